This design comes from an exercise in tuning for small area and a short achievable clock period on the open sky130 flow, not from production work. At most, simulation tests tie the RTL to the original design; equivalence was not proved. Runs are listed by start time; runs that overlapped did not see each other's results, and the first one shown may already differ from the original design. Some runs may be left out. An edit can pass the tests and still lose a function that they never use. Only the layout flow was run in runs 2 to 4 and 6; the RTL was not checked for function there.

===== flow/config.mk =====
export PLATFORM = sky130hd
export DESIGN_NAME = iir
export DESIGN_NICKNAME = iir
export VERILOG_FILES = /design/flow/design.v
export SDC_FILE = /design/flow/constraint.sdc
export NUM_CORES = 4
export LEC_CHECK = 0
export CAP_MARGIN = 20
export CORE_MARGIN = 2
export CORE_UTILIZATION = 40
export PLACE_DENSITY = 0.6
export SLEW_MARGIN = 20

===== flow/constraint.sdc =====
create_clock -name core_clock -period 13.0 [get_ports {clk}]
set_input_delay 2.6000 -clock core_clock [delete_from_list [all_inputs] [get_ports {clk}]]
set_output_delay 2.6000 -clock core_clock [all_outputs]
set_load 0.01 [all_outputs]

===== flow/design.v =====
`timescale 1ns / 1ps
module iir(clk,
           rst_n,
           x,
           y);
    input clk;
    input rst_n;
    input signed [31:0] x;
    output reg signed [31:0] y;
    reg signed [31:0] y1;
    reg signed [31:0] y2;
    reg signed [31:0] x1;
    reg signed [31:0] x2;
    always@(*)
    begin
        y = 6*x + (x1) + 2*(x2) - 4*(y1) - 3*(y2);
    end
    always@(posedge clk or negedge rst_n)
    begin
        if(~rst_n)
        begin
            y1 <= 0;
            y2 <= 0;
            x1 <= 0;
            x2 <= 0;
        end
        else
        begin
            y1 <= y;
            y2 <= y1;
            x1 <= x;
            x2 <= x1;
        end
    end
endmodule

===== flow/run.sh =====
#!/bin/bash
# synth_recipe.tcl (not shown) runs the flow's synth.tcl, then flattens the netlist and writes it again
# the make line also repeats each setting of config.mk as NAME=value (left out here)
make -C /OpenROAD-flow-scripts/flow DESIGN_CONFIG=/design/flow/config.mk WORK_HOME=/design/flow/orfs CLKGATE_MAP_FILE= SYNTH_SCRIPT=/design/flow/synth_recipe.tcl finish

==> results.ini, run 1 <==
[synthesis]
synth_most_common_cell = inv_1
synthFlopType = dfrtp_1
yosys_warnings = 1
synthArstFlopShare_pct = 100.0
ys_ff_latch = 127
syn_area_mm2 = 0.009951
syn_inst = 872
syn_avg_cell_area_um2 = 11.41
syn-num-nets = 1147
yosysTopAreaCell = dfrtp_1
yosys.area.top_type_share_pct = 31.94
ys_seq_area_share_pct = 31.94
netlist_top_cells_count = inv_1, dfrtp_1, ha_1
synth_edf_count = 0
synthTopCellsByArea = dfrtp_1, fa_1, ha_1, inv_1, xnor2_1
synthDistinctLibCells = 59

[clock_network]
cts_buffer_depth = 2
cts.repair.resized = 0
cts_tree = yes
clockRootBuffer = clkbuf_16
cts_num_sinks = 127
post_cts_buffers = 0
cts_buffers = 17
cts_hold_buf = 0
clock_latency_ns = 0.42
htree_levels = 4
clk_pin_slew_ns = 0.06

[floorplanning]
start_util_pct = 40.80
die_area_mm2 = 0.02616
coreArea_mm2 = 0.02439
die_h_um = 161.7
ioPinCount = 66
row_count = 57
die_w_um = 161.7

[timing]
holdWs_ns = 0.3507
fin_worst_skew_ns = 0.01013
period_needed_ns = 12.36
maxSlewViolCount = 0
maxSlewHeadroom_pct = 44.35
rsz0062_at_grt = false
setup_viol = 0
worst_pin_slew_ns = 0.8347
timing.final.crit_share_pct = 95.05
totalNegativeSetupSlack_ns = 0
hold_viol = 0
fmax_ghz = 0.08093

[detailed_routing]
drt_wl_total_um = 19140
firstDrtPassIters = 4
drtIter0Drc = 255
via_count = 6042
viasPerCell = 4.676
routedWlPerCell_um = 14.81
remaining_drc_errors = 0
ant_nets = 0

[finish]
num-nets-final = 1230
diodes = 0
nFillCells = 2227
stdcell_count = 1292
layout-drive-gt1-share_pct = 5.062
utilization_pct = 47.64
synthToLayoutAreaGrowth_pct = 16.76

[place]
port_buffers = 65
dp_hpwl_um = 15730
dp.cells = 1260
globalplace.congestion = 0.8070

[global_route]
overflow = 0
track_usage_pct = 16.20
grt_pass1_wl_um = 32970
grt_max_degree = 66
antenna_found_initial = 0
grt_pass1_vias = 6409

[status]
outcome = complete, no violations

[critical_path]
cp.required_ns = 10.40
r2r_cells = 16
crit_fanout = 5
endpoint_kind = output pin
worstSetupStartpointType = primary input
arrival_ns = 9.76
worstSetupPathType = primary input to output pin

[min_path]
holdPathStages = 0
worstHoldPathType = flop to flop

[run]
maxCapViolCount = 0

## final timing paths
check / start / endpoint / slack (ns)
min: y1[31] / y2[31] / 0.35
min in group asynchronous: rst_n / x1[31] / 2.16
max: x[2] / y[27] / 0.64
min reg2reg: y1[31] / y2[31] / 0.35
max in group asynchronous: rst_n / y2[15] / 9.57
max reg2reg: y2[2] / y1[28] / 8.03
## critical path, cell delays in order
cell,delay (ns)
clkdlybuf4s50_1,0.46
ha_1,0.33
ha_1,0.27
a21o_1,0.17
a21oi_1,0.26
o21bai_1,0.15
a211o_1,0.40
a31o_2,0.26
a21o_1,0.19
a21o_1,0.17
a21oi_1,0.17
xnor2_1,0.11
fa_1,0.48
inv_1,0.05
fa_1,0.39
fa_1,0.51
inv_1,0.04
ha_1,0.35
a21o_1,0.20
a21oi_1,0.19
o21bai_1,0.15
a221oi_1,0.33
a21boi_0,0.20
o21a_1,0.22
nor2_1,0.15
o21ai_0,0.10
a21oi_1,0.26
clkdlybuf4s50_1,0.60
## flip-flops by register name, summed over array words and instances (netlist names)
signal	flops
x1	32
x2	31
y1	32
y2	32
## cell usage in the layout, fill, tap and decap left out, types with 7 or more instances in the layout
cell,instances
a21o_1,19
a21oi_1,41
clkbuf_16,17
clkdlybuf4s50_1,64
dfrtp_1,127
fa_1,119
ha_1,122
inv_1,202
nand2_1,16
nor2_1,23
nor2b_1,7
nor3_1,7
o21a_1,12
o21ai_0,17
xnor2_1,52
xor2_1,14
## cells by family (layout without fill, tap and decap cells)
logic type / Yosys count / in the layout / synth area share [%]
adder cells (fa/ha/maj): 241 / 241 / 39.28
buffers and inverters: 204 / 300 / 7.695
AND/OR/NAND/NOR: 82 / 82 / 4.124
multiplexers: 2 / 2 / 0.2012
flip-flops: 127 / 127 / 31.94
XOR/XNOR: 66 / 66 / 5.809
AO/OA/AOI/OAI: 150 / 150 / 10.95
## layer usage
metal  routed length, µm  global-route usage, %
met5                   0                      0
met1                9760                  23.99
met2                8555                  24.51
met4                 210                  4.143
met3                 608                  3.269
## area by class of cell
class                   instances  area [µm²]  share of cell area [%]
inverters                     202       758.2                   6.526
well taps                     324       405.4                   3.489
clock buffers                  23       478.0                   4.114
clock inverters                 9       132.6                   1.142
repair buffers                 66       659.4                   5.675
multi-input cells             541        6007                   51.70
flip-flops and latches        127        3178                   27.35
## per-stage QoR
stage                     setup slack [ns]  instance area (µm²)
after floorplan                      2.269                 9951
after global placement              0.6569                11010
after detailed placement            0.5609                11010
after CTS                           0.5602                11620
after global routing               0.03822                11620
final                               0.6430                11620
Power of run 1 is left out: the tool's default activity adds up to more than one toggle a clock period on the data nets, which glitch-free logic cannot reach.
==> inputs of run 2 (changes only) <==
==> flow/design.v (replaced) <==
module iir(clk,
           rst_n,
           x,
           y);
    input clk;
    input rst_n;
    input signed [31:0] x;
    output reg signed [31:0] y;
    reg signed [31:0] s1;
    reg signed [31:0] s2;
    always @(*)
    begin
        y = 6*x + s1;
    end
    always @(posedge clk or negedge rst_n)
    begin
        if (~rst_n)
        begin
            s1 <= 0;
            s2 <= 0;
        end
        else
        begin
            s1 <= x - 4*y + s2;
            s2 <= 2*x - 3*y;
        end
    end
endmodule
==> results.ini, run 2 <==
[place]
dp_hpwl_um = 21050
dp_slack_ns = 1.863
globalplace.congestion = 0.8910
port_buffers = 65
dpl-instance-area_mm2 = 0.01097

[timing]
worst_pin_slew_ns = 0.9130
timing.final.crit_share_pct = 86.02
fmax_ghz = 0.08942
period_needed_ns = 11.18
fin_worst_skew_ns = 0.01295
totalNegativeSetupSlack_ns = 0
maxSlewViolCount = 0
maxSlewHeadroom_pct = 39.13
hold_viol = 0
rsz0062_at_grt = false
setup_ws_ns = 1.817
setup_viol = 0

[global_route]
track_usage_pct = 19.82
overflow = 0
antenna_found_initial = 0
grt_max_degree = 65
grt_pass1_wl_um = 41000
grt_pass1_vias = 8045

[finish]
layout-drive-gt1-share_pct = 2.258
layout_top_registers = s1 x32, s2 x32
finalInstanceArea_mm2 = 0.01125
synthToLayoutAreaGrowth_pct = 13.07
final_cell_mix = ha_1, inv_1, a21oi_1
num-nets-final = 1471
diodes = 0
mostFrequentLayoutCell = ha_1

[detailed_routing]
viasPerCell = 5.384
routedWlPerCell_um = 16.55
ant_nets = 0
via_count = 8183
drt_wl_total_um = 25150
remaining_drc_errors = 0
drtIter0Drc = 434
firstDrtPassIters = 5

[critical_path]
arrival_ns = 8.58
cp.required_ns = 10.40
worstSetupPathType = primary input to output pin
r2r_start = s1[1]
r2r-end = s2[30]
crit_fanout = 6
endpoint_kind = output pin
r2r_slack_ns = 6.21
r2r_cells = 24
worstSetupStartpointType = primary input

[floorplanning]
start_util_pct = 40.79
die_w_um = 161.7
coreArea_mm2 = 0.02439
ioPinCount = 66
row_count = 57
die_area_mm2 = 0.02615
die_h_um = 161.7

[run]
maxCapViolCount = 0

[synthesis]
yosys_warnings = 1
yosysTopAreaCell = ha_1
synthFlopType = dfrtp_1
syn_area_mm2 = 0.009950
yosys.area.top_type_share_pct = 24.14
synthDistinctLibCells = 61
syn-num-nets = 1402
syn_inst = 1125
synthArstFlopShare_pct = 100.0
syn_avg_cell_area_um2 = 8.844
synthTopCellsByArea = ha_1, dfrtp_1, fa_1, xnor2_1, inv_1
netlist_top_cells_count = ha_1, inv_1, a21oi_1
ys_seq_area_share_pct = 16.10
synth_most_common_cell = ha_1
ys_ff_latch = 64
synth_edf_count = 0

[clock_network]
cts_buffer_depth = 2
cts_num_sinks = 64
clockRootBuffer = clkbuf_16
clk_pin_slew_ns = 0.05
post_cts_buffers = 0
cts_hold_buf = 0
cts_tree = yes
cts_buffers = 9
clock_latency_ns = 0.35
htree_levels = 3
cts.repair.resized = 0

[min_path]
hold_start = s2[0]
holdPathStages = 1
worstHoldPathType = flop to flop
hold_path_end = s1[0]

[status]
outcome = complete, no violations

[run 2: logic make-up after synthesis]
group,Yosys count,share of synthesized area (%)
AO/OA/AOI/OAI,325,21.38
adder cells (fa/ha/maj),243,34.41
AND/OR/NAND/NOR,218,10.79
buffers and inverters,146,5.546
XOR/XNOR,129,11.78
flip-flops,64,16.10
[run 2: cell type report]
type | instances | area, µm²
fill | 2440 | 13140
multi-input combinational | 915 | 7796
sequential | 64 | 1602
timing repair buffer | 65 | 648.1
inverter | 139 | 521.8
tap | 324 | 405.4
clock buffer | 12 | 246.5
clock inverter | 1 | 30.03
[run 2: metrics by stage]
step / hold slack (ns) / instances / utilization [%]
floorplan: 0.4430 / 1125 / -
global placement: 0.4531 / 1507 / 44.99
detailed placement: 0.4622 / 1507 / 44.99
CTS: 0.4746 / 1520 / 46.12
global route: 0.4938 / 1520 / 46.12
finish: 0.4708 / 1520 / 46.12
[run 2: worst max path at each step]
| stage | startpoint | endpoint | slack [ns] | cells past startpoint |
|---|---|---|---|---|
| final | x[1] | y[29] | 1.82 | 25 |
| after global routing | x[1] | y[26] | 1.51 | 25 |
| after CTS | x[1] | y[29] | 1.82 | 25 |
| after detailed placement | x[1] | y[29] | 1.86 | 25 |
| after global placement | x[1] | y[29] | 1.97 | 25 |
| after floorplan | x[1] | y[29] | 3.55 | 23 |
[run 2: worst max-delay path, stage by stage]
cell and delay (ns):
clkdlybuf4s50_1 0.60, ha_1 0.27, ha_1 0.20, inv_1 0.08, fa_1 0.20, nor2b_1 0.07
o31a_1 0.28, o221ai_1 0.25, a31oi_1 0.19, a21o_1 0.21, a21o_1 0.20, a21o_1 0.19
a311o_1 0.35, a21oi_1 0.18, xnor2_1 0.10, ha_1 0.37, nand3_1 0.15, nor3_1 0.32
and3_1 0.20, a22oi_1 0.08, a31oi_1 0.28, a21o_1 0.17, a21oi_1 0.07, xnor2_1 0.36
clkdlybuf4s50_1 0.62
[run 2: per-layer routing]
metal | share of wire, % | global-route usage (%) | routed length (µm)
met5 | 0 | 0 | 0
met1 | 51 | 28.63 | 12900
met3 | 2.0 | 1.762 | 513
met2 | 43 | 30.98 | 10940
met4 | 3.2 | 7.321 | 799
Power of run 2 is left out for the same reason.
==> inputs of run 3 (changes only) <==
--- a/flow/config.mk
+++ b/flow/config.mk
@@ -9,4 +9,5 @@
 export CORE_MARGIN = 2
 export CORE_UTILIZATION = 40
 export PLACE_DENSITY = 0.6
+export SETUP_SLACK_MARGIN = 5
 export SLEW_MARGIN = 20
==> results.ini, run 3 <==
[detailed_routing]
ant_nets = 0
remaining_drc_errors = 0
routedWlPerCell_um = 17.07
drt_wl_total_um = 28110
drtIter0Drc = 527
viasPerCell = 5.259
firstDrtPassIters = 4
via_count = 8662

[critical_path]
crit_path_start = x[1]
arrival_ns = 6.94
crit_fanout = 3
endpoint_kind = output pin
r2r_start = s1[2]
worstSetupStartpointType = primary input
worstSetupPathType = primary input to output pin
critPathCapture = y[30]
r2r_slack_ns = 7.16
r2r-end = s1[31]
r2r_cells = 23
cp.required_ns = 10.40

[global_route]
antenna_found_initial = 0
grt_pass1_vias = 8877
grt_pass1_wl_um = 45070
grt_max_degree = 65
overflow = 0
track_usage_pct = 21.69

[synthesis]
syn-num-nets = 1402
syn_area_mm2 = 0.009950
syn_inst = 1125
netlist_top_cells_count = ha_1, inv_1, a21oi_1
yosys_warnings = 1
synthTopCellsByArea = ha_1, dfrtp_1, fa_1, xnor2_1, inv_1
synthFlopType = dfrtp_1
synth_edf_count = 0
synth_most_common_cell = ha_1
ys_seq_area_share_pct = 16.10
ys_ff_latch = 64
synthArstFlopShare_pct = 100.0
yosysTopAreaCell = ha_1
synthDistinctLibCells = 61
yosys.area.top_type_share_pct = 24.14
syn_avg_cell_area_um2 = 8.844

[place]
port_buffers = 65
globalplace.congestion = 0.8953
dp_hpwl_um = 20500
dp.cells = 1507

[floorplanning]
die_w_um = 161.7
ioPinCount = 66
start_util_pct = 40.79
row_count = 57
die_area_mm2 = 0.02615
die_h_um = 161.7
coreArea_mm2 = 0.02439

[timing]
period_needed_ns = 9.538
rsz0062_at_grt = true
timing.final.crit_share_pct = 73.37
maxSlewHeadroom_pct = 36.70
setup_viol = 0
fin_worst_skew_ns = 0.01306
fmax_ghz = 0.1048
totalNegativeSetupSlack_ns = 0
worst_pin_slew_ns = 0.9495
maxSlewViolCount = 0
hold_viol = 0

[run]
maxCapViolCount = 0

[clock_network]
cts_hold_buf = 0
cts_buffer_depth = 2
cts_tree = yes
clockRootBuffer = clkbuf_16
clk_pin_slew_ns = 0.07
htree_levels = 3
clock_latency_ns = 0.36
cts_buffers = 9
cts_num_sinks = 64

[finish]
final_cell_mix = ha_1, inv_1, buf_4
mostFrequentLayoutCell = ha_1
diodes = 0
num-nets-final = 1596
nFillCells = 2146
stdcell_count = 1647
utilization_pct = 57.10
layout-drive-gt1-share_pct = 29.48
synthToLayoutAreaGrowth_pct = 39.99
layout_top_registers = s1 x32, s2 x32

[status]
outcome = complete, no violations

[min_path]
worstHoldPathType = flop to flop

==> run 3: kinds of logic after synthesis <==
| family | share of synthesized area, % |
|---|---|
| XOR/XNOR | 11.78 |
| flip-flops | 16.10 |
| AO/OA/AOI/OAI | 21.38 |
| adder cells (fa/ha/maj) | 34.41 |
| AND/OR/NAND/NOR | 10.79 |
| buffers and inverters | 5.546 |
==> run 3: area by class of cell <==
class | count | area [µm²] | area share, %
clock inverters | 3 | 40.04 | 0.2875
clock buffers | 12 | 266.5 | 1.913
inverters | 139 | 521.8 | 3.746
well taps | 324 | 405.4 | 2.911
multi-input cells | 915 | 9433 | 67.72
repair buffers | 190 | 1660 | 11.92
flip-flops and latches | 64 | 1602 | 11.50
==> run 3: worst max-delay path: stages <==
cell and delay, ns:
buf_12 0.11, ha_4 0.23, ha_4 0.16, inv_2 0.06, fa_2 0.22, nor2b_2 0.05, o31a_1 0.29, o221ai_4 0.20
a31oi_4 0.14, a21o_1 0.17, a21o_1 0.16, a21o_1 0.17, a311o_1 0.29, a21oi_2 0.15, xnor2_1 0.08, ha_1 0.34
buf_4 0.15, buf_6 0.11, nand2_2 0.06, o21ai_2 0.05, a221oi_2 0.30, nor3b_4 0.29, buf_4 0.16, o31ai_4 0.06
xor2_2 0.18, buf_2 0.15
==> run 3: how the worst min path moves through the flow <==
stage	start	endpoint	depth (start not counted)	slack, ns
floorplan	s2[0]	s1[0]	1	0.44
global placement	s2[0]	s1[0]	1	0.46
detailed placement	s2[0]	s1[0]	1	0.47
CTS	s2[0]	s1[0]	1	0.50
global route	s2[0]	s1[0]	1	0.51
finish	s2[0]	s1[0]	1	0.50
==> run 3: what timing repair did <==
item,in CTS,in global routing
buffers inserted,81,44
resized for setup,313,125
pin swaps,86,81
cloned,0,0
setup endpoints to repair,65,59
==> run 3: through the flow <==
step | hold slack, ns | worst slack [ns] | cell area, µm²
CTS | 0.4958 | 3.495 | 13110
global route | 0.5146 | 3.243 | 13930
floorplan | 0.4430 | 3.988 | 10370
global placement | 0.4603 | 2.409 | 11370
detailed placement | 0.4748 | 2.337 | 11370
finish | 0.5010 | 3.462 | 13930
==> run 3: per-layer routing <==
metal  wire, µm  share of wire (%)  GRT usage (%)  up-vias
met5          0                  0              0        -
met4        580                2.1          6.235        0
met3        935                3.3          2.758       36
met2      13520                 48          37.39      132
met1      13070                 46          28.64     4154
li1           -                  -              -     4340
Power of run 3 is left out for the same reason.
==> inputs of run 4 (changes only) <==
--- a/flow/config.mk
+++ b/flow/config.mk
@@ -5,6 +5,7 @@
 export SDC_FILE = /design/flow/constraint.sdc
 export NUM_CORES = 4
 export LEC_CHECK = 0
+export ABC_AREA = 1
 export CAP_MARGIN = 20
 export CORE_MARGIN = 2
 export CORE_UTILIZATION = 40
==> results.ini, run 4 <==
[detailed_routing]
ant_nets = 0
drt_wl_total_um = 39970
via_count = 11361
viasPerCell = 5.235
firstDrtPassIters = 7
drtIter0Drc = 661
routedWlPerCell_um = 18.42
remaining_drc_errors = 0

[critical_path]
path_cells = buf_8 > ha_4 > ha_4 > inv_2 > fa_2 > nand3b_1 > nand2_2 > a21oi_4 > o21ai_2 > a21oi_2 > o21ai_2 > buf_4 > a21oi_4 > xnor2_2 > ha_4 > buf_4 > a21oi_4 > and2_4 > nand2_4 > a21oi_4 > nand2_2 > nand2_2 > nand2_1 > buf_2
path_buf_inv = 5
r2r_slack_ns = 7.87
arrival_ns = 6.19
worstSetupPathType = primary input to output pin
crit_path_max_incr_delay_ns = 0.33
r2r_cells = 39
r2r_start = s1[5]
cpMaxStageDelayCell = fa_2
cp_top_family = adder cells
r2r-end = s2[31]
worstSetupStartpointType = primary input
cp_common_cell = a21oi_4
crit_fanout = 4
cp.required_ns = 10.40
endpoint_kind = output pin

[floorplanning]
die_area_mm2 = 0.02919
start_util_pct = 40.30
row_count = 61
ioPinCount = 66
die_w_um = 170.8
die_h_um = 170.8
coreArea_mm2 = 0.02763

[finish]
stdcell_count = 2170
layout-drive-gt1-share_pct = 37.67
synthToLayoutAreaGrowth_pct = 50.48
num-nets-final = 2064
layout_top_registers = s1 x32, s2 x32
diodes = 0
mostFrequentLayoutCell = nand2_1
finalInstanceArea_mm2 = 0.01675
final_cell_mix = nand2_1, inv_1, buf_4

[min_path]
hold_path_end = s1[0]
hold_start = s2[0]
worstHoldPathType = flop to flop
holdPathStages = 1

[global_route]
overflow = 0
grt_pass1_wl_um = 58760
grt_pass1_vias = 11156
track_usage_pct = 26.38
antenna_found_initial = 0
grt_max_degree = 65

[timing]
maxSlewHeadroom_pct = 38.77
totalNegativeSetupSlack_ns = 0
maxSlewViolCount = 0
fin_worst_skew_ns = 0.009029
timing.final.crit_share_pct = 67.62
rsz0062_at_grt = true
period_needed_ns = 8.791
setup_ws_ns = 4.209
worst_pin_slew_ns = 0.9185
fmax_ghz = 0.1138
setup_viol = 0
hold_viol = 0

[synthesis]
syn-num-nets = 1801
synthFlopType = dfrtp_1
syn_area_mm2 = 0.01113
synth_edf_count = 0
yosysTopAreaCell = ha_1
ys_ff_latch = 64
netlist_top_cells_count = nand2_1, inv_1, ha_1
ys_seq_area_share_pct = 14.38
syn_avg_cell_area_um2 = 7.306
synthDistinctLibCells = 46
yosys.area.top_type_share_pct = 21.58
yosys_warnings = 1
synthTopCellsByArea = ha_1, dfrtp_1, nand2_1, fa_1, inv_1
synthArstFlopShare_pct = 100.0
syn_inst = 1524
synth_most_common_cell = nand2_1

[place]
globalplace.congestion = 0.9090
dp_hpwl_um = 29620
dpl-instance-area_mm2 = 0.01241
dp_slack_ns = 2.854
port_buffers = 65
dp.cells = 1967

[status]
outcome = complete, no violations

[clock_network]
cts_hold_buf = 0
htree_levels = 3
clock_latency_ns = 0.35
cts_buffer_depth = 2
cts_tree = yes
clk_pin_slew_ns = 0.06
cts_buffers = 9
clockRootBuffer = clkbuf_16
cts_num_sinks = 64

[run]
maxCapViolCount = 0

==> run 4: cell types whose count changed after synthesis, moves of 15 or more <==
cell / delta
nand2_1: +300
xnor2_1: -44
nand3_1: +29
nand2_2: +17
a21oi_1: +18
inv_1: +112
nand2b_1: -15
a21o_1: -39
xor2_1: +38
nor2_1: +40
o21a_1: -17
==> run 4: kinds of logic after synthesis <==
| family | count (synthesis) | share of synthesized area [%] |
|---|---|---|
| AO/OA/AOI/OAI | 255 | 13.80 |
| buffers and inverters | 262 | 8.877 |
| flip-flops | 64 | 14.38 |
| adder cells (fa/ha/maj) | 243 | 30.74 |
| AND/OR/NAND/NOR | 576 | 22.10 |
| XOR/XNOR | 124 | 10.09 |
==> run 4: final cells by class <==
cell class,count,area [µm²]
Sequential cell,64,1602
Inverter,260,978.4
Multi-Input combinational cell,1198,11240
Fill cell,2281,10870
Timing Repair Buffer,254,2138
Tap cell,378,473.0
Clock buffer,10,239.0
Clock inverter,6,82.58
==> run 4: worst max path at each step <==
stage / from / end / slack [ns] / cells past startpoint
6_report: x[2] / y[30] / 4.21 / 24
5_1_grt: x[3] / s2[31] / 4.10 / 51
4_1_cts: x[2] / y[27] / 4.35 / 25
3_5_place_dp: x[13] / y[27] / 2.85 / 20
3_3_place_gp: x[12] / y[25] / 2.89 / 20
2_1_floorplan: x[1] / y[27] / 4.78 / 21
==> run 4: worst register-to-register path, delay by kind of cell, from the launching register on <==
kind / cells / cell delay (ns)
buffers and inverters: 25 / 3.02
AND/OR/NAND/NOR: 13 / 1.30
flip-flops: 1 / 0.37
adder cells (fa/ha/maj): 1 / 0.37
==> run 4: stage by stage <==
| stage | util, % | hold WS, ns |
|---|---|---|
| final | 60.64 | 0.4681 |
| after global routing | 60.64 | 0.5031 |
| after CTS | 54.52 | 0.4725 |
| after detailed placement | 44.91 | 0.4600 |
| after global placement | 44.91 | 0.4480 |
| after floorplan | - | 0.4430 |
==> run 4: routing by layer <==
metal | track usage [%] | share of wire [%] | vias to the layer above
li1 | - | - | 5465
met1 | 36.82 | 46 | 5506
met2 | 43.32 | 47 | 312
met3 | 2.660 | 4.4 | 78
met4 | 7.775 | 2.8 | 0
met5 | 0 | 0 | -
==> run 4: timing repair <==
action,4_1_cts,5_1_grt
gates resized for setup,479,260
pin swaps,125,114
endpoints found under the setup margin,62,51
buffers inserted,124,63
Power of run 4 is left out for the same reason.
==> inputs of run 5 (changes only) <==
==> flow/design.v (replaced) <==
module iir(clk,
           rst_n,
           x,
           y);
    input clk;
    input rst_n;
    input signed [31:0] x;
    output signed [31:0] y;
    reg [31:0] s1;
    reg [31:0] nb;
    wire [31:0] s1_d;
    wire [31:0] nb_d;
    wire n1 = x[0] ^ s1[1];
    wire n2 = s1[1] & x[0];
    wire n3 = x[0] ^ x[1];
    wire n4 = n3 ^ s1[2];
    wire n5 = (x[0] & x[1]) | (x[0] & s1[2]) | (x[1] & s1[2]);
    wire n6 = x[1] ^ x[2];
    wire n7 = n6 ^ s1[3];
    wire n8 = (x[1] & x[2]) | (x[1] & s1[3]) | (x[2] & s1[3]);
    wire n9 = x[2] ^ x[3];
    wire n10 = n9 ^ s1[4];
    wire n11 = (x[2] & x[3]) | (x[2] & s1[4]) | (x[3] & s1[4]);
    wire n12 = x[3] ^ x[4];
    wire n13 = n12 ^ s1[5];
    wire n14 = (x[3] & x[4]) | (x[3] & s1[5]) | (x[4] & s1[5]);
    wire n15 = x[4] ^ x[5];
    wire n16 = n15 ^ s1[6];
    wire n17 = (x[4] & x[5]) | (x[4] & s1[6]) | (x[5] & s1[6]);
    wire n18 = x[5] ^ x[6];
    wire n19 = n18 ^ s1[7];
    wire n20 = (x[5] & x[6]) | (x[5] & s1[7]) | (x[6] & s1[7]);
    wire n21 = x[6] ^ x[7];
    wire n22 = n21 ^ s1[8];
    wire n23 = (x[6] & x[7]) | (x[6] & s1[8]) | (x[7] & s1[8]);
    wire n24 = x[7] ^ x[8];
    wire n25 = n24 ^ s1[9];
    wire n26 = (x[7] & x[8]) | (x[7] & s1[9]) | (x[8] & s1[9]);
    wire n27 = x[8] ^ x[9];
    wire n28 = n27 ^ s1[10];
    wire n29 = (x[8] & x[9]) | (x[8] & s1[10]) | (x[9] & s1[10]);
    wire n30 = x[9] ^ x[10];
    wire n31 = n30 ^ s1[11];
    wire n32 = (x[9] & x[10]) | (x[9] & s1[11]) | (x[10] & s1[11]);
    wire n33 = x[10] ^ x[11];
    wire n34 = n33 ^ s1[12];
    wire n35 = (x[10] & x[11]) | (x[10] & s1[12]) | (x[11] & s1[12]);
    wire n36 = x[11] ^ x[12];
    wire n37 = n36 ^ s1[13];
    wire n38 = (x[11] & x[12]) | (x[11] & s1[13]) | (x[12] & s1[13]);
    wire n39 = x[12] ^ x[13];
    wire n40 = n39 ^ s1[14];
    wire n41 = (x[12] & x[13]) | (x[12] & s1[14]) | (x[13] & s1[14]);
    wire n42 = x[13] ^ x[14];
    wire n43 = n42 ^ s1[15];
    wire n44 = (x[13] & x[14]) | (x[13] & s1[15]) | (x[14] & s1[15]);
    wire n45 = x[14] ^ x[15];
    wire n46 = n45 ^ s1[16];
    wire n47 = (x[14] & x[15]) | (x[14] & s1[16]) | (x[15] & s1[16]);
    wire n48 = x[15] ^ x[16];
    wire n49 = n48 ^ s1[17];
    wire n50 = (x[15] & x[16]) | (x[15] & s1[17]) | (x[16] & s1[17]);
    wire n51 = x[16] ^ x[17];
    wire n52 = n51 ^ s1[18];
    wire n53 = (x[16] & x[17]) | (x[16] & s1[18]) | (x[17] & s1[18]);
    wire n54 = x[17] ^ x[18];
    wire n55 = n54 ^ s1[19];
    wire n56 = (x[17] & x[18]) | (x[17] & s1[19]) | (x[18] & s1[19]);
    wire n57 = x[18] ^ x[19];
    wire n58 = n57 ^ s1[20];
    wire n59 = (x[18] & x[19]) | (x[18] & s1[20]) | (x[19] & s1[20]);
    wire n60 = x[19] ^ x[20];
    wire n61 = n60 ^ s1[21];
    wire n62 = (x[19] & x[20]) | (x[19] & s1[21]) | (x[20] & s1[21]);
    wire n63 = x[20] ^ x[21];
    wire n64 = n63 ^ s1[22];
    wire n65 = (x[20] & x[21]) | (x[20] & s1[22]) | (x[21] & s1[22]);
    wire n66 = x[21] ^ x[22];
    wire n67 = n66 ^ s1[23];
    wire n68 = (x[21] & x[22]) | (x[21] & s1[23]) | (x[22] & s1[23]);
    wire n69 = x[22] ^ x[23];
    wire n70 = n69 ^ s1[24];
    wire n71 = (x[22] & x[23]) | (x[22] & s1[24]) | (x[23] & s1[24]);
    wire n72 = x[23] ^ x[24];
    wire n73 = n72 ^ s1[25];
    wire n74 = (x[23] & x[24]) | (x[23] & s1[25]) | (x[24] & s1[25]);
    wire n75 = x[24] ^ x[25];
    wire n76 = n75 ^ s1[26];
    wire n77 = (x[24] & x[25]) | (x[24] & s1[26]) | (x[25] & s1[26]);
    wire n78 = x[25] ^ x[26];
    wire n79 = n78 ^ s1[27];
    wire n80 = (x[25] & x[26]) | (x[25] & s1[27]) | (x[26] & s1[27]);
    wire n81 = x[26] ^ x[27];
    wire n82 = n81 ^ s1[28];
    wire n83 = (x[26] & x[27]) | (x[26] & s1[28]) | (x[27] & s1[28]);
    wire n84 = x[27] ^ x[28];
    wire n85 = n84 ^ s1[29];
    wire n86 = (x[27] & x[28]) | (x[27] & s1[29]) | (x[28] & s1[29]);
    wire n87 = x[28] ^ x[29];
    wire n88 = n87 ^ s1[30];
    wire n89 = (x[28] & x[29]) | (x[28] & s1[30]) | (x[29] & s1[30]);
    wire n90 = x[29] ^ x[30];
    wire n91 = n90 ^ s1[31];
    wire n92 = (x[29] & x[30]) | (x[29] & s1[31]) | (x[30] & s1[31]);
    wire n93 = n4 ^ n2;
    wire n94 = n7 ^ n5;
    wire n95 = n10 ^ n8;
    wire n96 = n13 ^ n11;
    wire n97 = n16 ^ n14;
    wire n98 = n19 ^ n17;
    wire n99 = n22 ^ n20;
    wire n100 = n25 ^ n23;
    wire n101 = n28 ^ n26;
    wire n102 = n31 ^ n29;
    wire n103 = n34 ^ n32;
    wire n104 = n37 ^ n35;
    wire n105 = n40 ^ n38;
    wire n106 = n43 ^ n41;
    wire n107 = n46 ^ n44;
    wire n108 = n49 ^ n47;
    wire n109 = n52 ^ n50;
    wire n110 = n55 ^ n53;
    wire n111 = n58 ^ n56;
    wire n112 = n61 ^ n59;
    wire n113 = n64 ^ n62;
    wire n114 = n67 ^ n65;
    wire n115 = n70 ^ n68;
    wire n116 = n73 ^ n71;
    wire n117 = n76 ^ n74;
    wire n118 = n79 ^ n77;
    wire n119 = n82 ^ n80;
    wire n120 = n85 ^ n83;
    wire n121 = n88 ^ n86;
    wire n122 = n91 ^ n89;
    wire n123 = n4 & n2;
    wire n124 = n7 & n5;
    wire n125 = n10 & n8;
    wire n126 = n13 & n11;
    wire n127 = n16 & n14;
    wire n128 = n19 & n17;
    wire n129 = n22 & n20;
    wire n130 = n25 & n23;
    wire n131 = n28 & n26;
    wire n132 = n31 & n29;
    wire n133 = n34 & n32;
    wire n134 = n37 & n35;
    wire n135 = n40 & n38;
    wire n136 = n43 & n41;
    wire n137 = n46 & n44;
    wire n138 = n49 & n47;
    wire n139 = n52 & n50;
    wire n140 = n55 & n53;
    wire n141 = n58 & n56;
    wire n142 = n61 & n59;
    wire n143 = n64 & n62;
    wire n144 = n67 & n65;
    wire n145 = n70 & n68;
    wire n146 = n73 & n71;
    wire n147 = n76 & n74;
    wire n148 = n79 & n77;
    wire n149 = n82 & n80;
    wire n150 = n85 & n83;
    wire n151 = n88 & n86;
    wire n152 = n91 & n89;
    wire n153 = n1 & s1[0];
    wire n154 = n93 & n1;
    wire n155 = n94 & n123;
    wire n156 = n124 | n155;
    wire n157 = n94 & n93;
    wire n158 = n95 & n124;
    wire n159 = n125 | n158;
    wire n160 = n95 & n94;
    wire n161 = n96 & n125;
    wire n162 = n126 | n161;
    wire n163 = n96 & n95;
    wire n164 = n97 & n126;
    wire n165 = n127 | n164;
    wire n166 = n97 & n96;
    wire n167 = n98 & n127;
    wire n168 = n128 | n167;
    wire n169 = n98 & n97;
    wire n170 = n99 & n128;
    wire n171 = n129 | n170;
    wire n172 = n99 & n98;
    wire n173 = n100 & n129;
    wire n174 = n130 | n173;
    wire n175 = n100 & n99;
    wire n176 = n101 & n130;
    wire n177 = n131 | n176;
    wire n178 = n101 & n100;
    wire n179 = n102 & n131;
    wire n180 = n132 | n179;
    wire n181 = n102 & n101;
    wire n182 = n103 & n132;
    wire n183 = n133 | n182;
    wire n184 = n103 & n102;
    wire n185 = n104 & n133;
    wire n186 = n134 | n185;
    wire n187 = n104 & n103;
    wire n188 = n105 & n134;
    wire n189 = n135 | n188;
    wire n190 = n105 & n104;
    wire n191 = n106 & n135;
    wire n192 = n136 | n191;
    wire n193 = n106 & n105;
    wire n194 = n107 & n136;
    wire n195 = n137 | n194;
    wire n196 = n107 & n106;
    wire n197 = n108 & n137;
    wire n198 = n138 | n197;
    wire n199 = n108 & n107;
    wire n200 = n109 & n138;
    wire n201 = n139 | n200;
    wire n202 = n109 & n108;
    wire n203 = n110 & n139;
    wire n204 = n140 | n203;
    wire n205 = n110 & n109;
    wire n206 = n111 & n140;
    wire n207 = n141 | n206;
    wire n208 = n111 & n110;
    wire n209 = n112 & n141;
    wire n210 = n142 | n209;
    wire n211 = n112 & n111;
    wire n212 = n113 & n142;
    wire n213 = n143 | n212;
    wire n214 = n113 & n112;
    wire n215 = n114 & n143;
    wire n216 = n144 | n215;
    wire n217 = n114 & n113;
    wire n218 = n115 & n144;
    wire n219 = n145 | n218;
    wire n220 = n115 & n114;
    wire n221 = n116 & n145;
    wire n222 = n146 | n221;
    wire n223 = n116 & n115;
    wire n224 = n117 & n146;
    wire n225 = n147 | n224;
    wire n226 = n117 & n116;
    wire n227 = n118 & n147;
    wire n228 = n148 | n227;
    wire n229 = n118 & n117;
    wire n230 = n119 & n148;
    wire n231 = n149 | n230;
    wire n232 = n119 & n118;
    wire n233 = n120 & n149;
    wire n234 = n150 | n233;
    wire n235 = n120 & n119;
    wire n236 = n121 & n150;
    wire n237 = n151 | n236;
    wire n238 = n121 & n120;
    wire n239 = n122 & n151;
    wire n240 = n152 | n239;
    wire n241 = n122 & n121;
    wire n242 = n154 & s1[0];
    wire n243 = n157 & n153;
    wire n244 = n160 & n123;
    wire n245 = n159 | n244;
    wire n246 = n160 & n154;
    wire n247 = n163 & n156;
    wire n248 = n162 | n247;
    wire n249 = n163 & n157;
    wire n250 = n166 & n159;
    wire n251 = n165 | n250;
    wire n252 = n166 & n160;
    wire n253 = n169 & n162;
    wire n254 = n168 | n253;
    wire n255 = n169 & n163;
    wire n256 = n172 & n165;
    wire n257 = n171 | n256;
    wire n258 = n172 & n166;
    wire n259 = n175 & n168;
    wire n260 = n174 | n259;
    wire n261 = n175 & n169;
    wire n262 = n178 & n171;
    wire n263 = n177 | n262;
    wire n264 = n178 & n172;
    wire n265 = n181 & n174;
    wire n266 = n180 | n265;
    wire n267 = n181 & n175;
    wire n268 = n184 & n177;
    wire n269 = n183 | n268;
    wire n270 = n184 & n178;
    wire n271 = n187 & n180;
    wire n272 = n186 | n271;
    wire n273 = n187 & n181;
    wire n274 = n190 & n183;
    wire n275 = n189 | n274;
    wire n276 = n190 & n184;
    wire n277 = n193 & n186;
    wire n278 = n192 | n277;
    wire n279 = n193 & n187;
    wire n280 = n196 & n189;
    wire n281 = n195 | n280;
    wire n282 = n196 & n190;
    wire n283 = n199 & n192;
    wire n284 = n198 | n283;
    wire n285 = n199 & n193;
    wire n286 = n202 & n195;
    wire n287 = n201 | n286;
    wire n288 = n202 & n196;
    wire n289 = n205 & n198;
    wire n290 = n204 | n289;
    wire n291 = n205 & n199;
    wire n292 = n208 & n201;
    wire n293 = n207 | n292;
    wire n294 = n208 & n202;
    wire n295 = n211 & n204;
    wire n296 = n210 | n295;
    wire n297 = n211 & n205;
    wire n298 = n214 & n207;
    wire n299 = n213 | n298;
    wire n300 = n214 & n208;
    wire n301 = n217 & n210;
    wire n302 = n216 | n301;
    wire n303 = n217 & n211;
    wire n304 = n220 & n213;
    wire n305 = n219 | n304;
    wire n306 = n220 & n214;
    wire n307 = n223 & n216;
    wire n308 = n222 | n307;
    wire n309 = n223 & n217;
    wire n310 = n226 & n219;
    wire n311 = n225 | n310;
    wire n312 = n226 & n220;
    wire n313 = n229 & n222;
    wire n314 = n228 | n313;
    wire n315 = n229 & n223;
    wire n316 = n232 & n225;
    wire n317 = n231 | n316;
    wire n318 = n232 & n226;
    wire n319 = n235 & n228;
    wire n320 = n234 | n319;
    wire n321 = n235 & n229;
    wire n322 = n238 & n231;
    wire n323 = n237 | n322;
    wire n324 = n238 & n232;
    wire n325 = n241 & n234;
    wire n326 = n240 | n325;
    wire n327 = n241 & n235;
    wire n328 = n246 & s1[0];
    wire n329 = n249 & n153;
    wire n330 = n252 & n123;
    wire n331 = n251 | n330;
    wire n332 = n252 & n242;
    wire n333 = n255 & n156;
    wire n334 = n254 | n333;
    wire n335 = n255 & n243;
    wire n336 = n258 & n245;
    wire n337 = n257 | n336;
    wire n338 = n258 & n246;
    wire n339 = n261 & n248;
    wire n340 = n260 | n339;
    wire n341 = n261 & n249;
    wire n342 = n264 & n251;
    wire n343 = n263 | n342;
    wire n344 = n264 & n252;
    wire n345 = n267 & n254;
    wire n346 = n266 | n345;
    wire n347 = n267 & n255;
    wire n348 = n270 & n257;
    wire n349 = n269 | n348;
    wire n350 = n270 & n258;
    wire n351 = n273 & n260;
    wire n352 = n272 | n351;
    wire n353 = n273 & n261;
    wire n354 = n276 & n263;
    wire n355 = n275 | n354;
    wire n356 = n276 & n264;
    wire n357 = n279 & n266;
    wire n358 = n278 | n357;
    wire n359 = n279 & n267;
    wire n360 = n282 & n269;
    wire n361 = n281 | n360;
    wire n362 = n282 & n270;
    wire n363 = n285 & n272;
    wire n364 = n284 | n363;
    wire n365 = n285 & n273;
    wire n366 = n288 & n275;
    wire n367 = n287 | n366;
    wire n368 = n288 & n276;
    wire n369 = n291 & n278;
    wire n370 = n290 | n369;
    wire n371 = n291 & n279;
    wire n372 = n294 & n281;
    wire n373 = n293 | n372;
    wire n374 = n294 & n282;
    wire n375 = n297 & n284;
    wire n376 = n296 | n375;
    wire n377 = n297 & n285;
    wire n378 = n300 & n287;
    wire n379 = n299 | n378;
    wire n380 = n300 & n288;
    wire n381 = n303 & n290;
    wire n382 = n302 | n381;
    wire n383 = n303 & n291;
    wire n384 = n306 & n293;
    wire n385 = n305 | n384;
    wire n386 = n306 & n294;
    wire n387 = n309 & n296;
    wire n388 = n308 | n387;
    wire n389 = n309 & n297;
    wire n390 = n312 & n299;
    wire n391 = n311 | n390;
    wire n392 = n312 & n300;
    wire n393 = n315 & n302;
    wire n394 = n314 | n393;
    wire n395 = n315 & n303;
    wire n396 = n318 & n305;
    wire n397 = n317 | n396;
    wire n398 = n318 & n306;
    wire n399 = n321 & n308;
    wire n400 = n320 | n399;
    wire n401 = n321 & n309;
    wire n402 = n324 & n311;
    wire n403 = n323 | n402;
    wire n404 = n324 & n312;
    wire n405 = n327 & n314;
    wire n406 = n326 | n405;
    wire n407 = n327 & n315;
    wire n408 = n338 & s1[0];
    wire n409 = n341 & n153;
    wire n410 = n344 & n123;
    wire n411 = n343 | n410;
    wire n412 = n344 & n242;
    wire n413 = n347 & n156;
    wire n414 = n346 | n413;
    wire n415 = n347 & n243;
    wire n416 = n350 & n245;
    wire n417 = n349 | n416;
    wire n418 = n350 & n328;
    wire n419 = n353 & n248;
    wire n420 = n352 | n419;
    wire n421 = n353 & n329;
    wire n422 = n356 & n331;
    wire n423 = n355 | n422;
    wire n424 = n356 & n332;
    wire n425 = n359 & n334;
    wire n426 = n358 | n425;
    wire n427 = n359 & n335;
    wire n428 = n362 & n337;
    wire n429 = n361 | n428;
    wire n430 = n362 & n338;
    wire n431 = n365 & n340;
    wire n432 = n364 | n431;
    wire n433 = n365 & n341;
    wire n434 = n368 & n343;
    wire n435 = n367 | n434;
    wire n436 = n368 & n344;
    wire n437 = n371 & n346;
    wire n438 = n370 | n437;
    wire n439 = n371 & n347;
    wire n440 = n374 & n349;
    wire n441 = n373 | n440;
    wire n442 = n374 & n350;
    wire n443 = n377 & n352;
    wire n444 = n376 | n443;
    wire n445 = n377 & n353;
    wire n446 = n380 & n355;
    wire n447 = n379 | n446;
    wire n448 = n380 & n356;
    wire n449 = n383 & n358;
    wire n450 = n382 | n449;
    wire n451 = n383 & n359;
    wire n452 = n386 & n361;
    wire n453 = n385 | n452;
    wire n454 = n386 & n362;
    wire n455 = n389 & n364;
    wire n456 = n388 | n455;
    wire n457 = n389 & n365;
    wire n458 = n392 & n367;
    wire n459 = n391 | n458;
    wire n460 = n392 & n368;
    wire n461 = n395 & n370;
    wire n462 = n394 | n461;
    wire n463 = n395 & n371;
    wire n464 = n398 & n373;
    wire n465 = n397 | n464;
    wire n466 = n398 & n374;
    wire n467 = n401 & n376;
    wire n468 = n400 | n467;
    wire n469 = n401 & n377;
    wire n470 = n404 & n379;
    wire n471 = n403 | n470;
    wire n472 = n404 & n380;
    wire n473 = n407 & n382;
    wire n474 = n406 | n473;
    wire n475 = n407 & n383;
    wire n476 = n430 & s1[0];
    wire n477 = n433 & n153;
    wire n478 = n436 & n123;
    wire n479 = n435 | n478;
    wire n480 = n436 & n242;
    wire n481 = n439 & n156;
    wire n482 = n438 | n481;
    wire n483 = n439 & n243;
    wire n484 = n442 & n245;
    wire n485 = n441 | n484;
    wire n486 = n442 & n328;
    wire n487 = n445 & n248;
    wire n488 = n444 | n487;
    wire n489 = n445 & n329;
    wire n490 = n448 & n331;
    wire n491 = n447 | n490;
    wire n492 = n448 & n332;
    wire n493 = n451 & n334;
    wire n494 = n450 | n493;
    wire n495 = n451 & n335;
    wire n496 = n454 & n337;
    wire n497 = n453 | n496;
    wire n498 = n454 & n408;
    wire n499 = n457 & n340;
    wire n500 = n456 | n499;
    wire n501 = n457 & n409;
    wire n502 = n460 & n411;
    wire n503 = n459 | n502;
    wire n504 = n460 & n412;
    wire n505 = n463 & n414;
    wire n506 = n462 | n505;
    wire n507 = n463 & n415;
    wire n508 = n466 & n417;
    wire n509 = n465 | n508;
    wire n510 = n466 & n418;
    wire n511 = n469 & n420;
    wire n512 = n468 | n511;
    wire n513 = n469 & n421;
    wire n514 = n472 & n423;
    wire n515 = n471 | n514;
    wire n516 = n472 & n424;
    wire n517 = n475 & n426;
    wire n518 = n474 | n517;
    wire n519 = n475 & n427;
    wire n520 = n94 ^ n123;
    wire n521 = n95 ^ n156;
    wire n522 = n96 ^ n245;
    wire n523 = n97 ^ n248;
    wire n524 = n98 ^ n331;
    wire n525 = n99 ^ n334;
    wire n526 = n100 ^ n337;
    wire n527 = n101 ^ n340;
    wire n528 = n102 ^ n411;
    wire n529 = n103 ^ n414;
    wire n530 = n104 ^ n417;
    wire n531 = n105 ^ n420;
    wire n532 = n106 ^ n423;
    wire n533 = n107 ^ n426;
    wire n534 = n108 ^ n429;
    wire n535 = n109 ^ n432;
    wire n536 = n110 ^ n479;
    wire n537 = n111 ^ n482;
    wire n538 = n112 ^ n485;
    wire n539 = n113 ^ n488;
    wire n540 = n114 ^ n491;
    wire n541 = n115 ^ n494;
    wire n542 = n116 ^ n497;
    wire n543 = n117 ^ n500;
    wire n544 = n118 ^ n503;
    wire n545 = n119 ^ n506;
    wire n546 = n120 ^ n509;
    wire n547 = n121 ^ n512;
    wire n548 = n122 ^ n515;
    wire n549 = ~y[0];
    wire n550 = ~y[1];
    wire n551 = ~y[2];
    wire n552 = ~y[3];
    wire n553 = ~y[4];
    wire n554 = ~y[5];
    wire n555 = ~y[6];
    wire n556 = ~y[7];
    wire n557 = ~y[8];
    wire n558 = ~y[9];
    wire n559 = ~y[10];
    wire n560 = ~y[11];
    wire n561 = ~y[12];
    wire n562 = ~y[13];
    wire n563 = ~y[14];
    wire n564 = ~y[15];
    wire n565 = ~y[16];
    wire n566 = ~y[17];
    wire n567 = ~y[18];
    wire n568 = ~y[19];
    wire n569 = ~y[20];
    wire n570 = ~y[21];
    wire n571 = ~y[22];
    wire n572 = ~y[23];
    wire n573 = ~y[24];
    wire n574 = ~y[25];
    wire n575 = ~y[26];
    wire n576 = ~y[27];
    wire n577 = ~y[28];
    wire n578 = ~y[29];
    wire n579 = ~y[30];
    wire n580 = ~y[31];
    wire n581 = ~nb[0];
    wire n582 = ~nb[1];
    wire n583 = ~nb[2];
    wire n584 = ~nb[3];
    wire n585 = ~nb[4];
    wire n586 = ~nb[5];
    wire n587 = ~nb[6];
    wire n588 = ~nb[7];
    wire n589 = ~nb[8];
    wire n590 = ~nb[9];
    wire n591 = ~nb[10];
    wire n592 = ~nb[11];
    wire n593 = ~nb[12];
    wire n594 = ~nb[13];
    wire n595 = ~nb[14];
    wire n596 = ~nb[15];
    wire n597 = ~nb[16];
    wire n598 = ~nb[17];
    wire n599 = ~nb[18];
    wire n600 = ~nb[19];
    wire n601 = ~nb[20];
    wire n602 = ~nb[21];
    wire n603 = ~nb[22];
    wire n604 = ~nb[23];
    wire n605 = ~nb[24];
    wire n606 = ~nb[25];
    wire n607 = ~nb[26];
    wire n608 = ~nb[27];
    wire n609 = ~nb[28];
    wire n610 = ~nb[29];
    wire n611 = ~nb[30];
    wire n612 = ~nb[31];
    wire n613 = x[0] ^ n581;
    wire n614 = ~n613;
    wire n615 = x[0] & n581;
    wire n616 = x[0] ^ n581;
    wire n617 = n615 | n616;
    wire n618 = x[1] ^ n582;
    wire n619 = ~n618;
    wire n620 = x[1] & n582;
    wire n621 = x[1] ^ n582;
    wire n622 = n620 | n621;
    wire n623 = x[2] ^ n583;
    wire n624 = n623 ^ n549;
    wire n625 = (x[2] & n583) | (x[2] & n549) | (n583 & n549);
    wire n626 = x[3] ^ n584;
    wire n627 = n626 ^ n550;
    wire n628 = (x[3] & n584) | (x[3] & n550) | (n584 & n550);
    wire n629 = x[4] ^ n585;
    wire n630 = n629 ^ n551;
    wire n631 = (x[4] & n585) | (x[4] & n551) | (n585 & n551);
    wire n632 = x[5] ^ n586;
    wire n633 = n632 ^ n552;
    wire n634 = (x[5] & n586) | (x[5] & n552) | (n586 & n552);
    wire n635 = x[6] ^ n587;
    wire n636 = n635 ^ n553;
    wire n637 = (x[6] & n587) | (x[6] & n553) | (n587 & n553);
    wire n638 = x[7] ^ n588;
    wire n639 = n638 ^ n554;
    wire n640 = (x[7] & n588) | (x[7] & n554) | (n588 & n554);
    wire n641 = x[8] ^ n589;
    wire n642 = n641 ^ n555;
    wire n643 = (x[8] & n589) | (x[8] & n555) | (n589 & n555);
    wire n644 = x[9] ^ n590;
    wire n645 = n644 ^ n556;
    wire n646 = (x[9] & n590) | (x[9] & n556) | (n590 & n556);
    wire n647 = x[10] ^ n591;
    wire n648 = n647 ^ n557;
    wire n649 = (x[10] & n591) | (x[10] & n557) | (n591 & n557);
    wire n650 = x[11] ^ n592;
    wire n651 = n650 ^ n558;
    wire n652 = (x[11] & n592) | (x[11] & n558) | (n592 & n558);
    wire n653 = x[12] ^ n593;
    wire n654 = n653 ^ n559;
    wire n655 = (x[12] & n593) | (x[12] & n559) | (n593 & n559);
    wire n656 = x[13] ^ n594;
    wire n657 = n656 ^ n560;
    wire n658 = (x[13] & n594) | (x[13] & n560) | (n594 & n560);
    wire n659 = x[14] ^ n595;
    wire n660 = n659 ^ n561;
    wire n661 = (x[14] & n595) | (x[14] & n561) | (n595 & n561);
    wire n662 = x[15] ^ n596;
    wire n663 = n662 ^ n562;
    wire n664 = (x[15] & n596) | (x[15] & n562) | (n596 & n562);
    wire n665 = x[16] ^ n597;
    wire n666 = n665 ^ n563;
    wire n667 = (x[16] & n597) | (x[16] & n563) | (n597 & n563);
    wire n668 = x[17] ^ n598;
    wire n669 = n668 ^ n564;
    wire n670 = (x[17] & n598) | (x[17] & n564) | (n598 & n564);
    wire n671 = x[18] ^ n599;
    wire n672 = n671 ^ n565;
    wire n673 = (x[18] & n599) | (x[18] & n565) | (n599 & n565);
    wire n674 = x[19] ^ n600;
    wire n675 = n674 ^ n566;
    wire n676 = (x[19] & n600) | (x[19] & n566) | (n600 & n566);
    wire n677 = x[20] ^ n601;
    wire n678 = n677 ^ n567;
    wire n679 = (x[20] & n601) | (x[20] & n567) | (n601 & n567);
    wire n680 = x[21] ^ n602;
    wire n681 = n680 ^ n568;
    wire n682 = (x[21] & n602) | (x[21] & n568) | (n602 & n568);
    wire n683 = x[22] ^ n603;
    wire n684 = n683 ^ n569;
    wire n685 = (x[22] & n603) | (x[22] & n569) | (n603 & n569);
    wire n686 = x[23] ^ n604;
    wire n687 = n686 ^ n570;
    wire n688 = (x[23] & n604) | (x[23] & n570) | (n604 & n570);
    wire n689 = x[24] ^ n605;
    wire n690 = n689 ^ n571;
    wire n691 = (x[24] & n605) | (x[24] & n571) | (n605 & n571);
    wire n692 = x[25] ^ n606;
    wire n693 = n692 ^ n572;
    wire n694 = (x[25] & n606) | (x[25] & n572) | (n606 & n572);
    wire n695 = x[26] ^ n607;
    wire n696 = n695 ^ n573;
    wire n697 = (x[26] & n607) | (x[26] & n573) | (n607 & n573);
    wire n698 = x[27] ^ n608;
    wire n699 = n698 ^ n574;
    wire n700 = (x[27] & n608) | (x[27] & n574) | (n608 & n574);
    wire n701 = x[28] ^ n609;
    wire n702 = n701 ^ n575;
    wire n703 = (x[28] & n609) | (x[28] & n575) | (n609 & n575);
    wire n704 = x[29] ^ n610;
    wire n705 = n704 ^ n576;
    wire n706 = (x[29] & n610) | (x[29] & n576) | (n610 & n576);
    wire n707 = x[30] ^ n611;
    wire n708 = n707 ^ n577;
    wire n709 = (x[30] & n611) | (x[30] & n577) | (n611 & n577);
    wire n710 = x[31] ^ n612;
    wire n711 = n710 ^ n578;
    wire n712 = (x[31] & n612) | (x[31] & n578) | (n612 & n578);
    wire n713 = ~n614;
    wire n714 = n619 ^ n617;
    wire n715 = n624 ^ n622;
    wire n716 = n627 ^ n625;
    wire n717 = n630 ^ n628;
    wire n718 = n633 ^ n631;
    wire n719 = n636 ^ n634;
    wire n720 = n639 ^ n637;
    wire n721 = n642 ^ n640;
    wire n722 = n645 ^ n643;
    wire n723 = n648 ^ n646;
    wire n724 = n651 ^ n649;
    wire n725 = n654 ^ n652;
    wire n726 = n657 ^ n655;
    wire n727 = n660 ^ n658;
    wire n728 = n663 ^ n661;
    wire n729 = n666 ^ n664;
    wire n730 = n669 ^ n667;
    wire n731 = n672 ^ n670;
    wire n732 = n675 ^ n673;
    wire n733 = n678 ^ n676;
    wire n734 = n681 ^ n679;
    wire n735 = n684 ^ n682;
    wire n736 = n687 ^ n685;
    wire n737 = n690 ^ n688;
    wire n738 = n693 ^ n691;
    wire n739 = n696 ^ n694;
    wire n740 = n699 ^ n697;
    wire n741 = n702 ^ n700;
    wire n742 = n705 ^ n703;
    wire n743 = n708 ^ n706;
    wire n744 = n711 ^ n709;
    wire n745 = n619 & n617;
    wire n746 = n624 & n622;
    wire n747 = n627 & n625;
    wire n748 = n630 & n628;
    wire n749 = n633 & n631;
    wire n750 = n636 & n634;
    wire n751 = n639 & n637;
    wire n752 = n642 & n640;
    wire n753 = n645 & n643;
    wire n754 = n648 & n646;
    wire n755 = n651 & n649;
    wire n756 = n654 & n652;
    wire n757 = n657 & n655;
    wire n758 = n660 & n658;
    wire n759 = n663 & n661;
    wire n760 = n666 & n664;
    wire n761 = n669 & n667;
    wire n762 = n672 & n670;
    wire n763 = n675 & n673;
    wire n764 = n678 & n676;
    wire n765 = n681 & n679;
    wire n766 = n684 & n682;
    wire n767 = n687 & n685;
    wire n768 = n690 & n688;
    wire n769 = n693 & n691;
    wire n770 = n696 & n694;
    wire n771 = n699 & n697;
    wire n772 = n702 & n700;
    wire n773 = n705 & n703;
    wire n774 = n708 & n706;
    wire n775 = n711 & n709;
    wire n776 = n614 | n713;
    wire n777 = n714 & n776;
    wire n778 = n745 | n777;
    wire n779 = n714 & n713;
    wire n780 = n716 & n746;
    wire n781 = n747 | n780;
    wire n782 = n716 & n715;
    wire n783 = n718 & n748;
    wire n784 = n749 | n783;
    wire n785 = n718 & n717;
    wire n786 = n720 & n750;
    wire n787 = n751 | n786;
    wire n788 = n720 & n719;
    wire n789 = n722 & n752;
    wire n790 = n753 | n789;
    wire n791 = n722 & n721;
    wire n792 = n724 & n754;
    wire n793 = n755 | n792;
    wire n794 = n724 & n723;
    wire n795 = n726 & n756;
    wire n796 = n757 | n795;
    wire n797 = n726 & n725;
    wire n798 = n728 & n758;
    wire n799 = n759 | n798;
    wire n800 = n728 & n727;
    wire n801 = n730 & n760;
    wire n802 = n761 | n801;
    wire n803 = n730 & n729;
    wire n804 = n732 & n762;
    wire n805 = n763 | n804;
    wire n806 = n732 & n731;
    wire n807 = n734 & n764;
    wire n808 = n765 | n807;
    wire n809 = n734 & n733;
    wire n810 = n736 & n766;
    wire n811 = n767 | n810;
    wire n812 = n736 & n735;
    wire n813 = n738 & n768;
    wire n814 = n769 | n813;
    wire n815 = n738 & n737;
    wire n816 = n740 & n770;
    wire n817 = n771 | n816;
    wire n818 = n740 & n739;
    wire n819 = n742 & n772;
    wire n820 = n773 | n819;
    wire n821 = n742 & n741;
    wire n822 = n744 & n774;
    wire n823 = n775 | n822;
    wire n824 = n744 & n743;
    wire n825 = n782 & n778;
    wire n826 = n781 | n825;
    wire n827 = n782 & n779;
    wire n828 = n788 & n784;
    wire n829 = n787 | n828;
    wire n830 = n788 & n785;
    wire n831 = n794 & n790;
    wire n832 = n793 | n831;
    wire n833 = n794 & n791;
    wire n834 = n800 & n796;
    wire n835 = n799 | n834;
    wire n836 = n800 & n797;
    wire n837 = n806 & n802;
    wire n838 = n805 | n837;
    wire n839 = n806 & n803;
    wire n840 = n812 & n808;
    wire n841 = n811 | n840;
    wire n842 = n812 & n809;
    wire n843 = n818 & n814;
    wire n844 = n817 | n843;
    wire n845 = n818 & n815;
    wire n846 = n824 & n820;
    wire n847 = n823 | n846;
    wire n848 = n824 & n821;
    wire n849 = n830 & n826;
    wire n850 = n829 | n849;
    wire n851 = n830 & n827;
    wire n852 = n836 & n832;
    wire n853 = n835 | n852;
    wire n854 = n836 & n833;
    wire n855 = n842 & n838;
    wire n856 = n841 | n855;
    wire n857 = n842 & n839;
    wire n858 = n848 & n844;
    wire n859 = n847 | n858;
    wire n860 = n848 & n845;
    wire n861 = n854 & n850;
    wire n862 = n853 | n861;
    wire n863 = n854 & n851;
    wire n864 = n860 & n856;
    wire n865 = n859 | n864;
    wire n866 = n860 & n857;
    wire n867 = n866 & n862;
    wire n868 = n865 | n867;
    wire n869 = n866 & n863;
    wire n870 = n857 & n862;
    wire n871 = n856 | n870;
    wire n872 = n857 & n863;
    wire n873 = n833 & n850;
    wire n874 = n832 | n873;
    wire n875 = n833 & n851;
    wire n876 = n839 & n862;
    wire n877 = n838 | n876;
    wire n878 = n839 & n863;
    wire n879 = n845 & n871;
    wire n880 = n844 | n879;
    wire n881 = n845 & n872;
    wire n882 = n785 & n826;
    wire n883 = n784 | n882;
    wire n884 = n785 & n827;
    wire n885 = n791 & n850;
    wire n886 = n790 | n885;
    wire n887 = n791 & n851;
    wire n888 = n797 & n874;
    wire n889 = n796 | n888;
    wire n890 = n797 & n875;
    wire n891 = n803 & n862;
    wire n892 = n802 | n891;
    wire n893 = n803 & n863;
    wire n894 = n809 & n877;
    wire n895 = n808 | n894;
    wire n896 = n809 & n878;
    wire n897 = n815 & n871;
    wire n898 = n814 | n897;
    wire n899 = n815 & n872;
    wire n900 = n821 & n880;
    wire n901 = n820 | n900;
    wire n902 = n821 & n881;
    wire n903 = n715 & n778;
    wire n904 = n746 | n903;
    wire n905 = n715 & n779;
    wire n906 = n717 & n826;
    wire n907 = n748 | n906;
    wire n908 = n717 & n827;
    wire n909 = n719 & n883;
    wire n910 = n750 | n909;
    wire n911 = n719 & n884;
    wire n912 = n721 & n850;
    wire n913 = n752 | n912;
    wire n914 = n721 & n851;
    wire n915 = n723 & n886;
    wire n916 = n754 | n915;
    wire n917 = n723 & n887;
    wire n918 = n725 & n874;
    wire n919 = n756 | n918;
    wire n920 = n725 & n875;
    wire n921 = n727 & n889;
    wire n922 = n758 | n921;
    wire n923 = n727 & n890;
    wire n924 = n729 & n862;
    wire n925 = n760 | n924;
    wire n926 = n729 & n863;
    wire n927 = n731 & n892;
    wire n928 = n762 | n927;
    wire n929 = n731 & n893;
    wire n930 = n733 & n877;
    wire n931 = n764 | n930;
    wire n932 = n733 & n878;
    wire n933 = n735 & n895;
    wire n934 = n766 | n933;
    wire n935 = n735 & n896;
    wire n936 = n737 & n871;
    wire n937 = n768 | n936;
    wire n938 = n737 & n872;
    wire n939 = n739 & n898;
    wire n940 = n770 | n939;
    wire n941 = n739 & n899;
    wire n942 = n741 & n880;
    wire n943 = n772 | n942;
    wire n944 = n741 & n881;
    wire n945 = n743 & n901;
    wire n946 = n774 | n945;
    wire n947 = n743 & n902;
    wire n948 = ~n713;
    wire n949 = n714 ^ n776;
    wire n950 = n715 ^ n778;
    wire n951 = n716 ^ n904;
    wire n952 = n717 ^ n826;
    wire n953 = n718 ^ n907;
    wire n954 = n719 ^ n883;
    wire n955 = n720 ^ n910;
    wire n956 = n721 ^ n850;
    wire n957 = n722 ^ n913;
    wire n958 = n723 ^ n886;
    wire n959 = n724 ^ n916;
    wire n960 = n725 ^ n874;
    wire n961 = n726 ^ n919;
    wire n962 = n727 ^ n889;
    wire n963 = n728 ^ n922;
    wire n964 = n729 ^ n862;
    wire n965 = n730 ^ n925;
    wire n966 = n731 ^ n892;
    wire n967 = n732 ^ n928;
    wire n968 = n733 ^ n877;
    wire n969 = n734 ^ n931;
    wire n970 = n735 ^ n895;
    wire n971 = n736 ^ n934;
    wire n972 = n737 ^ n871;
    wire n973 = n738 ^ n937;
    wire n974 = n739 ^ n898;
    wire n975 = n740 ^ n940;
    wire n976 = n741 ^ n880;
    wire n977 = n742 ^ n943;
    wire n978 = n743 ^ n901;
    wire n979 = n744 ^ n946;
    wire n980 = s1[0] ^ s1[1];
    wire n981 = s1[1] & s1[0];
    wire n982 = s1[1] ^ s1[2];
    wire n983 = s1[2] & s1[1];
    wire n984 = s1[2] ^ s1[3];
    wire n985 = s1[3] & s1[2];
    wire n986 = x[0] ^ s1[3];
    wire n987 = n986 ^ s1[4];
    wire n988 = (x[0] & s1[3]) | (x[0] & s1[4]) | (s1[3] & s1[4]);
    wire n989 = x[1] ^ s1[4];
    wire n990 = n989 ^ s1[5];
    wire n991 = (x[1] & s1[4]) | (x[1] & s1[5]) | (s1[4] & s1[5]);
    wire n992 = x[2] ^ s1[5];
    wire n993 = n992 ^ s1[6];
    wire n994 = (x[2] & s1[5]) | (x[2] & s1[6]) | (s1[5] & s1[6]);
    wire n995 = x[3] ^ s1[6];
    wire n996 = n995 ^ s1[7];
    wire n997 = (x[3] & s1[6]) | (x[3] & s1[7]) | (s1[6] & s1[7]);
    wire n998 = x[4] ^ s1[7];
    wire n999 = n998 ^ s1[8];
    wire n1000 = (x[4] & s1[7]) | (x[4] & s1[8]) | (s1[7] & s1[8]);
    wire n1001 = x[5] ^ s1[8];
    wire n1002 = n1001 ^ s1[9];
    wire n1003 = (x[5] & s1[8]) | (x[5] & s1[9]) | (s1[8] & s1[9]);
    wire n1004 = x[6] ^ s1[9];
    wire n1005 = n1004 ^ s1[10];
    wire n1006 = (x[6] & s1[9]) | (x[6] & s1[10]) | (s1[9] & s1[10]);
    wire n1007 = x[7] ^ s1[10];
    wire n1008 = n1007 ^ s1[11];
    wire n1009 = (x[7] & s1[10]) | (x[7] & s1[11]) | (s1[10] & s1[11]);
    wire n1010 = x[8] ^ s1[11];
    wire n1011 = n1010 ^ s1[12];
    wire n1012 = (x[8] & s1[11]) | (x[8] & s1[12]) | (s1[11] & s1[12]);
    wire n1013 = x[9] ^ s1[12];
    wire n1014 = n1013 ^ s1[13];
    wire n1015 = (x[9] & s1[12]) | (x[9] & s1[13]) | (s1[12] & s1[13]);
    wire n1016 = x[10] ^ s1[13];
    wire n1017 = n1016 ^ s1[14];
    wire n1018 = (x[10] & s1[13]) | (x[10] & s1[14]) | (s1[13] & s1[14]);
    wire n1019 = x[11] ^ s1[14];
    wire n1020 = n1019 ^ s1[15];
    wire n1021 = (x[11] & s1[14]) | (x[11] & s1[15]) | (s1[14] & s1[15]);
    wire n1022 = x[12] ^ s1[15];
    wire n1023 = n1022 ^ s1[16];
    wire n1024 = (x[12] & s1[15]) | (x[12] & s1[16]) | (s1[15] & s1[16]);
    wire n1025 = x[13] ^ s1[16];
    wire n1026 = n1025 ^ s1[17];
    wire n1027 = (x[13] & s1[16]) | (x[13] & s1[17]) | (s1[16] & s1[17]);
    wire n1028 = x[14] ^ s1[17];
    wire n1029 = n1028 ^ s1[18];
    wire n1030 = (x[14] & s1[17]) | (x[14] & s1[18]) | (s1[17] & s1[18]);
    wire n1031 = x[15] ^ s1[18];
    wire n1032 = n1031 ^ s1[19];
    wire n1033 = (x[15] & s1[18]) | (x[15] & s1[19]) | (s1[18] & s1[19]);
    wire n1034 = x[16] ^ s1[19];
    wire n1035 = n1034 ^ s1[20];
    wire n1036 = (x[16] & s1[19]) | (x[16] & s1[20]) | (s1[19] & s1[20]);
    wire n1037 = x[17] ^ s1[20];
    wire n1038 = n1037 ^ s1[21];
    wire n1039 = (x[17] & s1[20]) | (x[17] & s1[21]) | (s1[20] & s1[21]);
    wire n1040 = x[18] ^ s1[21];
    wire n1041 = n1040 ^ s1[22];
    wire n1042 = (x[18] & s1[21]) | (x[18] & s1[22]) | (s1[21] & s1[22]);
    wire n1043 = x[19] ^ s1[22];
    wire n1044 = n1043 ^ s1[23];
    wire n1045 = (x[19] & s1[22]) | (x[19] & s1[23]) | (s1[22] & s1[23]);
    wire n1046 = x[20] ^ s1[23];
    wire n1047 = n1046 ^ s1[24];
    wire n1048 = (x[20] & s1[23]) | (x[20] & s1[24]) | (s1[23] & s1[24]);
    wire n1049 = x[21] ^ s1[24];
    wire n1050 = n1049 ^ s1[25];
    wire n1051 = (x[21] & s1[24]) | (x[21] & s1[25]) | (s1[24] & s1[25]);
    wire n1052 = x[22] ^ s1[25];
    wire n1053 = n1052 ^ s1[26];
    wire n1054 = (x[22] & s1[25]) | (x[22] & s1[26]) | (s1[25] & s1[26]);
    wire n1055 = x[23] ^ s1[26];
    wire n1056 = n1055 ^ s1[27];
    wire n1057 = (x[23] & s1[26]) | (x[23] & s1[27]) | (s1[26] & s1[27]);
    wire n1058 = x[24] ^ s1[27];
    wire n1059 = n1058 ^ s1[28];
    wire n1060 = (x[24] & s1[27]) | (x[24] & s1[28]) | (s1[27] & s1[28]);
    wire n1061 = x[25] ^ s1[28];
    wire n1062 = n1061 ^ s1[29];
    wire n1063 = (x[25] & s1[28]) | (x[25] & s1[29]) | (s1[28] & s1[29]);
    wire n1064 = x[26] ^ s1[29];
    wire n1065 = n1064 ^ s1[30];
    wire n1066 = (x[26] & s1[29]) | (x[26] & s1[30]) | (s1[29] & s1[30]);
    wire n1067 = x[27] ^ s1[30];
    wire n1068 = n1067 ^ s1[31];
    wire n1069 = (x[27] & s1[30]) | (x[27] & s1[31]) | (s1[30] & s1[31]);
    wire n1070 = n982 ^ n981;
    wire n1071 = n984 ^ n983;
    wire n1072 = n987 ^ n985;
    wire n1073 = n990 ^ n988;
    wire n1074 = n993 ^ n991;
    wire n1075 = n996 ^ n994;
    wire n1076 = n999 ^ n997;
    wire n1077 = n1002 ^ n1000;
    wire n1078 = n1005 ^ n1003;
    wire n1079 = n1008 ^ n1006;
    wire n1080 = n1011 ^ n1009;
    wire n1081 = n1014 ^ n1012;
    wire n1082 = n1017 ^ n1015;
    wire n1083 = n1020 ^ n1018;
    wire n1084 = n1023 ^ n1021;
    wire n1085 = n1026 ^ n1024;
    wire n1086 = n1029 ^ n1027;
    wire n1087 = n1032 ^ n1030;
    wire n1088 = n1035 ^ n1033;
    wire n1089 = n1038 ^ n1036;
    wire n1090 = n1041 ^ n1039;
    wire n1091 = n1044 ^ n1042;
    wire n1092 = n1047 ^ n1045;
    wire n1093 = n1050 ^ n1048;
    wire n1094 = n1053 ^ n1051;
    wire n1095 = n1056 ^ n1054;
    wire n1096 = n1059 ^ n1057;
    wire n1097 = n1062 ^ n1060;
    wire n1098 = n1065 ^ n1063;
    wire n1099 = n1068 ^ n1066;
    wire n1100 = n982 & n981;
    wire n1101 = n984 & n983;
    wire n1102 = n987 & n985;
    wire n1103 = n990 & n988;
    wire n1104 = n993 & n991;
    wire n1105 = n996 & n994;
    wire n1106 = n999 & n997;
    wire n1107 = n1002 & n1000;
    wire n1108 = n1005 & n1003;
    wire n1109 = n1008 & n1006;
    wire n1110 = n1011 & n1009;
    wire n1111 = n1014 & n1012;
    wire n1112 = n1017 & n1015;
    wire n1113 = n1020 & n1018;
    wire n1114 = n1023 & n1021;
    wire n1115 = n1026 & n1024;
    wire n1116 = n1029 & n1027;
    wire n1117 = n1032 & n1030;
    wire n1118 = n1035 & n1033;
    wire n1119 = n1038 & n1036;
    wire n1120 = n1041 & n1039;
    wire n1121 = n1044 & n1042;
    wire n1122 = n1047 & n1045;
    wire n1123 = n1050 & n1048;
    wire n1124 = n1053 & n1051;
    wire n1125 = n1056 & n1054;
    wire n1126 = n1059 & n1057;
    wire n1127 = n1062 & n1060;
    wire n1128 = n1065 & n1063;
    wire n1129 = n1068 & n1066;
    wire n1130 = n980 & s1[0];
    wire n1131 = n1071 & n1100;
    wire n1132 = n1101 | n1131;
    wire n1133 = n1071 & n1070;
    wire n1134 = n1073 & n1102;
    wire n1135 = n1103 | n1134;
    wire n1136 = n1073 & n1072;
    wire n1137 = n1075 & n1104;
    wire n1138 = n1105 | n1137;
    wire n1139 = n1075 & n1074;
    wire n1140 = n1077 & n1106;
    wire n1141 = n1107 | n1140;
    wire n1142 = n1077 & n1076;
    wire n1143 = n1079 & n1108;
    wire n1144 = n1109 | n1143;
    wire n1145 = n1079 & n1078;
    wire n1146 = n1081 & n1110;
    wire n1147 = n1111 | n1146;
    wire n1148 = n1081 & n1080;
    wire n1149 = n1083 & n1112;
    wire n1150 = n1113 | n1149;
    wire n1151 = n1083 & n1082;
    wire n1152 = n1085 & n1114;
    wire n1153 = n1115 | n1152;
    wire n1154 = n1085 & n1084;
    wire n1155 = n1087 & n1116;
    wire n1156 = n1117 | n1155;
    wire n1157 = n1087 & n1086;
    wire n1158 = n1089 & n1118;
    wire n1159 = n1119 | n1158;
    wire n1160 = n1089 & n1088;
    wire n1161 = n1091 & n1120;
    wire n1162 = n1121 | n1161;
    wire n1163 = n1091 & n1090;
    wire n1164 = n1093 & n1122;
    wire n1165 = n1123 | n1164;
    wire n1166 = n1093 & n1092;
    wire n1167 = n1095 & n1124;
    wire n1168 = n1125 | n1167;
    wire n1169 = n1095 & n1094;
    wire n1170 = n1097 & n1126;
    wire n1171 = n1127 | n1170;
    wire n1172 = n1097 & n1096;
    wire n1173 = n1099 & n1128;
    wire n1174 = n1129 | n1173;
    wire n1175 = n1099 & n1098;
    wire n1176 = n1133 & n1130;
    wire n1177 = n1139 & n1135;
    wire n1178 = n1138 | n1177;
    wire n1179 = n1139 & n1136;
    wire n1180 = n1145 & n1141;
    wire n1181 = n1144 | n1180;
    wire n1182 = n1145 & n1142;
    wire n1183 = n1151 & n1147;
    wire n1184 = n1150 | n1183;
    wire n1185 = n1151 & n1148;
    wire n1186 = n1157 & n1153;
    wire n1187 = n1156 | n1186;
    wire n1188 = n1157 & n1154;
    wire n1189 = n1163 & n1159;
    wire n1190 = n1162 | n1189;
    wire n1191 = n1163 & n1160;
    wire n1192 = n1169 & n1165;
    wire n1193 = n1168 | n1192;
    wire n1194 = n1169 & n1166;
    wire n1195 = n1175 & n1171;
    wire n1196 = n1174 | n1195;
    wire n1197 = n1175 & n1172;
    wire n1198 = n1179 & n1132;
    wire n1199 = n1178 | n1198;
    wire n1200 = n1179 & n1176;
    wire n1201 = n1185 & n1181;
    wire n1202 = n1184 | n1201;
    wire n1203 = n1185 & n1182;
    wire n1204 = n1191 & n1187;
    wire n1205 = n1190 | n1204;
    wire n1206 = n1191 & n1188;
    wire n1207 = n1197 & n1193;
    wire n1208 = n1196 | n1207;
    wire n1209 = n1197 & n1194;
    wire n1210 = n1203 & n1199;
    wire n1211 = n1202 | n1210;
    wire n1212 = n1203 & n1200;
    wire n1213 = n1209 & n1205;
    wire n1214 = n1208 | n1213;
    wire n1215 = n1209 & n1206;
    wire n1216 = n1215 & n1211;
    wire n1217 = n1214 | n1216;
    wire n1218 = n1215 & n1212;
    wire n1219 = n1206 & n1211;
    wire n1220 = n1205 | n1219;
    wire n1221 = n1206 & n1212;
    wire n1222 = n1182 & n1199;
    wire n1223 = n1181 | n1222;
    wire n1224 = n1182 & n1200;
    wire n1225 = n1188 & n1211;
    wire n1226 = n1187 | n1225;
    wire n1227 = n1188 & n1212;
    wire n1228 = n1194 & n1220;
    wire n1229 = n1193 | n1228;
    wire n1230 = n1194 & n1221;
    wire n1231 = n1136 & n1132;
    wire n1232 = n1135 | n1231;
    wire n1233 = n1136 & n1176;
    wire n1234 = n1142 & n1199;
    wire n1235 = n1141 | n1234;
    wire n1236 = n1142 & n1200;
    wire n1237 = n1148 & n1223;
    wire n1238 = n1147 | n1237;
    wire n1239 = n1148 & n1224;
    wire n1240 = n1154 & n1211;
    wire n1241 = n1153 | n1240;
    wire n1242 = n1154 & n1212;
    wire n1243 = n1160 & n1226;
    wire n1244 = n1159 | n1243;
    wire n1245 = n1160 & n1227;
    wire n1246 = n1166 & n1220;
    wire n1247 = n1165 | n1246;
    wire n1248 = n1166 & n1221;
    wire n1249 = n1172 & n1229;
    wire n1250 = n1171 | n1249;
    wire n1251 = n1172 & n1230;
    wire n1252 = n1070 & n1130;
    wire n1253 = n1072 & n1132;
    wire n1254 = n1102 | n1253;
    wire n1255 = n1072 & n1176;
    wire n1256 = n1074 & n1232;
    wire n1257 = n1104 | n1256;
    wire n1258 = n1074 & n1233;
    wire n1259 = n1076 & n1199;
    wire n1260 = n1106 | n1259;
    wire n1261 = n1076 & n1200;
    wire n1262 = n1078 & n1235;
    wire n1263 = n1108 | n1262;
    wire n1264 = n1078 & n1236;
    wire n1265 = n1080 & n1223;
    wire n1266 = n1110 | n1265;
    wire n1267 = n1080 & n1224;
    wire n1268 = n1082 & n1238;
    wire n1269 = n1112 | n1268;
    wire n1270 = n1082 & n1239;
    wire n1271 = n1084 & n1211;
    wire n1272 = n1114 | n1271;
    wire n1273 = n1084 & n1212;
    wire n1274 = n1086 & n1241;
    wire n1275 = n1116 | n1274;
    wire n1276 = n1086 & n1242;
    wire n1277 = n1088 & n1226;
    wire n1278 = n1118 | n1277;
    wire n1279 = n1088 & n1227;
    wire n1280 = n1090 & n1244;
    wire n1281 = n1120 | n1280;
    wire n1282 = n1090 & n1245;
    wire n1283 = n1092 & n1220;
    wire n1284 = n1122 | n1283;
    wire n1285 = n1092 & n1221;
    wire n1286 = n1094 & n1247;
    wire n1287 = n1124 | n1286;
    wire n1288 = n1094 & n1248;
    wire n1289 = n1096 & n1229;
    wire n1290 = n1126 | n1289;
    wire n1291 = n1096 & n1230;
    wire n1292 = n1098 & n1250;
    wire n1293 = n1128 | n1292;
    wire n1294 = n1098 & n1251;
    wire n1295 = n1071 ^ n1100;
    wire n1296 = n1072 ^ n1132;
    wire n1297 = n1073 ^ n1254;
    wire n1298 = n1074 ^ n1232;
    wire n1299 = n1075 ^ n1257;
    wire n1300 = n1076 ^ n1199;
    wire n1301 = n1077 ^ n1260;
    wire n1302 = n1078 ^ n1235;
    wire n1303 = n1079 ^ n1263;
    wire n1304 = n1080 ^ n1223;
    wire n1305 = n1081 ^ n1266;
    wire n1306 = n1082 ^ n1238;
    wire n1307 = n1083 ^ n1269;
    wire n1308 = n1084 ^ n1211;
    wire n1309 = n1085 ^ n1272;
    wire n1310 = n1086 ^ n1241;
    wire n1311 = n1087 ^ n1275;
    wire n1312 = n1088 ^ n1226;
    wire n1313 = n1089 ^ n1278;
    wire n1314 = n1090 ^ n1244;
    wire n1315 = n1091 ^ n1281;
    wire n1316 = n1092 ^ n1220;
    wire n1317 = n1093 ^ n1284;
    wire n1318 = n1094 ^ n1247;
    wire n1319 = n1095 ^ n1287;
    wire n1320 = n1096 ^ n1229;
    wire n1321 = n1097 ^ n1290;
    wire n1322 = n1098 ^ n1250;
    wire n1323 = n1099 ^ n1293;
    assign y[0] = s1[0];
    assign y[1] = n1;
    assign y[2] = n93;
    assign y[3] = n520;
    assign y[4] = n521;
    assign y[5] = n522;
    assign y[6] = n523;
    assign y[7] = n524;
    assign y[8] = n525;
    assign y[9] = n526;
    assign y[10] = n527;
    assign y[11] = n528;
    assign y[12] = n529;
    assign y[13] = n530;
    assign y[14] = n531;
    assign y[15] = n532;
    assign y[16] = n533;
    assign y[17] = n534;
    assign y[18] = n535;
    assign y[19] = n536;
    assign y[20] = n537;
    assign y[21] = n538;
    assign y[22] = n539;
    assign y[23] = n540;
    assign y[24] = n541;
    assign y[25] = n542;
    assign y[26] = n543;
    assign y[27] = n544;
    assign y[28] = n545;
    assign y[29] = n546;
    assign y[30] = n547;
    assign y[31] = n548;
    assign s1_d[0] = n948;
    assign s1_d[1] = n949;
    assign s1_d[2] = n950;
    assign s1_d[3] = n951;
    assign s1_d[4] = n952;
    assign s1_d[5] = n953;
    assign s1_d[6] = n954;
    assign s1_d[7] = n955;
    assign s1_d[8] = n956;
    assign s1_d[9] = n957;
    assign s1_d[10] = n958;
    assign s1_d[11] = n959;
    assign s1_d[12] = n960;
    assign s1_d[13] = n961;
    assign s1_d[14] = n962;
    assign s1_d[15] = n963;
    assign s1_d[16] = n964;
    assign s1_d[17] = n965;
    assign s1_d[18] = n966;
    assign s1_d[19] = n967;
    assign s1_d[20] = n968;
    assign s1_d[21] = n969;
    assign s1_d[22] = n970;
    assign s1_d[23] = n971;
    assign s1_d[24] = n972;
    assign s1_d[25] = n973;
    assign s1_d[26] = n974;
    assign s1_d[27] = n975;
    assign s1_d[28] = n976;
    assign s1_d[29] = n977;
    assign s1_d[30] = n978;
    assign s1_d[31] = n979;
    assign nb_d[0] = s1[0];
    assign nb_d[1] = n980;
    assign nb_d[2] = n1070;
    assign nb_d[3] = n1295;
    assign nb_d[4] = n1296;
    assign nb_d[5] = n1297;
    assign nb_d[6] = n1298;
    assign nb_d[7] = n1299;
    assign nb_d[8] = n1300;
    assign nb_d[9] = n1301;
    assign nb_d[10] = n1302;
    assign nb_d[11] = n1303;
    assign nb_d[12] = n1304;
    assign nb_d[13] = n1305;
    assign nb_d[14] = n1306;
    assign nb_d[15] = n1307;
    assign nb_d[16] = n1308;
    assign nb_d[17] = n1309;
    assign nb_d[18] = n1310;
    assign nb_d[19] = n1311;
    assign nb_d[20] = n1312;
    assign nb_d[21] = n1313;
    assign nb_d[22] = n1314;
    assign nb_d[23] = n1315;
    assign nb_d[24] = n1316;
    assign nb_d[25] = n1317;
    assign nb_d[26] = n1318;
    assign nb_d[27] = n1319;
    assign nb_d[28] = n1320;
    assign nb_d[29] = n1321;
    assign nb_d[30] = n1322;
    assign nb_d[31] = n1323;
    always @(posedge clk or negedge rst_n)
    begin
        if (~rst_n)
        begin
            s1 <= 32'd0;
            nb <= 32'd0;
        end
        else
        begin
            s1 <= s1_d;
            nb <= nb_d;
        end
    end
endmodule
--- a/flow/config.mk
+++ b/flow/config.mk
@@ -5,10 +5,8 @@
 export SDC_FILE = /design/flow/constraint.sdc
 export NUM_CORES = 4
 export LEC_CHECK = 0
-export ABC_AREA = 1
 export CAP_MARGIN = 20
 export CORE_MARGIN = 2
 export CORE_UTILIZATION = 40
 export PLACE_DENSITY = 0.6
-export SETUP_SLACK_MARGIN = 5
 export SLEW_MARGIN = 20
==> results.ini, run 5 <==
[timing]
maxSlewHeadroom_pct = 40.28
rsz0062_at_grt = false
totalNegativeSetupSlack_ns = 0
holdWs_ns = 0.4695
maxSlewViolCount = 0
worst_pin_slew_ns = 0.8958
period_needed_ns = 9.331
fmax_ghz = 0.1072
setup_viol = 0
hold_viol = 0
timing.final.crit_share_pct = 71.78
fin_worst_skew_ns = 0.007861

[synthesis]
syn_avg_cell_area_um2 = 10.79
syn_area_mm2 = 0.007757
synthDistinctLibCells = 51
yosys_warnings = 1
yosysTopAreaCell = fa_1
netlist_top_cells_count = fa_1, inv_1, ha_1
ys_seq_area_share_pct = 20.65
syn-num-nets = 960
syn_inst = 719
synthFlopType = dfrtp_1
ys_ff_latch = 64
synthTopCellsByArea = fa_1, dfrtp_1, ha_1, inv_1, xor2_1
yosys.area.top_type_share_pct = 29.94
synth_most_common_cell = fa_1
synth_edf_count = 0
synthArstFlopShare_pct = 100.0

[critical_path]
cp.required_ns = 10.40
endpoint_kind = output pin
worstSetupPathType = primary input to output pin
crit_path_start = x[0]
arrival_ns = 6.73
r2r_slack_ns = 6.66
r2r-end = s1[31]
r2r_start = s1[2]
crit_fanout = 4
r2r_cells = 25
worstSetupStartpointType = primary input

[global_route]
grt_pass1_wl_um = 28740
track_usage_pct = 18.30
overflow = 0
grt_max_degree = 65
grt_pass1_vias = 5687
antenna_found_initial = 0

[clock_network]
cts_buffers = 9
cts_buffer_depth = 2
cts_tree = yes
clock_latency_ns = 0.35
cts_num_sinks = 64
clk_pin_slew_ns = 0.05
clockRootBuffer = clkbuf_16
htree_levels = 3
cts_hold_buf = 0
post_cts_buffers = 0
cts.repair.resized = 0

[detailed_routing]
drtIter0Drc = 193
remaining_drc_errors = 0
drt_wl_total_um = 17030
firstDrtPassIters = 4
routedWlPerCell_um = 16.63
ant_nets = 0
via_count = 5214
viasPerCell = 5.092

[min_path]
worstHoldPathType = flop to flop
hold_path_end = nb[0]
holdPathStages = 0
hold_start = s1[0]

[finish]
num-nets-final = 1000
multi_input_area_mm2 = 0.005535
synthToLayoutAreaGrowth_pct = 12.69
ff_latch_area_mm2 = 0.001602
layout_top_registers = nb x32, s1 x32
nFillCells = 1773
diodes = 0
mostFrequentLayoutCell = fa_1
final_cell_mix = fa_1, inv_1, ha_1
layout-drive-gt1-share_pct = 3.796
finalInstanceArea_mm2 = 0.008742

[place]
port_buffers = 65
dpl-instance-area_mm2 = 0.008476
dp_hpwl_um = 14330
globalplace.congestion = 0.8613

[run]
maxCapViolCount = 0

[floorplanning]
coreArea_mm2 = 0.01889
die_area_mm2 = 0.02052
die_h_um = 143.3
die_w_um = 143.3
row_count = 50
ioPinCount = 66
start_util_pct = 41.06

[status]
outcome = complete, no violations

## run 5: cell types whose count changed after synthesis, sizes merged, moves of 30 or more
cell / previous run / this run
xor2: 82 / 38
nand3: 61 / 14
nor2: 108 / 20
inv: 260 / 96
fa: 51 / 116
nand2: 358 / 33
buf: 2 / 32
ha: 192 / 91
a21oi: 133 / 43
## run 5: through the flow
stage                     utilization, %  setup slack [ns]  cells
final                              46.27             3.669   1024
after global routing               46.27             3.429   1024
after CTS                          46.27             3.713   1024
after detailed placement           44.86             3.742   1008
after global placement             44.86             3.780   1008
after floorplan                        -             5.145    719
## run 5: cell families (layout without fill, tap and decap cells)
family / after synthesis / after routing / synth area share [%]
xor+xnor: 69 / 69 / 7.887
compound gates: 151 / 151 / 13.21
buf+inv: 133 / 178 / 8.000
fa+ha+maj: 207 / 207 / 44.61
flops: 64 / 64 / 20.65
simple gates: 95 / 95 / 5.645
## run 5: per-layer routing
layer	vias up	global-route usage [%]	share of wire [%]
li1	2455	-	-
met1	2641	24.40	45
met2	92	30.45	49
met3	26	3.219	3.3
met4	0	5.779	2.0
met5	-	0	0
## run 5: area by class of cell
class,instances,share of cell area (%)
inverters,96,4.122
multi-input cells,522,63.32
flip-flops and latches,64,18.32
well taps,260,3.721
repair buffers,66,7.471
clock inverters,4,0.2290
clock buffers,12,2.820
## run 5: how the worst max path moves through the flow
stage,cells past startpoint,end,slack (ns)
floorplan,13,y[18],5.14
global placement,14,y[18],3.78
detailed placement,14,y[18],3.74
CTS,14,y[18],3.71
global route,14,y[30],3.43
finish,14,y[30],3.67
## run 5: worst max-delay path, stage by stage
cell and delay [ns]:
clkdlybuf4s50_1 0.54, fa_1 0.59, ha_1 0.20, inv_1 0.07, fa_1 0.40, nor2b_1 0.16
o31a_1 0.19, o21ai_2 0.10, o211ai_2 0.22, a211oi_1 0.13, o21ai_0 0.36, nand2_1 0.11
o311ai_0 0.43, clkdlybuf4s50_1 0.63
Power of run 5 is left out for the same reason.
==> inputs of run 6 (changes only) <==
==> flow/design.v (replaced) <==
module iir(clk,
           rst_n,
           x,
           y);
    input clk;
    input rst_n;
    input signed [31:0] x;
    output signed [31:0] y;
    reg [31:0] s1;
    reg [31:0] nb;
    wire [31:0] s1_d;
    wire [31:0] nb_d;
    wire n1 = x[0] ^ s1[1];
    wire n2 = s1[1] & x[0];
    wire n3 = x[0] ^ x[1];
    wire n4 = n3 ^ s1[2];
    wire n5 = (x[0] & x[1]) | (x[0] & s1[2]) | (x[1] & s1[2]);
    wire n6 = x[1] ^ x[2];
    wire n7 = n6 ^ s1[3];
    wire n8 = (x[1] & x[2]) | (x[1] & s1[3]) | (x[2] & s1[3]);
    wire n9 = x[2] ^ x[3];
    wire n10 = n9 ^ s1[4];
    wire n11 = (x[2] & x[3]) | (x[2] & s1[4]) | (x[3] & s1[4]);
    wire n12 = x[3] ^ x[4];
    wire n13 = n12 ^ s1[5];
    wire n14 = (x[3] & x[4]) | (x[3] & s1[5]) | (x[4] & s1[5]);
    wire n15 = x[4] ^ x[5];
    wire n16 = n15 ^ s1[6];
    wire n17 = (x[4] & x[5]) | (x[4] & s1[6]) | (x[5] & s1[6]);
    wire n18 = x[5] ^ x[6];
    wire n19 = n18 ^ s1[7];
    wire n20 = (x[5] & x[6]) | (x[5] & s1[7]) | (x[6] & s1[7]);
    wire n21 = x[6] ^ x[7];
    wire n22 = n21 ^ s1[8];
    wire n23 = (x[6] & x[7]) | (x[6] & s1[8]) | (x[7] & s1[8]);
    wire n24 = x[7] ^ x[8];
    wire n25 = n24 ^ s1[9];
    wire n26 = (x[7] & x[8]) | (x[7] & s1[9]) | (x[8] & s1[9]);
    wire n27 = x[8] ^ x[9];
    wire n28 = n27 ^ s1[10];
    wire n29 = (x[8] & x[9]) | (x[8] & s1[10]) | (x[9] & s1[10]);
    wire n30 = x[9] ^ x[10];
    wire n31 = n30 ^ s1[11];
    wire n32 = (x[9] & x[10]) | (x[9] & s1[11]) | (x[10] & s1[11]);
    wire n33 = x[10] ^ x[11];
    wire n34 = n33 ^ s1[12];
    wire n35 = (x[10] & x[11]) | (x[10] & s1[12]) | (x[11] & s1[12]);
    wire n36 = x[11] ^ x[12];
    wire n37 = n36 ^ s1[13];
    wire n38 = (x[11] & x[12]) | (x[11] & s1[13]) | (x[12] & s1[13]);
    wire n39 = x[12] ^ x[13];
    wire n40 = n39 ^ s1[14];
    wire n41 = (x[12] & x[13]) | (x[12] & s1[14]) | (x[13] & s1[14]);
    wire n42 = x[13] ^ x[14];
    wire n43 = n42 ^ s1[15];
    wire n44 = (x[13] & x[14]) | (x[13] & s1[15]) | (x[14] & s1[15]);
    wire n45 = x[14] ^ x[15];
    wire n46 = n45 ^ s1[16];
    wire n47 = (x[14] & x[15]) | (x[14] & s1[16]) | (x[15] & s1[16]);
    wire n48 = x[15] ^ x[16];
    wire n49 = n48 ^ s1[17];
    wire n50 = (x[15] & x[16]) | (x[15] & s1[17]) | (x[16] & s1[17]);
    wire n51 = x[16] ^ x[17];
    wire n52 = n51 ^ s1[18];
    wire n53 = (x[16] & x[17]) | (x[16] & s1[18]) | (x[17] & s1[18]);
    wire n54 = x[17] ^ x[18];
    wire n55 = n54 ^ s1[19];
    wire n56 = (x[17] & x[18]) | (x[17] & s1[19]) | (x[18] & s1[19]);
    wire n57 = x[18] ^ x[19];
    wire n58 = n57 ^ s1[20];
    wire n59 = (x[18] & x[19]) | (x[18] & s1[20]) | (x[19] & s1[20]);
    wire n60 = x[19] ^ x[20];
    wire n61 = n60 ^ s1[21];
    wire n62 = (x[19] & x[20]) | (x[19] & s1[21]) | (x[20] & s1[21]);
    wire n63 = x[20] ^ x[21];
    wire n64 = n63 ^ s1[22];
    wire n65 = (x[20] & x[21]) | (x[20] & s1[22]) | (x[21] & s1[22]);
    wire n66 = x[21] ^ x[22];
    wire n67 = n66 ^ s1[23];
    wire n68 = (x[21] & x[22]) | (x[21] & s1[23]) | (x[22] & s1[23]);
    wire n69 = x[22] ^ x[23];
    wire n70 = n69 ^ s1[24];
    wire n71 = (x[22] & x[23]) | (x[22] & s1[24]) | (x[23] & s1[24]);
    wire n72 = x[23] ^ x[24];
    wire n73 = n72 ^ s1[25];
    wire n74 = (x[23] & x[24]) | (x[23] & s1[25]) | (x[24] & s1[25]);
    wire n75 = x[24] ^ x[25];
    wire n76 = n75 ^ s1[26];
    wire n77 = (x[24] & x[25]) | (x[24] & s1[26]) | (x[25] & s1[26]);
    wire n78 = x[25] ^ x[26];
    wire n79 = n78 ^ s1[27];
    wire n80 = (x[25] & x[26]) | (x[25] & s1[27]) | (x[26] & s1[27]);
    wire n81 = x[26] ^ x[27];
    wire n82 = n81 ^ s1[28];
    wire n83 = (x[26] & x[27]) | (x[26] & s1[28]) | (x[27] & s1[28]);
    wire n84 = x[27] ^ x[28];
    wire n85 = n84 ^ s1[29];
    wire n86 = (x[27] & x[28]) | (x[27] & s1[29]) | (x[28] & s1[29]);
    wire n87 = x[28] ^ x[29];
    wire n88 = n87 ^ s1[30];
    wire n89 = (x[28] & x[29]) | (x[28] & s1[30]) | (x[29] & s1[30]);
    wire n90 = x[29] ^ x[30];
    wire n91 = n90 ^ s1[31];
    wire n92 = (x[29] & x[30]) | (x[29] & s1[31]) | (x[30] & s1[31]);
    wire n93 = n4 ^ n2;
    wire n94 = n7 ^ n5;
    wire n95 = n10 ^ n8;
    wire n96 = n13 ^ n11;
    wire n97 = n16 ^ n14;
    wire n98 = n19 ^ n17;
    wire n99 = n22 ^ n20;
    wire n100 = n25 ^ n23;
    wire n101 = n28 ^ n26;
    wire n102 = n31 ^ n29;
    wire n103 = n34 ^ n32;
    wire n104 = n37 ^ n35;
    wire n105 = n40 ^ n38;
    wire n106 = n43 ^ n41;
    wire n107 = n46 ^ n44;
    wire n108 = n49 ^ n47;
    wire n109 = n52 ^ n50;
    wire n110 = n55 ^ n53;
    wire n111 = n58 ^ n56;
    wire n112 = n61 ^ n59;
    wire n113 = n64 ^ n62;
    wire n114 = n67 ^ n65;
    wire n115 = n70 ^ n68;
    wire n116 = n73 ^ n71;
    wire n117 = n76 ^ n74;
    wire n118 = n79 ^ n77;
    wire n119 = n82 ^ n80;
    wire n120 = n85 ^ n83;
    wire n121 = n88 ^ n86;
    wire n122 = n91 ^ n89;
    wire n123 = n4 & n2;
    wire n124 = n7 & n5;
    wire n125 = n10 & n8;
    wire n126 = n13 & n11;
    wire n127 = n16 & n14;
    wire n128 = n19 & n17;
    wire n129 = n22 & n20;
    wire n130 = n25 & n23;
    wire n131 = n28 & n26;
    wire n132 = n31 & n29;
    wire n133 = n34 & n32;
    wire n134 = n37 & n35;
    wire n135 = n40 & n38;
    wire n136 = n43 & n41;
    wire n137 = n46 & n44;
    wire n138 = n49 & n47;
    wire n139 = n52 & n50;
    wire n140 = n55 & n53;
    wire n141 = n58 & n56;
    wire n142 = n61 & n59;
    wire n143 = n64 & n62;
    wire n144 = n67 & n65;
    wire n145 = n70 & n68;
    wire n146 = n73 & n71;
    wire n147 = n76 & n74;
    wire n148 = n79 & n77;
    wire n149 = n82 & n80;
    wire n150 = n85 & n83;
    wire n151 = n88 & n86;
    wire n152 = n91 & n89;
    wire n153 = n1 & s1[0];
    wire n154 = n94 & n123;
    wire n155 = n124 | n154;
    wire n156 = n94 & n93;
    wire n157 = n96 & n125;
    wire n158 = n126 | n157;
    wire n159 = n96 & n95;
    wire n160 = n98 & n127;
    wire n161 = n128 | n160;
    wire n162 = n98 & n97;
    wire n163 = n100 & n129;
    wire n164 = n130 | n163;
    wire n165 = n100 & n99;
    wire n166 = n102 & n131;
    wire n167 = n132 | n166;
    wire n168 = n102 & n101;
    wire n169 = n104 & n133;
    wire n170 = n134 | n169;
    wire n171 = n104 & n103;
    wire n172 = n106 & n135;
    wire n173 = n136 | n172;
    wire n174 = n106 & n105;
    wire n175 = n108 & n137;
    wire n176 = n138 | n175;
    wire n177 = n108 & n107;
    wire n178 = n110 & n139;
    wire n179 = n140 | n178;
    wire n180 = n110 & n109;
    wire n181 = n112 & n141;
    wire n182 = n142 | n181;
    wire n183 = n112 & n111;
    wire n184 = n114 & n143;
    wire n185 = n144 | n184;
    wire n186 = n114 & n113;
    wire n187 = n116 & n145;
    wire n188 = n146 | n187;
    wire n189 = n116 & n115;
    wire n190 = n118 & n147;
    wire n191 = n148 | n190;
    wire n192 = n118 & n117;
    wire n193 = n120 & n149;
    wire n194 = n150 | n193;
    wire n195 = n120 & n119;
    wire n196 = n122 & n151;
    wire n197 = n152 | n196;
    wire n198 = n122 & n121;
    wire n199 = n93 & n153;
    wire n200 = n156 & n153;
    wire n201 = n97 & n158;
    wire n202 = n127 | n201;
    wire n203 = n97 & n159;
    wire n204 = n162 & n158;
    wire n205 = n161 | n204;
    wire n206 = n162 & n159;
    wire n207 = n101 & n164;
    wire n208 = n131 | n207;
    wire n209 = n101 & n165;
    wire n210 = n168 & n164;
    wire n211 = n167 | n210;
    wire n212 = n168 & n165;
    wire n213 = n105 & n170;
    wire n214 = n135 | n213;
    wire n215 = n105 & n171;
    wire n216 = n174 & n170;
    wire n217 = n173 | n216;
    wire n218 = n174 & n171;
    wire n219 = n109 & n176;
    wire n220 = n139 | n219;
    wire n221 = n109 & n177;
    wire n222 = n180 & n176;
    wire n223 = n179 | n222;
    wire n224 = n180 & n177;
    wire n225 = n113 & n182;
    wire n226 = n143 | n225;
    wire n227 = n113 & n183;
    wire n228 = n186 & n182;
    wire n229 = n185 | n228;
    wire n230 = n186 & n183;
    wire n231 = n117 & n188;
    wire n232 = n147 | n231;
    wire n233 = n117 & n189;
    wire n234 = n192 & n188;
    wire n235 = n191 | n234;
    wire n236 = n192 & n189;
    wire n237 = n121 & n194;
    wire n238 = n151 | n237;
    wire n239 = n121 & n195;
    wire n240 = n198 & n194;
    wire n241 = n197 | n240;
    wire n242 = n198 & n195;
    wire n243 = n95 & n155;
    wire n244 = n125 | n243;
    wire n245 = n95 & n200;
    wire n246 = n159 & n155;
    wire n247 = n158 | n246;
    wire n248 = n159 & n200;
    wire n249 = n203 & n155;
    wire n250 = n202 | n249;
    wire n251 = n203 & n200;
    wire n252 = n206 & n155;
    wire n253 = n205 | n252;
    wire n254 = n206 & n200;
    wire n255 = n103 & n211;
    wire n256 = n133 | n255;
    wire n257 = n103 & n212;
    wire n258 = n171 & n211;
    wire n259 = n170 | n258;
    wire n260 = n171 & n212;
    wire n261 = n215 & n211;
    wire n262 = n214 | n261;
    wire n263 = n215 & n212;
    wire n264 = n218 & n211;
    wire n265 = n217 | n264;
    wire n266 = n218 & n212;
    wire n267 = n111 & n223;
    wire n268 = n141 | n267;
    wire n269 = n111 & n224;
    wire n270 = n183 & n223;
    wire n271 = n182 | n270;
    wire n272 = n183 & n224;
    wire n273 = n227 & n223;
    wire n274 = n226 | n273;
    wire n275 = n227 & n224;
    wire n276 = n230 & n223;
    wire n277 = n229 | n276;
    wire n278 = n230 & n224;
    wire n279 = n119 & n235;
    wire n280 = n149 | n279;
    wire n281 = n119 & n236;
    wire n282 = n195 & n235;
    wire n283 = n194 | n282;
    wire n284 = n195 & n236;
    wire n285 = n239 & n235;
    wire n286 = n238 | n285;
    wire n287 = n239 & n236;
    wire n288 = n242 & n235;
    wire n289 = n241 | n288;
    wire n290 = n242 & n236;
    wire n291 = n99 & n253;
    wire n292 = n129 | n291;
    wire n293 = n99 & n254;
    wire n294 = n165 & n253;
    wire n295 = n164 | n294;
    wire n296 = n165 & n254;
    wire n297 = n209 & n253;
    wire n298 = n208 | n297;
    wire n299 = n209 & n254;
    wire n300 = n212 & n253;
    wire n301 = n211 | n300;
    wire n302 = n212 & n254;
    wire n303 = n257 & n253;
    wire n304 = n256 | n303;
    wire n305 = n257 & n254;
    wire n306 = n260 & n253;
    wire n307 = n259 | n306;
    wire n308 = n260 & n254;
    wire n309 = n263 & n253;
    wire n310 = n262 | n309;
    wire n311 = n263 & n254;
    wire n312 = n266 & n253;
    wire n313 = n265 | n312;
    wire n314 = n266 & n254;
    wire n315 = n115 & n277;
    wire n316 = n145 | n315;
    wire n317 = n115 & n278;
    wire n318 = n189 & n277;
    wire n319 = n188 | n318;
    wire n320 = n189 & n278;
    wire n321 = n233 & n277;
    wire n322 = n232 | n321;
    wire n323 = n233 & n278;
    wire n324 = n236 & n277;
    wire n325 = n235 | n324;
    wire n326 = n236 & n278;
    wire n327 = n281 & n277;
    wire n328 = n280 | n327;
    wire n329 = n281 & n278;
    wire n330 = n284 & n277;
    wire n331 = n283 | n330;
    wire n332 = n284 & n278;
    wire n333 = n287 & n277;
    wire n334 = n286 | n333;
    wire n335 = n287 & n278;
    wire n336 = n290 & n277;
    wire n337 = n289 | n336;
    wire n338 = n290 & n278;
    wire n339 = n107 & n313;
    wire n340 = n137 | n339;
    wire n341 = n107 & n314;
    wire n342 = n177 & n313;
    wire n343 = n176 | n342;
    wire n344 = n177 & n314;
    wire n345 = n221 & n313;
    wire n346 = n220 | n345;
    wire n347 = n221 & n314;
    wire n348 = n224 & n313;
    wire n349 = n223 | n348;
    wire n350 = n224 & n314;
    wire n351 = n269 & n313;
    wire n352 = n268 | n351;
    wire n353 = n269 & n314;
    wire n354 = n272 & n313;
    wire n355 = n271 | n354;
    wire n356 = n272 & n314;
    wire n357 = n275 & n313;
    wire n358 = n274 | n357;
    wire n359 = n275 & n314;
    wire n360 = n278 & n313;
    wire n361 = n277 | n360;
    wire n362 = n278 & n314;
    wire n363 = n317 & n313;
    wire n364 = n316 | n363;
    wire n365 = n317 & n314;
    wire n366 = n320 & n313;
    wire n367 = n319 | n366;
    wire n368 = n320 & n314;
    wire n369 = n323 & n313;
    wire n370 = n322 | n369;
    wire n371 = n323 & n314;
    wire n372 = n326 & n313;
    wire n373 = n325 | n372;
    wire n374 = n326 & n314;
    wire n375 = n329 & n313;
    wire n376 = n328 | n375;
    wire n377 = n329 & n314;
    wire n378 = n332 & n313;
    wire n379 = n331 | n378;
    wire n380 = n332 & n314;
    wire n381 = n335 & n313;
    wire n382 = n334 | n381;
    wire n383 = n335 & n314;
    wire n384 = n338 & n313;
    wire n385 = n337 | n384;
    wire n386 = n338 & n314;
    wire n387 = n94 ^ n123;
    wire n388 = n95 ^ n155;
    wire n389 = n96 ^ n244;
    wire n390 = n97 ^ n247;
    wire n391 = n98 ^ n250;
    wire n392 = n99 ^ n253;
    wire n393 = n100 ^ n292;
    wire n394 = n101 ^ n295;
    wire n395 = n102 ^ n298;
    wire n396 = n103 ^ n301;
    wire n397 = n104 ^ n304;
    wire n398 = n105 ^ n307;
    wire n399 = n106 ^ n310;
    wire n400 = n107 ^ n313;
    wire n401 = n108 ^ n340;
    wire n402 = n109 ^ n343;
    wire n403 = n110 ^ n346;
    wire n404 = n111 ^ n349;
    wire n405 = n112 ^ n352;
    wire n406 = n113 ^ n355;
    wire n407 = n114 ^ n358;
    wire n408 = n115 ^ n361;
    wire n409 = n116 ^ n364;
    wire n410 = n117 ^ n367;
    wire n411 = n118 ^ n370;
    wire n412 = n119 ^ n373;
    wire n413 = n120 ^ n376;
    wire n414 = n121 ^ n379;
    wire n415 = n122 ^ n382;
    wire n416 = ~y[0];
    wire n417 = ~y[1];
    wire n418 = ~y[2];
    wire n419 = ~y[3];
    wire n420 = ~y[4];
    wire n421 = ~y[5];
    wire n422 = ~y[6];
    wire n423 = ~y[7];
    wire n424 = ~y[8];
    wire n425 = ~y[9];
    wire n426 = ~y[10];
    wire n427 = ~y[11];
    wire n428 = ~y[12];
    wire n429 = ~y[13];
    wire n430 = ~y[14];
    wire n431 = ~y[15];
    wire n432 = ~y[16];
    wire n433 = ~y[17];
    wire n434 = ~y[18];
    wire n435 = ~y[19];
    wire n436 = ~y[20];
    wire n437 = ~y[21];
    wire n438 = ~y[22];
    wire n439 = ~y[23];
    wire n440 = ~y[24];
    wire n441 = ~y[25];
    wire n442 = ~y[26];
    wire n443 = ~y[27];
    wire n444 = ~y[28];
    wire n445 = ~y[29];
    wire n446 = ~y[30];
    wire n447 = ~y[31];
    wire n448 = ~nb[0];
    wire n449 = ~nb[1];
    wire n450 = ~nb[2];
    wire n451 = ~nb[3];
    wire n452 = ~nb[4];
    wire n453 = ~nb[5];
    wire n454 = ~nb[6];
    wire n455 = ~nb[7];
    wire n456 = ~nb[8];
    wire n457 = ~nb[9];
    wire n458 = ~nb[10];
    wire n459 = ~nb[11];
    wire n460 = ~nb[12];
    wire n461 = ~nb[13];
    wire n462 = ~nb[14];
    wire n463 = ~nb[15];
    wire n464 = ~nb[16];
    wire n465 = ~nb[17];
    wire n466 = ~nb[18];
    wire n467 = ~nb[19];
    wire n468 = ~nb[20];
    wire n469 = ~nb[21];
    wire n470 = ~nb[22];
    wire n471 = ~nb[23];
    wire n472 = ~nb[24];
    wire n473 = ~nb[25];
    wire n474 = ~nb[26];
    wire n475 = ~nb[27];
    wire n476 = ~nb[28];
    wire n477 = ~nb[29];
    wire n478 = ~nb[30];
    wire n479 = ~nb[31];
    wire n480 = x[0] ^ n448;
    wire n481 = ~n480;
    wire n482 = x[0] & n448;
    wire n483 = x[0] ^ n448;
    wire n484 = n482 | n483;
    wire n485 = x[1] ^ n449;
    wire n486 = ~n485;
    wire n487 = x[1] & n449;
    wire n488 = x[1] ^ n449;
    wire n489 = n487 | n488;
    wire n490 = x[2] ^ n450;
    wire n491 = n490 ^ n416;
    wire n492 = (x[2] & n450) | (x[2] & n416) | (n450 & n416);
    wire n493 = x[3] ^ n451;
    wire n494 = n493 ^ n417;
    wire n495 = (x[3] & n451) | (x[3] & n417) | (n451 & n417);
    wire n496 = x[4] ^ n452;
    wire n497 = n496 ^ n418;
    wire n498 = (x[4] & n452) | (x[4] & n418) | (n452 & n418);
    wire n499 = x[5] ^ n453;
    wire n500 = n499 ^ n419;
    wire n501 = (x[5] & n453) | (x[5] & n419) | (n453 & n419);
    wire n502 = x[6] ^ n454;
    wire n503 = n502 ^ n420;
    wire n504 = (x[6] & n454) | (x[6] & n420) | (n454 & n420);
    wire n505 = x[7] ^ n455;
    wire n506 = n505 ^ n421;
    wire n507 = (x[7] & n455) | (x[7] & n421) | (n455 & n421);
    wire n508 = x[8] ^ n456;
    wire n509 = n508 ^ n422;
    wire n510 = (x[8] & n456) | (x[8] & n422) | (n456 & n422);
    wire n511 = x[9] ^ n457;
    wire n512 = n511 ^ n423;
    wire n513 = (x[9] & n457) | (x[9] & n423) | (n457 & n423);
    wire n514 = x[10] ^ n458;
    wire n515 = n514 ^ n424;
    wire n516 = (x[10] & n458) | (x[10] & n424) | (n458 & n424);
    wire n517 = x[11] ^ n459;
    wire n518 = n517 ^ n425;
    wire n519 = (x[11] & n459) | (x[11] & n425) | (n459 & n425);
    wire n520 = x[12] ^ n460;
    wire n521 = n520 ^ n426;
    wire n522 = (x[12] & n460) | (x[12] & n426) | (n460 & n426);
    wire n523 = x[13] ^ n461;
    wire n524 = n523 ^ n427;
    wire n525 = (x[13] & n461) | (x[13] & n427) | (n461 & n427);
    wire n526 = x[14] ^ n462;
    wire n527 = n526 ^ n428;
    wire n528 = (x[14] & n462) | (x[14] & n428) | (n462 & n428);
    wire n529 = x[15] ^ n463;
    wire n530 = n529 ^ n429;
    wire n531 = (x[15] & n463) | (x[15] & n429) | (n463 & n429);
    wire n532 = x[16] ^ n464;
    wire n533 = n532 ^ n430;
    wire n534 = (x[16] & n464) | (x[16] & n430) | (n464 & n430);
    wire n535 = x[17] ^ n465;
    wire n536 = n535 ^ n431;
    wire n537 = (x[17] & n465) | (x[17] & n431) | (n465 & n431);
    wire n538 = x[18] ^ n466;
    wire n539 = n538 ^ n432;
    wire n540 = (x[18] & n466) | (x[18] & n432) | (n466 & n432);
    wire n541 = x[19] ^ n467;
    wire n542 = n541 ^ n433;
    wire n543 = (x[19] & n467) | (x[19] & n433) | (n467 & n433);
    wire n544 = x[20] ^ n468;
    wire n545 = n544 ^ n434;
    wire n546 = (x[20] & n468) | (x[20] & n434) | (n468 & n434);
    wire n547 = x[21] ^ n469;
    wire n548 = n547 ^ n435;
    wire n549 = (x[21] & n469) | (x[21] & n435) | (n469 & n435);
    wire n550 = x[22] ^ n470;
    wire n551 = n550 ^ n436;
    wire n552 = (x[22] & n470) | (x[22] & n436) | (n470 & n436);
    wire n553 = x[23] ^ n471;
    wire n554 = n553 ^ n437;
    wire n555 = (x[23] & n471) | (x[23] & n437) | (n471 & n437);
    wire n556 = x[24] ^ n472;
    wire n557 = n556 ^ n438;
    wire n558 = (x[24] & n472) | (x[24] & n438) | (n472 & n438);
    wire n559 = x[25] ^ n473;
    wire n560 = n559 ^ n439;
    wire n561 = (x[25] & n473) | (x[25] & n439) | (n473 & n439);
    wire n562 = x[26] ^ n474;
    wire n563 = n562 ^ n440;
    wire n564 = (x[26] & n474) | (x[26] & n440) | (n474 & n440);
    wire n565 = x[27] ^ n475;
    wire n566 = n565 ^ n441;
    wire n567 = (x[27] & n475) | (x[27] & n441) | (n475 & n441);
    wire n568 = x[28] ^ n476;
    wire n569 = n568 ^ n442;
    wire n570 = (x[28] & n476) | (x[28] & n442) | (n476 & n442);
    wire n571 = x[29] ^ n477;
    wire n572 = n571 ^ n443;
    wire n573 = (x[29] & n477) | (x[29] & n443) | (n477 & n443);
    wire n574 = x[30] ^ n478;
    wire n575 = n574 ^ n444;
    wire n576 = (x[30] & n478) | (x[30] & n444) | (n478 & n444);
    wire n577 = x[31] ^ n479;
    wire n578 = n577 ^ n445;
    wire n579 = (x[31] & n479) | (x[31] & n445) | (n479 & n445);
    wire n580 = ~n481;
    wire n581 = n486 ^ n484;
    wire n582 = n491 ^ n489;
    wire n583 = n494 ^ n492;
    wire n584 = n497 ^ n495;
    wire n585 = n500 ^ n498;
    wire n586 = n503 ^ n501;
    wire n587 = n506 ^ n504;
    wire n588 = n509 ^ n507;
    wire n589 = n512 ^ n510;
    wire n590 = n515 ^ n513;
    wire n591 = n518 ^ n516;
    wire n592 = n521 ^ n519;
    wire n593 = n524 ^ n522;
    wire n594 = n527 ^ n525;
    wire n595 = n530 ^ n528;
    wire n596 = n533 ^ n531;
    wire n597 = n536 ^ n534;
    wire n598 = n539 ^ n537;
    wire n599 = n542 ^ n540;
    wire n600 = n545 ^ n543;
    wire n601 = n548 ^ n546;
    wire n602 = n551 ^ n549;
    wire n603 = n554 ^ n552;
    wire n604 = n557 ^ n555;
    wire n605 = n560 ^ n558;
    wire n606 = n563 ^ n561;
    wire n607 = n566 ^ n564;
    wire n608 = n569 ^ n567;
    wire n609 = n572 ^ n570;
    wire n610 = n575 ^ n573;
    wire n611 = n578 ^ n576;
    wire n612 = n486 & n484;
    wire n613 = n491 & n489;
    wire n614 = n494 & n492;
    wire n615 = n497 & n495;
    wire n616 = n500 & n498;
    wire n617 = n503 & n501;
    wire n618 = n506 & n504;
    wire n619 = n509 & n507;
    wire n620 = n512 & n510;
    wire n621 = n515 & n513;
    wire n622 = n518 & n516;
    wire n623 = n521 & n519;
    wire n624 = n524 & n522;
    wire n625 = n527 & n525;
    wire n626 = n530 & n528;
    wire n627 = n533 & n531;
    wire n628 = n536 & n534;
    wire n629 = n539 & n537;
    wire n630 = n542 & n540;
    wire n631 = n545 & n543;
    wire n632 = n548 & n546;
    wire n633 = n551 & n549;
    wire n634 = n554 & n552;
    wire n635 = n557 & n555;
    wire n636 = n560 & n558;
    wire n637 = n563 & n561;
    wire n638 = n566 & n564;
    wire n639 = n569 & n567;
    wire n640 = n572 & n570;
    wire n641 = n575 & n573;
    wire n642 = n578 & n576;
    wire n643 = n481 | n580;
    wire n644 = n581 & n643;
    wire n645 = n612 | n644;
    wire n646 = n581 & n580;
    wire n647 = n583 & n613;
    wire n648 = n614 | n647;
    wire n649 = n583 & n582;
    wire n650 = n585 & n615;
    wire n651 = n616 | n650;
    wire n652 = n585 & n584;
    wire n653 = n587 & n617;
    wire n654 = n618 | n653;
    wire n655 = n587 & n586;
    wire n656 = n589 & n619;
    wire n657 = n620 | n656;
    wire n658 = n589 & n588;
    wire n659 = n591 & n621;
    wire n660 = n622 | n659;
    wire n661 = n591 & n590;
    wire n662 = n593 & n623;
    wire n663 = n624 | n662;
    wire n664 = n593 & n592;
    wire n665 = n595 & n625;
    wire n666 = n626 | n665;
    wire n667 = n595 & n594;
    wire n668 = n597 & n627;
    wire n669 = n628 | n668;
    wire n670 = n597 & n596;
    wire n671 = n599 & n629;
    wire n672 = n630 | n671;
    wire n673 = n599 & n598;
    wire n674 = n601 & n631;
    wire n675 = n632 | n674;
    wire n676 = n601 & n600;
    wire n677 = n603 & n633;
    wire n678 = n634 | n677;
    wire n679 = n603 & n602;
    wire n680 = n605 & n635;
    wire n681 = n636 | n680;
    wire n682 = n605 & n604;
    wire n683 = n607 & n637;
    wire n684 = n638 | n683;
    wire n685 = n607 & n606;
    wire n686 = n609 & n639;
    wire n687 = n640 | n686;
    wire n688 = n609 & n608;
    wire n689 = n611 & n641;
    wire n690 = n642 | n689;
    wire n691 = n611 & n610;
    wire n692 = n649 & n645;
    wire n693 = n648 | n692;
    wire n694 = n649 & n646;
    wire n695 = n652 & n648;
    wire n696 = n651 | n695;
    wire n697 = n652 & n649;
    wire n698 = n655 & n651;
    wire n699 = n654 | n698;
    wire n700 = n655 & n652;
    wire n701 = n658 & n654;
    wire n702 = n657 | n701;
    wire n703 = n658 & n655;
    wire n704 = n661 & n657;
    wire n705 = n660 | n704;
    wire n706 = n661 & n658;
    wire n707 = n664 & n660;
    wire n708 = n663 | n707;
    wire n709 = n664 & n661;
    wire n710 = n667 & n663;
    wire n711 = n666 | n710;
    wire n712 = n667 & n664;
    wire n713 = n670 & n666;
    wire n714 = n669 | n713;
    wire n715 = n670 & n667;
    wire n716 = n673 & n669;
    wire n717 = n672 | n716;
    wire n718 = n673 & n670;
    wire n719 = n676 & n672;
    wire n720 = n675 | n719;
    wire n721 = n676 & n673;
    wire n722 = n679 & n675;
    wire n723 = n678 | n722;
    wire n724 = n679 & n676;
    wire n725 = n682 & n678;
    wire n726 = n681 | n725;
    wire n727 = n682 & n679;
    wire n728 = n685 & n681;
    wire n729 = n684 | n728;
    wire n730 = n685 & n682;
    wire n731 = n688 & n684;
    wire n732 = n687 | n731;
    wire n733 = n688 & n685;
    wire n734 = n691 & n687;
    wire n735 = n690 | n734;
    wire n736 = n691 & n688;
    wire n737 = n697 & n645;
    wire n738 = n696 | n737;
    wire n739 = n697 & n646;
    wire n740 = n700 & n693;
    wire n741 = n699 | n740;
    wire n742 = n700 & n694;
    wire n743 = n703 & n696;
    wire n744 = n702 | n743;
    wire n745 = n703 & n697;
    wire n746 = n706 & n699;
    wire n747 = n705 | n746;
    wire n748 = n706 & n700;
    wire n749 = n709 & n702;
    wire n750 = n708 | n749;
    wire n751 = n709 & n703;
    wire n752 = n712 & n705;
    wire n753 = n711 | n752;
    wire n754 = n712 & n706;
    wire n755 = n715 & n708;
    wire n756 = n714 | n755;
    wire n757 = n715 & n709;
    wire n758 = n718 & n711;
    wire n759 = n717 | n758;
    wire n760 = n718 & n712;
    wire n761 = n721 & n714;
    wire n762 = n720 | n761;
    wire n763 = n721 & n715;
    wire n764 = n724 & n717;
    wire n765 = n723 | n764;
    wire n766 = n724 & n718;
    wire n767 = n727 & n720;
    wire n768 = n726 | n767;
    wire n769 = n727 & n721;
    wire n770 = n730 & n723;
    wire n771 = n729 | n770;
    wire n772 = n730 & n724;
    wire n773 = n733 & n726;
    wire n774 = n732 | n773;
    wire n775 = n733 & n727;
    wire n776 = n736 & n729;
    wire n777 = n735 | n776;
    wire n778 = n736 & n730;
    wire n779 = n745 & n645;
    wire n780 = n744 | n779;
    wire n781 = n745 & n646;
    wire n782 = n748 & n693;
    wire n783 = n747 | n782;
    wire n784 = n748 & n694;
    wire n785 = n751 & n738;
    wire n786 = n750 | n785;
    wire n787 = n751 & n739;
    wire n788 = n754 & n741;
    wire n789 = n753 | n788;
    wire n790 = n754 & n742;
    wire n791 = n757 & n744;
    wire n792 = n756 | n791;
    wire n793 = n757 & n745;
    wire n794 = n760 & n747;
    wire n795 = n759 | n794;
    wire n796 = n760 & n748;
    wire n797 = n763 & n750;
    wire n798 = n762 | n797;
    wire n799 = n763 & n751;
    wire n800 = n766 & n753;
    wire n801 = n765 | n800;
    wire n802 = n766 & n754;
    wire n803 = n769 & n756;
    wire n804 = n768 | n803;
    wire n805 = n769 & n757;
    wire n806 = n772 & n759;
    wire n807 = n771 | n806;
    wire n808 = n772 & n760;
    wire n809 = n775 & n762;
    wire n810 = n774 | n809;
    wire n811 = n775 & n763;
    wire n812 = n778 & n765;
    wire n813 = n777 | n812;
    wire n814 = n778 & n766;
    wire n815 = n793 & n645;
    wire n816 = n792 | n815;
    wire n817 = n793 & n646;
    wire n818 = n796 & n693;
    wire n819 = n795 | n818;
    wire n820 = n796 & n694;
    wire n821 = n799 & n738;
    wire n822 = n798 | n821;
    wire n823 = n799 & n739;
    wire n824 = n802 & n741;
    wire n825 = n801 | n824;
    wire n826 = n802 & n742;
    wire n827 = n805 & n780;
    wire n828 = n804 | n827;
    wire n829 = n805 & n781;
    wire n830 = n808 & n783;
    wire n831 = n807 | n830;
    wire n832 = n808 & n784;
    wire n833 = n811 & n786;
    wire n834 = n810 | n833;
    wire n835 = n811 & n787;
    wire n836 = n814 & n789;
    wire n837 = n813 | n836;
    wire n838 = n814 & n790;
    wire n839 = n582 & n645;
    wire n840 = n613 | n839;
    wire n841 = n582 & n646;
    wire n842 = n584 & n693;
    wire n843 = n615 | n842;
    wire n844 = n584 & n694;
    wire n845 = n586 & n738;
    wire n846 = n617 | n845;
    wire n847 = n586 & n739;
    wire n848 = n588 & n741;
    wire n849 = n619 | n848;
    wire n850 = n588 & n742;
    wire n851 = n590 & n780;
    wire n852 = n621 | n851;
    wire n853 = n590 & n781;
    wire n854 = n592 & n783;
    wire n855 = n623 | n854;
    wire n856 = n592 & n784;
    wire n857 = n594 & n786;
    wire n858 = n625 | n857;
    wire n859 = n594 & n787;
    wire n860 = n596 & n789;
    wire n861 = n627 | n860;
    wire n862 = n596 & n790;
    wire n863 = n598 & n816;
    wire n864 = n629 | n863;
    wire n865 = n598 & n817;
    wire n866 = n600 & n819;
    wire n867 = n631 | n866;
    wire n868 = n600 & n820;
    wire n869 = n602 & n822;
    wire n870 = n633 | n869;
    wire n871 = n602 & n823;
    wire n872 = n604 & n825;
    wire n873 = n635 | n872;
    wire n874 = n604 & n826;
    wire n875 = n606 & n828;
    wire n876 = n637 | n875;
    wire n877 = n606 & n829;
    wire n878 = n608 & n831;
    wire n879 = n639 | n878;
    wire n880 = n608 & n832;
    wire n881 = n610 & n834;
    wire n882 = n641 | n881;
    wire n883 = n610 & n835;
    wire n884 = ~n580;
    wire n885 = n581 ^ n643;
    wire n886 = n582 ^ n645;
    wire n887 = n583 ^ n840;
    wire n888 = n584 ^ n693;
    wire n889 = n585 ^ n843;
    wire n890 = n586 ^ n738;
    wire n891 = n587 ^ n846;
    wire n892 = n588 ^ n741;
    wire n893 = n589 ^ n849;
    wire n894 = n590 ^ n780;
    wire n895 = n591 ^ n852;
    wire n896 = n592 ^ n783;
    wire n897 = n593 ^ n855;
    wire n898 = n594 ^ n786;
    wire n899 = n595 ^ n858;
    wire n900 = n596 ^ n789;
    wire n901 = n597 ^ n861;
    wire n902 = n598 ^ n816;
    wire n903 = n599 ^ n864;
    wire n904 = n600 ^ n819;
    wire n905 = n601 ^ n867;
    wire n906 = n602 ^ n822;
    wire n907 = n603 ^ n870;
    wire n908 = n604 ^ n825;
    wire n909 = n605 ^ n873;
    wire n910 = n606 ^ n828;
    wire n911 = n607 ^ n876;
    wire n912 = n608 ^ n831;
    wire n913 = n609 ^ n879;
    wire n914 = n610 ^ n834;
    wire n915 = n611 ^ n882;
    wire n916 = s1[0] ^ s1[1];
    wire n917 = s1[1] & s1[0];
    wire n918 = s1[1] ^ s1[2];
    wire n919 = s1[2] & s1[1];
    wire n920 = s1[2] ^ s1[3];
    wire n921 = s1[3] & s1[2];
    wire n922 = x[0] ^ s1[3];
    wire n923 = n922 ^ s1[4];
    wire n924 = (x[0] & s1[3]) | (x[0] & s1[4]) | (s1[3] & s1[4]);
    wire n925 = x[1] ^ s1[4];
    wire n926 = n925 ^ s1[5];
    wire n927 = (x[1] & s1[4]) | (x[1] & s1[5]) | (s1[4] & s1[5]);
    wire n928 = x[2] ^ s1[5];
    wire n929 = n928 ^ s1[6];
    wire n930 = (x[2] & s1[5]) | (x[2] & s1[6]) | (s1[5] & s1[6]);
    wire n931 = x[3] ^ s1[6];
    wire n932 = n931 ^ s1[7];
    wire n933 = (x[3] & s1[6]) | (x[3] & s1[7]) | (s1[6] & s1[7]);
    wire n934 = x[4] ^ s1[7];
    wire n935 = n934 ^ s1[8];
    wire n936 = (x[4] & s1[7]) | (x[4] & s1[8]) | (s1[7] & s1[8]);
    wire n937 = x[5] ^ s1[8];
    wire n938 = n937 ^ s1[9];
    wire n939 = (x[5] & s1[8]) | (x[5] & s1[9]) | (s1[8] & s1[9]);
    wire n940 = x[6] ^ s1[9];
    wire n941 = n940 ^ s1[10];
    wire n942 = (x[6] & s1[9]) | (x[6] & s1[10]) | (s1[9] & s1[10]);
    wire n943 = x[7] ^ s1[10];
    wire n944 = n943 ^ s1[11];
    wire n945 = (x[7] & s1[10]) | (x[7] & s1[11]) | (s1[10] & s1[11]);
    wire n946 = x[8] ^ s1[11];
    wire n947 = n946 ^ s1[12];
    wire n948 = (x[8] & s1[11]) | (x[8] & s1[12]) | (s1[11] & s1[12]);
    wire n949 = x[9] ^ s1[12];
    wire n950 = n949 ^ s1[13];
    wire n951 = (x[9] & s1[12]) | (x[9] & s1[13]) | (s1[12] & s1[13]);
    wire n952 = x[10] ^ s1[13];
    wire n953 = n952 ^ s1[14];
    wire n954 = (x[10] & s1[13]) | (x[10] & s1[14]) | (s1[13] & s1[14]);
    wire n955 = x[11] ^ s1[14];
    wire n956 = n955 ^ s1[15];
    wire n957 = (x[11] & s1[14]) | (x[11] & s1[15]) | (s1[14] & s1[15]);
    wire n958 = x[12] ^ s1[15];
    wire n959 = n958 ^ s1[16];
    wire n960 = (x[12] & s1[15]) | (x[12] & s1[16]) | (s1[15] & s1[16]);
    wire n961 = x[13] ^ s1[16];
    wire n962 = n961 ^ s1[17];
    wire n963 = (x[13] & s1[16]) | (x[13] & s1[17]) | (s1[16] & s1[17]);
    wire n964 = x[14] ^ s1[17];
    wire n965 = n964 ^ s1[18];
    wire n966 = (x[14] & s1[17]) | (x[14] & s1[18]) | (s1[17] & s1[18]);
    wire n967 = x[15] ^ s1[18];
    wire n968 = n967 ^ s1[19];
    wire n969 = (x[15] & s1[18]) | (x[15] & s1[19]) | (s1[18] & s1[19]);
    wire n970 = x[16] ^ s1[19];
    wire n971 = n970 ^ s1[20];
    wire n972 = (x[16] & s1[19]) | (x[16] & s1[20]) | (s1[19] & s1[20]);
    wire n973 = x[17] ^ s1[20];
    wire n974 = n973 ^ s1[21];
    wire n975 = (x[17] & s1[20]) | (x[17] & s1[21]) | (s1[20] & s1[21]);
    wire n976 = x[18] ^ s1[21];
    wire n977 = n976 ^ s1[22];
    wire n978 = (x[18] & s1[21]) | (x[18] & s1[22]) | (s1[21] & s1[22]);
    wire n979 = x[19] ^ s1[22];
    wire n980 = n979 ^ s1[23];
    wire n981 = (x[19] & s1[22]) | (x[19] & s1[23]) | (s1[22] & s1[23]);
    wire n982 = x[20] ^ s1[23];
    wire n983 = n982 ^ s1[24];
    wire n984 = (x[20] & s1[23]) | (x[20] & s1[24]) | (s1[23] & s1[24]);
    wire n985 = x[21] ^ s1[24];
    wire n986 = n985 ^ s1[25];
    wire n987 = (x[21] & s1[24]) | (x[21] & s1[25]) | (s1[24] & s1[25]);
    wire n988 = x[22] ^ s1[25];
    wire n989 = n988 ^ s1[26];
    wire n990 = (x[22] & s1[25]) | (x[22] & s1[26]) | (s1[25] & s1[26]);
    wire n991 = x[23] ^ s1[26];
    wire n992 = n991 ^ s1[27];
    wire n993 = (x[23] & s1[26]) | (x[23] & s1[27]) | (s1[26] & s1[27]);
    wire n994 = x[24] ^ s1[27];
    wire n995 = n994 ^ s1[28];
    wire n996 = (x[24] & s1[27]) | (x[24] & s1[28]) | (s1[27] & s1[28]);
    wire n997 = x[25] ^ s1[28];
    wire n998 = n997 ^ s1[29];
    wire n999 = (x[25] & s1[28]) | (x[25] & s1[29]) | (s1[28] & s1[29]);
    wire n1000 = x[26] ^ s1[29];
    wire n1001 = n1000 ^ s1[30];
    wire n1002 = (x[26] & s1[29]) | (x[26] & s1[30]) | (s1[29] & s1[30]);
    wire n1003 = x[27] ^ s1[30];
    wire n1004 = n1003 ^ s1[31];
    wire n1005 = (x[27] & s1[30]) | (x[27] & s1[31]) | (s1[30] & s1[31]);
    wire n1006 = n918 ^ n917;
    wire n1007 = n920 ^ n919;
    wire n1008 = n923 ^ n921;
    wire n1009 = n926 ^ n924;
    wire n1010 = n929 ^ n927;
    wire n1011 = n932 ^ n930;
    wire n1012 = n935 ^ n933;
    wire n1013 = n938 ^ n936;
    wire n1014 = n941 ^ n939;
    wire n1015 = n944 ^ n942;
    wire n1016 = n947 ^ n945;
    wire n1017 = n950 ^ n948;
    wire n1018 = n953 ^ n951;
    wire n1019 = n956 ^ n954;
    wire n1020 = n959 ^ n957;
    wire n1021 = n962 ^ n960;
    wire n1022 = n965 ^ n963;
    wire n1023 = n968 ^ n966;
    wire n1024 = n971 ^ n969;
    wire n1025 = n974 ^ n972;
    wire n1026 = n977 ^ n975;
    wire n1027 = n980 ^ n978;
    wire n1028 = n983 ^ n981;
    wire n1029 = n986 ^ n984;
    wire n1030 = n989 ^ n987;
    wire n1031 = n992 ^ n990;
    wire n1032 = n995 ^ n993;
    wire n1033 = n998 ^ n996;
    wire n1034 = n1001 ^ n999;
    wire n1035 = n1004 ^ n1002;
    wire n1036 = n918 & n917;
    wire n1037 = n920 & n919;
    wire n1038 = n923 & n921;
    wire n1039 = n926 & n924;
    wire n1040 = n929 & n927;
    wire n1041 = n932 & n930;
    wire n1042 = n935 & n933;
    wire n1043 = n938 & n936;
    wire n1044 = n941 & n939;
    wire n1045 = n944 & n942;
    wire n1046 = n947 & n945;
    wire n1047 = n950 & n948;
    wire n1048 = n953 & n951;
    wire n1049 = n956 & n954;
    wire n1050 = n959 & n957;
    wire n1051 = n962 & n960;
    wire n1052 = n965 & n963;
    wire n1053 = n968 & n966;
    wire n1054 = n971 & n969;
    wire n1055 = n974 & n972;
    wire n1056 = n977 & n975;
    wire n1057 = n980 & n978;
    wire n1058 = n983 & n981;
    wire n1059 = n986 & n984;
    wire n1060 = n989 & n987;
    wire n1061 = n992 & n990;
    wire n1062 = n995 & n993;
    wire n1063 = n998 & n996;
    wire n1064 = n1001 & n999;
    wire n1065 = n1004 & n1002;
    wire n1066 = n916 & s1[0];
    wire n1067 = n1007 & n1036;
    wire n1068 = n1037 | n1067;
    wire n1069 = n1007 & n1006;
    wire n1070 = n1009 & n1038;
    wire n1071 = n1039 | n1070;
    wire n1072 = n1009 & n1008;
    wire n1073 = n1011 & n1040;
    wire n1074 = n1041 | n1073;
    wire n1075 = n1011 & n1010;
    wire n1076 = n1013 & n1042;
    wire n1077 = n1043 | n1076;
    wire n1078 = n1013 & n1012;
    wire n1079 = n1015 & n1044;
    wire n1080 = n1045 | n1079;
    wire n1081 = n1015 & n1014;
    wire n1082 = n1017 & n1046;
    wire n1083 = n1047 | n1082;
    wire n1084 = n1017 & n1016;
    wire n1085 = n1019 & n1048;
    wire n1086 = n1049 | n1085;
    wire n1087 = n1019 & n1018;
    wire n1088 = n1021 & n1050;
    wire n1089 = n1051 | n1088;
    wire n1090 = n1021 & n1020;
    wire n1091 = n1023 & n1052;
    wire n1092 = n1053 | n1091;
    wire n1093 = n1023 & n1022;
    wire n1094 = n1025 & n1054;
    wire n1095 = n1055 | n1094;
    wire n1096 = n1025 & n1024;
    wire n1097 = n1027 & n1056;
    wire n1098 = n1057 | n1097;
    wire n1099 = n1027 & n1026;
    wire n1100 = n1029 & n1058;
    wire n1101 = n1059 | n1100;
    wire n1102 = n1029 & n1028;
    wire n1103 = n1031 & n1060;
    wire n1104 = n1061 | n1103;
    wire n1105 = n1031 & n1030;
    wire n1106 = n1033 & n1062;
    wire n1107 = n1063 | n1106;
    wire n1108 = n1033 & n1032;
    wire n1109 = n1035 & n1064;
    wire n1110 = n1065 | n1109;
    wire n1111 = n1035 & n1034;
    wire n1112 = n1069 & n1066;
    wire n1113 = n1075 & n1071;
    wire n1114 = n1074 | n1113;
    wire n1115 = n1075 & n1072;
    wire n1116 = n1081 & n1077;
    wire n1117 = n1080 | n1116;
    wire n1118 = n1081 & n1078;
    wire n1119 = n1087 & n1083;
    wire n1120 = n1086 | n1119;
    wire n1121 = n1087 & n1084;
    wire n1122 = n1093 & n1089;
    wire n1123 = n1092 | n1122;
    wire n1124 = n1093 & n1090;
    wire n1125 = n1099 & n1095;
    wire n1126 = n1098 | n1125;
    wire n1127 = n1099 & n1096;
    wire n1128 = n1105 & n1101;
    wire n1129 = n1104 | n1128;
    wire n1130 = n1105 & n1102;
    wire n1131 = n1111 & n1107;
    wire n1132 = n1110 | n1131;
    wire n1133 = n1111 & n1108;
    wire n1134 = n1115 & n1068;
    wire n1135 = n1114 | n1134;
    wire n1136 = n1115 & n1112;
    wire n1137 = n1121 & n1117;
    wire n1138 = n1120 | n1137;
    wire n1139 = n1121 & n1118;
    wire n1140 = n1127 & n1123;
    wire n1141 = n1126 | n1140;
    wire n1142 = n1127 & n1124;
    wire n1143 = n1133 & n1129;
    wire n1144 = n1132 | n1143;
    wire n1145 = n1133 & n1130;
    wire n1146 = n1139 & n1135;
    wire n1147 = n1138 | n1146;
    wire n1148 = n1139 & n1136;
    wire n1149 = n1145 & n1141;
    wire n1150 = n1144 | n1149;
    wire n1151 = n1145 & n1142;
    wire n1152 = n1151 & n1147;
    wire n1153 = n1150 | n1152;
    wire n1154 = n1151 & n1148;
    wire n1155 = n1142 & n1147;
    wire n1156 = n1141 | n1155;
    wire n1157 = n1142 & n1148;
    wire n1158 = n1118 & n1135;
    wire n1159 = n1117 | n1158;
    wire n1160 = n1118 & n1136;
    wire n1161 = n1124 & n1147;
    wire n1162 = n1123 | n1161;
    wire n1163 = n1124 & n1148;
    wire n1164 = n1130 & n1156;
    wire n1165 = n1129 | n1164;
    wire n1166 = n1130 & n1157;
    wire n1167 = n1072 & n1068;
    wire n1168 = n1071 | n1167;
    wire n1169 = n1072 & n1112;
    wire n1170 = n1078 & n1135;
    wire n1171 = n1077 | n1170;
    wire n1172 = n1078 & n1136;
    wire n1173 = n1084 & n1159;
    wire n1174 = n1083 | n1173;
    wire n1175 = n1084 & n1160;
    wire n1176 = n1090 & n1147;
    wire n1177 = n1089 | n1176;
    wire n1178 = n1090 & n1148;
    wire n1179 = n1096 & n1162;
    wire n1180 = n1095 | n1179;
    wire n1181 = n1096 & n1163;
    wire n1182 = n1102 & n1156;
    wire n1183 = n1101 | n1182;
    wire n1184 = n1102 & n1157;
    wire n1185 = n1108 & n1165;
    wire n1186 = n1107 | n1185;
    wire n1187 = n1108 & n1166;
    wire n1188 = n1006 & n1066;
    wire n1189 = n1008 & n1068;
    wire n1190 = n1038 | n1189;
    wire n1191 = n1008 & n1112;
    wire n1192 = n1010 & n1168;
    wire n1193 = n1040 | n1192;
    wire n1194 = n1010 & n1169;
    wire n1195 = n1012 & n1135;
    wire n1196 = n1042 | n1195;
    wire n1197 = n1012 & n1136;
    wire n1198 = n1014 & n1171;
    wire n1199 = n1044 | n1198;
    wire n1200 = n1014 & n1172;
    wire n1201 = n1016 & n1159;
    wire n1202 = n1046 | n1201;
    wire n1203 = n1016 & n1160;
    wire n1204 = n1018 & n1174;
    wire n1205 = n1048 | n1204;
    wire n1206 = n1018 & n1175;
    wire n1207 = n1020 & n1147;
    wire n1208 = n1050 | n1207;
    wire n1209 = n1020 & n1148;
    wire n1210 = n1022 & n1177;
    wire n1211 = n1052 | n1210;
    wire n1212 = n1022 & n1178;
    wire n1213 = n1024 & n1162;
    wire n1214 = n1054 | n1213;
    wire n1215 = n1024 & n1163;
    wire n1216 = n1026 & n1180;
    wire n1217 = n1056 | n1216;
    wire n1218 = n1026 & n1181;
    wire n1219 = n1028 & n1156;
    wire n1220 = n1058 | n1219;
    wire n1221 = n1028 & n1157;
    wire n1222 = n1030 & n1183;
    wire n1223 = n1060 | n1222;
    wire n1224 = n1030 & n1184;
    wire n1225 = n1032 & n1165;
    wire n1226 = n1062 | n1225;
    wire n1227 = n1032 & n1166;
    wire n1228 = n1034 & n1186;
    wire n1229 = n1064 | n1228;
    wire n1230 = n1034 & n1187;
    wire n1231 = n1007 ^ n1036;
    wire n1232 = n1008 ^ n1068;
    wire n1233 = n1009 ^ n1190;
    wire n1234 = n1010 ^ n1168;
    wire n1235 = n1011 ^ n1193;
    wire n1236 = n1012 ^ n1135;
    wire n1237 = n1013 ^ n1196;
    wire n1238 = n1014 ^ n1171;
    wire n1239 = n1015 ^ n1199;
    wire n1240 = n1016 ^ n1159;
    wire n1241 = n1017 ^ n1202;
    wire n1242 = n1018 ^ n1174;
    wire n1243 = n1019 ^ n1205;
    wire n1244 = n1020 ^ n1147;
    wire n1245 = n1021 ^ n1208;
    wire n1246 = n1022 ^ n1177;
    wire n1247 = n1023 ^ n1211;
    wire n1248 = n1024 ^ n1162;
    wire n1249 = n1025 ^ n1214;
    wire n1250 = n1026 ^ n1180;
    wire n1251 = n1027 ^ n1217;
    wire n1252 = n1028 ^ n1156;
    wire n1253 = n1029 ^ n1220;
    wire n1254 = n1030 ^ n1183;
    wire n1255 = n1031 ^ n1223;
    wire n1256 = n1032 ^ n1165;
    wire n1257 = n1033 ^ n1226;
    wire n1258 = n1034 ^ n1186;
    wire n1259 = n1035 ^ n1229;
    assign y[0] = s1[0];
    assign y[1] = n1;
    assign y[2] = n93;
    assign y[3] = n387;
    assign y[4] = n388;
    assign y[5] = n389;
    assign y[6] = n390;
    assign y[7] = n391;
    assign y[8] = n392;
    assign y[9] = n393;
    assign y[10] = n394;
    assign y[11] = n395;
    assign y[12] = n396;
    assign y[13] = n397;
    assign y[14] = n398;
    assign y[15] = n399;
    assign y[16] = n400;
    assign y[17] = n401;
    assign y[18] = n402;
    assign y[19] = n403;
    assign y[20] = n404;
    assign y[21] = n405;
    assign y[22] = n406;
    assign y[23] = n407;
    assign y[24] = n408;
    assign y[25] = n409;
    assign y[26] = n410;
    assign y[27] = n411;
    assign y[28] = n412;
    assign y[29] = n413;
    assign y[30] = n414;
    assign y[31] = n415;
    assign s1_d[0] = n884;
    assign s1_d[1] = n885;
    assign s1_d[2] = n886;
    assign s1_d[3] = n887;
    assign s1_d[4] = n888;
    assign s1_d[5] = n889;
    assign s1_d[6] = n890;
    assign s1_d[7] = n891;
    assign s1_d[8] = n892;
    assign s1_d[9] = n893;
    assign s1_d[10] = n894;
    assign s1_d[11] = n895;
    assign s1_d[12] = n896;
    assign s1_d[13] = n897;
    assign s1_d[14] = n898;
    assign s1_d[15] = n899;
    assign s1_d[16] = n900;
    assign s1_d[17] = n901;
    assign s1_d[18] = n902;
    assign s1_d[19] = n903;
    assign s1_d[20] = n904;
    assign s1_d[21] = n905;
    assign s1_d[22] = n906;
    assign s1_d[23] = n907;
    assign s1_d[24] = n908;
    assign s1_d[25] = n909;
    assign s1_d[26] = n910;
    assign s1_d[27] = n911;
    assign s1_d[28] = n912;
    assign s1_d[29] = n913;
    assign s1_d[30] = n914;
    assign s1_d[31] = n915;
    assign nb_d[0] = s1[0];
    assign nb_d[1] = n916;
    assign nb_d[2] = n1006;
    assign nb_d[3] = n1231;
    assign nb_d[4] = n1232;
    assign nb_d[5] = n1233;
    assign nb_d[6] = n1234;
    assign nb_d[7] = n1235;
    assign nb_d[8] = n1236;
    assign nb_d[9] = n1237;
    assign nb_d[10] = n1238;
    assign nb_d[11] = n1239;
    assign nb_d[12] = n1240;
    assign nb_d[13] = n1241;
    assign nb_d[14] = n1242;
    assign nb_d[15] = n1243;
    assign nb_d[16] = n1244;
    assign nb_d[17] = n1245;
    assign nb_d[18] = n1246;
    assign nb_d[19] = n1247;
    assign nb_d[20] = n1248;
    assign nb_d[21] = n1249;
    assign nb_d[22] = n1250;
    assign nb_d[23] = n1251;
    assign nb_d[24] = n1252;
    assign nb_d[25] = n1253;
    assign nb_d[26] = n1254;
    assign nb_d[27] = n1255;
    assign nb_d[28] = n1256;
    assign nb_d[29] = n1257;
    assign nb_d[30] = n1258;
    assign nb_d[31] = n1259;
    always @(posedge clk or negedge rst_n)
    begin
        if (~rst_n)
        begin
            s1 <= 32'd0;
            nb <= 32'd0;
        end
        else
        begin
            s1 <= s1_d;
            nb <= nb_d;
        end
    end
endmodule
==> results.ini, run 6 <==
[status]
outcome = complete, no violations

[finish]
synthToLayoutAreaGrowth_pct = 12.80
layout-drive-gt1-share_pct = 3.194
layout_top_registers = nb x32, s1 x32
final_cell_mix = fa_1, inv_1, ha_1
ff_latch_area_mm2 = 0.001602
multi_input_area_mm2 = 0.005270
diodes = 0
nFillCells = 1725
mostFrequentLayoutCell = fa_1
num-nets-final = 960

[clock_network]
cts_hold_buf = 0
cts_tree = yes
cts_num_sinks = 64
clk_pin_slew_ns = 0.05
clock_latency_ns = 0.34
clockRootBuffer = clkbuf_16
htree_levels = 3
cts_buffer_depth = 2
cts_buffers = 9
cts.repair.resized = 0
post_cts_buffers = 0

[timing]
totalNegativeSetupSlack_ns = 0
rsz0062_at_grt = false
period_needed_ns = 9.441
worst_pin_slew_ns = 0.9057
setup_viol = 0
maxSlewHeadroom_pct = 39.62
timing.final.crit_share_pct = 72.63
fin_worst_skew_ns = 0.01029
fmax_ghz = 0.1059
hold_viol = 0
maxSlewViolCount = 0
setup_ws_ns = 3.559

[detailed_routing]
firstDrtPassIters = 4
route.met3.wl_um = 550
remaining_drc_errors = 0
via_count = 4789
dr_wl_met2_um = 8271
routedWlPerCell_um = 16.91
viasPerCell = 5.020
drtIter0Drc = 161
top_layer = met4
ant_nets = 0
met1_length_um = 7147
drt_wl_total_um = 16130

[floorplanning]
coreArea_mm2 = 0.01858
die_area_mm2 = 0.01989
die_h_um = 141.0
row_count = 50
ioPinCount = 66
start_util_pct = 40.42
die_w_um = 141.0

[synthesis]
syn_area_mm2 = 0.007510
synthDistinctLibCells = 49
synth_most_common_cell = fa_1
yosys_warnings = 1
syn-num-nets = 915
syn_inst = 672
synth_edf_count = 0
syn_avg_cell_area_um2 = 11.18
ys_seq_area_share_pct = 21.33
ys_ff_latch = 64
yosysTopAreaCell = fa_1
synthFlopType = dfrtp_1
synthArstFlopShare_pct = 100.0
yosys.area.top_type_share_pct = 31.72
synthTopCellsByArea = fa_1, dfrtp_1, ha_1, inv_1, xor2_1
netlist_top_cells_count = fa_1, inv_1, ha_1

[place]
dp_slack_ns = 3.539
dp_hpwl_um = 13610
port_buffers = 65
globalplace.congestion = 0.8382

[critical_path]
crit_fanout = 4
r2r_start = s1[2]
path_cells = clkdlybuf4s50_1 > fa_1 > ha_1 > fa_1 > a211oi_1 > o21ai_0 > nand3_1 > a21oi_2 > o21a_1 > o21a_1 > or4b_1 > o311ai_1 > clkdlybuf4s50_1
worstSetupStartpointType = primary input
crit_path_max_incr_delay_ns = 0.64
worstSetupPathType = primary input to output pin
arrival_ns = 6.84
cp.required_ns = 10.40
path_buf_inv = 2
cp_top_family = buffers and inverters
endpoint_kind = output pin
cpMaxStageDelayCell = clkdlybuf4s50_1
crit_path_start = x[1]

[min_path]
hold_start = s1[0]
worstHoldPathType = flop to flop

[run]
maxCapViolCount = 0

[global_route]
grt_pass1_vias = 5459
grt_max_degree = 65
antenna_found_initial = 0
grt_pass1_wl_um = 27320
overflow = 0
track_usage_pct = 17.78

-- run 6: cell count changes after synthesis, moves of 5 or more --
| cell | change |
|---|---|
| o21ai_0 | -7 |
| nand2_1 | -18 |
| a21oi_1 | -11 |
| o211ai_1 | -5 |
| xor2_1 | -6 |
| inv_1 | +10 |
| nand3_1 | -8 |
-- run 6: final timing paths --
check                              end  slack [ns]  cells after the start
min in group asynchronous       nb[14]        2.47                      2
worst max register to register  s1[31]        6.46                     24
max in group asynchronous        s1[4]        9.94                      2
worst min-delay path             nb[0]        0.47                      0
worst min register to register   nb[0]        0.47                      0
worst max-delay path             y[23]        3.56                     13
-- run 6: worst reg2reg max path: cells and delay by family, from the launching register on --
family | cells | cell delay (ns)
AOI/OAI and AO/OA | 11 | 2.63
xor gates and xnor gates | 4 | 0.82
buffers and inverters | 1 | 0.07
adders and majority gates | 6 | 2.21
DFF | 1 | 0.43
and+or+nand+nor | 2 | 0.31
-- run 6: final cells by class --
class	instances	share of cell area (%)
clock buffers	13	2.954
repair buffers	66	7.710
clock inverters	1	0.05908
well taps	234	3.456
multi-input cells	470	62.22
inverters	106	4.697
flip-flops and latches	64	18.91
-- run 6: cell families after synthesis --
group	synth area share, %
AO/OA/AOI/OAI	10.16
AND/OR/NAND/NOR	6.281
buffers and inverters	8.497
adder cells (fa/ha/maj)	46.72
XOR/XNOR	6.881
flip-flops	21.33
multiplexers	0.1333
-- run 6: through the flow --
step                      util, %  cell area [µm²]  cells  hold WS (ns)
after floorplan                 -             7510    672        0.4006
after global placement      44.22             8215    940        0.4820
after detailed placement    44.22             8215    940        0.4875
after CTS                   45.59             8471    954        0.5016
after global routing        45.59             8471    954        0.5115
final                       45.59             8471    954        0.4728
-- run 6: routing by layer --
layer | GRT usage (%) | vias to the layer above
met5 | 0 | -
met4 | 4.211 | 0
met3 | 3.465 | 10
met2 | 31.35 | 75
met1 | 22.68 | 2431
li1 | - | 2273
Power of run 6 is left out for the same reason.
==> inputs of run 7 (changes only) <==
==> flow/design.v: back to that of run 5 <==
--- a/flow/config.mk
+++ b/flow/config.mk
@@ -5,6 +5,7 @@
 export SDC_FILE = /design/flow/constraint.sdc
 export NUM_CORES = 4
 export LEC_CHECK = 0
+export ABC_CLOCK_PERIOD_IN_PS = 2500
 export CAP_MARGIN = 20
 export CORE_MARGIN = 2
 export CORE_UTILIZATION = 40
==> results.ini, run 7 <==
[floorplanning]
coreArea_mm2 = 0.01889
row_count = 50
start_util_pct = 41.06
die_area_mm2 = 0.02052
die_h_um = 143.3
ioPinCount = 66
die_w_um = 143.3

[critical_path]
cp.required_ns = 10.40
arrival_ns = 6.73
path_cells = clkdlybuf4s50_1 > fa_1 > ha_1 > inv_1 > fa_1 > nor2b_1 > o31a_1 > o21ai_2 > o211ai_2 > a211oi_1 > o21ai_0 > nand2_1 > o311ai_0 > clkdlybuf4s50_1
cpMaxStageDelayCell = clkdlybuf4s50_1
endpoint_kind = output pin
r2r_start = s1[2]
crit_fanout = 4
r2r-end = s1[31]
r2r_slack_ns = 6.66
worstSetupStartpointType = primary input
worstSetupPathType = primary input to output pin
r2r_cells = 25
crit_path_max_incr_delay_ns = 0.63

[global_route]
grt_max_degree = 65
grt_pass1_wl_um = 28740
antenna_found_initial = 0
overflow = 0
grt_pass1_vias = 5687
track_usage_pct = 18.30

[synthesis]
synth_edf_count = 0
synth_most_common_cell = fa_1
yosys.area.top_type_share_pct = 29.94
syn_area_mm2 = 0.007757
yosys_warnings = 1
netlist_top_cells_count = fa_1, inv_1, ha_1
syn-num-nets = 960
synthArstFlopShare_pct = 100.0
syn_avg_cell_area_um2 = 10.79
ys_ff_latch = 64
synthTopCellsByArea = fa_1, dfrtp_1, ha_1, inv_1, xor2_1
syn_inst = 719
synthFlopType = dfrtp_1
synthDistinctLibCells = 51
ys_seq_area_share_pct = 20.65
yosysTopAreaCell = fa_1

[detailed_routing]
via_count = 5214
firstDrtPassIters = 4
routedWlPerCell_um = 16.63
drt_wl_total_um = 17030
remaining_drc_errors = 0
ant_nets = 0
viasPerCell = 5.092
drtIter0Drc = 193

[timing]
maxSlewViolCount = 0
fmax_ghz = 0.1072
period_needed_ns = 9.331
timing.final.crit_share_pct = 71.78
worst_pin_slew_ns = 0.8958
setup_viol = 0
totalNegativeSetupSlack_ns = 0
fin_worst_skew_ns = 0.007861
rsz0062_at_grt = false
hold_viol = 0
maxSlewHeadroom_pct = 40.28

[clock_network]
cts.repair.resized = 0
clk_pin_slew_ns = 0.05
post_cts_buffers = 0
htree_levels = 3
cts_buffers = 9
cts_hold_buf = 0
clockRootBuffer = clkbuf_16
cts_tree = yes
clock_latency_ns = 0.35
cts_buffer_depth = 2
cts_num_sinks = 64

[place]
dp_hpwl_um = 14330
globalplace.congestion = 0.8613
port_buffers = 65

[min_path]
hold_start = s1[0]
holdPathStages = 0
worstHoldPathType = flop to flop
hold_path_end = nb[0]

[finish]
layout_top_registers = nb x32, s1 x32
diodes = 0
synthToLayoutAreaGrowth_pct = 12.69
multi_input_area_mm2 = 0.005535
final_cell_mix = fa_1, inv_1, ha_1
ff_latch_area_mm2 = 0.001602
layout-drive-gt1-share_pct = 3.796
nFillCells = 1773
num-nets-final = 1000
mostFrequentLayoutCell = fa_1

[status]
outcome = complete, no violations

[run]
maxCapViolCount = 0

## run 7: changes by cell type in the layout (fill, tap and decap cells not counted), moves of 4 or more
cell | before | now
nand2_1 | 15 | 33
a21oi_1 | 31 | 42
inv_1 | 106 | 96
nand3_1 | 6 | 14
o21ai_0 | 18 | 25
xor2_1 | 32 | 38
o211ai_1 | 0 | 5
and4_1 | 5 | 1
nor2_1 | 16 | 20
nor3_1 | 11 | 7
o21bai_1 | 3 | 7
## run 7: metal layers
layer	vias to the layer above	GRT usage [%]	share of wire (%)
met5	-	0	0
met4	0	5.779	2.0
met3	26	3.219	3.3
met2	92	30.45	49
met1	2641	24.40	45
li1	2455	-	-
## run 7: metrics by stage
step | cells | setup WS (ns) | hold WS (ns) | cell area (µm²) | util, %
after floorplan | 719 | 5.145 | 0.4006 | 7757 | -
after global placement | 1008 | 3.780 | 0.4533 | 8476 | 44.86
after detailed placement | 1008 | 3.742 | 0.4593 | 8476 | 44.86
after CTS | 1024 | 3.713 | 0.4763 | 8742 | 46.27
after global routing | 1024 | 3.429 | 0.4929 | 8742 | 46.27
final | 1024 | 3.669 | 0.4695 | 8742 | 46.27
## run 7: cell families (layout without fill, tap and decap cells)
| logic type | count (synthesis) | count (layout) | share of synthesized area, % |
|---|---|---|---|
| buf+inv | 133 | 178 | 8.000 |
| simple gates | 95 | 95 | 5.645 |
| fa+ha+maj | 207 | 207 | 44.61 |
| compound gates | 151 | 151 | 13.21 |
| flops | 64 | 64 | 20.65 |
| xor+xnor | 69 | 69 | 7.887 |
## run 7: final cells by class
class,count,area share [%]
sequential,64,18.32
tap,260,3.721
clock inverter,4,0.2290
multi-input combinational,522,63.32
clock buffer,12,2.820
inverter,96,4.122
timing repair buffer,66,7.471
## run 7: critical path: cells and delay by family
| family | cells | cell delay [ns] |
|---|---|---|
| adders and majority gates | 3 | 1.19 |
| and+or+nand+nor | 2 | 0.27 |
| AOI/OAI and AO/OA | 6 | 1.43 |
| buffers and inverters | 3 | 1.24 |
## run 7: worst max-delay path by stage
stage | startpoint | endpoint | slack (ns) | cells past startpoint
after CTS | x[0] | y[18] | 3.71 | 14
after global routing | x[0] | y[30] | 3.43 | 14
final | x[0] | y[30] | 3.67 | 14
after global placement | x[0] | y[18] | 3.78 | 14
after floorplan | x[0] | y[18] | 5.14 | 13
after detailed placement | x[0] | y[18] | 3.74 | 14
Power of run 7 is left out for the same reason.
==> inputs of run 8 (changes only) <==
--- a/flow/config.mk
+++ b/flow/config.mk
@@ -5,9 +5,9 @@
 export SDC_FILE = /design/flow/constraint.sdc
 export NUM_CORES = 4
 export LEC_CHECK = 0
-export ABC_CLOCK_PERIOD_IN_PS = 2500
 export CAP_MARGIN = 20
 export CORE_MARGIN = 2
 export CORE_UTILIZATION = 40
 export PLACE_DENSITY = 0.6
+export SETUP_SLACK_MARGIN = 4.5
 export SLEW_MARGIN = 20
==> results.ini, run 8 <==
[clock_network]
cts_buffers = 9
cts_tree = yes
clockRootBuffer = clkbuf_16
cts_num_sinks = 64
cts_buffer_depth = 2
htree_levels = 3
clock_latency_ns = 0.35
clk_pin_slew_ns = 0.05

[finish]
final_cell_mix = fa_1, inv_1, ha_1
synthToLayoutAreaGrowth_pct = 16.00
num-nets-final = 1011
layout_top_registers = nb x32, s1 x32
mostFrequentLayoutCell = fa_1
diodes = 0
utilization_pct = 47.63
layout-drive-gt1-share_pct = 12.13

[synthesis]
ys_ff_latch = 64
synth_most_common_cell = fa_1
yosys.area.top_type_share_pct = 29.94
syn_avg_cell_area_um2 = 10.79
yosys_warnings = 1
synthTopCellsByArea = fa_1, dfrtp_1, ha_1, inv_1, xor2_1
ys_seq_area_share_pct = 20.65
synthDistinctLibCells = 51
syn_inst = 719
yosysTopAreaCell = fa_1
synthFlopType = dfrtp_1
synth_edf_count = 0
synthArstFlopShare_pct = 100.0
syn_area_mm2 = 0.007757
syn-num-nets = 960
netlist_top_cells_count = fa_1, inv_1, ha_1

[timing]
worst_pin_slew_ns = 0.9167
fin_worst_skew_ns = 0.007954
setup_viol = 0
setup_ws_ns = 4.480
period_needed_ns = 8.520
totalNegativeSetupSlack_ns = 0
timing.final.crit_share_pct = 65.54
fmax_ghz = 0.1174
hold_viol = 0
maxSlewViolCount = 0
maxSlewHeadroom_pct = 38.89
rsz0062_at_grt = true

[global_route]
track_usage_pct = 18.37
grt_pass1_vias = 5709
grt_max_degree = 65
antenna_found_initial = 0
overflow = 0
grt_pass1_wl_um = 28860

[detailed_routing]
via_count = 5306
ant_nets = 0
firstDrtPassIters = 4
viasPerCell = 5.127
drtIter0Drc = 170
routedWlPerCell_um = 16.80
drt_wl_total_um = 17390
remaining_drc_errors = 0

[critical_path]
cp.required_ns = 10.40
r2r-end = s1[31]
crit_fanout = 6
arrival_ns = 5.92
endpoint_kind = output pin
worstSetupStartpointType = primary input
worstSetupPathType = primary input to output pin
r2r_slack_ns = 7.09
r2r_start = s1[2]
r2r_cells = 25

[run]
maxCapViolCount = 0

[place]
dp_hpwl_um = 14330
port_buffers = 65
globalplace.congestion = 0.8613
dp_slack_ns = 3.742

[min_path]
worstHoldPathType = flop to flop
hold_path_end = nb[0]
hold_start = s1[0]
holdPathStages = 0

[status]
outcome = complete, no violations

[floorplanning]
die_w_um = 143.3
coreArea_mm2 = 0.01889
start_util_pct = 41.06
die_area_mm2 = 0.02052
die_h_um = 143.3
row_count = 50
ioPinCount = 66

[run 8: cell counts after synthesis]
No cell type changed its count.
[run 8: metal layers]
layer,wire [µm],vias to the layer above,GRT usage (%)
met2,8810,106,30.67
met3,564,24,3.219
met4,319,0,5.779
met1,7694,2701,24.43
met5,0,-,0
li1,-,2475,-
[run 8: repair_timing]
action,in CTS,in global routing
gates cloned,0,0
hold endpoints to repair,0,0
pin swaps,8,17
setup buffers,3,8
resized for setup,55,74
endpoints found under the setup margin,23,21
hold buffers,0,0
[run 8: through the flow]
stage	hold slack [ns]	instance area (µm²)	std cells
after global placement	0.4533	8476	1008
final	0.4694	8999	1035
after global routing	0.4928	8999	1035
after detailed placement	0.4593	8476	1008
after CTS	0.4763	8786	1027
after floorplan	0.4006	7757	719
[run 8: area by class of cell]
| cell class | count | area, µm² |
|---|---|---|
| Clock inverter | 4 | 20.02 |
| Fill cell | 1761 | 9894 |
| Clock buffer | 12 | 246.5 |
| Inverter | 96 | 360.3 |
| Multi-Input combinational cell | 522 | 5792 |
| Timing Repair Buffer | 77 | 653.1 |
| Tap cell | 260 | 325.3 |
| Sequential cell | 64 | 1602 |
[run 8: how the worst max path moves through the flow]
stage                     slack [ns]  startpoint  depth (start not counted)  endpoint
after floorplan                 5.14        x[0]                         13     y[18]
after global placement          3.78        x[0]                         14     y[18]
after detailed placement        3.74        x[0]                         14     y[18]
after CTS                       4.29       x[11]                         12     y[31]
after global routing            4.28        x[6]                         12     y[31]
final                           4.48        x[6]                         12     y[31]
[run 8: cell families after synthesis]
| kind of cell | count (synthesis) | share of synthesized area, % |
|---|---|---|
| compound gates | 151 | 13.21 |
| xor+xnor | 69 | 7.887 |
| fa+ha+maj | 207 | 44.61 |
| buf+inv | 133 | 8.000 |
| flops | 64 | 20.65 |
| simple gates | 95 | 5.645 |
[run 8: critical path, stage by stage]
cell and delay, ns:
clkdlybuf4s15_2 0.26, fa_1 0.55, ha_4 0.35, nand2_1 0.12, a2111oi_4 0.42, a21oi_4 0.13
nor3_2 0.22, nor2_1 0.09, a31oi_2 0.28, a41oi_2 0.17, xnor2_1 0.19, clkdlybuf4s50_1 0.55
Power of run 8 is left out for the same reason.

==> afterwards: timing with drivers on the ports <==
The flow's constraints put no driver on any port. The routed layouts listed below were extracted and timed again, unchanged, in two steps. Step 1 sets driving cells, clkbuf_16 on the clock port and buf_2 on the other inputs (assumed; they add their load-dependent delay and slew). Step 2 moves the port delays by t, midway between the first and last clock arrival at a register: inputs arrive t later, outputs are due t later. That takes back most of the time a late clock gives input paths. Three values: no drivers, after step 1, after step 2; two values: the first two.
run	t, ns	setup WS [ns]	clock arrival spread, ns	pins driven straight from the clock port
run 1	0.457	0.643 / 0.619 / 0.619	0.011 / 0.010	1
run 2	0.387	1.817 / 1.795 / 1.795	0.013 / 0.013	1
run 3	0.394	3.462 / 3.411 / 3.330	0.014 / 0.013	1
run 4	0.385	4.209 / 4.168 / 3.852	0.009 / 0.009	1
run 5	0.387	3.669 / 3.644 / 3.644	0.008 / 0.008	1
run 6	0.385	3.559 / 3.532 / 3.532	0.011 / 0.011	1
run 7	0.387	3.669 / 3.644 / 3.644	0.008 / 0.008	1
run 8	0.387	4.480 / 4.458 / 4.458	0.008 / 0.008	1
After both steps every run listed still meets setup and hold. The setup slack of run 4, which loses most, moves by -0.041 ns with the drivers and by -0.357 ns with both steps.
